This is an optimization exercise on Yosys and OpenROAD, whose aim is small area, not a production implementation. RTL that was checked went through simulation tests only; none was proved equivalent to the original. Runs are listed by start time; runs that overlapped did not see each other's results, and the first one shown may already differ from the original design. The series may have gaps, and a smaller design here may also do less where the tests do not look. For run 6, only the layout was checked, not whether the RTL still works. Power figures rest on the tool's default switching activity, not on a simulated workload.

===== flow/config.mk =====
export PLATFORM = sky130hd
export DESIGN_NAME = uart_core
export DESIGN_NICKNAME = uart_core
export VERILOG_FILES = /design/flow/design.v
export SDC_FILE = /design/flow/constraint.sdc
export NUM_CORES = 4
export LEC_CHECK = 0
export CAP_MARGIN = 20
export CORE_MARGIN = 2
export CORE_UTILIZATION = 40
export PLACE_DENSITY = 0.6
export SLEW_MARGIN = 20

===== flow/constraint.sdc =====
create_clock -name core_clock -period 10.0 [get_ports {clk}]
set_input_delay 2.0000 -clock core_clock [delete_from_list [all_inputs] [get_ports {clk}]]
set_output_delay 2.0000 -clock core_clock [all_outputs]
set_load 0.01 [all_outputs]

===== flow/design.v =====
`default_nettype none
module uart_core
#(
    parameter DELAY_FRAMES = 2700
)
(
    input wire clk, reset,
    input wire uart_rx,
    output wire uart_tx,
    input wire tx_send,
    input wire [7:0] tx_data_in,
    input wire tx_data_in_en,
    output reg tx_fifo_overflow,
    output reg tx_done,
    output wire [7:0] rx_data_in,
    output reg byteReady
);
assign rx_data_in = dataIn;
localparam HALF_DELAY_WAIT = (DELAY_FRAMES / 2);
reg [3:0] rxState;
reg [12:0] rxCounter;
reg [7:0] dataIn;
reg [2:0] rxBitNumber;
localparam RX_STATE_IDLE = 0;
localparam RX_STATE_START_BIT = 1;
localparam RX_STATE_READ_WAIT = 2;
localparam RX_STATE_READ = 3;
localparam RX_STATE_STOP_BIT = 5;
always @(posedge clk) begin
    if (reset == 1) begin
        rxState <= RX_STATE_IDLE;
        rxCounter <= 0;
        dataIn <= 0;
        rxBitNumber <= 0;
        byteReady <= 0;
    end else
    case (rxState)
        RX_STATE_IDLE: begin
            byteReady <= 0;
            if (uart_rx == 0) begin
                rxState <= RX_STATE_START_BIT;
                rxCounter <= 1;
                rxBitNumber <= 0;
                byteReady <= 0;
            end
        end
        RX_STATE_START_BIT: begin
            if (rxCounter == HALF_DELAY_WAIT) begin
                rxState <= RX_STATE_READ_WAIT;
                rxCounter <= 1;
            end else
                rxCounter <= rxCounter + 1;
        end
        RX_STATE_READ_WAIT: begin
            rxCounter <= rxCounter + 1;
            if ((rxCounter + 1) == DELAY_FRAMES) begin
                rxState <= RX_STATE_READ;
            end
        end
        RX_STATE_READ: begin
            rxCounter <= 1;
            dataIn <= {uart_rx, dataIn[7:1]};
            rxBitNumber <= rxBitNumber + 1;
            if (rxBitNumber == 3'b111)
                rxState <= RX_STATE_STOP_BIT;
            else
                rxState <= RX_STATE_READ_WAIT;
        end
        RX_STATE_STOP_BIT: begin
            rxCounter <= rxCounter + 1;
            if ((rxCounter + 1) == DELAY_FRAMES) begin
                rxState <= RX_STATE_IDLE;
                rxCounter <= 0;
                byteReady <= 1;
            end
        end
        default: rxState <= RX_STATE_IDLE;
    endcase
end
reg tx_fifo_shift;
reg [3:0] tx_state;
reg [24:0] tx_counter;
reg [7:0] data_out;
reg tx_pin_register;
reg [2:0] tx_bit_number;
assign uart_tx = tx_pin_register;
integer i;
localparam MEMORY_LENGTH = 16;
reg [7:0] tx_fifo [MEMORY_LENGTH-1:0];
reg [4:0] tx_fifo_pos;
always @(posedge clk) begin
    if (reset == 1) begin
        for (i = 0; i < MEMORY_LENGTH; i = i + 1) begin
            tx_fifo[i] <= 0;
        end
        tx_fifo_pos <= 0;
        tx_fifo_overflow <= 0;
    end else if (tx_data_in_en) begin
        if (tx_fifo_shift && tx_fifo_pos != 0) begin
            for (i = 0; i < MEMORY_LENGTH - 1; i = i + 1) begin
                tx_fifo[i] <= tx_fifo[i+1];
            end
            tx_fifo[tx_fifo_pos - 1] <= tx_data_in;
        end else if (tx_fifo_pos != MEMORY_LENGTH) begin
            tx_fifo_pos <= tx_fifo_pos + 1;
            tx_fifo[tx_fifo_pos[3:0]] <= tx_data_in;
        end else begin
            tx_fifo_overflow <= 1;
        end
    end else if (tx_fifo_shift && tx_fifo_pos != 0) begin
        for (i = 0; i < MEMORY_LENGTH - 1; i = i + 1) begin
            tx_fifo[i] <= tx_fifo[i+1];
        end
        tx_fifo_pos <= tx_fifo_pos - 1;
    end
end
localparam TX_STATE_IDLE = 0;
localparam TX_STATE_START_BIT = 1;
localparam TX_STATE_WRITE = 2;
localparam TX_STATE_STOP_BIT = 3;
localparam TX_STATE_DEBOUNCE = 4;
always @(posedge clk) begin
    if (reset == 1) begin
        tx_state <= TX_STATE_IDLE;
        tx_fifo_shift <= 0;
        tx_counter <= 0;
        tx_done <= 0;
        tx_pin_register <= 1;
        data_out <= 0;
        tx_bit_number <= 0;
    end else
    case (tx_state)
        TX_STATE_IDLE: begin
            tx_fifo_shift <= 0;
            if (tx_send == 1 && tx_fifo_pos != 0) begin
                tx_state <= TX_STATE_START_BIT;
                tx_counter <= 0;
                tx_done <= 0;
            end else begin
                tx_pin_register <= 1;
            end
        end
        TX_STATE_START_BIT: begin
            tx_pin_register <= 0;
            if ((tx_counter + 1) == DELAY_FRAMES) begin
                tx_state <= TX_STATE_WRITE;
                data_out <= tx_fifo[0];
                tx_bit_number <= 0;
                tx_counter <= 0;
            end else
                tx_counter <= tx_counter + 1;
        end
        TX_STATE_WRITE: begin
            tx_pin_register <= data_out[tx_bit_number];
            if ((tx_counter + 1) == DELAY_FRAMES) begin
                if (tx_bit_number == 3'b111) begin
                    tx_state <= TX_STATE_STOP_BIT;
                end else begin
                    tx_state <= TX_STATE_WRITE;
                    tx_bit_number <= tx_bit_number + 1;
                end
                tx_counter <= 0;
            end else
                tx_counter <= tx_counter + 1;
        end
        TX_STATE_STOP_BIT: begin
            tx_pin_register <= 1;
            if (tx_counter + 2 == DELAY_FRAMES)
                tx_fifo_shift <= 1;
            if ((tx_counter + 1) == DELAY_FRAMES) begin
                tx_fifo_shift <= 0;
                if (tx_fifo_pos == 1) begin
                    tx_state <= TX_STATE_IDLE;
                    tx_done <= 1;
                end else begin
                    tx_state <= TX_STATE_START_BIT;
                end
                tx_counter <= 0;
            end else
                tx_counter <= tx_counter + 1;
        end
        default: tx_state <= TX_STATE_IDLE;
    endcase
end
endmodule

===== flow/run.sh =====
#!/bin/bash
# synth_recipe.tcl (not shown) runs the flow's synth.tcl, then flattens the netlist and writes it again
# the make line also repeats each setting of config.mk as NAME=value (left out here)
make -C /OpenROAD-flow-scripts/flow DESIGN_CONFIG=/design/flow/config.mk WORK_HOME=/design/flow/orfs CLKGATE_MAP_FILE= SYNTH_SCRIPT=/design/flow/synth_recipe.tcl finish

==> impl_results.html, run 1 <==
<table>
<tr><th>Metric</th><th>Value</th></tr>
<tr><th colspan="2">Run status</th></tr>
<tr><td>Status</td><td>timing/DRC/antenna clean</td></tr>
<tr><th colspan="2">Drt</th></tr>
<tr><td>Amount of wire on met3 after detailed routing</td><td>985 microns</td></tr>
<tr><td>Wire length per cell after detailed routing</td><td>16.9 microns</td></tr>
<tr><td>Routed met1 length</td><td>12.4 mm</td></tr>
<tr><td>Router iterations before antenna repair</td><td>5</td></tr>
<tr><td>DRT iter0 DRCs</td><td>567</td></tr>
<tr><td>Vias</td><td>8198</td></tr>
<tr><td>Vias/cell</td><td>5.62</td></tr>
<tr><td>Sum of routed wire length over all layers</td><td>24.7 mm</td></tr>
<tr><td>Top layer reached by signal wires</td><td>met4</td></tr>
<tr><td>Remaining number of nets flagged by the antenna check after routing</td><td>0</td></tr>
<tr><td>DRC</td><td>0</td></tr>
<tr><td>Detail Route met2 WL</td><td>10.7 mm</td></tr>
<tr><th colspan="2">Clocking</th></tr>
<tr><td>Post-cts hold buffer count</td><td>0</td></tr>
<tr><td>Insertion delay to the later sink of the worst-skew pair</td><td>0.51 ns</td></tr>
<tr><td>Total of cells resized after clock tree synthesis</td><td>0</td></tr>
<tr><td>TritonCTS clock tree</td><td>done</td></tr>
<tr><td>Buffer count from post-CTS setup fixing</td><td>0</td></tr>
<tr><td>Number of buffers created by CTS</td><td>24</td></tr>
<tr><td>Maximum level of the CTS H-tree</td><td>1</td></tr>
<tr><td>Buffers from clock root to sink, at most</td><td>3</td></tr>
<tr><td>Root buffer cell</td><td>sky130_fd_sc_hd__clkbuf_16</td></tr>
<tr><td>Clock transition at the register clock pins on the worst setup and hold paths after CTS</td><td>0.06 ns</td></tr>
<tr><td>Number of sinks handled by clock tree synthesis</td><td>203</td></tr>
<tr><th colspan="2">Global routing</th></tr>
<tr><td>Initial antenna violation count</td><td>0</td></tr>
<tr><td>Vias in the first global route</td><td>7660</td></tr>
<tr><td>Global routing usage summed across all routing layers</td><td>17.1%</td></tr>
<tr><td>First-pass GRT wire length</td><td>40.3 mm</td></tr>
<tr><td>Maximum number of pins on one net before global-route repair</td><td>84</td></tr>
<tr><td>Global route overflow</td><td>0</td></tr>
<tr><th colspan="2">Final layout</th></tr>
<tr><td>Post-route non-filler standard cell count</td><td>1460</td></tr>
<tr><td>Antenna fix cells</td><td>0</td></tr>
<tr><td>Layout cell share with drive strength beyond 1</td><td>7.42%</td></tr>
<tr><td>Number of nets at the end of the flow</td><td>1132</td></tr>
<tr><td>Area growth from synthesis to layout</td><td>10.4%</td></tr>
<tr><th colspan="2">Logic synthesis</th></tr>
<tr><td>Number of enable-type register cells in the synthesized netlist</td><td>128</td></tr>
<tr><td>Yosys top cell by area</td><td>sky130_fd_sc_hd__edfxtp_1</td></tr>
<tr><td>Count of state elements after synthesis</td><td>203</td></tr>
<tr><td>Main area contributors after synthesis</td><td>sky130_fd_sc_hd__edfxtp_1 (35%), sky130_fd_sc_hd__dfxtp_1 (14%), sky130_fd_sc_hd__mux2i_1 (8.4%)</td></tr>
<tr><td>Syn_nets</td><td>1151</td></tr>
<tr><td>Cell count after synthesis</td><td>1120</td></tr>
<tr><td>Fraction of the yosys area taken by sequential cells</td><td>48.9%</td></tr>
<tr><td>Cell area after synthesis</td><td>10900 sq um</td></tr>
<tr><td>Synthesized area per cell</td><td>9.76 sq um</td></tr>
<tr><td>Synth async-reset ratio</td><td>0%</td></tr>
<tr><td>Share of Yosys cell area claimed by the top area cell type</td><td>35.1%</td></tr>
<tr><td>Yosys warns</td><td>1</td></tr>
<tr><td>Most frequently used cell type in the post-synthesis netlist</td><td>sky130_fd_sc_hd__nand2_1</td></tr>
<tr><td>Commonest cells in the netlist</td><td>sky130_fd_sc_hd__nand2_1 (200), sky130_fd_sc_hd__edfxtp_1 (128), sky130_fd_sc_hd__mux2i_1 (92)</td></tr>
<tr><td>Synth unique cells</td><td>83</td></tr>
<tr><td>Most used DFF post-synth</td><td>sky130_fd_sc_hd__edfxtp_1</td></tr>
<tr><th colspan="2">Power and ir drop</th></tr>
<tr><td>Sw Pwr</td><td>0.731 mW</td></tr>
<tr><td>Internal power of the cells</td><td>1.65 mW</td></tr>
<tr><td>Sequential cell fraction of total power</td><td>43.3%</td></tr>
<tr><td>Share of power burned in the clock network</td><td>35.5%</td></tr>
<tr><td>Leakage power summed over all cells</td><td>4.48 nW</td></tr>
<tr><td>Switching share of total power</td><td>30.7%</td></tr>
<tr><td>Pwr/cell area</td><td>198 nW/um^2</td></tr>
<tr><td>Combinational group share of total power</td><td>21.2%</td></tr>
<tr><td>Maximum VDD drop</td><td>0.000119 V</td></tr>
<tr><th colspan="2">Placed design</th></tr>
<tr><td>Gp weighted congestion</td><td>0.832</td></tr>
<tr><td>HPWL after detailed placement</td><td>16.0 mm</td></tr>
<tr><td>Port Buffer Count</td><td>24</td></tr>
<tr><td>Total instance count after detailed placement</td><td>1415</td></tr>
<tr><th colspan="2">Timing</th></tr>
<tr><td>RSZ-0062 raised after global routing</td><td>false</td></tr>
<tr><td>Final setup fails</td><td>0</td></tr>
<tr><td>Normalized max-slew margin</td><td>28.8%</td></tr>
<tr><td>Achievable clock frequency</td><td>213 MHz</td></tr>
<tr><td>Slew of the pin with the lowest slew margin</td><td>1.06 ns</td></tr>
<tr><td>Hold Fails Final Rpt</td><td>0</td></tr>
<tr><td>Portion of the clock cycle consumed by the worst path in the final layout</td><td>47.0%</td></tr>
<tr><td>Worst-case clock skew</td><td>0.00808 ns</td></tr>
<tr><td>Minimum clock period after layout</td><td>4.70 ns</td></tr>
<tr><td>Final Max Tran Viols</td><td>0</td></tr>
<tr><td>Setup total negative slack</td><td>0 ns</td></tr>
<tr><th colspan="2">Worst setup path</th></tr>
<tr><td>R2r worst-path depth</td><td>9</td></tr>
<tr><td>Worst flop-to-flop path endpoint</td><td>tx_fifo[8][0]$_DFFE_PP_</td></tr>
<tr><td>Kind of launch point of the worst setup path</td><td>input port</td></tr>
<tr><td>R2r startpoint</td><td>tx_fifo_pos[0]$_SDFFE_PP0P_</td></tr>
<tr><td>Flop-to-flop setup slack</td><td>5.76 ns</td></tr>
<tr><td>Kind of critical path</td><td>input port to register</td></tr>
<tr><td>Arrival time at the worst endpoint</td><td>4.90 ns</td></tr>
<tr><td>Critical-path maximum fanout</td><td>83</td></tr>
<tr><td>Nature of the critical path endpoint</td><td>register</td></tr>
<tr><td>Data required time at the worst endpoint</td><td>10.21 ns</td></tr>
<tr><th colspan="2">Worst hold path</th></tr>
<tr><td>Hold path startpoint</td><td>dataIn[0]$_SDFFE_PP0P_</td></tr>
<tr><td>Hold Path Stages</td><td>2</td></tr>
<tr><td>WHS Endpoint</td><td>dataIn[0]$_SDFFE_PP0P_</td></tr>
<tr><td>Type of the most critical hold path</td><td>register to register</td></tr>
<tr><th colspan="2">Floorplanning</th></tr>
<tr><td>Standard cell core area</td><td>26900 sq um</td></tr>
<tr><td>Total I/O pin count</td><td>25</td></tr>
<tr><td>Die area</td><td>28700 sq um</td></tr>
<tr><td>Die X-Extent</td><td>169 microns</td></tr>
<tr><td>Die Ht</td><td>169 microns</td></tr>
<tr><td>Starting density of the core</td><td>40.7%</td></tr>
<tr><td>FP Rows</td><td>60</td></tr>
<tr><th colspan="2">Job</th></tr>
<tr><td>Max-cap check violation count</td><td>0</td></tr>
</table>
## layout by cell type, fill, tap and decap left out, drive strengths merged, types with 5 or more instances in the layout
cell type      synthesis  layout
nor3                  35      35
nor2                  57      57
o21ai                 85      85
ha                    18      18
xor2                  10      10
or3                   12      12
nand2b                10      10
a21oi                 57      57
or4                    5       5
dfxtp                 75      75
nor3b                  8       8
a21o                  13      13
and3                  11      11
nor2b                  5       5
or2                    8       8
xnor2                 13      13
and2                   9       9
o31ai                  5       5
nand3                 51      51
nand4                 20      20
mux2i                 92      92
a31oi                  6       6
clkdlybuf4s50          0      23
a22oi                  7       7
buf                   27       5
clkbuf                47      33
inv                   24      24
edfxtp               128     128
nand2                204     204
clkinv                 1      11
nor4                  12      12
## layer usage
layer  up-vias  track usage (%)
met5         -                0
met4         0             4.42
met3        42             2.45
met2       172             26.8
met1      3941             24.9
li1       4043                -
## state kept, by name, summed over array words and instances, names as in the netlist
signal	cells
byteReady	1
dataIn	8
data_out	8
rxBitNumber	3
rxCounter	13
rxState	3
tx_bit_number	3
tx_counter	25
tx_done	1
tx_fifo	128
tx_fifo_overflow	1
tx_fifo_pos	5
tx_fifo_shift	1
tx_pin_register	1
tx_state	2
## how the worst max path moves through the flow
stage / startpoint / end / slack (ns) / cells past startpoint
after CTS: reset / tx_fifo[5][2]$_DFFE_PP_ / 5.23 / 8
after global placement: tx_data_in_en / tx_fifo[14][3]$_DFFE_PP_ / 4.81 / 7
after detailed placement: reset / tx_fifo[5][7]$_DFFE_PP_ / 4.65 / 8
after global routing: reset / tx_fifo[8][1]$_DFFE_PP_ / 5.01 / 7
after floorplan: reset / tx_fifo[12][0]$_DFFE_PP_ / 6.01 / 7
final: reset / tx_fifo[8][0]$_DFFE_PP_ / 5.30 / 7
## cell families after synthesis
| group | share of synthesized area, % |
|---|---|
| xor gates and xnor gates | 1.84 |
| muxes | 9.04 |
| AOI/OAI and AO/OA | 12.6 |
| adders and majority gates | 2.06 |
| and+or+nand+nor | 21.6 |
| buffers and inverters | 4.00 |
| DFF | 48.9 |
## area by class of cell
| cell class | count | area, sq um |
|---|---|---|
| flip-flops and latches | 203 | 5350 |
| clock buffers | 32 | 652 |
| clock inverters | 12 | 105 |
| multi-input cells | 818 | 5170 |
| well taps | 341 | 427 |
| fillers | 2584 | 14800 |
| repair buffers | 29 | 273 |
| inverters | 25 | 93.8 |
## power groups by stage
stage,clock network [mW],registers [mW],logic (mW)
finish,0.847,1.03,0.504
global route,0.896,1.04,0.565
CTS,0.868,1.03,0.497
detailed placement,0,1.05,0.492
global placement,0,1.05,0.489
floorplan,0,1.02,0.400
## stage by stage
step | cell area [sq um] | power [mW] | setup slack [ns] | hold slack (ns) | util, %
after global routing | 12100 | 2.50 | 5.01 | 0.496 | 44.9
after detailed placement | 11300 | 1.54 | 4.65 | 0.446 | 42.0
final | 12100 | 2.38 | 5.30 | 0.450 | 44.9
after floorplan | 10900 | 1.42 | 6.01 | 0.455 | -
after global placement | 11300 | 1.54 | 4.81 | 0.448 | 42.0
after CTS | 12000 | 2.40 | 5.23 | 0.453 | 44.8
## worst max-delay path, stage by stage
cell                      delay [ns]
sky130_fd_sc_hd__buf_2          0.09
sky130_fd_sc_hd__buf_4          0.29
sky130_fd_sc_hd__nor2_4         0.16
sky130_fd_sc_hd__buf_4          0.63
sky130_fd_sc_hd__a41oi_1        0.52
sky130_fd_sc_hd__a21oi_1        0.94
sky130_fd_sc_hd__o21ai_0        0.24
==> inputs of run 2 (changes only) <==
==> flow/design.v (replaced) <==
`default_nettype none
module uart_core
#(
    parameter DELAY_FRAMES = 2700
)
(
    input wire clk, reset,
    input wire uart_rx,
    output wire uart_tx,
    input wire tx_send,
    input wire [7:0] tx_data_in,
    input wire tx_data_in_en,
    output reg tx_fifo_overflow,
    output reg tx_done,
    output wire [7:0] rx_data_in,
    output reg byteReady
);
localparam HALF_DELAY_WAIT = (DELAY_FRAMES / 2);
reg rx_busy;
reg [11:0] rx_cnt;
reg [3:0] rx_bit;
reg [7:0] dataIn;
assign rx_data_in = dataIn;
wire rx_wrap = (rx_cnt == DELAY_FRAMES - 1);
wire rx_end  = (rx_cnt == DELAY_FRAMES - 2) && (rx_bit == 4'd9);
always @(posedge clk) begin
    if (reset) begin
        rx_busy <= 1'b0;
        dataIn <= 8'd0;
        byteReady <= 1'b0;
    end else if (!rx_busy) begin
        byteReady <= 1'b0;
        rx_cnt <= DELAY_FRAMES - HALF_DELAY_WAIT;
        rx_bit <= 4'd0;
        if (!uart_rx)
            rx_busy <= 1'b1;
    end else begin
        if (rx_end) begin
            rx_busy <= 1'b0;
            byteReady <= 1'b1;
        end
        if (rx_wrap) begin
            rx_cnt <= 12'd0;
            rx_bit <= rx_bit + 4'd1;
            if (rx_bit != 4'd0)
                dataIn <= {uart_rx, dataIn[7:1]};
        end else
            rx_cnt <= rx_cnt + 12'd1;
    end
end
reg [7:0] st [0:15];
reg [15:0] v;
wire deq;
wire full = &v;
wire wr = tx_data_in_en && (!full || deq);
wire [15:0] mv;
assign mv[15] = deq;
genvar g;
generate
    for (g = 0; g < 15; g = g + 1) begin : g_mv
        assign mv[g] = v[g] && (!v[g+1] || mv[g+1]);
    end
endgenerate
wire [15:0] in = {mv[14:0], wr};
integer i;
always @(posedge clk) begin
    if (in[0])
        st[0] <= tx_data_in;
    for (i = 1; i < 16; i = i + 1)
        if (in[i])
            st[i] <= st[i-1];
end
always @(posedge clk) begin
    if (reset) begin
        v <= 16'd0;
        tx_fifo_overflow <= 1'b0;
    end else begin
        v <= (v & ~mv) | in;
        if (tx_data_in_en && full && !deq)
            tx_fifo_overflow <= 1'b1;
    end
end
reg tx_busy;
reg [11:0] tx_cnt;
reg [3:0] tx_ph;
wire [7:0] head = st[15];
wire tx_wrap = (tx_cnt == DELAY_FRAMES - 1);
wire tx_end  = (tx_cnt == DELAY_FRAMES - 2) && (tx_ph == 4'd8);
assign deq = tx_busy && tx_end;
wire last = !(|v[14:0]);
assign uart_tx = !tx_busy || (tx_ph[3] ? (tx_ph[2:0] == 3'd0) : head[tx_ph[2:0]]);
always @(posedge clk) begin
    if (reset) begin
        tx_busy <= 1'b0;
        tx_done <= 1'b0;
    end else if (!tx_busy) begin
        tx_cnt <= DELAY_FRAMES - 1;
        tx_ph <= 4'd8;
        if (tx_send && (|v)) begin
            tx_busy <= 1'b1;
            tx_done <= 1'b0;
        end
    end else begin
        if (tx_end) begin
            tx_cnt <= DELAY_FRAMES - 1;
            if (last) begin
                tx_busy <= 1'b0;
                tx_done <= 1'b1;
            end
        end else if (tx_wrap) begin
            tx_cnt <= 12'd0;
            tx_ph <= (tx_ph == 4'd8) ? 4'd15 : tx_ph + 4'd1;
        end else
            tx_cnt <= tx_cnt + 12'd1;
    end
end
endmodule
==> impl_results.html, run 2 <==
<table>
<tr><th>Metric</th><th>Value</th></tr>
<tr><th colspan="2">Timing</th></tr>
<tr><td>Minimum clock period after layout</td><td>4.34 ns</td></tr>
<tr><td>Achievable clock frequency</td><td>230 MHz</td></tr>
<tr><td>Final Max Tran Viols</td><td>0</td></tr>
<tr><td>Setup total negative slack</td><td>0 ns</td></tr>
<tr><td>Final setup fails</td><td>0</td></tr>
<tr><td>RSZ-0062 raised after global routing</td><td>false</td></tr>
<tr><td>Slew of the pin with the lowest slew margin</td><td>0.867 ns</td></tr>
<tr><td>Portion of the clock cycle consumed by the worst path in the final layout</td><td>43.4%</td></tr>
<tr><td>Normalized max-slew margin</td><td>41.9%</td></tr>
<tr><td>Worst-case clock skew</td><td>0.00923 ns</td></tr>
<tr><td>Hold Fails Final Rpt</td><td>0</td></tr>
<tr><th colspan="2">Clocking</th></tr>
<tr><td>Root buffer cell</td><td>sky130_fd_sc_hd__clkbuf_16</td></tr>
<tr><td>TritonCTS clock tree</td><td>done</td></tr>
<tr><td>Buffer count from post-CTS setup fixing</td><td>0</td></tr>
<tr><td>Total of cells resized after clock tree synthesis</td><td>0</td></tr>
<tr><td>Number of sinks handled by clock tree synthesis</td><td>189</td></tr>
<tr><td>Clock transition at the register clock pins on the worst setup and hold paths after CTS</td><td>0.07 ns</td></tr>
<tr><td>Insertion delay to the later sink of the worst-skew pair</td><td>0.42 ns</td></tr>
<tr><td>Buffers from clock root to sink, at most</td><td>2</td></tr>
<tr><td>Maximum level of the CTS H-tree</td><td>4</td></tr>
<tr><td>Number of buffers created by CTS</td><td>17</td></tr>
<tr><td>Post-cts hold buffer count</td><td>0</td></tr>
<tr><th colspan="2">Floorplanning</th></tr>
<tr><td>Die Ht</td><td>137 microns</td></tr>
<tr><td>FP Rows</td><td>48</td></tr>
<tr><td>Die area</td><td>18900 sq um</td></tr>
<tr><td>Standard cell core area</td><td>17400 sq um</td></tr>
<tr><td>Total I/O pin count</td><td>25</td></tr>
<tr><td>Die X-Extent</td><td>137 microns</td></tr>
<tr><td>Starting density of the core</td><td>41.0%</td></tr>
<tr><th colspan="2">Logic synthesis</th></tr>
<tr><td>Count of state elements after synthesis</td><td>189</td></tr>
<tr><td>Most used DFF post-synth</td><td>sky130_fd_sc_hd__edfxtp_1</td></tr>
<tr><td>Syn_nets</td><td>471</td></tr>
<tr><td>Synth unique cells</td><td>47</td></tr>
<tr><td>Number of enable-type register cells in the synthesized netlist</td><td>160</td></tr>
<tr><td>Share of Yosys cell area claimed by the top area cell type</td><td>67.6%</td></tr>
<tr><td>Commonest cells in the netlist</td><td>sky130_fd_sc_hd__edfxtp_1 (160), sky130_fd_sc_hd__dfxtp_1 (29), sky130_fd_sc_hd__nand2_1 (29)</td></tr>
<tr><td>Cell area after synthesis</td><td>7110 sq um</td></tr>
<tr><td>Main area contributors after synthesis</td><td>sky130_fd_sc_hd__edfxtp_1 (68%), sky130_fd_sc_hd__dfxtp_1 (8.2%), sky130_fd_sc_hd__ha_1 (1.6%)</td></tr>
<tr><td>Most frequently used cell type in the post-synthesis netlist</td><td>sky130_fd_sc_hd__edfxtp_1</td></tr>
<tr><td>Yosys warns</td><td>2</td></tr>
<tr><td>Cell count after synthesis</td><td>449</td></tr>
<tr><td>Synth async-reset ratio</td><td>0%</td></tr>
<tr><td>Yosys top cell by area</td><td>sky130_fd_sc_hd__edfxtp_1</td></tr>
<tr><td>Fraction of the yosys area taken by sequential cells</td><td>75.7%</td></tr>
<tr><td>Synthesized area per cell</td><td>15.8 sq um</td></tr>
<tr><th colspan="2">Final layout</th></tr>
<tr><td>Most common cell after layout, fill and taps aside</td><td>sky130_fd_sc_hd__edfxtp_1</td></tr>
<tr><td>Largest registers in the final layout</td><td>st x128, v x16</td></tr>
<tr><td>Most used cells in the layout excluding fill and tap cells</td><td>sky130_fd_sc_hd__edfxtp_1 (160), sky130_fd_sc_hd__nand2_1 (29), sky130_fd_sc_hd__dfxtp_1 (29)</td></tr>
<tr><td>Register ranked first by flip-flop count</td><td>st</td></tr>
<tr><td>Area taken by flip-flops and latches</td><td>5390 sq um</td></tr>
<tr><td>Layout filler cell count</td><td>1489</td></tr>
<tr><td>Footprint of the multi-input gates</td><td>1590 sq um</td></tr>
<tr><td>Max FFs per register</td><td>128</td></tr>
<tr><td>Utilization after layout</td><td>46.7%</td></tr>
<tr><td>Layout cell share with drive strength beyond 1</td><td>10.7%</td></tr>
<tr><td>Area growth from synthesis to layout</td><td>14.0%</td></tr>
<tr><td>Number of nets at the end of the flow</td><td>503</td></tr>
<tr><td>Antenna fix cells</td><td>0</td></tr>
<tr><th colspan="2">Power and ir drop</th></tr>
<tr><td>Internal power of the cells</td><td>1.20 mW</td></tr>
<tr><td>Pwr/cell area</td><td>189 nW/um^2</td></tr>
<tr><td>Share of power burned in the clock network</td><td>39.7%</td></tr>
<tr><td>Maximum VDD drop</td><td>0.000131 V</td></tr>
<tr><td>Sum of internal, switching and leakage power</td><td>1.53 mW</td></tr>
<tr><td>Leakage power summed over all cells</td><td>2.64 nW</td></tr>
<tr><td>Combinational group share of total power</td><td>3.0%</td></tr>
<tr><td>Sequential cell fraction of total power</td><td>57.3%</td></tr>
<tr><td>Sw Pwr</td><td>0.325 mW</td></tr>
<tr><td>Switching share of total power</td><td>21.2%</td></tr>
<tr><th colspan="2">Global routing</th></tr>
<tr><td>Initial antenna violation count</td><td>0</td></tr>
<tr><td>Global routing usage summed across all routing layers</td><td>11.6%</td></tr>
<tr><td>Maximum number of pins on one net before global-route repair</td><td>33</td></tr>
<tr><td>Global route overflow</td><td>0</td></tr>
<tr><td>First-pass GRT wire length</td><td>16.5 mm</td></tr>
<tr><td>Vias in the first global route</td><td>3485</td></tr>
<tr><th colspan="2">Drt</th></tr>
<tr><td>Router iterations before antenna repair</td><td>4</td></tr>
<tr><td>Remaining number of nets flagged by the antenna check after routing</td><td>0</td></tr>
<tr><td>DRT iter0 DRCs</td><td>254</td></tr>
<tr><td>Wire length per cell after detailed routing</td><td>14.0 microns</td></tr>
<tr><td>Vias/cell</td><td>5.00</td></tr>
<tr><td>DRC</td><td>0</td></tr>
<tr><td>Vias</td><td>3593</td></tr>
<tr><td>Sum of routed wire length over all layers</td><td>10.0 mm</td></tr>
<tr><th colspan="2">Worst setup path</th></tr>
<tr><td>Nature of the critical path endpoint</td><td>output port</td></tr>
<tr><td>Data required time at the worst endpoint</td><td>8.00 ns</td></tr>
<tr><td>Kind of critical path</td><td>register to output port</td></tr>
<tr><td>Flop-to-flop setup slack</td><td>7.41 ns</td></tr>
<tr><td>Critical-path maximum fanout</td><td>5</td></tr>
<tr><td>Kind of launch point of the worst setup path</td><td>register</td></tr>
<tr><td>Arrival time at the worst endpoint</td><td>2.34 ns</td></tr>
<tr><td>R2r startpoint</td><td>tx_ph[0]$_SDFFCE_PN0P_</td></tr>
<tr><td>R2r worst-path depth</td><td>6</td></tr>
<tr><td>Worst flop-to-flop path endpoint</td><td>st[11][3]$_DFFE_PP_</td></tr>
<tr><th colspan="2">Worst hold path</th></tr>
<tr><td>WHS Endpoint</td><td>st[11][6]$_DFFE_PP_</td></tr>
<tr><td>Type of the most critical hold path</td><td>register to register</td></tr>
<tr><td>Hold Path Stages</td><td>0</td></tr>
<tr><td>Hold path startpoint</td><td>st[10][6]$_DFFE_PP_</td></tr>
<tr><th colspan="2">Placed design</th></tr>
<tr><td>Port Buffer Count</td><td>24</td></tr>
<tr><td>HPWL after detailed placement</td><td>6.94 mm</td></tr>
<tr><td>Gp weighted congestion</td><td>0.798</td></tr>
<tr><th colspan="2">Run status</th></tr>
<tr><td>Status</td><td>timing/DRC/antenna clean</td></tr>
<tr><th colspan="2">Job</th></tr>
<tr><td>Max-cap check violation count</td><td>0</td></tr>
</table>
==> run 2: cell count changes after synthesis, sizes merged, moves of 30 or more <==
cell and change:
a21oi -39, o21ai -66, nor3 -30, edfxtp +32
mux2i -92, clkbuf -41, nand2 -175, dfxtp -46
nand3 -32, nor2 -33
==> run 2: how the worst max path moves through the flow <==
stage,from,endpoint,depth (start not counted)
4_1_cts,tx_ph[0]$_SDFFCE_PN0P_,uart_tx,5
5_1_grt,tx_ph[0]$_SDFFCE_PN0P_,uart_tx,5
3_5_place_dp,reset,tx_ph[2]$_SDFFCE_PN0P_,4
2_1_floorplan,reset,tx_ph[0]$_SDFFCE_PN0P_,4
6_report,tx_ph[0]$_SDFFCE_PN0P_,uart_tx,5
3_3_place_gp,reset,tx_ph[0]$_SDFFCE_PN0P_,4
==> run 2: layout make-up <==
cell class                 instances  area share, %
timing repair buffer              25           2.99
inverter                          18          0.833
clock inverter                    15           1.40
clock buffer                      17           5.25
sequential                       189           66.4
multi-input combinational        230           19.6
tap                              225           3.47
==> run 2: routing by layer <==
metal  wire length, microns  up-vias  share of wire [%]  GRT usage, %
li1                       -     1768                  -             -
met1                   4400     1751                 44          14.3
met2                   4960       62                 49          18.4
met3                    546       12                5.4          4.27
met4                    136        0                1.4          4.64
met5                      0        -                  0             0
==> run 2: worst max-delay path, cell delays in order (launching register included) <==
cell and delay, ns:
sky130_fd_sc_hd__edfxtp_1 0.47, sky130_fd_sc_hd__mux4_2 0.53, sky130_fd_sc_hd__nand2_1 0.08, sky130_fd_sc_hd__a21oi_1 0.06
sky130_fd_sc_hd__a311o_1 0.32, sky130_fd_sc_hd__clkdlybuf4s50_1 0.47
==> run 2: power groups by stage <==
stage | Clock (mW) | Combinational (mW) | Sequential (mW)
3_3_place_gp | 0 | 0.0455 | 0.892
2_1_floorplan | 0 | 0.0340 | 0.889
4_1_cts | 0.627 | 0.0475 | 0.876
6_report | 0.606 | 0.0465 | 0.876
5_1_grt | 0.659 | 0.0522 | 0.877
3_5_place_dp | 0 | 0.0472 | 0.893
==> run 2: kinds of logic after synthesis <==
kind of cell / after synthesis / share of synthesized area [%]
mux: 2 / 0.633
buf+inv: 30 / 1.88
fa+ha+maj: 9 / 1.58
simple gates: 125 / 10.7
xor+xnor: 21 / 2.59
compound gates: 73 / 6.91
flops: 189 / 75.7
==> run 2: metrics by stage <==
stage	hold slack, ns	cell area [sq um]	instances	worst slack (ns)
after floorplan	0.400	7110	449	6.15
after global placement	0.402	7570	687	5.59
after detailed placement	0.405	7570	687	5.51
after CTS	0.419	8110	719	5.62
after global routing	0.425	8110	719	5.54
final	0.414	8110	719	5.66
==> inputs of run 3 (changes only) <==
==> flow/design.v (replaced) <==
`default_nettype none
module uart_core
#(
    parameter DELAY_FRAMES = 2700
)
(
    input wire clk, reset,
    input wire uart_rx,
    output wire uart_tx,
    input wire tx_send,
    input wire [7:0] tx_data_in,
    input wire tx_data_in_en,
    output reg tx_fifo_overflow,
    output wire tx_done,
    output wire [7:0] rx_data_in,
    output wire byteReady
);
localparam HALF_DELAY_WAIT = (DELAY_FRAMES / 2);
function [11:0] lfsr_step(input [11:0] s);
    lfsr_step = {s[10:0], s[11] ^ s[10] ^ s[9] ^ s[3]};
endfunction
function [11:0] lfsr_nth(input integer n);
    integer k;
    begin
        lfsr_nth = 12'd1;
        for (k = 0; k < n; k = k + 1)
            lfsr_nth = lfsr_step(lfsr_nth);
    end
endfunction
localparam [11:0] C_ZERO  = lfsr_nth(0);
localparam [11:0] C_LAST  = lfsr_nth(DELAY_FRAMES - 1);
localparam [11:0] C_LAST2 = lfsr_nth(DELAY_FRAMES - 2);
localparam [11:0] C_RXST  = lfsr_nth(DELAY_FRAMES - HALF_DELAY_WAIT);
reg rx_busy;
reg [11:0] rx_cnt;
reg [3:0] rx_bit;
reg [7:0] dataIn;
assign rx_data_in = dataIn;
wire rx_wrap = (rx_cnt == C_LAST);
wire rx_end  = (rx_cnt == C_LAST2) && (rx_bit == 4'd9);
assign byteReady = !rx_busy && (rx_bit == 4'd9);
always @(posedge clk) begin
    if (reset)
        rx_busy <= 1'b0;
    else if (!rx_busy)
        rx_busy <= !uart_rx;
    else if (rx_end)
        rx_busy <= 1'b0;
end
always @(posedge clk) begin
    if (reset || !rx_busy) begin
        rx_cnt <= C_RXST;
        rx_bit <= 4'd0;
    end else if (rx_wrap) begin
        rx_cnt <= C_ZERO;
        rx_bit <= rx_bit + 4'd1;
    end else
        rx_cnt <= lfsr_step(rx_cnt);
end
always @(posedge clk) begin
    if (reset)
        dataIn <= 8'd0;
    else if (rx_busy && rx_wrap && rx_bit != 4'd0)
        dataIn <= {uart_rx, dataIn[7:1]};
end
reg [7:0] st [0:15];
reg [15:0] v;
wire deq;
wire full = &v;
wire wr = tx_data_in_en && (!full || deq);
wire [15:0] mv;
assign mv[15] = deq;
genvar g;
generate
    for (g = 0; g < 15; g = g + 1) begin : g_mv
        assign mv[g] = v[g] && (!v[g+1] || mv[g+1]);
    end
endgenerate
wire [15:0] in = {mv[14:0], wr};
integer i;
always @(posedge clk) begin
    if (in[0])
        st[0] <= tx_data_in;
    for (i = 1; i < 16; i = i + 1)
        if (in[i])
            st[i] <= st[i-1];
end
always @(posedge clk) begin
    if (reset) begin
        v <= 16'd0;
        tx_fifo_overflow <= 1'b0;
    end else begin
        v <= (v & ~mv) | in;
        if (tx_data_in_en && full && !deq)
            tx_fifo_overflow <= 1'b1;
    end
end
reg tx_busy;
reg [11:0] tx_cnt;
reg [3:0] tx_ph;
wire [7:0] head = st[15];
wire tx_wrap = (tx_cnt == C_LAST);
wire tx_end  = (tx_cnt == C_LAST2) && (tx_ph == 4'd8);
assign deq = tx_busy && tx_end;
wire last = !(|v[14:0]);
wire tx_start = !tx_busy && tx_send && (|v);
assign uart_tx = !tx_busy || (tx_ph[3] ? (tx_ph[2:0] == 3'd0) : head[tx_ph[2:0]]);
assign tx_done = !tx_busy && tx_ph[3];
always @(posedge clk) begin
    if (reset)
        tx_busy <= 1'b0;
    else if (tx_start)
        tx_busy <= 1'b1;
    else if (deq && last)
        tx_busy <= 1'b0;
end
always @(posedge clk) begin
    if (!tx_busy || tx_end)
        tx_cnt <= C_LAST;
    else if (tx_wrap)
        tx_cnt <= C_ZERO;
    else
        tx_cnt <= lfsr_step(tx_cnt);
end
always @(posedge clk) begin
    if (reset)
        tx_ph <= 4'd0;
    else if (tx_start)
        tx_ph <= 4'd8;
    else if (tx_busy && tx_wrap)
        tx_ph <= (tx_ph == 4'd8) ? 4'd15 : tx_ph + 4'd1;
end
endmodule
==> impl_results.html, run 3 <==
<table>
<tr><th>Metric</th><th>Value</th></tr>
<tr><th colspan="2">Drt</th></tr>
<tr><td>Remaining number of nets flagged by the antenna check after routing</td><td>0</td></tr>
<tr><td>Vias/cell</td><td>4.87</td></tr>
<tr><td>DRC</td><td>0</td></tr>
<tr><td>DRT iter0 DRCs</td><td>284</td></tr>
<tr><td>Wire length per cell after detailed routing</td><td>14.0 microns</td></tr>
<tr><td>Sum of routed wire length over all layers</td><td>9.41 mm</td></tr>
<tr><td>Vias</td><td>3279</td></tr>
<tr><td>Router iterations before antenna repair</td><td>4</td></tr>
<tr><th colspan="2">Timing</th></tr>
<tr><td>Minimum clock period after layout</td><td>4.17 ns</td></tr>
<tr><td>Achievable clock frequency</td><td>240 MHz</td></tr>
<tr><td>Final Max Tran Viols</td><td>0</td></tr>
<tr><td>Hold Fails Final Rpt</td><td>0</td></tr>
<tr><td>Final setup fails</td><td>0</td></tr>
<tr><td>Normalized max-slew margin</td><td>39.8%</td></tr>
<tr><td>Portion of the clock cycle consumed by the worst path in the final layout</td><td>41.7%</td></tr>
<tr><td>Slew of the pin with the lowest slew margin</td><td>0.895 ns</td></tr>
<tr><td>Worst-case clock skew</td><td>0.00586 ns</td></tr>
<tr><td>RSZ-0062 raised after global routing</td><td>false</td></tr>
<tr><td>Setup total negative slack</td><td>0 ns</td></tr>
<tr><th colspan="2">Power and ir drop</th></tr>
<tr><td>Pwr/cell area</td><td>209 nW/um^2</td></tr>
<tr><td>Sw Pwr</td><td>0.320 mW</td></tr>
<tr><td>Maximum VDD drop</td><td>0.000113 V</td></tr>
<tr><td>Sequential cell fraction of total power</td><td>53.8%</td></tr>
<tr><td>Leakage power summed over all cells</td><td>2.60 nW</td></tr>
<tr><td>Share of power burned in the clock network</td><td>42.8%</td></tr>
<tr><td>Combinational group share of total power</td><td>3.4%</td></tr>
<tr><td>Switching share of total power</td><td>20.3%</td></tr>
<tr><td>Internal power of the cells</td><td>1.25 mW</td></tr>
<tr><th colspan="2">Clocking</th></tr>
<tr><td>Clock transition at the register clock pins on the worst setup and hold paths after CTS</td><td>0.06 ns</td></tr>
<tr><td>Root buffer cell</td><td>sky130_fd_sc_hd__clkbuf_16</td></tr>
<tr><td>Insertion delay to the later sink of the worst-skew pair</td><td>0.42 ns</td></tr>
<tr><td>Post-cts hold buffer count</td><td>0</td></tr>
<tr><td>Number of sinks handled by clock tree synthesis</td><td>187</td></tr>
<tr><td>Buffer count from post-CTS setup fixing</td><td>0</td></tr>
<tr><td>Total of cells resized after clock tree synthesis</td><td>0</td></tr>
<tr><td>TritonCTS clock tree</td><td>done</td></tr>
<tr><td>Buffers from clock root to sink, at most</td><td>2</td></tr>
<tr><td>Maximum level of the CTS H-tree</td><td>4</td></tr>
<tr><td>Number of buffers created by CTS</td><td>17</td></tr>
<tr><th colspan="2">Logic synthesis</th></tr>
<tr><td>Share of Yosys cell area claimed by the top area cell type</td><td>59.3%</td></tr>
<tr><td>Cell count after synthesis</td><td>412</td></tr>
<tr><td>Cell area after synthesis</td><td>6480 sq um</td></tr>
<tr><td>Compound-gate portion of the synthesized area</td><td>6.43%</td></tr>
<tr><td>Number of enable-type register cells in the synthesized netlist</td><td>128</td></tr>
<tr><td>Fraction of the yosys area taken by sequential cells</td><td>77.5%</td></tr>
<tr><td>Commonest cells in the netlist</td><td>sky130_fd_sc_hd__edfxtp_1 (128), sky130_fd_sc_hd__dfxtp_1 (59), sky130_fd_sc_hd__nand2_1 (35)</td></tr>
<tr><td>Main combinational cell family by area after synthesis</td><td>simple AND/OR/NAND/NOR gates</td></tr>
<tr><td>Synth unique cells</td><td>48</td></tr>
<tr><td>Post-Synth Simple-Gate Area</td><td>9.69%</td></tr>
<tr><td>Synth async-reset ratio</td><td>0%</td></tr>
<tr><td>Yosys top cell by area</td><td>sky130_fd_sc_hd__edfxtp_1</td></tr>
<tr><td>Multiplexer area fraction after synthesis</td><td>2.08%</td></tr>
<tr><td>Yosys warns</td><td>2</td></tr>
<tr><td>Most frequently used cell type in the post-synthesis netlist</td><td>sky130_fd_sc_hd__edfxtp_1</td></tr>
<tr><td>Main area contributors after synthesis</td><td>sky130_fd_sc_hd__edfxtp_1 (59%), sky130_fd_sc_hd__dfxtp_1 (18%), sky130_fd_sc_hd__nand2_1 (2.0%)</td></tr>
<tr><td>Adder and majority gate portion of the synthesized area</td><td>1.74%</td></tr>
<tr><td>Syn_nets</td><td>434</td></tr>
<tr><td>Count of state elements after synthesis</td><td>187</td></tr>
<tr><td>Synthesized area per cell</td><td>15.7 sq um</td></tr>
<tr><td>Most used DFF post-synth</td><td>sky130_fd_sc_hd__edfxtp_1</td></tr>
<tr><td>Synth Area in XOR/XNOR</td><td>0.676%</td></tr>
<tr><th colspan="2">Placed design</th></tr>
<tr><td>HPWL after detailed placement</td><td>6.38 mm</td></tr>
<tr><td>Total instance count after detailed placement</td><td>641</td></tr>
<tr><td>Port Buffer Count</td><td>24</td></tr>
<tr><td>Gp weighted congestion</td><td>0.793</td></tr>
<tr><th colspan="2">Final layout</th></tr>
<tr><td>Antenna fix cells</td><td>0</td></tr>
<tr><td>Area growth from synthesis to layout</td><td>16.4%</td></tr>
<tr><td>Number of nets at the end of the flow</td><td>466</td></tr>
<tr><td>Most common cell after layout, fill and taps aside</td><td>sky130_fd_sc_hd__edfxtp_1</td></tr>
<tr><td>Area taken by flip-flops and latches</td><td>5020 sq um</td></tr>
<tr><td>Footprint of the multi-input gates</td><td>1340 sq um</td></tr>
<tr><td>Post-route non-filler standard cell count</td><td>673</td></tr>
<tr><td>Register ranked first by flip-flop count</td><td>st</td></tr>
<tr><td>Layout filler cell count</td><td>1393</td></tr>
<tr><td>Layout cell share with drive strength beyond 1</td><td>8.53%</td></tr>
<tr><td>Most used cells in the layout excluding fill and tap cells</td><td>sky130_fd_sc_hd__edfxtp_1 (128), sky130_fd_sc_hd__dfxtp_1 (59), sky130_fd_sc_hd__nand2_1 (35)</td></tr>
<tr><td>Max FFs per register</td><td>128</td></tr>
<tr><td>Largest registers in the final layout</td><td>st x128, v x16</td></tr>
<tr><th colspan="2">Job</th></tr>
<tr><td>Max-cap check violation count</td><td>0</td></tr>
<tr><th colspan="2">Global routing</th></tr>
<tr><td>First-pass GRT wire length</td><td>16.2 mm</td></tr>
<tr><td>Initial antenna violation count</td><td>0</td></tr>
<tr><td>Global routing usage summed across all routing layers</td><td>12.0%</td></tr>
<tr><td>Global route overflow</td><td>0</td></tr>
<tr><td>Vias in the first global route</td><td>3329</td></tr>
<tr><td>Maximum number of pins on one net before global-route repair</td><td>23</td></tr>
<tr><th colspan="2">Floorplanning</th></tr>
<tr><td>Die area</td><td>17200 sq um</td></tr>
<tr><td>Starting density of the core</td><td>40.8%</td></tr>
<tr><td>FP Rows</td><td>46</td></tr>
<tr><td>Total I/O pin count</td><td>25</td></tr>
<tr><td>Die Ht</td><td>131 microns</td></tr>
<tr><td>Standard cell core area</td><td>15900 sq um</td></tr>
<tr><td>Die X-Extent</td><td>131 microns</td></tr>
<tr><th colspan="2">Worst setup path</th></tr>
<tr><td>R2r startpoint</td><td>tx_ph[0]$_SDFFE_PP0P_</td></tr>
<tr><td>Data required time at the worst endpoint</td><td>8.00 ns</td></tr>
<tr><td>R2r worst-path depth</td><td>6</td></tr>
<tr><td>Kind of critical path</td><td>register to output port</td></tr>
<tr><td>Arrival time at the worst endpoint</td><td>2.17 ns</td></tr>
<tr><td>Flop-to-flop setup slack</td><td>7.23 ns</td></tr>
<tr><td>Worst flop-to-flop path endpoint</td><td>st[11][5]$_DFFE_PP_</td></tr>
<tr><td>Nature of the critical path endpoint</td><td>output port</td></tr>
<tr><td>Kind of launch point of the worst setup path</td><td>register</td></tr>
<tr><td>Critical-path maximum fanout</td><td>7</td></tr>
<tr><th colspan="2">Worst hold path</th></tr>
<tr><td>Type of the most critical hold path</td><td>register to register</td></tr>
<tr><td>Hold Path Stages</td><td>0</td></tr>
<tr><td>WHS Endpoint</td><td>st[13][5]$_DFFE_PP_</td></tr>
<tr><td>Hold path startpoint</td><td>st[12][5]$_DFFE_PP_</td></tr>
<tr><th colspan="2">Run status</th></tr>
<tr><td>Status</td><td>timing/DRC/antenna clean</td></tr>
</table>
run 3: cell types whose count changed after synthesis, moves of 5 or more:
cell                       before  now
sky130_fd_sc_hd__edfxtp_1     160  128
sky130_fd_sc_hd__dfxtp_1       29   59
sky130_fd_sc_hd__o21ai_0       17    4
sky130_fd_sc_hd__xor2_1        12    0
sky130_fd_sc_hd__nor2_1        24   13
sky130_fd_sc_hd__nand3_1       19    9
sky130_fd_sc_hd__mux2i_1        0    9
sky130_fd_sc_hd__o31ai_1        7    0
sky130_fd_sc_hd__a21o_1         0    6
sky130_fd_sc_hd__nand2_1       29   35
sky130_fd_sc_hd__nand4_1       10    4
sky130_fd_sc_hd__a21oi_1       18   13
sky130_fd_sc_hd__or3_1          1    6
run 3: worst max path at each step:
stage,startpoint,to,slack (ns),cells past startpoint
global route,tx_ph[0]$_SDFFE_PP0P_,uart_tx,5.71,4
floorplan,tx_ph[0]$_SDFFE_PP0P_,uart_tx,6.82,3
CTS,tx_ph[0]$_SDFFE_PP0P_,uart_tx,5.80,4
finish,tx_ph[0]$_SDFFE_PP0P_,uart_tx,5.83,4
detailed placement,reset,v[5]$_SDFF_PP0_,5.88,4
global placement,reset,tx_fifo_overflow$_SDFFE_PP0P_,5.96,4
run 3: final cells by class:
| cell class | count | area share (%) |
|---|---|---|
| Clock buffer | 18 | 5.69 |
| Clock inverter | 14 | 2.24 |
| Inverter | 20 | 0.995 |
| Multi-Input combinational cell | 194 | 17.7 |
| Sequential cell | 187 | 66.6 |
| Tap cell | 216 | 3.58 |
| Timing Repair Buffer | 24 | 3.18 |
run 3: kinds of logic after synthesis:
logic type      Yosys count
flops                   187
simple gates            113
compound gates           56
buf+inv                  31
mux                      11
fa+ha+maj                 9
xor+xnor                  5
run 3: through the flow:
step / util (%) / setup WS [ns] / power (mW) / hold slack, ns / cell area, sq um
4_1_cts: 47.5 / 5.80 / 1.59 / 0.417 / 7540
3_3_place_gp: 43.7 / 5.96 / 0.914 / 0.401 / 6950
3_5_place_dp: 43.7 / 5.88 / 0.916 / 0.405 / 6950
5_1_grt: 47.5 / 5.71 / 1.64 / 0.423 / 7540
6_report: 47.5 / 5.83 / 1.57 / 0.416 / 7540
2_1_floorplan: - / 6.82 / 0.899 / 0.400 / 6480
run 3: critical path, cell delays in order (launching register included):
cell and delay, ns:
sky130_fd_sc_hd__dfxtp_1 0.49, sky130_fd_sc_hd__mux4_2 0.55, sky130_fd_sc_hd__nand3b_1 0.10, sky130_fd_sc_hd__nand4_1 0.10, sky130_fd_sc_hd__clkdlybuf4s50_1 0.51
run 3: power groups by stage:
stage | sequential, mW | clock, mW | combinational (mW)
after floorplan | 0.859 | 0 | 0.0401
after global placement | 0.863 | 0 | 0.0513
after detailed placement | 0.864 | 0 | 0.0527
after CTS | 0.846 | 0.694 | 0.0532
after global routing | 0.848 | 0.729 | 0.0590
final | 0.847 | 0.674 | 0.0529
run 3: layer usage:
metal | routed length (microns) | GRT usage [%] | vias to the layer above
li1 | - | - | 1611
met3 | 445 | 4.48 | 12
met1 | 4230 | 15.1 | 1586
met5 | 0 | 0 | -
met4 | 144 | 5.07 | 0
met2 | 4590 | 18.9 | 70
==> inputs of run 4 (changes only) <==
--- a/flow/config.mk
+++ b/flow/config.mk
@@ -9,4 +9,7 @@
 export CORE_MARGIN = 2
-export CORE_UTILIZATION = 40
-export PLACE_DENSITY = 0.6
+export CORE_UTILIZATION = 60
+export CTS_BUF_LIST = sky130_fd_sc_hd__clkbuf_8
+export CTS_CLUSTER_DIAMETER = 100
+export CTS_CLUSTER_SIZE = 40
+export PLACE_DENSITY = 0.75
 export SLEW_MARGIN = 20
==> impl_results.html, run 4 <==
<table>
<tr><th>Metric</th><th>Value</th></tr>
<tr><th colspan="2">Timing</th></tr>
<tr><td>Minimum clock period after layout</td><td>4.24 ns</td></tr>
<tr><td>Normalized max-slew margin</td><td>42.0%</td></tr>
<tr><td>Final setup fails</td><td>0</td></tr>
<tr><td>Slew of the pin with the lowest slew margin</td><td>0.862 ns</td></tr>
<tr><td>Achievable clock frequency</td><td>236 MHz</td></tr>
<tr><td>Worst-case clock skew</td><td>0.00961 ns</td></tr>
<tr><td>Hold Fails Final Rpt</td><td>0</td></tr>
<tr><td>Final Max Tran Viols</td><td>0</td></tr>
<tr><td>Setup total negative slack</td><td>0 ns</td></tr>
<tr><td>RSZ-0062 raised after global routing</td><td>false</td></tr>
<tr><td>Portion of the clock cycle consumed by the worst path in the final layout</td><td>42.4%</td></tr>
<tr><th colspan="2">Global routing</th></tr>
<tr><td>Global routing usage summed across all routing layers</td><td>18.4%</td></tr>
<tr><td>Maximum number of pins on one net before global-route repair</td><td>23</td></tr>
<tr><td>Global route overflow</td><td>0</td></tr>
<tr><td>First-pass GRT wire length</td><td>15.8 mm</td></tr>
<tr><td>Vias in the first global route</td><td>3326</td></tr>
<tr><td>Initial antenna violation count</td><td>0</td></tr>
<tr><th colspan="2">Logic synthesis</th></tr>
<tr><td>Synthesized area per cell</td><td>15.7 sq um</td></tr>
<tr><td>Yosys warns</td><td>2</td></tr>
<tr><td>Yosys top cell by area</td><td>sky130_fd_sc_hd__edfxtp_1</td></tr>
<tr><td>Cell area after synthesis</td><td>6480 sq um</td></tr>
<tr><td>Share of Yosys cell area claimed by the top area cell type</td><td>59.3%</td></tr>
<tr><td>Count of state elements after synthesis</td><td>187</td></tr>
<tr><td>Syn_nets</td><td>434</td></tr>
<tr><td>Synth async-reset ratio</td><td>0%</td></tr>
<tr><td>Fraction of the yosys area taken by sequential cells</td><td>77.5%</td></tr>
<tr><td>Synth unique cells</td><td>48</td></tr>
<tr><td>Commonest cells in the netlist</td><td>sky130_fd_sc_hd__edfxtp_1 (128), sky130_fd_sc_hd__dfxtp_1 (59), sky130_fd_sc_hd__nand2_1 (35)</td></tr>
<tr><td>Cell count after synthesis</td><td>412</td></tr>
<tr><td>Number of enable-type register cells in the synthesized netlist</td><td>128</td></tr>
<tr><td>Most frequently used cell type in the post-synthesis netlist</td><td>sky130_fd_sc_hd__edfxtp_1</td></tr>
<tr><td>Most used DFF post-synth</td><td>sky130_fd_sc_hd__edfxtp_1</td></tr>
<tr><td>Main area contributors after synthesis</td><td>sky130_fd_sc_hd__edfxtp_1 (59%), sky130_fd_sc_hd__dfxtp_1 (18%), sky130_fd_sc_hd__nand2_1 (2.0%)</td></tr>
<tr><th colspan="2">Power and ir drop</th></tr>
<tr><td>Leakage power summed over all cells</td><td>2.50 nW</td></tr>
<tr><td>Maximum VDD drop</td><td>0.000169 V</td></tr>
<tr><td>Pwr/cell area</td><td>191 nW/um^2</td></tr>
<tr><th colspan="2">Placed design</th></tr>
<tr><td>Total instance count after detailed placement</td><td>561</td></tr>
<tr><td>Gp weighted congestion</td><td>0.838</td></tr>
<tr><td>HPWL after detailed placement</td><td>6.55 mm</td></tr>
<tr><td>Port Buffer Count</td><td>24</td></tr>
<tr><th colspan="2">Clocking</th></tr>
<tr><td>Root buffer cell</td><td>sky130_fd_sc_hd__clkbuf_8</td></tr>
<tr><td>Buffers from clock root to sink, at most</td><td>2</td></tr>
<tr><td>Total of cells resized after clock tree synthesis</td><td>0</td></tr>
<tr><td>TritonCTS clock tree</td><td>done</td></tr>
<tr><td>Clock transition at the register clock pins on the worst setup and hold paths after CTS</td><td>0.09 ns</td></tr>
<tr><td>Insertion delay to the later sink of the worst-skew pair</td><td>0.45 ns</td></tr>
<tr><td>Number of sinks handled by clock tree synthesis</td><td>187</td></tr>
<tr><td>Number of buffers created by CTS</td><td>17</td></tr>
<tr><td>Buffer count from post-CTS setup fixing</td><td>0</td></tr>
<tr><td>Maximum level of the CTS H-tree</td><td>4</td></tr>
<tr><td>Post-cts hold buffer count</td><td>0</td></tr>
<tr><th colspan="2">Final layout</th></tr>
<tr><td>Largest registers in the final layout</td><td>st x128, v x16</td></tr>
<tr><td>Area growth from synthesis to layout</td><td>11.8%</td></tr>
<tr><td>Layout filler cell count</td><td>726</td></tr>
<tr><td>Most used cells in the layout excluding fill and tap cells</td><td>sky130_fd_sc_hd__edfxtp_1 (128), sky130_fd_sc_hd__dfxtp_1 (59), sky130_fd_sc_hd__nand2_1 (35)</td></tr>
<tr><td>Antenna fix cells</td><td>0</td></tr>
<tr><td>Post-route non-filler standard cell count</td><td>593</td></tr>
<tr><td>Utilization after layout</td><td>69.6%</td></tr>
<tr><td>Number of nets at the end of the flow</td><td>466</td></tr>
<tr><td>Register ranked first by flip-flop count</td><td>st</td></tr>
<tr><td>Area taken by flip-flops and latches</td><td>5020 sq um</td></tr>
<tr><td>Most common cell after layout, fill and taps aside</td><td>sky130_fd_sc_hd__edfxtp_1</td></tr>
<tr><td>Layout cell share with drive strength beyond 1</td><td>8.75%</td></tr>
<tr><td>Max FFs per register</td><td>128</td></tr>
<tr><td>Footprint of the multi-input gates</td><td>1340 sq um</td></tr>
<tr><th colspan="2">Worst hold path</th></tr>
<tr><td>Hold Path Stages</td><td>0</td></tr>
<tr><td>WHS Endpoint</td><td>st[5][4]$_DFFE_PP_</td></tr>
<tr><td>Type of the most critical hold path</td><td>register to register</td></tr>
<tr><td>Hold path startpoint</td><td>st[4][4]$_DFFE_PP_</td></tr>
<tr><th colspan="2">Run status</th></tr>
<tr><td>Status</td><td>timing/DRC/antenna clean</td></tr>
<tr><th colspan="2">Worst setup path</th></tr>
<tr><td>R2r worst-path depth</td><td>6</td></tr>
<tr><td>Kind of launch point of the worst setup path</td><td>register</td></tr>
<tr><td>Arrival time at the worst endpoint</td><td>2.24 ns</td></tr>
<tr><td>Worst flop-to-flop path endpoint</td><td>st[4][5]$_DFFE_PP_</td></tr>
<tr><td>Flop-to-flop setup slack</td><td>7.17 ns</td></tr>
<tr><td>Kind of critical path</td><td>register to output port</td></tr>
<tr><td>R2r startpoint</td><td>tx_ph[0]$_SDFFE_PP0P_</td></tr>
<tr><td>Nature of the critical path endpoint</td><td>output port</td></tr>
<tr><td>Critical-path maximum fanout</td><td>7</td></tr>
<tr><td>Data required time at the worst endpoint</td><td>8.00 ns</td></tr>
<tr><th colspan="2">Floorplanning</th></tr>
<tr><td>Starting density of the core</td><td>62.2%</td></tr>
<tr><td>Standard cell core area</td><td>10400 sq um</td></tr>
<tr><td>Die Ht</td><td>108 microns</td></tr>
<tr><td>FP Rows</td><td>37</td></tr>
<tr><td>Die area</td><td>11600 sq um</td></tr>
<tr><td>Total I/O pin count</td><td>25</td></tr>
<tr><td>Die X-Extent</td><td>108 microns</td></tr>
<tr><th colspan="2">Drt</th></tr>
<tr><td>Wire length per cell after detailed routing</td><td>16.2 microns</td></tr>
<tr><td>Vias</td><td>3304</td></tr>
<tr><td>DRC</td><td>0</td></tr>
<tr><td>Vias/cell</td><td>5.57</td></tr>
<tr><td>Router iterations before antenna repair</td><td>4</td></tr>
<tr><td>Sum of routed wire length over all layers</td><td>9.61 mm</td></tr>
<tr><td>DRT iter0 DRCs</td><td>230</td></tr>
<tr><td>Remaining number of nets flagged by the antenna check after routing</td><td>0</td></tr>
<tr><th colspan="2">Job</th></tr>
<tr><td>Max-cap check violation count</td><td>0</td></tr>
</table>
## run 4: cell type report
cell class,instances,share of cell area (%)
clock buffers,17,3.23
clock inverters,15,2.30
inverters,20,1.04
multi-input cells,194,18.4
flip-flops and latches,187,69.3
well taps,136,2.35
repair buffers,24,3.31
## run 4: critical path, stage by stage, from the launching register on
cell and delay, ns:
sky130_fd_sc_hd__dfxtp_1 0.52, sky130_fd_sc_hd__mux4_2 0.58, sky130_fd_sc_hd__nand2_1 0.08, sky130_fd_sc_hd__nand4_1 0.09, sky130_fd_sc_hd__clkdlybuf4s50_1 0.52
## run 4: metal layers
metal,share of wire (%),up-vias,track usage [%]
li1,-,1605,-
met1,42,1612,22.1
met2,51,71,31.1
met3,5.0,16,6.15
met4,1.7,0,7.14
met5,0,-,0
## run 4: cell families after synthesis
family | count (synthesis) | synth area share (%)
compound gates | 56 | 6.43
xor+xnor | 5 | 0.676
fa+ha+maj | 9 | 1.74
buf+inv | 31 | 1.85
flops | 187 | 77.5
mux | 11 | 2.08
simple gates | 113 | 9.69
## run 4: worst max-delay path by stage
stage	start	to	slack, ns	cells after the start
after floorplan	tx_ph[0]$_SDFFE_PP0P_	uart_tx	6.82	3
after global placement	reset	tx_fifo_overflow$_SDFFE_PP0P_	6.00	4
after detailed placement	reset	tx_fifo_overflow$_SDFFE_PP0P_	5.86	4
after CTS	tx_ph[0]$_SDFFE_PP0P_	uart_tx	5.70	4
after global routing	tx_ph[0]$_SDFFE_PP0P_	uart_tx	5.65	4
final	tx_ph[0]$_SDFFE_PP0P_	uart_tx	5.76	4
## run 4: stage by stage
step | cell area (sq um) | hold slack [ns] | worst slack (ns) | power, mW
final | 7250 | 0.417 | 5.76 | 1.39
after floorplan | 6480 | 0.400 | 6.82 | 0.899
after global placement | 6850 | 0.403 | 6.00 | 0.913
after detailed placement | 6850 | 0.405 | 5.86 | 0.916
after global routing | 7250 | 0.421 | 5.65 | 1.44
after CTS | 7250 | 0.420 | 5.70 | 1.40
## run 4: where the power goes
part	leakage, nW	internal [mW]	switching (mW)	total [mW]
clock	0.188	0.226	0.262	0.488
sequential	1.64	0.834	0.0119	0.846
combinational	0.668	0.0241	0.0283	0.0524
total	2.50	1.08	0.302	1.39
==> inputs of run 5 (changes only) <==
--- a/flow/design.v
+++ b/flow/design.v
@@ -21,14 +21,33 @@
 endfunction
-function [11:0] lfsr_nth(input integer n);
+function [11:0] lfsr_adv(input [11:0] s, input integer n);
     integer k;
     begin
-        lfsr_nth = 12'd1;
+        lfsr_adv = s;
         for (k = 0; k < n; k = k + 1)
-            lfsr_nth = lfsr_step(lfsr_nth);
+            lfsr_adv = lfsr_step(lfsr_adv);
     end
 endfunction
-localparam [11:0] C_ZERO  = lfsr_nth(0);
-localparam [11:0] C_LAST  = lfsr_nth(DELAY_FRAMES - 1);
-localparam [11:0] C_LAST2 = lfsr_nth(DELAY_FRAMES - 2);
-localparam [11:0] C_RXST  = lfsr_nth(DELAY_FRAMES - HALF_DELAY_WAIT);
+function [11:0] lfsr_find(input integer n);
+    integer k;
+    reg [11:0] y;
+    reg found;
+    begin
+        found = 1'b0;
+        lfsr_find = 12'd0;
+        for (k = 0; k < 4096 && !found; k = k + 1) begin
+            y = 12'd1708 + k;
+            if (y != 12'd0 && (lfsr_step(lfsr_adv(y, n - 1)) ^ 12'd1) == y) begin
+                lfsr_find = y;
+                found = 1'b1;
+            end
+        end
+    end
+endfunction
+localparam [11:0] C_ZERO  = lfsr_find(DELAY_FRAMES);
+localparam [11:0] C_LAST  = lfsr_adv(C_ZERO, DELAY_FRAMES - 1);
+localparam [11:0] C_LAST2 = lfsr_adv(C_ZERO, DELAY_FRAMES - 2);
+localparam [11:0] C_RXST  = lfsr_adv(C_ZERO, DELAY_FRAMES - HALF_DELAY_WAIT);
+function [11:0] cnt_step(input [11:0] s);
+    cnt_step = lfsr_step(s) ^ {11'd0, s == C_LAST};
+endfunction
 reg rx_busy;
@@ -53,7 +72,7 @@
         rx_bit <= 4'd0;
-    end else if (rx_wrap) begin
-        rx_cnt <= C_ZERO;
-        rx_bit <= rx_bit + 4'd1;
-    end else
-        rx_cnt <= lfsr_step(rx_cnt);
+    end else begin
+        rx_cnt <= cnt_step(rx_cnt);
+        if (rx_wrap)
+            rx_bit <= rx_bit + 4'd1;
+    end
 end
@@ -68,19 +87,16 @@
 wire deq;
-wire full = &v;
-wire wr = tx_data_in_en && (!full || deq);
-wire [15:0] mv;
-assign mv[15] = deq;
+wire [16:0] mv;
+assign mv[16] = deq;
 genvar g;
 generate
-    for (g = 0; g < 15; g = g + 1) begin : g_mv
-        assign mv[g] = v[g] && (!v[g+1] || mv[g+1]);
+    for (g = 0; g < 16; g = g + 1) begin : g_mv
+        assign mv[g] = mv[g+1] || !v[g];
     end
 endgenerate
-wire [15:0] in = {mv[14:0], wr};
 integer i;
 always @(posedge clk) begin
-    if (in[0])
+    if (mv[0])
         st[0] <= tx_data_in;
     for (i = 1; i < 16; i = i + 1)
-        if (in[i])
+        if (mv[i])
             st[i] <= st[i-1];
@@ -88,10 +104,14 @@
 always @(posedge clk) begin
-    if (reset) begin
+    if (reset)
         v <= 16'd0;
+    else
+        for (i = 0; i < 16; i = i + 1)
+            if (mv[i])
+                v[i] <= (i == 0) ? tx_data_in_en : v[i-1];
+end
+always @(posedge clk) begin
+    if (reset)
         tx_fifo_overflow <= 1'b0;
-    end else begin
-        v <= (v & ~mv) | in;
-        if (tx_data_in_en && full && !deq)
-            tx_fifo_overflow <= 1'b1;
-    end
+    else if (tx_data_in_en && !mv[0])
+        tx_fifo_overflow <= 1'b1;
 end
@@ -117,8 +137,6 @@
 always @(posedge clk) begin
-    if (!tx_busy || tx_end)
+    if (!tx_busy)
         tx_cnt <= C_LAST;
-    else if (tx_wrap)
-        tx_cnt <= C_ZERO;
     else
-        tx_cnt <= lfsr_step(tx_cnt);
+        tx_cnt <= cnt_step(tx_cnt);
 end
--- a/flow/config.mk
+++ b/flow/config.mk
@@ -9,7 +9,4 @@
 export CORE_MARGIN = 2
-export CORE_UTILIZATION = 60
-export CTS_BUF_LIST = sky130_fd_sc_hd__clkbuf_8
-export CTS_CLUSTER_DIAMETER = 100
-export CTS_CLUSTER_SIZE = 40
-export PLACE_DENSITY = 0.75
+export CORE_UTILIZATION = 40
+export PLACE_DENSITY = 0.6
 export SLEW_MARGIN = 20
==> impl_results.html, run 5 <==
<table>
<tr><th>Metric</th><th>Value</th></tr>
<tr><th colspan="2">Drt</th></tr>
<tr><td>DRT iter0 DRCs</td><td>208</td></tr>
<tr><td>Sum of routed wire length over all layers</td><td>8.93 mm</td></tr>
<tr><td>Vias</td><td>3144</td></tr>
<tr><td>DRC</td><td>0</td></tr>
<tr><td>Router iterations before antenna repair</td><td>4</td></tr>
<tr><td>Wire length per cell after detailed routing</td><td>13.4 microns</td></tr>
<tr><td>Vias/cell</td><td>4.73</td></tr>
<tr><td>Remaining number of nets flagged by the antenna check after routing</td><td>0</td></tr>
<tr><th colspan="2">Final layout</th></tr>
<tr><td>Number of nets at the end of the flow</td><td>459</td></tr>
<tr><td>Most used cells in the layout excluding fill and tap cells</td><td>sky130_fd_sc_hd__edfxtp_1 (128), sky130_fd_sc_hd__dfxtp_1 (59), sky130_fd_sc_hd__nor2_1 (26)</td></tr>
<tr><td>Layout filler cell count</td><td>1395</td></tr>
<tr><td>Max FFs per register</td><td>128</td></tr>
<tr><td>Footprint of the multi-input gates</td><td>1230 sq um</td></tr>
<tr><td>Area growth from synthesis to layout</td><td>15.9%</td></tr>
<tr><td>Most common cell after layout, fill and taps aside</td><td>sky130_fd_sc_hd__edfxtp_1</td></tr>
<tr><td>Antenna fix cells</td><td>0</td></tr>
<tr><td>Layout cell share with drive strength beyond 1</td><td>7.57%</td></tr>
<tr><td>Largest registers in the final layout</td><td>st x128, v x16</td></tr>
<tr><td>Area taken by flip-flops and latches</td><td>5020 sq um</td></tr>
<tr><td>Layout Cell Area excl Fill</td><td>7400 sq um</td></tr>
<tr><td>Register ranked first by flip-flop count</td><td>st</td></tr>
<tr><th colspan="2">Placed design</th></tr>
<tr><td>Gp weighted congestion</td><td>0.730</td></tr>
<tr><td>HPWL after detailed placement</td><td>6.09 mm</td></tr>
<tr><td>Placed instance area</td><td>6850 sq um</td></tr>
<tr><td>Port Buffer Count</td><td>24</td></tr>
<tr><th colspan="2">Power and ir drop</th></tr>
<tr><td>Combinational group share of total power</td><td>2.1%</td></tr>
<tr><td>Share of power burned in the clock network</td><td>41.1%</td></tr>
<tr><td>Maximum VDD drop</td><td>0.000136 V</td></tr>
<tr><td>Sequential cell fraction of total power</td><td>56.9%</td></tr>
<tr><td>Sum of internal, switching and leakage power</td><td>1.54 mW</td></tr>
<tr><td>Internal power of the cells</td><td>1.24 mW</td></tr>
<tr><td>Switching share of total power</td><td>19.3%</td></tr>
<tr><td>Sw Pwr</td><td>0.297 mW</td></tr>
<tr><td>Leakage power summed over all cells</td><td>2.65 nW</td></tr>
<tr><td>Pwr/cell area</td><td>207 nW/um^2</td></tr>
<tr><th colspan="2">Worst setup path</th></tr>
<tr><td>R2r worst-path depth</td><td>5</td></tr>
<tr><td>R2r startpoint</td><td>tx_ph[0]$_SDFFE_PP0P_</td></tr>
<tr><td>Data required time at the worst endpoint</td><td>8.00 ns</td></tr>
<tr><td>Arrival time at the worst endpoint</td><td>2.17 ns</td></tr>
<tr><td>Critical-path maximum fanout</td><td>8</td></tr>
<tr><td>Worst flop-to-flop path endpoint</td><td>st[3][0]$_DFFE_PP_</td></tr>
<tr><td>Flop-to-flop setup slack</td><td>7.23 ns</td></tr>
<tr><td>Nature of the critical path endpoint</td><td>output port</td></tr>
<tr><td>Kind of critical path</td><td>register to output port</td></tr>
<tr><td>Kind of launch point of the worst setup path</td><td>register</td></tr>
<tr><th colspan="2">Logic synthesis</th></tr>
<tr><td>Synthesized area per cell</td><td>15.8 sq um</td></tr>
<tr><td>Most frequently used cell type in the post-synthesis netlist</td><td>sky130_fd_sc_hd__edfxtp_1</td></tr>
<tr><td>Count of state elements after synthesis</td><td>187</td></tr>
<tr><td>Syn_nets</td><td>426</td></tr>
<tr><td>Main area contributors after synthesis</td><td>sky130_fd_sc_hd__edfxtp_1 (60%), sky130_fd_sc_hd__dfxtp_1 (18%), sky130_fd_sc_hd__ha_1 (1.8%)</td></tr>
<tr><td>Cell area after synthesis</td><td>6390 sq um</td></tr>
<tr><td>Fraction of the yosys area taken by sequential cells</td><td>78.7%</td></tr>
<tr><td>Yosys warns</td><td>2</td></tr>
<tr><td>Most used DFF post-synth</td><td>sky130_fd_sc_hd__edfxtp_1</td></tr>
<tr><td>Synth unique cells</td><td>43</td></tr>
<tr><td>Cell count after synthesis</td><td>404</td></tr>
<tr><td>Yosys top cell by area</td><td>sky130_fd_sc_hd__edfxtp_1</td></tr>
<tr><td>Synth async-reset ratio</td><td>0%</td></tr>
<tr><td>Number of enable-type register cells in the synthesized netlist</td><td>128</td></tr>
<tr><td>Share of Yosys cell area claimed by the top area cell type</td><td>60.2%</td></tr>
<tr><td>Commonest cells in the netlist</td><td>sky130_fd_sc_hd__edfxtp_1 (128), sky130_fd_sc_hd__dfxtp_1 (59), sky130_fd_sc_hd__nor2_1 (26)</td></tr>
<tr><th colspan="2">Worst hold path</th></tr>
<tr><td>Hold path startpoint</td><td>st[12][2]$_DFFE_PP_</td></tr>
<tr><td>WHS Endpoint</td><td>st[13][2]$_DFFE_PP_</td></tr>
<tr><td>Hold Path Stages</td><td>0</td></tr>
<tr><td>Type of the most critical hold path</td><td>register to register</td></tr>
<tr><th colspan="2">Timing</th></tr>
<tr><td>Normalized max-slew margin</td><td>31.6%</td></tr>
<tr><td>RSZ-0062 raised after global routing</td><td>false</td></tr>
<tr><td>Setup total negative slack</td><td>0 ns</td></tr>
<tr><td>Achievable clock frequency</td><td>240 MHz</td></tr>
<tr><td>Final setup fails</td><td>0</td></tr>
<tr><td>Slew of the pin with the lowest slew margin</td><td>1.02 ns</td></tr>
<tr><td>Hold Fails Final Rpt</td><td>0</td></tr>
<tr><td>Minimum clock period after layout</td><td>4.17 ns</td></tr>
<tr><td>Worst-case clock skew</td><td>0.00618 ns</td></tr>
<tr><td>Final Max Tran Viols</td><td>0</td></tr>
<tr><td>Portion of the clock cycle consumed by the worst path in the final layout</td><td>41.7%</td></tr>
<tr><th colspan="2">Floorplanning</th></tr>
<tr><td>Die X-Extent</td><td>130 microns</td></tr>
<tr><td>Standard cell core area</td><td>15800 sq um</td></tr>
<tr><td>Starting density of the core</td><td>40.5%</td></tr>
<tr><td>Die area</td><td>17000 sq um</td></tr>
<tr><td>Die Ht</td><td>130 microns</td></tr>
<tr><td>FP Rows</td><td>46</td></tr>
<tr><td>Total I/O pin count</td><td>25</td></tr>
<tr><th colspan="2">Clocking</th></tr>
<tr><td>Post-cts hold buffer count</td><td>0</td></tr>
<tr><td>Buffers from clock root to sink, at most</td><td>2</td></tr>
<tr><td>Number of buffers created by CTS</td><td>17</td></tr>
<tr><td>Clock transition at the register clock pins on the worst setup and hold paths after CTS</td><td>0.06 ns</td></tr>
<tr><td>Maximum level of the CTS H-tree</td><td>4</td></tr>
<tr><td>Number of sinks handled by clock tree synthesis</td><td>187</td></tr>
<tr><td>Insertion delay to the later sink of the worst-skew pair</td><td>0.42 ns</td></tr>
<tr><td>Root buffer cell</td><td>sky130_fd_sc_hd__clkbuf_16</td></tr>
<tr><td>Total of cells resized after clock tree synthesis</td><td>0</td></tr>
<tr><td>TritonCTS clock tree</td><td>done</td></tr>
<tr><td>Buffer count from post-CTS setup fixing</td><td>0</td></tr>
<tr><th colspan="2">Global routing</th></tr>
<tr><td>First-pass GRT wire length</td><td>15.1 mm</td></tr>
<tr><td>Initial antenna violation count</td><td>0</td></tr>
<tr><td>Global routing usage summed across all routing layers</td><td>11.7%</td></tr>
<tr><td>Global route overflow</td><td>0</td></tr>
<tr><td>Vias in the first global route</td><td>3144</td></tr>
<tr><td>Maximum number of pins on one net before global-route repair</td><td>32</td></tr>
<tr><th colspan="2">Job</th></tr>
<tr><td>Max-cap check violation count</td><td>0</td></tr>
<tr><th colspan="2">Run status</th></tr>
<tr><td>Status</td><td>timing/DRC/antenna clean</td></tr>
</table>
## run 5: cell count changes after synthesis, moves of 5 or more
cell	previous run	this run
sky130_fd_sc_hd__nand2_1	35	18
sky130_fd_sc_hd__nand2b_1	3	18
sky130_fd_sc_hd__nor2_1	13	26
sky130_fd_sc_hd__and2_1	6	13
sky130_fd_sc_hd__o21a_1	7	0
sky130_fd_sc_hd__a21o_1	6	0
sky130_fd_sc_hd__nor4_1	5	11
sky130_fd_sc_hd__nand4_1	4	9
sky130_fd_sc_hd__or3_1	6	1
## run 5: how the worst max path moves through the flow
stage / startpoint / endpoint / slack (ns) / depth (start not counted)
after floorplan: tx_ph[0]$_SDFFE_PP0P_ / uart_tx / 6.84 / 4
after global placement: reset / rx_bit[2]$_SDFFE_PP0N_ / 5.90 / 5
after detailed placement: reset / rx_bit[2]$_SDFFE_PP0N_ / 5.84 / 5
after CTS: tx_ph[0]$_SDFFE_PP0P_ / uart_tx / 5.79 / 4
after global routing: tx_ph[0]$_SDFFE_PP0P_ / uart_tx / 5.71 / 4
final: tx_ph[0]$_SDFFE_PP0P_ / uart_tx / 5.83 / 4
## run 5: power groups by stage
stage          Clock [mW]  Sequential (mW)  Combinational [mW]
6_report            0.631            0.873              0.0318
5_1_grt             0.687            0.876              0.0358
4_1_cts             0.650            0.873              0.0318
3_5_place_dp            0            0.890              0.0314
3_3_place_gp            0            0.888              0.0306
2_1_floorplan           0            0.883              0.0226
## run 5: per-layer routing
| layer | up-vias | wire length [microns] | track usage (%) | share of wire [%] |
|---|---|---|---|---|
| li1 | 1567 | - | - | - |
| met1 | 1512 | 4120 | 14.7 | 46 |
| met2 | 46 | 4330 | 18.4 | 48 |
| met3 | 19 | 292 | 3.79 | 3.3 |
| met4 | 0 | 181 | 5.63 | 2.0 |
| met5 | - | 0 | 0 | 0 |
## run 5: cell type report
cell class / count / area share (%)
Sequential cell: 187 / 67.9
Multi-Input combinational cell: 186 / 16.6
Clock buffer: 18 / 5.80
Tap cell: 216 / 3.65
Timing Repair Buffer: 24 / 3.25
Clock inverter: 13 / 1.71
Inverter: 21 / 1.06
## run 5: critical path, stage by stage, from the launching register on
cell	delay, ns
sky130_fd_sc_hd__dfxtp_1	0.51
sky130_fd_sc_hd__mux4_2	0.55
sky130_fd_sc_hd__nand3_1	0.10
sky130_fd_sc_hd__nand4_1	0.09
sky130_fd_sc_hd__clkdlybuf4s50_1	0.51
## run 5: per-stage QoR
step / instances / utilization (%) / setup slack [ns] / hold WS, ns
finish: 665 / 46.9 / 5.83 / 0.413
global route: 665 / 46.9 / 5.71 / 0.424
CTS: 665 / 46.9 / 5.79 / 0.417
detailed placement: 634 / 43.4 / 5.84 / 0.405
global placement: 634 / 43.4 / 5.90 / 0.401
floorplan: 404 / - / 6.84 / 0.400
## run 5: kinds of logic (layout without fill, tap and decap cells)
logic type	count (synthesis)	after routing	share of synthesized area, %
xor+xnor	6	6	0.823
buf+inv	31	76	2.06
flops	187	187	78.7
compound gates	28	28	2.80
mux	11	11	2.12
fa+ha+maj	9	9	1.76
simple gates	132	132	11.8
==> inputs of run 6 (changes only) <==
--- a/flow/design.v
+++ b/flow/design.v
@@ -8,3 +8,3 @@
     input wire uart_rx,
-    output wire uart_tx,
+    output reg uart_tx,
     input wire tx_send,
@@ -84,28 +84,27 @@
 end
-reg [7:0] st [0:15];
-reg [15:0] v;
+reg [7:0] r [0:15];
+reg [4:0] tp, hp;
 wire deq;
-wire [16:0] mv;
-assign mv[16] = deq;
-genvar g;
-generate
-    for (g = 0; g < 16; g = g + 1) begin : g_mv
-        assign mv[g] = mv[g+1] || !v[g];
-    end
-endgenerate
+wire [4:0] tp1 = tp + 5'd1;
+wire [4:0] hp1 = hp + 5'd1;
+wire empty = (hp == tp);
+wire full  = (hp == (tp ^ 5'd16));
+wire last  = (hp == tp1);
+wire wr = tx_data_in_en && (!full || deq);
 integer i;
 always @(posedge clk) begin
-    if (mv[0])
-        st[0] <= tx_data_in;
-    for (i = 1; i < 16; i = i + 1)
-        if (mv[i])
-            st[i] <= st[i-1];
+    for (i = 0; i < 16; i = i + 1)
+        if (wr && tp1[3:0] == i)
+            r[i] <= (i % 2) ? ~tx_data_in : tx_data_in;
+        else
+            r[i] <= ~r[(i + 15) % 16];
 end
 always @(posedge clk) begin
-    if (reset)
-        v <= 16'd0;
-    else
-        for (i = 0; i < 16; i = i + 1)
-            if (mv[i])
-                v[i] <= (i == 0) ? tx_data_in_en : v[i-1];
+    if (reset) begin
+        tp <= 5'd0;
+        hp <= 5'd0;
+    end else begin
+        tp <= wr ? tp : tp1;
+        hp <= deq ? hp : hp1;
+    end
 end
@@ -114,3 +113,3 @@
         tx_fifo_overflow <= 1'b0;
-    else if (tx_data_in_en && !mv[0])
+    else if (tx_data_in_en && full && !deq)
         tx_fifo_overflow <= 1'b1;
@@ -120,3 +119,5 @@
 reg [3:0] tx_ph;
-wire [7:0] head = st[15];
+reg tx_cap;
+wire [7:0] h15 = ~r[15];
+wire [2:0] tx_nb = tx_ph[2:0] + 3'd1;
 wire tx_wrap = (tx_cnt == C_LAST);
@@ -124,5 +125,3 @@
 assign deq = tx_busy && tx_end;
-wire last = !(|v[14:0]);
-wire tx_start = !tx_busy && tx_send && (|v);
-assign uart_tx = !tx_busy || (tx_ph[3] ? (tx_ph[2:0] == 3'd0) : head[tx_ph[2:0]]);
+wire tx_start = !tx_busy && tx_send && !empty;
 assign tx_done = !tx_busy && tx_ph[3];
@@ -150,2 +149,12 @@
 end
+always @(posedge clk) begin
+    if (hp[3:0] == 4'd15)
+        tx_cap <= h15[tx_nb];
+end
+always @(posedge clk) begin
+    if (reset)
+        uart_tx <= 1'b1;
+    else if (tx_busy && tx_wrap)
+        uart_tx <= (tx_ph == 4'd8) ? 1'b0 : (tx_ph == 4'd7) ? 1'b1 : tx_cap;
+end
 endmodule
==> impl_results.html, run 6 <==
<table>
<tr><th>Metric</th><th>Value</th></tr>
<tr><th colspan="2">Drt</th></tr>
<tr><td>Sum of routed wire length over all layers</td><td>13.9 mm</td></tr>
<tr><td>Wire length per cell after detailed routing</td><td>16.6 microns</td></tr>
<tr><td>Amount of wire on met3 after detailed routing</td><td>592 microns</td></tr>
<tr><td>Top layer reached by signal wires</td><td>met4</td></tr>
<tr><td>Detail Route met2 WL</td><td>6.03 mm</td></tr>
<tr><td>Remaining number of nets flagged by the antenna check after routing</td><td>0</td></tr>
<tr><td>Vias</td><td>4227</td></tr>
<tr><td>Vias/cell</td><td>5.04</td></tr>
<tr><td>Routed met1 length</td><td>7.11 mm</td></tr>
<tr><td>Router iterations before antenna repair</td><td>5</td></tr>
<tr><td>DRT iter0 DRCs</td><td>279</td></tr>
<tr><td>DRC</td><td>0</td></tr>
<tr><th colspan="2">Logic synthesis</th></tr>
<tr><td>Synth async-reset ratio</td><td>0%</td></tr>
<tr><td>Adder and majority gate portion of the synthesized area</td><td>2.75%</td></tr>
<tr><td>Count of state elements after synthesis</td><td>183</td></tr>
<tr><td>Multiplexer area fraction after synthesis</td><td>16.4%</td></tr>
<tr><td>Compound-gate portion of the synthesized area</td><td>6.21%</td></tr>
<tr><td>Fraction of the yosys area taken by sequential cells</td><td>53.9%</td></tr>
<tr><td>Main combinational cell family by area after synthesis</td><td>multiplexers</td></tr>
<tr><td>Yosys top cell by area</td><td>sky130_fd_sc_hd__dfxtp_1</td></tr>
<tr><td>Post-Synth Simple-Gate Area</td><td>14.0%</td></tr>
<tr><td>Yosys warns</td><td>2</td></tr>
<tr><td>Synth unique cells</td><td>48</td></tr>
<tr><td>Share of Yosys cell area claimed by the top area cell type</td><td>53.5%</td></tr>
<tr><td>Most frequently used cell type in the post-synthesis netlist</td><td>sky130_fd_sc_hd__dfxtp_1</td></tr>
<tr><td>Synth Area in XOR/XNOR</td><td>3.62%</td></tr>
<tr><td>Cell area after synthesis</td><td>6820 sq um</td></tr>
<tr><td>Syn_nets</td><td>615</td></tr>
<tr><td>Cell count after synthesis</td><td>587</td></tr>
<tr><td>Most used DFF post-synth</td><td>sky130_fd_sc_hd__dfxtp_1</td></tr>
<tr><td>Commonest cells in the netlist</td><td>sky130_fd_sc_hd__dfxtp_1 (182), sky130_fd_sc_hd__mux2i_1 (107), sky130_fd_sc_hd__nor2_1 (42)</td></tr>
<tr><td>Synthesized area per cell</td><td>11.6 sq um</td></tr>
<tr><td>Number of enable-type register cells in the synthesized netlist</td><td>1</td></tr>
<tr><td>Main area contributors after synthesis</td><td>sky130_fd_sc_hd__dfxtp_1 (53%), sky130_fd_sc_hd__mux2i_1 (16%), sky130_fd_sc_hd__a22oi_1 (3.5%)</td></tr>
<tr><th colspan="2">Clocking</th></tr>
<tr><td>TritonCTS clock tree</td><td>done</td></tr>
<tr><td>Maximum level of the CTS H-tree</td><td>4</td></tr>
<tr><td>Buffer count from post-CTS setup fixing</td><td>0</td></tr>
<tr><td>Number of sinks handled by clock tree synthesis</td><td>183</td></tr>
<tr><td>Buffers from clock root to sink, at most</td><td>2</td></tr>
<tr><td>Number of buffers created by CTS</td><td>17</td></tr>
<tr><td>Post-cts hold buffer count</td><td>0</td></tr>
<tr><td>Insertion delay to the later sink of the worst-skew pair</td><td>0.44 ns</td></tr>
<tr><td>Total of cells resized after clock tree synthesis</td><td>0</td></tr>
<tr><td>Root buffer cell</td><td>sky130_fd_sc_hd__clkbuf_16</td></tr>
<tr><td>Clock transition at the register clock pins on the worst setup and hold paths after CTS</td><td>0.07 ns</td></tr>
<tr><th colspan="2">Timing</th></tr>
<tr><td>Setup ws final</td><td>6.15 ns</td></tr>
<tr><td>Minimum clock period after layout</td><td>3.85 ns</td></tr>
<tr><td>Final Max Tran Viols</td><td>0</td></tr>
<tr><td>Hold Fails Final Rpt</td><td>0</td></tr>
<tr><td>Achievable clock frequency</td><td>260 MHz</td></tr>
<tr><td>Final setup fails</td><td>0</td></tr>
<tr><td>Slew of the pin with the lowest slew margin</td><td>1.05 ns</td></tr>
<tr><td>Portion of the clock cycle consumed by the worst path in the final layout</td><td>38.5%</td></tr>
<tr><td>Hold slack</td><td>0.403 ns</td></tr>
<tr><td>Normalized max-slew margin</td><td>29.9%</td></tr>
<tr><td>Worst-case clock skew</td><td>0.0136 ns</td></tr>
<tr><td>Setup total negative slack</td><td>0 ns</td></tr>
<tr><td>RSZ-0062 raised after global routing</td><td>false</td></tr>
<tr><th colspan="2">Final layout</th></tr>
<tr><td>Max FFs per register</td><td>128</td></tr>
<tr><td>Footprint of the multi-input gates</td><td>2940 sq um</td></tr>
<tr><td>Layout cell share with drive strength beyond 1</td><td>8.41%</td></tr>
<tr><td>Register ranked first by flip-flop count</td><td>r</td></tr>
<tr><td>Area taken by flip-flops and latches</td><td>3670 sq um</td></tr>
<tr><td>Layout filler cell count</td><td>1511</td></tr>
<tr><td>Area growth from synthesis to layout</td><td>14.8%</td></tr>
<tr><td>Antenna fix cells</td><td>0</td></tr>
<tr><td>Largest registers in the final layout</td><td>r x128, rx_cnt x12, tx_cnt x12</td></tr>
<tr><td>Most common cell after layout, fill and taps aside</td><td>sky130_fd_sc_hd__dfxtp_1</td></tr>
<tr><td>Most used cells in the layout excluding fill and tap cells</td><td>sky130_fd_sc_hd__dfxtp_1 (182), sky130_fd_sc_hd__mux2i_1 (107), sky130_fd_sc_hd__nor2_1 (42)</td></tr>
<tr><td>Layout Cell Area excl Fill</td><td>7820 sq um</td></tr>
<tr><td>Number of nets at the end of the flow</td><td>633</td></tr>
<tr><th colspan="2">Placed design</th></tr>
<tr><td>Placed instance area</td><td>7220 sq um</td></tr>
<tr><td>Gp weighted congestion</td><td>0.761</td></tr>
<tr><td>Port Buffer Count</td><td>24</td></tr>
<tr><td>HPWL after detailed placement</td><td>9.58 mm</td></tr>
<tr><td>Dpl ws</td><td>5.80 ns</td></tr>
<tr><th colspan="2">Worst setup path</th></tr>
<tr><td>Arrival time at the worst endpoint</td><td>1.85 ns</td></tr>
<tr><td>Data required time at the worst endpoint</td><td>8.00 ns</td></tr>
<tr><td>Flop-to-flop setup slack</td><td>6.69 ns</td></tr>
<tr><td>Slowest cell on the critical path</td><td>sky130_fd_sc_hd__clkdlybuf4s50_1</td></tr>
<tr><td>R2r startpoint</td><td>tx_ph[0]$_SDFFE_PP0P_</td></tr>
<tr><td>Kind of launch point of the worst setup path</td><td>register</td></tr>
<tr><td>Sum of buffers and inverters on the critical path</td><td>1</td></tr>
<tr><td>Worst flop-to-flop path endpoint</td><td>r[11][7]$_DFF_P_</td></tr>
<tr><td>R2r worst-path depth</td><td>8</td></tr>
<tr><td>Critical-path maximum fanout</td><td>5</td></tr>
<tr><td>Top delay family on crit path</td><td>buffers and inverters</td></tr>
<tr><td>Nature of the critical path endpoint</td><td>output port</td></tr>
<tr><td>Crit-path max cell delay</td><td>0.57 ns</td></tr>
<tr><td>Kind of critical path</td><td>register to output port</td></tr>
<tr><td>CP Cell Sequence</td><td>ha_1, nand2_1, nor3_1, clkdlybuf4s50_1</td></tr>
<tr><th colspan="2">Worst hold path</th></tr>
<tr><td>Hold path startpoint</td><td>r[10][6]$_DFF_P_</td></tr>
<tr><td>Type of the most critical hold path</td><td>register to register</td></tr>
<tr><td>Hold Path Stages</td><td>1</td></tr>
<tr><td>WHS Endpoint</td><td>r[11][6]$_DFF_P_</td></tr>
<tr><th colspan="2">Floorplanning</th></tr>
<tr><td>Die area</td><td>18100 sq um</td></tr>
<tr><td>Starting density of the core</td><td>41.0%</td></tr>
<tr><td>Die Ht</td><td>135 microns</td></tr>
<tr><td>Die X-Extent</td><td>135 microns</td></tr>
<tr><td>FP Rows</td><td>47</td></tr>
<tr><td>Standard cell core area</td><td>16600 sq um</td></tr>
<tr><td>Total I/O pin count</td><td>25</td></tr>
<tr><th colspan="2">Global routing</th></tr>
<tr><td>Initial antenna violation count</td><td>0</td></tr>
<tr><td>Global routing usage summed across all routing layers</td><td>16.3%</td></tr>
<tr><td>First-pass GRT wire length</td><td>22.7 mm</td></tr>
<tr><td>Maximum number of pins on one net before global-route repair</td><td>27</td></tr>
<tr><td>Vias in the first global route</td><td>4204</td></tr>
<tr><td>Global route overflow</td><td>0</td></tr>
<tr><th colspan="2">Power and ir drop</th></tr>
<tr><td>Sum of internal, switching and leakage power</td><td>1.82 mW</td></tr>
<tr><td>Leakage power summed over all cells</td><td>2.82 nW</td></tr>
<tr><td>Pwr/cell area</td><td>233 nW/um^2</td></tr>
<tr><td>Maximum VDD drop</td><td>0.000149 V</td></tr>
<tr><th colspan="2">Job</th></tr>
<tr><td>Max-cap check violation count</td><td>0</td></tr>
<tr><th colspan="2">Run status</th></tr>
<tr><td>Status</td><td>timing/DRC/antenna clean</td></tr>
</table>
==> run 6: cell types whose count changed after synthesis, sizes merged, moves of 6 or more <==
cell	delta
ha	+6
buf	+8
mux2i	+98
nor2	+16
xor2	+8
nor2b	+6
xnor2	+12
edfxtp	-127
a22oi	+32
dfxtp	+123
clkbuf	+11
==> run 6: area by class of cell <==
cell class / instances / share of cell area, %
sequential: 183 / 47.0
multi-input combinational: 355 / 37.5
clock buffer: 18 / 5.62
tap: 220 / 3.52
timing repair buffer: 27 / 3.36
clock inverter: 14 / 1.98
inverter: 21 / 1.01
==> run 6: logic make-up (layout without fill, tap and decap cells) <==
| group | count (synthesis) | after routing |
|---|---|---|
| flops | 183 | 183 |
| simple gates | 143 | 143 |
| mux | 109 | 109 |
| compound gates | 62 | 62 |
| buf+inv | 49 | 80 |
| xor+xnor | 26 | 26 |
| fa+ha+maj | 15 | 15 |
==> run 6: routing by layer <==
metal  global-route usage (%)  up-vias
met5                        0        -
met4                     4.91        0
met3                     4.50       17
met2                     23.8       66
met1                     23.5     2051
li1                         -     2093
==> run 6: worst max-delay path by stage <==
stage / depth (start not counted) / start / slack [ns] / end
2_1_floorplan: 4 / tx_data_in_en / 6.61 / r[2][0]$_DFF_P_
3_3_place_gp: 4 / tx_data_in_en / 5.84 / r[11][7]$_DFF_P_
3_5_place_dp: 4 / tx_data_in_en / 5.80 / r[11][7]$_DFF_P_
4_1_cts: 4 / rx_bit[0]$_SDFFE_PP0N_ / 6.15 / byteReady
5_1_grt: 4 / rx_bit[0]$_SDFFE_PP0N_ / 6.04 / byteReady
6_report: 4 / rx_bit[0]$_SDFFE_PP0N_ / 6.15 / byteReady
==> run 6: power breakdown <==
group	internal [mW]	total, mW	switching (mW)	leakage [nW]
combinational	0.0983	0.188	0.0896	0.991
sequential	0.903	0.969	0.0661	1.54
clock	0.362	0.668	0.306	0.288
==> run 6: stage by stage <==
step / utilization [%] / cells
3_5_place_dp: 43.4 / 806
6_report: 47.0 / 838
2_1_floorplan: - / 587
4_1_cts: 47.0 / 838
3_3_place_gp: 43.4 / 806
5_1_grt: 47.0 / 838
==> run 6: worst reg2reg max path, delay by kind of cell (launching register included) <==
kind                       cells  cell delay, ns
muxes                          1            0.28
adders and majority gates      1            0.23
DFF                            1            0.37
buffers and inverters          2            0.40
and+or+nand+nor                3            1.69
AOI/OAI and AO/OA              1            0.28
==> inputs of run 7 (changes only) <==
--- a/flow/design.v
+++ b/flow/design.v
@@ -8,3 +8,3 @@
     input wire uart_rx,
-    output reg uart_tx,
+    output wire uart_tx,
     input wire tx_send,
@@ -84,27 +84,28 @@
 end
-reg [7:0] r [0:15];
-reg [4:0] tp, hp;
+reg [7:0] st [0:15];
+reg [15:0] v;
 wire deq;
-wire [4:0] tp1 = tp + 5'd1;
-wire [4:0] hp1 = hp + 5'd1;
-wire empty = (hp == tp);
-wire full  = (hp == (tp ^ 5'd16));
-wire last  = (hp == tp1);
-wire wr = tx_data_in_en && (!full || deq);
+wire [16:0] mv;
+assign mv[16] = deq;
+genvar g;
+generate
+    for (g = 0; g < 16; g = g + 1) begin : g_mv
+        assign mv[g] = mv[g+1] || !v[g];
+    end
+endgenerate
 integer i;
 always @(posedge clk) begin
-    for (i = 0; i < 16; i = i + 1)
-        if (wr && tp1[3:0] == i)
-            r[i] <= (i % 2) ? ~tx_data_in : tx_data_in;
-        else
-            r[i] <= ~r[(i + 15) % 16];
+    if (mv[0])
+        st[0] <= tx_data_in;
+    for (i = 1; i < 16; i = i + 1)
+        if (mv[i])
+            st[i] <= st[i-1];
 end
 always @(posedge clk) begin
-    if (reset) begin
-        tp <= 5'd0;
-        hp <= 5'd0;
-    end else begin
-        tp <= wr ? tp : tp1;
-        hp <= deq ? hp : hp1;
-    end
+    if (reset)
+        v <= 16'd0;
+    else
+        for (i = 0; i < 16; i = i + 1)
+            if (mv[i])
+                v[i] <= (i == 0) ? tx_data_in_en : v[i-1];
 end
@@ -113,3 +114,3 @@
         tx_fifo_overflow <= 1'b0;
-    else if (tx_data_in_en && full && !deq)
+    else if (tx_data_in_en && !mv[0])
         tx_fifo_overflow <= 1'b1;
@@ -119,5 +120,3 @@
 reg [3:0] tx_ph;
-reg tx_cap;
-wire [7:0] h15 = ~r[15];
-wire [2:0] tx_nb = tx_ph[2:0] + 3'd1;
+wire [7:0] head = st[15];
 wire tx_wrap = (tx_cnt == C_LAST);
@@ -125,3 +124,5 @@
 assign deq = tx_busy && tx_end;
-wire tx_start = !tx_busy && tx_send && !empty;
+wire last = !(|v[14:0]);
+wire tx_start = !tx_busy && tx_send && (|v);
+assign uart_tx = !tx_busy || (tx_ph[3] ? (tx_ph[2:0] == 3'd0) : head[tx_ph[2:0]]);
 assign tx_done = !tx_busy && tx_ph[3];
@@ -149,12 +150,2 @@
 end
-always @(posedge clk) begin
-    if (hp[3:0] == 4'd15)
-        tx_cap <= h15[tx_nb];
-end
-always @(posedge clk) begin
-    if (reset)
-        uart_tx <= 1'b1;
-    else if (tx_busy && tx_wrap)
-        uart_tx <= (tx_ph == 4'd8) ? 1'b0 : (tx_ph == 4'd7) ? 1'b1 : tx_cap;
-end
 endmodule
==> flow/flow/run.sh (new file) <==
#!/bin/bash
# Standard ORFS layout with smaller port buffers and a leaner clock tree.
set -euo pipefail
bash standard.sh \
  BUFFER_PORTS_ARGS="-buffer_cell sky130_fd_sc_hd__buf_1" \
  CTS_ARGS="-sink_clustering_enable -repair_clock_nets -buf_list sky130_fd_sc_hd__clkbuf_8 -root_buf sky130_fd_sc_hd__clkbuf_8 -dont_use_dummy_load -sink_clustering_size 30 -sink_clustering_max_diameter 80" \
  finish > standard.log 2>&1
==> flow/standard.sh (new file) <==
#!/bin/bash
# synth_recipe.tcl (not shown) runs the flow's synth.tcl, then flattens the netlist and writes it again
# the make line also repeats each setting of config.mk as NAME=value (left out here)
make -C /OpenROAD-flow-scripts/flow DESIGN_CONFIG=/design/flow/config.mk WORK_HOME=/design/flow/orfs CLKGATE_MAP_FILE= SYNTH_SCRIPT=/design/flow/synth_recipe.tcl "${@:-finish}"
removed: flow/run.sh
==> impl_results.html, run 7 <==
<table>
<tr><th>Metric</th><th>Value</th></tr>
<tr><th colspan="2">Drt</th></tr>
<tr><td>Remaining number of nets flagged by the antenna check after routing</td><td>0</td></tr>
<tr><td>Wire length per cell after detailed routing</td><td>13.3 microns</td></tr>
<tr><td>Router iterations before antenna repair</td><td>4</td></tr>
<tr><td>Sum of routed wire length over all layers</td><td>8.69 mm</td></tr>
<tr><td>Vias/cell</td><td>4.77</td></tr>
<tr><td>DRC</td><td>0</td></tr>
<tr><td>DRT iter0 DRCs</td><td>212</td></tr>
<tr><td>Vias</td><td>3109</td></tr>
<tr><th colspan="2">Logic synthesis</th></tr>
<tr><td>Synthesized area per cell</td><td>15.8 sq um</td></tr>
<tr><td>Yosys top cell by area</td><td>sky130_fd_sc_hd__edfxtp_1</td></tr>
<tr><td>Most used DFF post-synth</td><td>sky130_fd_sc_hd__edfxtp_1</td></tr>
<tr><td>Syn_nets</td><td>426</td></tr>
<tr><td>Most frequently used cell type in the post-synthesis netlist</td><td>sky130_fd_sc_hd__edfxtp_1</td></tr>
<tr><td>Fraction of the yosys area taken by sequential cells</td><td>78.7%</td></tr>
<tr><td>Cell count after synthesis</td><td>404</td></tr>
<tr><td>Main area contributors after synthesis</td><td>sky130_fd_sc_hd__edfxtp_1 (60%), sky130_fd_sc_hd__dfxtp_1 (18%), sky130_fd_sc_hd__ha_1 (1.8%)</td></tr>
<tr><td>Count of state elements after synthesis</td><td>187</td></tr>
<tr><td>Number of enable-type register cells in the synthesized netlist</td><td>128</td></tr>
<tr><td>Yosys warns</td><td>2</td></tr>
<tr><td>Synth unique cells</td><td>43</td></tr>
<tr><td>Share of Yosys cell area claimed by the top area cell type</td><td>60.2%</td></tr>
<tr><td>Cell area after synthesis</td><td>6390 sq um</td></tr>
<tr><td>Synth async-reset ratio</td><td>0%</td></tr>
<tr><td>Commonest cells in the netlist</td><td>sky130_fd_sc_hd__edfxtp_1 (128), sky130_fd_sc_hd__dfxtp_1 (59), sky130_fd_sc_hd__nor2_1 (26)</td></tr>
<tr><th colspan="2">Power and ir drop</th></tr>
<tr><td>Pwr/cell area</td><td>182 nW/um^2</td></tr>
<tr><td>Share of power burned in the clock network</td><td>28.7%</td></tr>
<tr><td>Leakage power summed over all cells</td><td>2.45 nW</td></tr>
<tr><td>Sequential cell fraction of total power</td><td>69.1%</td></tr>
<tr><td>Sw Pwr</td><td>0.241 mW</td></tr>
<tr><td>Switching share of total power</td><td>19.1%</td></tr>
<tr><td>Combinational group share of total power</td><td>2.2%</td></tr>
<tr><td>Sum of internal, switching and leakage power</td><td>1.26 mW</td></tr>
<tr><td>Internal power of the cells</td><td>1.02 mW</td></tr>
<tr><td>Maximum VDD drop</td><td>0.000117 V</td></tr>
<tr><th colspan="2">Worst setup path</th></tr>
<tr><td>Worst flop-to-flop path endpoint</td><td>st[3][2]$_DFFE_PP_</td></tr>
<tr><td>Flop-to-flop setup slack</td><td>7.26 ns</td></tr>
<tr><td>Data required time at the worst endpoint</td><td>8.00 ns</td></tr>
<tr><td>Crit-path max cell delay</td><td>0.54 ns</td></tr>
<tr><td>CP Cell Sequence</td><td>mux4_2, nand3_1, nand4_1, buf_1</td></tr>
<tr><td>Worst setup endpoint</td><td>uart_tx</td></tr>
<tr><td>Critical-path maximum fanout</td><td>8</td></tr>
<tr><td>Arrival time at the worst endpoint</td><td>1.83 ns</td></tr>
<tr><td>Nature of the critical path endpoint</td><td>output port</td></tr>
<tr><td>Slowest cell on the critical path</td><td>sky130_fd_sc_hd__mux4_2</td></tr>
<tr><td>Beginning of the critical path</td><td>tx_ph[0]$_SDFFE_PP0P_</td></tr>
<tr><td>Kind of critical path</td><td>register to output port</td></tr>
<tr><td>R2r startpoint</td><td>tx_ph[0]$_SDFFE_PP0P_</td></tr>
<tr><td>R2r worst-path depth</td><td>5</td></tr>
<tr><td>Kind of launch point of the worst setup path</td><td>register</td></tr>
<tr><th colspan="2">Placed design</th></tr>
<tr><td>Dpl ws</td><td>6.60 ns</td></tr>
<tr><td>Port Buffer Count</td><td>24</td></tr>
<tr><td>Gp weighted congestion</td><td>0.711</td></tr>
<tr><td>HPWL after detailed placement</td><td>5.95 mm</td></tr>
<tr><th colspan="2">Timing</th></tr>
<tr><td>Hold slack</td><td>0.408 ns</td></tr>
<tr><td>Achievable clock frequency</td><td>261 MHz</td></tr>
<tr><td>Final Max Tran Viols</td><td>0</td></tr>
<tr><td>Normalized max-slew margin</td><td>46.9%</td></tr>
<tr><td>Portion of the clock cycle consumed by the worst path in the final layout</td><td>38.3%</td></tr>
<tr><td>Setup total negative slack</td><td>0 ns</td></tr>
<tr><td>Worst-case clock skew</td><td>0.0278 ns</td></tr>
<tr><td>Minimum clock period after layout</td><td>3.83 ns</td></tr>
<tr><td>Hold Fails Final Rpt</td><td>0</td></tr>
<tr><td>RSZ-0062 raised after global routing</td><td>false</td></tr>
<tr><td>Final setup fails</td><td>0</td></tr>
<tr><td>Setup ws final</td><td>6.17 ns</td></tr>
<tr><td>Slew of the pin with the lowest slew margin</td><td>0.797 ns</td></tr>
<tr><th colspan="2">Clocking</th></tr>
<tr><td>Buffer count from post-CTS setup fixing</td><td>0</td></tr>
<tr><td>Post-cts hold buffer count</td><td>0</td></tr>
<tr><td>Number of sinks handled by clock tree synthesis</td><td>187</td></tr>
<tr><td>Root buffer cell</td><td>sky130_fd_sc_hd__clkbuf_8</td></tr>
<tr><td>Total of cells resized after clock tree synthesis</td><td>0</td></tr>
<tr><td>Insertion delay to the later sink of the worst-skew pair</td><td>0.44 ns</td></tr>
<tr><td>Clock transition at the register clock pins on the worst setup and hold paths after CTS</td><td>0.08 ns</td></tr>
<tr><td>Maximum level of the CTS H-tree</td><td>4</td></tr>
<tr><td>Number of buffers created by CTS</td><td>17</td></tr>
<tr><td>Buffers from clock root to sink, at most</td><td>2</td></tr>
<tr><td>TritonCTS clock tree</td><td>done</td></tr>
<tr><th colspan="2">Floorplanning</th></tr>
<tr><td>Die Ht</td><td>130 microns</td></tr>
<tr><td>Total I/O pin count</td><td>25</td></tr>
<tr><td>FP Rows</td><td>46</td></tr>
<tr><td>Standard cell core area</td><td>15800 sq um</td></tr>
<tr><td>Die area</td><td>17000 sq um</td></tr>
<tr><td>Die X-Extent</td><td>130 microns</td></tr>
<tr><td>Starting density of the core</td><td>40.5%</td></tr>
<tr><th colspan="2">Global routing</th></tr>
<tr><td>Maximum number of pins on one net before global-route repair</td><td>32</td></tr>
<tr><td>Vias in the first global route</td><td>3051</td></tr>
<tr><td>Global routing usage summed across all routing layers</td><td>11.0%</td></tr>
<tr><td>Global route overflow</td><td>0</td></tr>
<tr><td>First-pass GRT wire length</td><td>14.2 mm</td></tr>
<tr><td>Initial antenna violation count</td><td>0</td></tr>
<tr><th colspan="2">Final layout</th></tr>
<tr><td>Layout filler cell count</td><td>1450</td></tr>
<tr><td>Max FFs per register</td><td>128</td></tr>
<tr><td>Number of nets at the end of the flow</td><td>460</td></tr>
<tr><td>Antenna fix cells</td><td>0</td></tr>
<tr><td>Register ranked first by flip-flop count</td><td>st</td></tr>
<tr><td>Largest registers in the final layout</td><td>st x128, v x16</td></tr>
<tr><td>Area growth from synthesis to layout</td><td>8.60%</td></tr>
<tr><td>Footprint of the multi-input gates</td><td>1230 sq um</td></tr>
<tr><td>Layout cell share with drive strength beyond 1</td><td>5.73%</td></tr>
<tr><td>Area taken by flip-flops and latches</td><td>5020 sq um</td></tr>
<tr><td>Most used cells in the layout excluding fill and tap cells</td><td>sky130_fd_sc_hd__edfxtp_1 (128), sky130_fd_sc_hd__dfxtp_1 (59), sky130_fd_sc_hd__nor2_1 (26)</td></tr>
<tr><td>Most common cell after layout, fill and taps aside</td><td>sky130_fd_sc_hd__edfxtp_1</td></tr>
<tr><th colspan="2">Worst hold path</th></tr>
<tr><td>Type of the most critical hold path</td><td>register to register</td></tr>
<tr><th colspan="2">Run status</th></tr>
<tr><td>Status</td><td>timing/DRC/antenna clean</td></tr>
<tr><th colspan="2">Job</th></tr>
<tr><td>Max-cap check violation count</td><td>0</td></tr>
</table>
## run 7: changes by cell type in the layout (fill, tap and decap cells not counted), sizes merged, moves of 6 or more
cell,before,now
a22oi,32,0
xnor2,16,4
dfxtp,182,59
inv,29,21
mux2i,107,9
xor2,10,2
nor2b,7,1
buf,3,25
edfxtp,1,128
ha,15,9
nor2,42,26
clkdlybuf4s50,24,0
## run 7: layer usage
metal,GRT usage [%],wire (microns)
met3,4.28,381
met4,4.88,57
met5,0,0
met1,13.2,4020
met2,17.9,4240
## run 7: metrics by stage
stage          util, %  instance area (sq um)  std cells
2_1_floorplan        -                   6390        404
3_3_place_gp      42.5                   6700        635
3_5_place_dp      42.5                   6700        635
4_1_cts           44.0                   6940        652
5_1_grt           44.0                   6940        652
6_report          44.0                   6940        652
## run 7: final cells by class
| class | count | area share (%) |
|---|---|---|
| multi-input cells | 186 | 17.8 |
| repair buffers | 25 | 1.41 |
| well taps | 216 | 3.90 |
| clock buffers | 17 | 3.37 |
| inverters | 21 | 1.14 |
| flip-flops and latches | 187 | 72.4 |
## run 7: cell families after synthesis
logic type | after synthesis | synth area share (%)
mux | 11 | 2.12
xor+xnor | 6 | 0.823
flops | 187 | 78.7
compound gates | 28 | 2.80
buf+inv | 31 | 2.06
fa+ha+maj | 9 | 1.76
simple gates | 132 | 11.8
## run 7: worst min path at each step
stage	startpoint	to	slack, ns	cells after the start
floorplan	st[9][0]$_DFFE_PP_	st[10][0]$_DFFE_PP_	0.40	0
global placement	st[9][4]$_DFFE_PP_	st[10][4]$_DFFE_PP_	0.40	0
detailed placement	st[9][0]$_DFFE_PP_	st[10][0]$_DFFE_PP_	0.40	0
CTS	st[14][0]$_DFFE_PP_	st[15][0]$_DFFE_PP_	0.41	0
global route	st[7][6]$_DFFE_PP_	st[8][6]$_DFFE_PP_	0.41	0
finish	st[14][0]$_DFFE_PP_	st[15][0]$_DFFE_PP_	0.41	0
## run 7: power groups by stage
stage	sequential (mW)	clock (mW)	combinational [mW]
6_report	0.872	0.363	0.0279
5_1_grt	0.875	0.410	0.0313
4_1_cts	0.872	0.382	0.0281
3_5_place_dp	0.890	0	0.0279
3_3_place_gp	0.888	0	0.0272
2_1_floorplan	0.883	0	0.0226
## run 7: worst max-delay path, delay by kind of cell (launching register included)
family                 cells  cell delay, ns
multiplexers               1            0.54
AND/OR/NAND/NOR            2            0.20
flip-flops                 1            0.51
buffers and inverters      1            0.16
==> inputs of run 8 (changes only) <==
--- a/flow/design.v
+++ b/flow/design.v
@@ -49,2 +49,8 @@
 localparam [11:0] C_RXST  = lfsr_adv(C_ZERO, DELAY_FRAMES - HALF_DELAY_WAIT);
+function [3:0] bit_step(input [3:0] b);
+    bit_step = {b[2:0], b[3] ^ b[2]};
+endfunction
+localparam [3:0] B_0 = 4'd1;
+localparam [3:0] B_9 = bit_step(bit_step(bit_step(bit_step(bit_step(
+                       bit_step(bit_step(bit_step(bit_step(B_0)))))))));
 function [11:0] cnt_step(input [11:0] s);
@@ -58,4 +64,4 @@
 wire rx_wrap = (rx_cnt == C_LAST);
-wire rx_end  = (rx_cnt == C_LAST2) && (rx_bit == 4'd9);
-assign byteReady = !rx_busy && (rx_bit == 4'd9);
+wire rx_end  = (rx_cnt == C_LAST2) && (rx_bit == B_9);
+assign byteReady = !rx_busy && (rx_bit == B_9);
 always @(posedge clk) begin
@@ -71,3 +77,3 @@
         rx_cnt <= C_RXST;
-        rx_bit <= 4'd0;
+        rx_bit <= B_0;
     end else begin
@@ -75,3 +81,3 @@
         if (rx_wrap)
-            rx_bit <= rx_bit + 4'd1;
+            rx_bit <= bit_step(rx_bit);
     end
@@ -81,3 +87,3 @@
         dataIn <= 8'd0;
-    else if (rx_busy && rx_wrap && rx_bit != 4'd0)
+    else if (rx_busy && rx_wrap && rx_bit != B_0)
         dataIn <= {uart_rx, dataIn[7:1]};
--- a/flow/config.mk
+++ b/flow/config.mk
@@ -7,2 +7,3 @@
 export LEC_CHECK = 0
+export ABC_AREA = 1
 export CAP_MARGIN = 20
==> impl_results.html, run 8 <==
<table>
<tr><th>Metric</th><th>Value</th></tr>
<tr><th colspan="2">Floorplanning</th></tr>
<tr><td>Standard cell core area</td><td>15300 sq um</td></tr>
<tr><td>Starting density of the core</td><td>41.3%</td></tr>
<tr><td>Die Ht</td><td>130 microns</td></tr>
<tr><td>Die X-Extent</td><td>130 microns</td></tr>
<tr><td>Die area</td><td>16800 sq um</td></tr>
<tr><td>FP Rows</td><td>45</td></tr>
<tr><td>Total I/O pin count</td><td>25</td></tr>
<tr><th colspan="2">Global routing</th></tr>
<tr><td>Initial antenna violation count</td><td>0</td></tr>
<tr><td>Maximum number of pins on one net before global-route repair</td><td>23</td></tr>
<tr><td>Met2 capacity usage during global routing</td><td>17.4%</td></tr>
<tr><td>Fraction of met1 tracks used by global routing</td><td>10.2%</td></tr>
<tr><td>Routing layer with the top usage in global route</td><td>met2</td></tr>
<tr><td>Global Route met3 Usage</td><td>3.57%</td></tr>
<tr><td>First-pass GRT wire length</td><td>12.5 mm</td></tr>
<tr><td>Vias in the first global route</td><td>2947</td></tr>
<tr><td>Global route overflow</td><td>0</td></tr>
<tr><td>Global routing usage summed across all routing layers</td><td>9.88%</td></tr>
<tr><th colspan="2">Power and ir drop</th></tr>
<tr><td>Leakage power summed over all cells</td><td>2.48 nW</td></tr>
<tr><td>Switching share of total power</td><td>18.7%</td></tr>
<tr><td>Sw Pwr</td><td>0.235 mW</td></tr>
<tr><td>Sequential cell fraction of total power</td><td>69.5%</td></tr>
<tr><td>Maximum VDD drop</td><td>0.000113 V</td></tr>
<tr><td>Pwr/cell area</td><td>182 nW/um^2</td></tr>
<tr><td>Internal power of the cells</td><td>1.02 mW</td></tr>
<tr><td>Combinational group share of total power</td><td>2.2%</td></tr>
<tr><td>Share of power burned in the clock network</td><td>28.4%</td></tr>
<tr><th colspan="2">Placed design</th></tr>
<tr><td>HPWL after detailed placement</td><td>5.47 mm</td></tr>
<tr><td>Gp weighted congestion</td><td>0.749</td></tr>
<tr><td>Port Buffer Count</td><td>24</td></tr>
<tr><th colspan="2">Timing</th></tr>
<tr><td>RSZ-0062 raised after global routing</td><td>false</td></tr>
<tr><td>Normalized max-slew margin</td><td>30.2%</td></tr>
<tr><td>Final setup fails</td><td>0</td></tr>
<tr><td>Setup total negative slack</td><td>0 ns</td></tr>
<tr><td>Portion of the clock cycle consumed by the worst path in the final layout</td><td>37.1%</td></tr>
<tr><td>Worst-case clock skew</td><td>0.0232 ns</td></tr>
<tr><td>Final Max Tran Viols</td><td>0</td></tr>
<tr><td>Achievable clock frequency</td><td>270 MHz</td></tr>
<tr><td>Minimum clock period after layout</td><td>3.71 ns</td></tr>
<tr><td>Hold Fails Final Rpt</td><td>0</td></tr>
<tr><td>Slew of the pin with the lowest slew margin</td><td>1.05 ns</td></tr>
<tr><th colspan="2">Drt</th></tr>
<tr><td>DRC</td><td>0</td></tr>
<tr><td>Vias</td><td>3012</td></tr>
<tr><td>Sum of routed wire length over all layers</td><td>7.70 mm</td></tr>
<tr><td>Remaining number of nets flagged by the antenna check after routing</td><td>0</td></tr>
<tr><td>Router iterations before antenna repair</td><td>4</td></tr>
<tr><td>Vias/cell</td><td>4.44</td></tr>
<tr><td>Wire length per cell after detailed routing</td><td>11.4 microns</td></tr>
<tr><td>DRT iter0 DRCs</td><td>178</td></tr>
<tr><th colspan="2">Clocking</th></tr>
<tr><td>Buffer count from post-CTS setup fixing</td><td>0</td></tr>
<tr><td>Number of buffers created by CTS</td><td>17</td></tr>
<tr><td>Buffers from clock root to sink, at most</td><td>2</td></tr>
<tr><td>Total of cells resized after clock tree synthesis</td><td>0</td></tr>
<tr><td>Insertion delay to the later sink of the worst-skew pair</td><td>0.44 ns</td></tr>
<tr><td>Maximum level of the CTS H-tree</td><td>4</td></tr>
<tr><td>Post-cts hold buffer count</td><td>0</td></tr>
<tr><td>Clock transition at the register clock pins on the worst setup and hold paths after CTS</td><td>0.07 ns</td></tr>
<tr><td>Number of sinks handled by clock tree synthesis</td><td>187</td></tr>
<tr><td>TritonCTS clock tree</td><td>done</td></tr>
<tr><td>Root buffer cell</td><td>sky130_fd_sc_hd__clkbuf_8</td></tr>
<tr><th colspan="2">Worst hold path</th></tr>
<tr><td>Type of the most critical hold path</td><td>register to register</td></tr>
<tr><td>Hold Path Stages</td><td>0</td></tr>
<tr><th colspan="2">Final layout</th></tr>
<tr><td>Max FFs per register</td><td>128</td></tr>
<tr><td>Layout cell share with drive strength beyond 1</td><td>8.35%</td></tr>
<tr><td>Layout filler cell count</td><td>1361</td></tr>
<tr><td>Register ranked first by flip-flop count</td><td>st</td></tr>
<tr><td>Area growth from synthesis to layout</td><td>8.94%</td></tr>
<tr><td>Largest registers in the final layout</td><td>st x128, v x16</td></tr>
<tr><td>Antenna fix cells</td><td>0</td></tr>
<tr><td>Most used cells in the layout excluding fill and tap cells</td><td>sky130_fd_sc_hd__edfxtp_1 (128), sky130_fd_sc_hd__inv_1 (71), sky130_fd_sc_hd__dfxtp_1 (59)</td></tr>
<tr><td>Area taken by flip-flops and latches</td><td>5020 sq um</td></tr>
<tr><td>Footprint of the multi-input gates</td><td>1010 sq um</td></tr>
<tr><td>Most common cell after layout, fill and taps aside</td><td>sky130_fd_sc_hd__edfxtp_1</td></tr>
<tr><td>Utilization after layout</td><td>45.0%</td></tr>
<tr><td>Number of nets at the end of the flow</td><td>490</td></tr>
<tr><th colspan="2">Logic synthesis</th></tr>
<tr><td>Syn_nets</td><td>452</td></tr>
<tr><td>Commonest cells in the netlist</td><td>sky130_fd_sc_hd__edfxtp_1 (128), sky130_fd_sc_hd__inv_1 (71), sky130_fd_sc_hd__dfxtp_1 (59)</td></tr>
<tr><td>Synth async-reset ratio</td><td>0%</td></tr>
<tr><td>Main combinational cell family by area after synthesis</td><td>simple AND/OR/NAND/NOR gates</td></tr>
<tr><td>Post-Synth Simple-Gate Area</td><td>8.44%</td></tr>
<tr><td>Count of state elements after synthesis</td><td>187</td></tr>
<tr><td>Synth Area in XOR/XNOR</td><td>0.831%</td></tr>
<tr><td>Most used DFF post-synth</td><td>sky130_fd_sc_hd__edfxtp_1</td></tr>
<tr><td>Yosys warns</td><td>2</td></tr>
<tr><td>Most frequently used cell type in the post-synthesis netlist</td><td>sky130_fd_sc_hd__edfxtp_1</td></tr>
<tr><td>Share of Yosys cell area claimed by the top area cell type</td><td>60.7%</td></tr>
<tr><td>Synth unique cells</td><td>32</td></tr>
<tr><td>Number of enable-type register cells in the synthesized netlist</td><td>128</td></tr>
<tr><td>Compound-gate portion of the synthesized area</td><td>5.04%</td></tr>
<tr><td>Cell count after synthesis</td><td>431</td></tr>
<tr><td>Multiplexer area fraction after synthesis</td><td>0%</td></tr>
<tr><td>Main area contributors after synthesis</td><td>sky130_fd_sc_hd__edfxtp_1 (61%), sky130_fd_sc_hd__dfxtp_1 (19%), sky130_fd_sc_hd__inv_1 (4.2%)</td></tr>
<tr><td>Fraction of the yosys area taken by sequential cells</td><td>79.4%</td></tr>
<tr><td>Synthesized area per cell</td><td>14.7 sq um</td></tr>
<tr><td>Adder and majority gate portion of the synthesized area</td><td>1.58%</td></tr>
<tr><td>Cell area after synthesis</td><td>6330 sq um</td></tr>
<tr><td>Yosys top cell by area</td><td>sky130_fd_sc_hd__edfxtp_1</td></tr>
<tr><th colspan="2">Run status</th></tr>
<tr><td>Status</td><td>timing/DRC/antenna clean</td></tr>
<tr><th colspan="2">Worst setup path</th></tr>
<tr><td>Flop-to-flop setup slack</td><td>7.00 ns</td></tr>
<tr><td>Worst flop-to-flop path endpoint</td><td>st[0][5]$_DFFE_PP_</td></tr>
<tr><td>Arrival time at the worst endpoint</td><td>1.71 ns</td></tr>
<tr><td>Nature of the critical path endpoint</td><td>output port</td></tr>
<tr><td>CP Cell Sequence</td><td>inv_1, o21ai_0, o221ai_1, o211ai_1, nand3_1, buf_1</td></tr>
<tr><td>Worst setup endpoint</td><td>uart_tx</td></tr>
<tr><td>Critical-path maximum fanout</td><td>7</td></tr>
<tr><td>Data required time at the worst endpoint</td><td>8.00 ns</td></tr>
<tr><td>R2r worst-path depth</td><td>14</td></tr>
<tr><td>Slowest cell on the critical path</td><td>sky130_fd_sc_hd__dfxtp_1</td></tr>
<tr><td>Kind of launch point of the worst setup path</td><td>register</td></tr>
<tr><td>Beginning of the critical path</td><td>tx_ph[0]$_SDFFE_PP0P_</td></tr>
<tr><td>Kind of critical path</td><td>register to output port</td></tr>
<tr><td>R2r startpoint</td><td>tx_ph[0]$_SDFFE_PP0P_</td></tr>
<tr><td>Crit-path max cell delay</td><td>0.43 ns</td></tr>
<tr><th colspan="2">Job</th></tr>
<tr><td>Max-cap check violation count</td><td>0</td></tr>
</table>
run 8: layout make-up:
class / instances / share of cell area (%)
Multi-Input combinational cell: 166 / 14.6
Tap cell: 211 / 3.83
Inverter: 73 / 3.98
Sequential cell: 187 / 72.9
Clock buffer: 17 / 3.39
Timing Repair Buffer: 24 / 1.31
run 8: metal layers:
layer / wire, microns / up-vias
met5: 0 / -
met4: 132 / 0
met3: 281 / 10
met2: 3940 / 36
met1: 3350 / 1421
li1: - / 1545
run 8: cells by family after synthesis:
| kind of cell | after synthesis |
|---|---|
| DFF | 187 |
| and+or+nand+nor | 97 |
| buffers and inverters | 78 |
| AOI/OAI and AO/OA | 55 |
| adders and majority gates | 8 |
| xor gates and xnor gates | 6 |
run 8: worst min-delay path by stage:
stage / start / to / slack (ns)
final: st[3][5]$_DFFE_PP_ / st[4][5]$_DFFE_PP_ / 0.41
after global routing: st[3][5]$_DFFE_PP_ / st[4][5]$_DFFE_PP_ / 0.41
after CTS: st[3][5]$_DFFE_PP_ / st[4][5]$_DFFE_PP_ / 0.41
after detailed placement: st[9][5]$_DFFE_PP_ / st[10][5]$_DFFE_PP_ / 0.40
after global placement: st[11][0]$_DFFE_PP_ / st[12][0]$_DFFE_PP_ / 0.40
after floorplan: st[9][0]$_DFFE_PP_ / st[10][0]$_DFFE_PP_ / 0.40
run 8: power by group through the flow:
stage | registers [mW] | clock network (mW) | logic (mW)
3_5_place_dp | 0.889 | 0 | 0.0277
6_report | 0.871 | 0.356 | 0.0275
5_1_grt | 0.874 | 0.405 | 0.0321
2_1_floorplan | 0.883 | 0 | 0.0218
4_1_cts | 0.872 | 0.376 | 0.0279
3_3_place_gp | 0.887 | 0 | 0.0272
run 8: worst max-delay path, delay by kind of cell (launching register included):
family                 cells  cell delay, ns
buffers and inverters      2            0.31
flip-flops                 1            0.43
AND/OR/NAND/NOR            1            0.08
AO/OA/AOI/OAI              3            0.45
run 8: per-stage QoR:
stage               power, mW  hold WS [ns]  area (sq um)  std cells  setup slack, ns
finish                   1.25         0.405          6890        678             6.29
global route             1.31         0.410          6890        678             6.13
global placement        0.914         0.401          6660        661             6.51
detailed placement      0.917         0.405          6660        661             6.43
CTS                      1.28         0.407          6890        678             6.26
floorplan               0.905         0.400          6330        431             7.00
==> inputs of run 9 (changes only) <==
--- a/flow/design.v
+++ b/flow/design.v
@@ -91,3 +91,3 @@
 reg [7:0] st [0:15];
-reg [15:0] v;
+reg [15:0] e;
 wire deq;
@@ -98,3 +98,3 @@
     for (g = 0; g < 16; g = g + 1) begin : g_mv
-        assign mv[g] = mv[g+1] || !v[g];
+        assign mv[g] = mv[g+1] || e[g];
     end
@@ -111,3 +111,3 @@
     if (reset)
-        v <= 16'd0;
+        e <= 16'hffff;
     else
@@ -115,3 +115,3 @@
             if (mv[i])
-                v[i] <= (i == 0) ? tx_data_in_en : v[i-1];
+                e[i] <= (i == 0) ? !tx_data_in_en : e[i-1];
 end
@@ -130,4 +130,4 @@
 assign deq = tx_busy && tx_end;
-wire last = !(|v[14:0]);
-wire tx_start = !tx_busy && tx_send && (|v);
+wire last = &e[14:0];
+wire tx_start = !tx_busy && tx_send && !(&e);
 assign uart_tx = !tx_busy || (tx_ph[3] ? (tx_ph[2:0] == 3'd0) : head[tx_ph[2:0]]);
--- a/flow/config.mk
+++ b/flow/config.mk
@@ -7,3 +7,2 @@
 export LEC_CHECK = 0
-export ABC_AREA = 1
 export CAP_MARGIN = 20
==> impl_results.html, run 9 <==
<table>
<tr><th>Metric</th><th>Value</th></tr>
<tr><th colspan="2">Logic synthesis</th></tr>
<tr><td>Fraction of the yosys area taken by sequential cells</td><td>79.8%</td></tr>
<tr><td>Most used DFF post-synth</td><td>sky130_fd_sc_hd__edfxtp_1</td></tr>
<tr><td>Yosys top cell by area</td><td>sky130_fd_sc_hd__edfxtp_1</td></tr>
<tr><td>Count of state elements after synthesis</td><td>187</td></tr>
<tr><td>Number of enable-type register cells in the synthesized netlist</td><td>128</td></tr>
<tr><td>Cell count after synthesis</td><td>370</td></tr>
<tr><td>Yosys warns</td><td>2</td></tr>
<tr><td>Commonest cells in the netlist</td><td>sky130_fd_sc_hd__edfxtp_1 (128), sky130_fd_sc_hd__dfxtp_1 (59), sky130_fd_sc_hd__nand2_1 (16)</td></tr>
<tr><td>Adder and majority gate portion of the synthesized area</td><td>1.59%</td></tr>
<tr><td>Post-Synth Simple-Gate Area</td><td>10.9%</td></tr>
<tr><td>Cell area after synthesis</td><td>6300 sq um</td></tr>
<tr><td>Synth async-reset ratio</td><td>0%</td></tr>
<tr><td>Multiplexer area fraction after synthesis</td><td>2.62%</td></tr>
<tr><td>Main combinational cell family by area after synthesis</td><td>simple AND/OR/NAND/NOR gates</td></tr>
<tr><td>Synth Area in XOR/XNOR</td><td>0.695%</td></tr>
<tr><td>Share of Yosys cell area claimed by the top area cell type</td><td>61.0%</td></tr>
<tr><td>Synth unique cells</td><td>45</td></tr>
<tr><td>Main area contributors after synthesis</td><td>sky130_fd_sc_hd__edfxtp_1 (61%), sky130_fd_sc_hd__dfxtp_1 (19%), sky130_fd_sc_hd__mux2i_1 (1.9%)</td></tr>
<tr><td>Synthesized area per cell</td><td>17.0 sq um</td></tr>
<tr><td>Syn_nets</td><td>391</td></tr>
<tr><td>Compound-gate portion of the synthesized area</td><td>3.36%</td></tr>
<tr><td>Most frequently used cell type in the post-synthesis netlist</td><td>sky130_fd_sc_hd__edfxtp_1</td></tr>
<tr><th colspan="2">Placed design</th></tr>
<tr><td>HPWL after detailed placement</td><td>5.77 mm</td></tr>
<tr><td>Dpl ws</td><td>6.70 ns</td></tr>
<tr><td>Total instance count after detailed placement</td><td>600</td></tr>
<tr><td>Placed instance area</td><td>6640 sq um</td></tr>
<tr><td>Gp weighted congestion</td><td>0.734</td></tr>
<tr><td>Port Buffer Count</td><td>24</td></tr>
<tr><th colspan="2">Power and ir drop</th></tr>
<tr><td>Leakage power summed over all cells</td><td>2.42 nW</td></tr>
<tr><td>Maximum VDD drop</td><td>0.000111 V</td></tr>
<tr><td>Pwr/cell area</td><td>183 nW/um^2</td></tr>
<tr><th colspan="2">Final layout</th></tr>
<tr><td>Layout cell share with drive strength beyond 1</td><td>7.14%</td></tr>
<tr><td>Number of nets at the end of the flow</td><td>429</td></tr>
<tr><td>Register ranked first by flip-flop count</td><td>st</td></tr>
<tr><td>Most common cell after layout, fill and taps aside</td><td>sky130_fd_sc_hd__edfxtp_1</td></tr>
<tr><td>Antenna fix cells</td><td>0</td></tr>
<tr><td>Area growth from synthesis to layout</td><td>9.10%</td></tr>
<tr><td>Largest registers in the final layout</td><td>st x128, e x16</td></tr>
<tr><td>Max FFs per register</td><td>128</td></tr>
<tr><td>Most used cells in the layout excluding fill and tap cells</td><td>sky130_fd_sc_hd__edfxtp_1 (128), sky130_fd_sc_hd__dfxtp_1 (59), sky130_fd_sc_hd__buf_1 (24)</td></tr>
<tr><td>Layout Cell Area excl Fill</td><td>6870 sq um</td></tr>
<tr><td>Post-route non-filler standard cell count</td><td>617</td></tr>
<tr><th colspan="2">Drt</th></tr>
<tr><td>Sum of routed wire length over all layers</td><td>8.21 mm</td></tr>
<tr><td>Router iterations before antenna repair</td><td>4</td></tr>
<tr><td>Remaining number of nets flagged by the antenna check after routing</td><td>0</td></tr>
<tr><td>DRC</td><td>0</td></tr>
<tr><td>Vias/cell</td><td>4.74</td></tr>
<tr><td>Wire length per cell after detailed routing</td><td>13.3 microns</td></tr>
<tr><td>Vias</td><td>2927</td></tr>
<tr><td>DRT iter0 DRCs</td><td>215</td></tr>
<tr><th colspan="2">Worst hold path</th></tr>
<tr><td>Type of the most critical hold path</td><td>register to register</td></tr>
<tr><th colspan="2">Floorplanning</th></tr>
<tr><td>Die area</td><td>16800 sq um</td></tr>
<tr><td>Die X-Extent</td><td>129 microns</td></tr>
<tr><td>Starting density of the core</td><td>41.1%</td></tr>
<tr><td>Total I/O pin count</td><td>25</td></tr>
<tr><td>Die Ht</td><td>129 microns</td></tr>
<tr><td>Standard cell core area</td><td>15300 sq um</td></tr>
<tr><td>FP Rows</td><td>45</td></tr>
<tr><th colspan="2">Clocking</th></tr>
<tr><td>TritonCTS clock tree</td><td>done</td></tr>
<tr><td>Insertion delay to the later sink of the worst-skew pair</td><td>0.45 ns</td></tr>
<tr><td>Number of buffers created by CTS</td><td>17</td></tr>
<tr><td>Clock transition at the register clock pins on the worst setup and hold paths after CTS</td><td>0.10 ns</td></tr>
<tr><td>Post-cts hold buffer count</td><td>0</td></tr>
<tr><td>Maximum level of the CTS H-tree</td><td>4</td></tr>
<tr><td>Buffers from clock root to sink, at most</td><td>2</td></tr>
<tr><td>Number of sinks handled by clock tree synthesis</td><td>187</td></tr>
<tr><td>Root buffer cell</td><td>sky130_fd_sc_hd__clkbuf_8</td></tr>
<tr><td>Buffer count from post-CTS setup fixing</td><td>0</td></tr>
<tr><td>Total of cells resized after clock tree synthesis</td><td>0</td></tr>
<tr><th colspan="2">Timing</th></tr>
<tr><td>Worst-case clock skew</td><td>0.0349 ns</td></tr>
<tr><td>Achievable clock frequency</td><td>267 MHz</td></tr>
<tr><td>Portion of the clock cycle consumed by the worst path in the final layout</td><td>37.5%</td></tr>
<tr><td>Minimum clock period after layout</td><td>3.75 ns</td></tr>
<tr><td>Normalized max-slew margin</td><td>56.2%</td></tr>
<tr><td>Slew of the pin with the lowest slew margin</td><td>0.655 ns</td></tr>
<tr><td>Hold Fails Final Rpt</td><td>0</td></tr>
<tr><td>RSZ-0062 raised after global routing</td><td>false</td></tr>
<tr><td>Final setup fails</td><td>0</td></tr>
<tr><td>Hold slack</td><td>0.407 ns</td></tr>
<tr><td>Setup ws final</td><td>6.25 ns</td></tr>
<tr><td>Setup total negative slack</td><td>0 ns</td></tr>
<tr><td>Final Max Tran Viols</td><td>0</td></tr>
<tr><th colspan="2">Run status</th></tr>
<tr><td>Status</td><td>timing/DRC/antenna clean</td></tr>
<tr><th colspan="2">Job</th></tr>
<tr><td>Max-cap check violation count</td><td>0</td></tr>
<tr><th colspan="2">Worst setup path</th></tr>
<tr><td>Beginning of the critical path</td><td>tx_ph[0]$_SDFFE_PP0P_</td></tr>
<tr><td>Top delay family on crit path</td><td>multiplexers</td></tr>
<tr><td>R2r worst-path depth</td><td>7</td></tr>
<tr><td>R2r startpoint</td><td>tx_ph[0]$_SDFFE_PP0P_</td></tr>
<tr><td>CP Cell Sequence</td><td>mux4_2, nand3b_1, nand4_1, buf_1</td></tr>
<tr><td>Critical-path maximum fanout</td><td>5</td></tr>
<tr><td>Arrival time at the worst endpoint</td><td>1.75 ns</td></tr>
<tr><td>Crit-path max cell delay</td><td>0.53 ns</td></tr>
<tr><td>Worst setup endpoint</td><td>uart_tx</td></tr>
<tr><td>Sum of buffers and inverters on the critical path</td><td>1</td></tr>
<tr><td>Slowest cell on the critical path</td><td>sky130_fd_sc_hd__mux4_2</td></tr>
<tr><td>Data required time at the worst endpoint</td><td>8.00 ns</td></tr>
<tr><td>Kind of critical path</td><td>register to output port</td></tr>
<tr><td>Levels on crit path</td><td>4</td></tr>
<tr><td>Worst flop-to-flop path endpoint</td><td>st[4][6]$_DFFE_PP_</td></tr>
<tr><td>Nature of the critical path endpoint</td><td>output port</td></tr>
<tr><td>Kind of launch point of the worst setup path</td><td>register</td></tr>
<tr><td>Flop-to-flop setup slack</td><td>6.99 ns</td></tr>
<tr><th colspan="2">Global routing</th></tr>
<tr><td>Maximum number of pins on one net before global-route repair</td><td>23</td></tr>
<tr><td>First-pass GRT wire length</td><td>13.9 mm</td></tr>
<tr><td>Global route overflow</td><td>0</td></tr>
<tr><td>Initial antenna violation count</td><td>0</td></tr>
<tr><td>Global routing usage summed across all routing layers</td><td>10.9%</td></tr>
<tr><td>Vias in the first global route</td><td>3036</td></tr>
</table>
[run 9: logic make-up (layout without fill, tap and decap cells)]
logic type,Yosys count,count (layout)
AND/OR/NAND/NOR,111,111
AO/OA/AOI/OAI,28,28
buffers and inverters,17,53
flip-flops,187,187
XOR/XNOR,5,5
multiplexers,14,14
adder cells (fa/ha/maj),8,8
[run 9: per-layer routing]
metal | part of all wire (%) | routed length (microns) | GRT usage [%]
met1 | 44 | 3650 | 12.8
met2 | 50 | 4080 | 18.2
met3 | 4.3 | 350 | 4.09
met4 | 1.6 | 129 | 4.68
met5 | 0 | 0 | 0
[run 9: stage by stage]
step	util [%]	total power, mW
CTS	44.9	1.28
floorplan	-	0.906
global route	44.9	1.31
detailed placement	43.3	0.919
finish	44.9	1.26
global placement	43.3	0.915
[run 9: where the power goes]
group	total [mW]	leakage, nW	switching [mW]	internal (mW)
Clock	0.357	0.122	0.206	0.150
Combinational	0.0286	0.466	0.0144	0.0142
Sequential	0.872	1.84	0.0139	0.858
[run 9: worst reg2reg max path, delay by kind of cell (launching register included)]
family / cells / cell delay, ns
buf+inv: 2 / 0.35
fa+ha+maj: 1 / 0.23
simple gates: 3 / 1.23
compound gates: 1 / 0.48
flops: 1 / 0.45
[run 9: worst min path at each step]
stage,start,to,slack [ns],cells after the start
finish,st[5][3]$_DFFE_PP_,st[6][3]$_DFFE_PP_,0.41,0
global route,st[5][3]$_DFFE_PP_,st[6][3]$_DFFE_PP_,0.41,0
CTS,st[3][2]$_DFFE_PP_,st[4][2]$_DFFE_PP_,0.41,0
detailed placement,st[9][2]$_DFFE_PP_,st[10][2]$_DFFE_PP_,0.40,0
global placement,st[10][4]$_DFFE_PP_,st[11][4]$_DFFE_PP_,0.40,0
floorplan,st[9][0]$_DFFE_PP_,st[10][0]$_DFFE_PP_,0.40,0
[run 9: area by class of cell]
cell class              instances  area, sq um
well taps                     211          264
multi-input cells             166         1210
flip-flops and latches        187         5020
fillers                      1367         8440
inverters                      11         41.3
clock buffers                  17          234
repair buffers                 25         97.6
==> inputs of run 10 (changes only) <==
--- a/flow/config.mk
+++ b/flow/config.mk
@@ -7,2 +7,3 @@
 export LEC_CHECK = 0
+export ABC_AREA = 1
 export CAP_MARGIN = 20
==> impl_results.html, run 10 <==
<table>
<tr><th>Metric</th><th>Value</th></tr>
<tr><th colspan="2">Worst setup path</th></tr>
<tr><td>Top delay family on crit path</td><td>flip-flops</td></tr>
<tr><td>Flop-to-flop setup slack</td><td>6.62 ns</td></tr>
<tr><td>Nature of the critical path endpoint</td><td>output port</td></tr>
<tr><td>Critical-path maximum fanout</td><td>8</td></tr>
<tr><td>Sum of buffers and inverters on the critical path</td><td>2</td></tr>
<tr><td>Arrival time at the worst endpoint</td><td>1.68 ns</td></tr>
<tr><td>CP Cell Sequence</td><td>inv_1, o21ai_0, o22ai_1, o211ai_1, nand3_1, buf_1</td></tr>
<tr><td>R2r worst-path depth</td><td>14</td></tr>
<tr><td>Worst flop-to-flop path endpoint</td><td>st[0][4]$_DFFE_PP_</td></tr>
<tr><td>Kind of launch point of the worst setup path</td><td>register</td></tr>
<tr><td>Slowest cell on the critical path</td><td>sky130_fd_sc_hd__dfxtp_1</td></tr>
<tr><td>Data required time at the worst endpoint</td><td>8.00 ns</td></tr>
<tr><td>Crit-path max cell delay</td><td>0.45 ns</td></tr>
<tr><td>R2r startpoint</td><td>tx_ph[0]$_SDFFE_PP0P_</td></tr>
<tr><td>Kind of critical path</td><td>register to output port</td></tr>
<tr><th colspan="2">Logic synthesis</th></tr>
<tr><td>Main area contributors after synthesis</td><td>sky130_fd_sc_hd__edfxtp_1 (61%), sky130_fd_sc_hd__dfxtp_1 (19%), sky130_fd_sc_hd__inv_1 (3.9%)</td></tr>
<tr><td>Number of enable-type register cells in the synthesized netlist</td><td>128</td></tr>
<tr><td>Syn_nets</td><td>454</td></tr>
<tr><td>Commonest cells in the netlist</td><td>sky130_fd_sc_hd__edfxtp_1 (128), sky130_fd_sc_hd__inv_1 (66), sky130_fd_sc_hd__dfxtp_1 (59)</td></tr>
<tr><td>Synthesized area per cell</td><td>14.6 sq um</td></tr>
<tr><td>Synth unique cells</td><td>33</td></tr>
<tr><td>Cell count after synthesis</td><td>433</td></tr>
<tr><td>Yosys warns</td><td>2</td></tr>
<tr><td>Fraction of the yosys area taken by sequential cells</td><td>79.5%</td></tr>
<tr><td>Share of Yosys cell area claimed by the top area cell type</td><td>60.8%</td></tr>
<tr><td>Most frequently used cell type in the post-synthesis netlist</td><td>sky130_fd_sc_hd__edfxtp_1</td></tr>
<tr><td>Yosys top cell by area</td><td>sky130_fd_sc_hd__edfxtp_1</td></tr>
<tr><td>Count of state elements after synthesis</td><td>187</td></tr>
<tr><td>Most used DFF post-synth</td><td>sky130_fd_sc_hd__edfxtp_1</td></tr>
<tr><td>Synth async-reset ratio</td><td>0%</td></tr>
<tr><td>Cell area after synthesis</td><td>6320 sq um</td></tr>
<tr><th colspan="2">Clocking</th></tr>
<tr><td>TritonCTS clock tree</td><td>done</td></tr>
<tr><td>Number of sinks handled by clock tree synthesis</td><td>187</td></tr>
<tr><td>Maximum level of the CTS H-tree</td><td>4</td></tr>
<tr><td>Buffers from clock root to sink, at most</td><td>2</td></tr>
<tr><td>Clock transition at the register clock pins on the worst setup and hold paths after CTS</td><td>0.08 ns</td></tr>
<tr><td>Post-cts hold buffer count</td><td>0</td></tr>
<tr><td>Buffer count from post-CTS setup fixing</td><td>0</td></tr>
<tr><td>Root buffer cell</td><td>sky130_fd_sc_hd__clkbuf_8</td></tr>
<tr><td>Total of cells resized after clock tree synthesis</td><td>0</td></tr>
<tr><td>Number of buffers created by CTS</td><td>17</td></tr>
<tr><td>Insertion delay to the later sink of the worst-skew pair</td><td>0.44 ns</td></tr>
<tr><th colspan="2">Drt</th></tr>
<tr><td>Sum of routed wire length over all layers</td><td>8.10 mm</td></tr>
<tr><td>DRT iter0 DRCs</td><td>211</td></tr>
<tr><td>Wire length per cell after detailed routing</td><td>11.9 microns</td></tr>
<tr><td>Remaining number of nets flagged by the antenna check after routing</td><td>0</td></tr>
<tr><td>Router iterations before antenna repair</td><td>6</td></tr>
<tr><td>Vias</td><td>3083</td></tr>
<tr><td>DRC</td><td>0</td></tr>
<tr><td>Vias/cell</td><td>4.53</td></tr>
<tr><th colspan="2">Floorplanning</th></tr>
<tr><td>Die X-Extent</td><td>130 microns</td></tr>
<tr><td>Die Ht</td><td>130 microns</td></tr>
<tr><td>Die area</td><td>16800 sq um</td></tr>
<tr><td>Total I/O pin count</td><td>25</td></tr>
<tr><td>Standard cell core area</td><td>15300 sq um</td></tr>
<tr><td>FP Rows</td><td>45</td></tr>
<tr><td>Starting density of the core</td><td>41.3%</td></tr>
<tr><th colspan="2">Final layout</th></tr>
<tr><td>Most used cells in the layout excluding fill and tap cells</td><td>sky130_fd_sc_hd__edfxtp_1 (128), sky130_fd_sc_hd__inv_1 (66), sky130_fd_sc_hd__dfxtp_1 (59)</td></tr>
<tr><td>Area growth from synthesis to layout</td><td>9.01%</td></tr>
<tr><td>Number of nets at the end of the flow</td><td>493</td></tr>
<tr><td>Layout cell share with drive strength beyond 1</td><td>7.66%</td></tr>
<tr><td>Max FFs per register</td><td>128</td></tr>
<tr><td>Largest registers in the final layout</td><td>st x128, e x16</td></tr>
<tr><td>Most common cell after layout, fill and taps aside</td><td>sky130_fd_sc_hd__edfxtp_1</td></tr>
<tr><td>Antenna fix cells</td><td>0</td></tr>
<tr><td>Layout filler cell count</td><td>1404</td></tr>
<tr><td>Register ranked first by flip-flop count</td><td>st</td></tr>
<tr><th colspan="2">Placed design</th></tr>
<tr><td>Gp weighted congestion</td><td>0.789</td></tr>
<tr><td>HPWL after detailed placement</td><td>5.75 mm</td></tr>
<tr><td>Port Buffer Count</td><td>24</td></tr>
<tr><th colspan="2">Worst hold path</th></tr>
<tr><td>Hold Path Stages</td><td>0</td></tr>
<tr><td>Hold path startpoint</td><td>st[13][6]$_DFFE_PP_</td></tr>
<tr><td>WHS Endpoint</td><td>st[14][6]$_DFFE_PP_</td></tr>
<tr><td>Type of the most critical hold path</td><td>register to register</td></tr>
<tr><th colspan="2">Power and ir drop</th></tr>
<tr><td>Maximum VDD drop</td><td>0.000113 V</td></tr>
<tr><td>Pwr/cell area</td><td>183 nW/um^2</td></tr>
<tr><td>Leakage power summed over all cells</td><td>2.64 nW</td></tr>
<tr><td>Sum of internal, switching and leakage power</td><td>1.26 mW</td></tr>
<tr><th colspan="2">Global routing</th></tr>
<tr><td>Initial antenna violation count</td><td>0</td></tr>
<tr><td>First-pass GRT wire length</td><td>13.7 mm</td></tr>
<tr><td>Vias in the first global route</td><td>3059</td></tr>
<tr><td>Global route overflow</td><td>0</td></tr>
<tr><td>Global routing usage summed across all routing layers</td><td>10.6%</td></tr>
<tr><td>Maximum number of pins on one net before global-route repair</td><td>26</td></tr>
<tr><th colspan="2">Timing</th></tr>
<tr><td>RSZ-0062 raised after global routing</td><td>false</td></tr>
<tr><td>Worst-case clock skew</td><td>0.0275 ns</td></tr>
<tr><td>Slew of the pin with the lowest slew margin</td><td>0.834 ns</td></tr>
<tr><td>Final setup fails</td><td>0</td></tr>
<tr><td>Setup total negative slack</td><td>0 ns</td></tr>
<tr><td>Achievable clock frequency</td><td>272 MHz</td></tr>
<tr><td>Final Max Tran Viols</td><td>0</td></tr>
<tr><td>Hold Fails Final Rpt</td><td>0</td></tr>
<tr><td>Portion of the clock cycle consumed by the worst path in the final layout</td><td>36.8%</td></tr>
<tr><td>Minimum clock period after layout</td><td>3.68 ns</td></tr>
<tr><td>Normalized max-slew margin</td><td>44.4%</td></tr>
<tr><th colspan="2">Job</th></tr>
<tr><td>Max-cap check violation count</td><td>0</td></tr>
<tr><th colspan="2">Run status</th></tr>
<tr><td>Status</td><td>timing/DRC/antenna clean</td></tr>
</table>
## run 10: cell types whose count changed in the layout (fill, tap and decap cells not counted), sizes merged, moves of 5 or more
cell / previous run / this run
a21oi: 2 / 14
nor2b: 5 / 0
nand2: 16 / 48
mux2i: 12 / 0
a21o: 12 / 0
inv: 11 / 67
nor2: 10 / 32
and2: 14 / 0
nand4: 8 / 13
nand2b: 12 / 0
o21ai: 2 / 24
## run 10: routing by layer
layer | vias to the layer above | GRT usage (%) | share of wire (%)
li1 | 1548 | - | -
met1 | 1493 | 12.0 | 44
met2 | 32 | 18.2 | 52
met3 | 10 | 4.29 | 3.0
met4 | 0 | 3.73 | 1.2
met5 | - | 0 | 0
## run 10: cell type report
cell class,instances,area [sq um],share of cell area (%)
well taps,211,264,3.83
repair buffers,24,90.1,1.31
multi-input cells,174,1020,14.8
clock buffers,17,234,3.40
flip-flops and latches,187,5020,73.0
inverters,68,255,3.71
## run 10: logic make-up (layout without fill, tap and decap cells)
group / after synthesis / after routing / synth area share [%]
buf+inv: 72 / 109 / 4.34
xor+xnor: 7 / 7 / 0.970
fa+ha+maj: 8 / 8 / 1.58
compound gates: 47 / 47 / 4.22
flops: 187 / 187 / 79.5
simple gates: 112 / 112 / 9.37
## run 10: power by group
group	total [mW]	leakage, nW	internal [mW]	switching, mW
combinational	0.0278	0.682	0.0104	0.0173
sequential	0.871	1.84	0.858	0.0130
clock	0.359	0.122	0.151	0.208
total	1.26	2.64	1.02	0.239
## run 10: worst max path at each step
stage / start / to / depth (start not counted)
floorplan: tx_ph[0]$_SDFFE_PP0P_ / uart_tx / 5
global placement: reset / rx_cnt[8]$_SDFF_PP1_ / 4
detailed placement: tx_ph[0]$_SDFFE_PP0P_ / st[0][3]$_DFFE_PP_ / 14
CTS: tx_ph[0]$_SDFFE_PP0P_ / uart_tx / 6
global route: tx_ph[0]$_SDFFE_PP0P_ / uart_tx / 6
finish: tx_ph[0]$_SDFFE_PP0P_ / uart_tx / 6
## run 10: stage by stage
| stage | setup WS [ns] | hold WS (ns) | utilization, % | std cells | area (sq um) |
|---|---|---|---|---|---|
| 6_report | 6.32 | 0.414 | 45.0 | 681 | 6890 |
| 5_1_grt | 6.17 | 0.423 | 45.0 | 681 | 6890 |
| 4_1_cts | 6.29 | 0.419 | 45.0 | 681 | 6890 |
| 3_5_place_dp | 6.52 | 0.405 | 43.4 | 664 | 6650 |
| 3_3_place_gp | 6.69 | 0.400 | 43.4 | 664 | 6650 |
| 2_1_floorplan | 6.99 | 0.400 | - | 433 | 6320 |

==> static timing again, ports no longer ideal <==
In the flow no input, the clock included, has a driving cell. The finished layouts below were timed again as built, in two steps.
Step 1: set_driving_cell puts a clkbuf_16 on clk and a buf_2 on each other input, an assumption about the parent block.
Step 2 times the ports against the registers' clock, not the clock port: input delays grow and output delays shrink by t, the midpoint of the rising clock arrivals with the driver on.
Slacks: ideal / step 1 / step 2; pairs: ideal / step 1.
run | shift t [ns] | slack for setup (ns) | worst register clock-pin slew, ns | worst data-port slew with drivers (ns)
run 1 | 0.550 | 5.305 / 5.330 / 4.779 | 0.06 / 0.06 | 0.06
run 2 | 0.461 | 5.657 / 5.614 / 6.075 | 0.07 / 0.07 | 0.05
run 3 | 0.457 | 5.833 / 5.795 / 5.830 | 0.07 / 0.07 | 0.03
run 4 | 0.481 | 5.764 / 5.730 / 5.790 | 0.10 / 0.10 | 0.04
run 5 | 0.457 | 5.827 / 5.790 / 5.855 | 0.07 / 0.07 | 0.04
run 6 | 0.472 | 6.155 / 6.113 / 5.763 | 0.08 / 0.08 | 0.03
run 7 | 0.463 | 6.170 / 6.135 / 6.598 | 0.09 / 0.09 | 0.04
run 8 | 0.462 | 6.293 / 6.261 / 6.415 | 0.09 / 0.09 | 0.03
run 9 | 0.468 | 6.251 / 6.216 / 6.684 | 0.10 / 0.10 | 0.03
run 10 | 0.456 | 6.322 / 6.291 / 6.566 | 0.09 / 0.09 | 0.03
After both steps setup and hold are still met in every run listed. The setup slack of run 1, which loses most, moves by +0.025 ns with the drivers and by -0.526 ns with both steps.
